Source: an optimization exercise on an open RTL-to-GDS flow (aim: small area and a short achievable clock period). Production flows keep margins and buffers that such runs may drop. The RTL was checked by simulation tests, not by an equivalence proof against the original design. Runs are listed by start time; runs that overlapped did not see each other's results, and the first one shown may already differ from the original design. Not every run is shown, and edits may drop behaviour that the tests do not exercise. Power figures rest on the tool's default switching activity, not on a simulated workload.

`run.sh`:
```
#!/bin/bash
# synth_recipe.tcl (not shown) runs the flow's synth.tcl, then flattens the netlist and writes it again
# the make line also repeats each setting of config.mk as NAME=value (left out here)
make -C /OpenROAD-flow-scripts/flow DESIGN_CONFIG=/design/flow/config.mk WORK_HOME=/design/flow/orfs CLKGATE_MAP_FILE= SYNTH_SCRIPT=/design/flow/synth_recipe.tcl finish
```
`config.mk`:
```
export PLATFORM = sky130hd
export DESIGN_NAME = risky
export DESIGN_NICKNAME = risky
export VERILOG_FILES = /design/flow/design.v
export SDC_FILE = /design/flow/constraint.sdc
export NUM_CORES = 4
export LEC_CHECK = 0
export CAP_MARGIN = 20
export CORE_MARGIN = 2
export CORE_UTILIZATION = 40
export PLACE_DENSITY = 0.6
export SLEW_MARGIN = 20
```
`design.v`:
```
`default_nettype none
module risky (
    input  logic        clk,
    input  logic        rst_n,
    output logic [31:0] imem_addr_o,
    output logic        imem_re_o,
    input  logic [31:0] imem_rdata_i,
    output logic [ 8:0] dmem_addr_o,
    output logic [ 3:0] dmem_wmask_o,
    output logic [31:0] dmem_wdata_o,
    input  logic [31:0] dmem_rdata_i,
    output logic        wb_we_o,
    output logic [ 4:0] wb_rd_o,
    output logic [31:0] wb_data_o
);
  logic [31:0] f_instr;
  logic        f_flush;
  logic [31:0] pc;
  logic [ 4:0] d_rd;
  logic [31:0] d_imm;
  logic        d_re, d_we;
  logic [ 1:0] d_wd;        
  logic        d_uns;       
  logic        d_br, d_jmp;
  logic [ 2:0] d_f3;        
  logic        d_a_rs1, d_a_pc, d_b_rs2, d_b_imm, d_sub;
  logic        d_r_add, d_r_lt, d_lt_s, d_r_xor, d_r_or, d_r_and, d_r_sll, d_r_srl;
  logic [31:1][31:0] xr;
  logic [31:1]       vld;
  logic [31:0]       rs1q, rs2q;
  logic [ 4:0]       srs1q, srs2q;
  logic [ 4:0] e_rd;
  logic        e_re, e_we;
  logic [ 1:0] e_wd;
  logic        e_uns;
  logic [31:0] e_rs2;
  logic        was_store;
  logic [31:0] e_alu;
  logic [ 4:0] m_rd;
  logic [31:0] m_val;
  logic [ 4:0] w_rd;
  logic        w_we;
  logic [31:0] w_data;
  logic        stall;
  logic        taken;
  logic fetch_bj, incr;
  assign imem_addr_o = pc;
  assign imem_re_o   = ~stall;
  assign fetch_bj = ~stall & (imem_rdata_i[6:0] == 7'b110_0011 ||
                              imem_rdata_i[6:0] == 7'b110_1111);
  assign incr     = f_flush ? d_br : ~fetch_bj;
  always_ff @(posedge clk, negedge rst_n) begin
    if (!rst_n) begin
      f_instr <= '0;
      f_flush <= 1'b0;
    end else begin
      if (f_flush) f_instr <= '0;
      else if (!stall) f_instr <= imem_rdata_i;
      f_flush <= f_flush ? ~d_br : fetch_bj;
    end
  end
  logic [31:0] pc_4, pc_br;
  assign pc_4  = pc + 32'd4;
  assign pc_br = pc + d_imm;
  always_ff @(posedge clk, negedge rst_n) begin
    if (!rst_n) pc <= '0;
    else if (incr) pc <= taken ? pc_br : pc_4;
  end
  logic [31:0] ins;
  logic [ 6:0] op;
  logic [ 2:0] f3;
  logic [ 6:0] f7;
  assign ins = f_instr;
  assign op  = ins[6:0];
  assign f3  = ins[14:12];
  assign f7  = ins[31:25];
  logic is_lui, is_auipc, is_jal, is_jalr, is_br, is_ld, is_st, is_r, is_i;
  logic f7_0, f7_20, sh_i;
  assign f7_0  = (f7 == 7'b000_0000);
  assign f7_20 = (f7 == 7'b010_0000);
  assign sh_i  = (f3 == 3'b001) | (f3 == 3'b101);
  assign is_lui   = (op == 7'b011_0111);
  assign is_auipc = (op == 7'b001_0111);
  assign is_jal   = (op == 7'b110_1111);
  assign is_jalr  = (op == 7'b110_0111) & (f3 == 3'b000);
  assign is_br    = (op == 7'b110_0011) & (f3[2:1] != 2'b01);
  assign is_ld    = (op == 7'b000_0011) & (f3 != 3'b011) & (f3 != 3'b110) & (f3 != 3'b111);
  assign is_st    = (op == 7'b010_0011) & (f3[2] == 1'b0) & (f3 != 3'b011);
  assign is_r     = (op == 7'b011_0011) &
                    (f7_0 | (f7_20 & ((f3 == 3'b000) | (f3 == 3'b101))));
  assign is_i     = (op == 7'b001_0011) &
                    (~sh_i | f7_0 | (f7_20 & (f3 == 3'b101)));
  logic [4:0] sel_rs1, sel_rs2;
  assign sel_rs1 = (is_jalr | is_br | is_ld | is_st | is_r | is_i) ? ins[19:15] : 5'd0;
  assign sel_rs2 = (is_br | is_st | is_r) ? ins[24:20] : 5'd0;
  logic [31:0] imm;
  always_comb begin
    if (is_lui | is_auipc) imm = {ins[31:12], 12'd0};
    else if (is_jal) imm = {{12{ins[31]}}, ins[19:12], ins[20], ins[30:21], 1'b0};
    else if (is_br) imm = {{20{ins[31]}}, ins[7], ins[30:25], ins[11:8], 1'b0};
    else if (is_st) imm = {{20{ins[31]}}, ins[31:25], ins[11:7]};
    else if (is_i & sh_i) imm = {27'd0, ins[24:20]};
    else imm = {20'd0, ins[31:20]};
  end
  logic arith;   
  assign arith = is_r | is_i;
  always_ff @(posedge clk, negedge rst_n) begin
    if (!rst_n) begin
      d_rd    <= '0;
      d_re    <= 1'b0;
      d_we    <= 1'b0;
      d_wd    <= '0;
      d_uns   <= 1'b0;
      d_br    <= 1'b0;
      d_jmp   <= 1'b0;
      d_f3    <= '0;
      d_a_rs1 <= 1'b0;
      d_a_pc  <= 1'b0;
      d_b_rs2 <= 1'b0;
      d_b_imm <= 1'b0;
      d_sub   <= 1'b0;
      d_r_add <= 1'b0;
      d_r_lt  <= 1'b0;
      d_lt_s  <= 1'b0;
      d_r_xor <= 1'b0;
      d_r_or  <= 1'b0;
      d_r_and <= 1'b0;
      d_r_sll <= 1'b0;
      d_r_srl <= 1'b0;
    end else if (!stall) begin
      d_rd    <= (is_lui | is_auipc | is_jal | is_jalr | is_ld | arith) ? ins[11:7] : 5'd0;
      d_re    <= is_ld;
      d_we    <= is_st;
      d_wd    <= (f3[1:0] == 2'b10) ? 2'd2 : (f3[0] ? 2'd1 : 2'd0);
      d_uns   <= f3[2];
      d_br    <= is_br | is_jal;
      d_jmp   <= is_jal | is_jalr;
      d_f3    <= f3;
      d_a_rs1 <= is_br | is_ld | is_st | arith;
      d_a_pc  <= is_auipc | is_jalr;
      d_b_rs2 <= is_br | is_r;
      d_b_imm <= is_lui | is_auipc | is_jal | is_ld | is_st | is_i;
      d_sub   <= is_br | (arith & (f3 == 3'b010 || f3 == 3'b011)) |
                 (is_r & (f3 == 3'b000) & f7_20);
      d_r_add <= ~arith | (f3 == 3'b000);
      d_r_lt  <= arith & (f3 == 3'b010 || f3 == 3'b011);
      d_lt_s  <= ~f3[0];
      d_r_xor <= arith & (f3 == 3'b100);
      d_r_or  <= arith & (f3 == 3'b110);
      d_r_and <= arith & (f3 == 3'b111);
      d_r_sll <= arith & (f3 == 3'b001);
      d_r_srl <= arith & (f3 == 3'b101);
    end
  end
  always_ff @(posedge clk) begin
    if (!stall) d_imm <= imm;
  end
  logic [31:0] rd1, rd2;
  always_comb begin
    rd1 = '0;
    rd2 = '0;
    for (int i = 1; i < 32; i++) begin
      rd1 = rd1 | ({32{(sel_rs1 == 5'(i)) & vld[i]}} & xr[i]);
      rd2 = rd2 | ({32{(sel_rs2 == 5'(i)) & vld[i]}} & xr[i]);
    end
  end
  always_ff @(posedge clk, negedge rst_n) begin
    if (!rst_n) begin
      srs1q <= '0;
      srs2q <= '0;
      vld   <= '0;
    end else begin
      srs1q <= sel_rs1;
      srs2q <= sel_rs2;
      for (int i = 1; i < 32; i++) if (w_we && w_rd == 5'(i)) vld[i] <= 1'b1;
    end
  end
  always_ff @(posedge clk) begin
    rs1q <= rd1;
    rs2q <= rd2;
    for (int i = 1; i < 32; i++) if (w_we && w_rd == 5'(i)) xr[i] <= w_data;
  end
  logic [31:0] ld_data, mval_n;
  always_comb begin
    case (e_wd)
      2'd0:    ld_data = {e_uns ? 24'd0 : {24{dmem_rdata_i[7]}}, dmem_rdata_i[7:0]};
      2'd1:    ld_data = e_uns ? {16'd0, dmem_rdata_i[7:0], dmem_rdata_i[7:0]}
                               : {{16{dmem_rdata_i[15]}}, dmem_rdata_i[15:0]};
      default: ld_data = dmem_rdata_i;
    endcase
    mval_n = e_re ? ld_data : e_alu;
  end
  logic fw1_m, fw1_w, fw2_m, fw2_w;
  assign fw1_m = (srs1q != 5'd0) & (srs1q == e_rd);
  assign fw1_w = (srs1q != 5'd0) & (srs1q == m_rd);
  assign fw2_m = (srs2q != 5'd0) & (srs2q == e_rd);
  assign fw2_w = (srs2q != 5'd0) & (srs2q == m_rd);
  logic [31:0] fwd1, fwd2, rs1_ns;
  assign rs1_ns = fw1_w ? m_val : rs1q;
  assign fwd1   = fw1_m ? mval_n : rs1_ns;
  assign fwd2   = fw2_m ? mval_n : (fw2_w ? m_val : rs2q);
  logic [31:0] opa, opb;
  assign opa = ({32{d_a_rs1}} & fwd1) | ({32{d_a_pc}} & pc);
  assign opb = ({32{d_b_rs2}} & fwd2) | ({32{d_b_imm}} & d_imm);
  logic [31:0] sum;
  logic        cout;
  assign {cout, sum} = {1'b0, opa} + {1'b0, opb ^ {32{d_sub}}} + {32'd0, d_sub};
  logic ltu, lts, eq;
  assign ltu = ~cout;
  assign lts = ltu ^ opa[31] ^ opb[31];
  assign eq  = (opa == opb);
  logic [31:0] sll, srl;
  assign sll = opa << opb[4:0];
  assign srl = (|opb[31:5]) ? 32'd0 : (opa >> opb[4:0]);
  logic [31:0] res;
  assign res = ({32{d_r_add}} & sum) |
               {31'd0, d_r_lt & (d_lt_s ? lts : ltu)} |
               ({32{d_r_xor}} & (opa ^ opb)) |
               ({32{d_r_or}} & (opa | opb)) |
               ({32{d_r_and}} & (opa & opb)) |
               ({32{d_r_sll}} & sll) |
               ({32{d_r_srl}} & srl);
  logic cond;
  assign cond  = d_f3[2] ? (((d_f3[1] ^ d_f3[0]) ? ltu : lts) ^ d_f3[0]) : (eq ^ d_f3[0]);
  assign taken = (d_br & cond) | d_jmp;
  logic [31:0] sa, sb, sc;
  logic [31:0] s_maj;
  assign sa    = rs1_ns;
  assign sb    = d_imm;
  assign sc    = e_alu;
  assign s_maj = (sa & sb) | ((sa | sb) & ~sc);
  assign stall = d_re & was_store & ((sa ^ sb ^ sc) == {s_maj[30:0], 1'b0});
  always_ff @(posedge clk, negedge rst_n) begin
    if (!rst_n) begin
      e_rd      <= '0;
      e_re      <= 1'b0;
      e_we      <= 1'b0;
      e_wd      <= '0;
      e_uns     <= 1'b0;
      was_store <= 1'b0;
    end else begin
      if (!stall) begin
        e_rd  <= d_rd;
        e_re  <= d_re;
        e_we  <= d_we;
        e_wd  <= d_wd;
        e_uns <= d_uns;
      end else begin
        e_rd  <= '0;
        e_re  <= 1'b0;
        e_we  <= 1'b0;
        e_wd  <= '0;
        e_uns <= 1'b0;
      end
      was_store <= d_we;
    end
  end
  always_ff @(posedge clk) begin
    if (!stall) e_rs2 <= fwd2;
    e_alu <= res;
  end
  assign dmem_addr_o  = e_alu[8:0];
  assign dmem_wdata_o = e_rs2;
  assign dmem_wmask_o = e_we ? {e_wd[1], e_wd[1], e_wd != 2'd0, 1'b1} : 4'b0000;
  always_ff @(posedge clk, negedge rst_n) begin
    if (!rst_n) m_rd <= '0;
    else m_rd <= e_rd;
  end
  always_ff @(posedge clk) m_val <= mval_n;
  always_ff @(posedge clk, negedge rst_n) begin
    if (!rst_n) begin
      w_rd <= '0;
      w_we <= 1'b0;
    end else begin
      w_rd <= m_rd;
      w_we <= 1'b1;
    end
  end
  always_ff @(posedge clk) w_data <= m_val;
  assign wb_we_o   = w_we;
  assign wb_rd_o   = w_rd;
  assign wb_data_o = w_data;
endmodule
```
`constraint.sdc`:
```
create_clock -name core_clock -period 16.0 [get_ports {clk}]
set_input_delay 3.2000 -clock core_clock [delete_from_list [all_inputs] [get_ports {clk}]]
set_output_delay 3.2000 -clock core_clock [all_outputs]
set_load 0.01 [all_outputs]
```
==> flow_metrics.py, run 1 <==
metrics = {
    "run_status": {
        "outcome": "no timing/DRC/antenna violations",
    },
    "worst_setup_path": {
        "crit_path_top_delay_cell": "sky130_fd_sc_hd__clkinv_2",
        "critical_path_cell_list": "xor2_1, or3_1, nor2_2, buf_4, mux2_2, fa_1, xor2_1, nand4_1, nor4_1, and4_1, clkinv_2, clkdlybuf4s50_1",
        "critPathMostFrequentCell": "sky130_fd_sc_hd__xor2_1",
        "crit_path_start_kind": "flop",
        "reg2regPathDepth": 24,
        "critical_path_class": "reg -> out",
        "setup.reg_to_reg.worst_slack_ps": 8250,
        "arrival_ps": 6330,
        "crit_path_end_kind": "primary output",
        "rr_endpoint": "pc[0]$_DFFE_PN0P_",
        "path_max_fanout": 37,
        "cpPeakStageDelay_ps": 680,
        "worstReg2RegStart": "srs2q[1]$_DFF_PN0_",
        "critPathRequiredTime_ps": 12800,
    },
    "cts": {
        "clk_pin_slew_worst_setup_hold_paths_ps": 60,
        "post_cts.repair.setup_buffers": 0,
        "worst_skew_pair.late_latency_ps": 810,
        "cts_htree_levels": 4,
        "clock_tree_from_tritoncts": "done",
        "cts_max_path_buffers": 3,
        "root_buffer": "sky130_fd_sc_hd__clkbuf_16",
        "clock-sinks": 1371,
        "number_of_buffers_inserted_during_clock_tree_synthesis": 146,
        "post_cts_hold_buffer_count": 0,
        "cts-resized-gates": 0,
    },
    "placed_design": {
        "placement.setup.worst_slack_ps": 6298,
        "numPortBuffers": 181,
        "finalWeightedCongestion": 0.9930,
        "hpwlAfterDp_um": 191500,
        "detailed_place.area_sq_mm": 0.07069,
    },
    "synthesis": {
        "synth_flop_cell": "sky130_fd_sc_hd__edfxtp_1",
        "synth_edf_count": 1056,
        "main_combinational_cell_family_by_area_after_synthesis": "compound AO/OA/AOI/OAI gates",
        "synth_mux_area_share_pct": 3.210,
        "yosys.area_share.adder_pct": 3.418,
        "avgSynthCellArea_sq_um": 12.20,
        "count_of_yosys_warnings_during_synthesis": 1,
        "post_synthesis_sequential_area_ratio_pct": 58.61,
        "synth_simple_gate_area_share_pct": 9.399,
        "share_of_the_synthesized_area_in_compound_gates_ao_oa_aoi_oai_pct": 20.01,
        "synth.lib_cells_used.distinct": 92,
        "postSynth.asyncResetShare_pct": 11.31,
        "post_synth_inst_count": 5425,
        "ys_seq_elements": 1371,
        "xor_xnor_share_of_the_synthesized_area_pct": 1.919,
        "mapped_area_sq_mm": 0.06619,
    },
    "timing": {
        "worstMarginPinSlew_ps": 1198,
        "timing.final.crit_share_pct": 59.53,
        "rsz0062_at_grt": "false",
        "setup_total_negative_slack_ps": 0,
        "fin_crit_ps": 9525,
        "final-setup-viol-count": 0,
        "fin_skew_ps": 64.82,
        "maxSlewHeadroom_pct": 20.11,
        "hold_violations": 0,
        "max_clock_freq_mhz": 105.0,
        "final_critical_path_setup_slack_ps": 6475,
        "slew_violations": 0,
    },
    "detailed_routing": {
        "via_count": 56810,
        "vias_per_cell": 7.260,
        "routed_wire_length_per_instance_um": 41.90,
        "dr.pass1.iters": 11,
        "first_iter_violations": 11639,
        "detail_route.wirelength_um": 327900,
        "antenna_violating_nets_post_route": 0,
        "remaining_drc_errors": 0,
    },
    "cells_and_area": {
        "layout.filler_cells": 14927,
        "mostFrequentLayoutCell": "sky130_fd_sc_hd__edfxtp_1",
        "final_cell_area_sq_mm": 0.07561,
        "drive_above_1_share_pct": 10.41,
        "finish.utilization_pct": 45.93,
        "layout.cells.most_common_list": "sky130_fd_sc_hd__edfxtp_1, sky130_fd_sc_hd__a22oi_1, sky130_fd_sc_hd__nand2_1, sky130_fd_sc_hd__a22o_1, sky130_fd_sc_hd__a221oi_1",
        "areaGrowthSynthToFinish_pct": 14.23,
        "layout.nets": 5732,
    },
    "global_routing": {
        "antenna_found_initial": 22,
        "gr-usage-met2_pct": 55.30,
        "most_congested_layer_reported_by_global_routing": "met2",
        "grtUsageTotal_pct": 37.65,
        "gr-total-overflow": 0,
        "grt_first_pass_wirelength_um": 439800,
        "grtUsageMet3_pct": 13.50,
        "grt_use_met1_pct": 46.18,
        "first_global_vias": 53171,
        "grt_max_degree": 93,
    },
    "min_path": {
        "worstHoldPathType": "reg -> reg",
        "hold_path.startpoint": "m_val[23]$_DFF_P_",
        "hold-path-cell-count": 0,
        "whs_endpoint": "w_data[23]$_DFF_P_",
    },
    "floorplan": {
        "fp.dieW_um": 410.8,
        "starting_density_of_the_core_pct": 40.21,
        "rows": 149,
        "floorplan.core_area_sq_mm": 0.1646,
        "fp.dieArea_sq_mm": 0.1687,
        "ports": 182,
        "dieHeight_um": 410.8,
    },
    "run": {
        "cap_viol_max_count": 0,
    },
}
## sequential cells by signal, summed over array words and instances (netlist names), 31 cells and up
signal	cells
xr	992
d_imm	32
e_alu	32
e_rs2	32
f_instr	32
m_val	32
pc	32
rs1q	32
rs2q	32
w_data	32
vld	31
## synth_stat cells (all sizes together) (55+ instances only)
library cell | n | area (sq um)
xnor2 | 86 | 753.2
ha | 128 | 1602
o21ai | 182 | 918.4
xor2 | 59 | 516.8
mux2i | 171 | 1715
buf | 139 | 691.9
nand4 | 130 | 813.3
a22oi | 379 | 2845
inv | 153 | 574.3
nor2 | 194 | 733.2
nor3 | 95 | 480.5
o211ai | 55 | 426.7
dfxtp | 160 | 3203
a22o | 289 | 2531
a21o | 62 | 465.5
and3 | 59 | 369.1
clkbuf | 268 | 1006
nand3 | 177 | 890.9
edfxtp | 1056 | 31710
nand2 | 363 | 1363
a221oi | 281 | 2467
dfrtp | 155 | 3879
a222oi | 64 | 640.6
a21oi | 158 | 790.8
## cell type report
cell class | instances | area, sq um | share of cell area [%]
antenna | 9 | 22.52 | 0.02979
clock buffer | 186 | 3958 | 5.234
clock inverter | 84 | 930.9 | 1.231
inverter | 153 | 575.6 | 0.7612
multi-input combinational | 3494 | 25580 | 33.84
sequential | 1371 | 38800 | 51.32
tap | 2189 | 2739 | 3.622
timing repair buffer | 339 | 2999 | 3.967
## worst max-delay path: cells and delay by family (launching register included)
kind,cells,cell delay [ps]
xor gates and xnor gates,2,460
adders and majority gates,1,520
buffers and inverters,3,1690
DFF,1,460
muxes,1,460
and+or+nand+nor,5,1910
## how the worst max path moves through the flow
stage	endpoint	start	depth (start not counted)
final	imem_re_o	srs1q[0]$_DFF_PN0_	12
after detailed placement	pc[1]$_DFFE_PN0P_	dmem_rdata_i[7]	19
after global routing	imem_re_o	srs1q[0]$_DFF_PN0_	12
after CTS	imem_re_o	srs1q[0]$_DFF_PN0_	12
after floorplan	pc[0]$_DFFE_PN0P_	dmem_rdata_i[2]	23
after global placement	pc[0]$_DFFE_PN0P_	dmem_rdata_i[15]	21
## logic make-up after synthesis
group                    count (synthesis)
AO/OA/AOI/OAI                         1731
XOR/XNOR                               145
adder cells (fa/ha/maj)                161
buffers and inverters                  560
flip-flops                            1371
multiplexers                           205
other                                    1
AND/OR/NAND/NOR                       1251
## metal layers
layer / share of wire, % / vias up / routed length [um]
met4: 8.8 / 18 / 28840
met3: 15 / 1552 / 49410
li1: - / 21832 / -
met5: 0.038 / - / 124
met1: 34 / 27678 / 112400
met2: 42 / 5730 / 137100
## through the flow
step,instances,hold slack (ps)
final,7825,363.8
after detailed placement,7546,353.8
after global placement,7546,342.9
after floorplan,5425,330.8
after global routing,7816,372.8
after CTS,7816,362.5
Power of run 1 is not shown: the default activity estimate is doubtful for this run.
==> run 2, diff against run 1 <==
--- a/design.v
+++ b/design.v
@@ -16,18 +16,22 @@
   logic [31:0] f_instr;
   logic        f_flush;
-  logic [31:0] pc;
+  logic [31:0] pc;          
+  logic [31:0] pc_a, pc_b;   
+  logic        pc_s;         
   logic [ 4:0] d_rd;
   logic [31:0] d_imm;
   logic        d_re, d_we;
   logic [ 1:0] d_wd;        
-  logic        d_uns;       
   logic        d_br, d_jmp;
   logic [ 2:0] d_f3;        
-  logic        d_a_rs1, d_a_pc, d_b_rs2, d_b_imm, d_sub;
+  logic        d_sub;
+  logic        a_l0, a_l1, a_lhu, a_lbs, a_lw, a_lhs, a_al, a_w, a_r, a_p;
+  logic        b_l0, b_l1, b_lhu, b_lbs, b_lw, b_lhs, b_al, b_w, b_r, b_i;
+  logic        la_m, la_w, la_r, lb_m, lb_w, lb_r, lb_i;
+  logic        s_m, s_w;
   logic        d_r_add, d_r_lt, d_lt_s, d_r_xor, d_r_or, d_r_and, d_r_sll, d_r_srl;
   logic [31:1][31:0] xr;
   logic [31:1]       vld;
   logic [31:0]       rs1q, rs2q;
-  logic [ 4:0]       srs1q, srs2q;
   logic [ 4:0] e_rd;
   logic        e_re, e_we;
@@ -35,5 +39,5 @@
   logic        e_uns;
   logic [31:0] e_rs2;
-  logic        was_store;
+  logic        ls_pend;     
   logic [31:0] e_alu;
   logic [ 4:0] m_rd;
@@ -63,7 +67,16 @@
   assign pc_4  = pc + 32'd4;
   assign pc_br = pc + d_imm;
+  assign pc = pc_s ? pc_a : pc_b;
   always_ff @(posedge clk, negedge rst_n) begin
-    if (!rst_n) pc <= '0;
-    else if (incr) pc <= taken ? pc_br : pc_4;
+    if (!rst_n) begin
+      pc_b <= '0;
+      pc_s <= 1'b0;
+    end else if (incr) begin
+      pc_b <= pc_4;
+      pc_s <= taken;
+    end
+  end
+  always_ff @(posedge clk) begin
+    if (incr) pc_a <= pc_br;
   end
   logic [31:0] ins;
@@ -111,12 +124,7 @@
       d_we    <= 1'b0;
       d_wd    <= '0;
-      d_uns   <= 1'b0;
       d_br    <= 1'b0;
       d_jmp   <= 1'b0;
       d_f3    <= '0;
-      d_a_rs1 <= 1'b0;
-      d_a_pc  <= 1'b0;
-      d_b_rs2 <= 1'b0;
-      d_b_imm <= 1'b0;
       d_sub   <= 1'b0;
       d_r_add <= 1'b0;
@@ -133,12 +141,7 @@
       d_we    <= is_st;
       d_wd    <= (f3[1:0] == 2'b10) ? 2'd2 : (f3[0] ? 2'd1 : 2'd0);
-      d_uns   <= f3[2];
       d_br    <= is_br | is_jal;
       d_jmp   <= is_jal | is_jalr;
       d_f3    <= f3;
-      d_a_rs1 <= is_br | is_ld | is_st | arith;
-      d_a_pc  <= is_auipc | is_jalr;
-      d_b_rs2 <= is_br | is_r;
-      d_b_imm <= is_lui | is_auipc | is_jal | is_ld | is_st | is_i;
       d_sub   <= is_br | (arith & (f3 == 3'b010 || f3 == 3'b011)) |
                  (is_r & (f3 == 3'b000) & f7_20);
@@ -156,21 +159,102 @@
     if (!stall) d_imm <= imm;
   end
-  logic [31:0] rd1, rd2;
+  logic a_rs1_n, a_pc_n, b_rs2_n, b_imm_n;
+  logic fw1m_n, fw1w_n, fw2m_n, fw2w_n;
+  assign a_rs1_n = stall | is_br | is_ld | is_st | arith;
+  assign a_pc_n  = ~stall & (is_auipc | is_jalr);
+  assign b_rs2_n = ~stall & (is_br | is_r);
+  assign b_imm_n = stall | is_lui | is_auipc | is_jal | is_ld | is_st | is_i;
+  assign fw1m_n  = ~stall & (sel_rs1 != 5'd0) & (sel_rs1 == d_rd);
+  assign fw1w_n  = (sel_rs1 != 5'd0) & (sel_rs1 == e_rd);
+  assign fw2m_n  = ~stall & (sel_rs2 != 5'd0) & (sel_rs2 == d_rd);
+  assign fw2w_n  = (sel_rs2 != 5'd0) & (sel_rs2 == e_rd);
+  logic lg_n;
+  assign lg_n = ~stall & arith & (f3[2] | (f3[1:0] == 2'b01));
+  logic e_re_n, k_w, k_hs, k_hu, k_bs;
+  assign e_re_n = ~stall & d_re;
+  assign k_w    = (d_wd == 2'd2);
+  assign k_hs   = (d_wd == 2'd1) & ~d_f3[2];
+  assign k_hu   = (d_wd == 2'd1) & d_f3[2];
+  assign k_bs   = (d_wd == 2'd0) & ~d_f3[2];
+  logic am_n, aw_n, ar_n, bm_n, bw_n, br_n;
+  assign am_n = a_rs1_n & fw1m_n;
+  assign aw_n = a_rs1_n & ~fw1m_n & fw1w_n;
+  assign ar_n = a_rs1_n & ~fw1m_n & ~fw1w_n;
+  assign bm_n = b_rs2_n & fw2m_n;
+  assign bw_n = b_rs2_n & ~fw2m_n & fw2w_n;
+  assign br_n = b_rs2_n & ~fw2m_n & ~fw2w_n;
+  logic [31:0] oh1, oh2;
   always_comb begin
-    rd1 = '0;
-    rd2 = '0;
+    oh1[0] = 1'b0;
+    oh2[0] = 1'b0;
     for (int i = 1; i < 32; i++) begin
-      rd1 = rd1 | ({32{(sel_rs1 == 5'(i)) & vld[i]}} & xr[i]);
-      rd2 = rd2 | ({32{(sel_rs2 == 5'(i)) & vld[i]}} & xr[i]);
+      oh1[i] = (sel_rs1 == 5'(i)) & vld[i];
+      oh2[i] = (sel_rs2 == 5'(i)) & vld[i];
+    end
+  end
+  logic [31:0][10:0] n1, n2;
+  for (genvar b = 0; b < 32; b++) begin : g_rd
+    for (genvar k = 0; k < 10; k++) begin : g_grp
+      rf_aoi222 u_p1 (
+          .a0(oh1[3*k+1]), .b0(xr[3*k+1][b]),
+          .a1(oh1[3*k+2]), .b1(xr[3*k+2][b]),
+          .a2(oh1[3*k+3]), .b2(xr[3*k+3][b]),
+          .y (n1[b][k])
+      );
+      rf_aoi222 u_p2 (
+          .a0(oh2[3*k+1]), .b0(xr[3*k+1][b]),
+          .a1(oh2[3*k+2]), .b1(xr[3*k+2][b]),
+          .a2(oh2[3*k+3]), .b2(xr[3*k+3][b]),
+          .y (n2[b][k])
+      );
+    end
+    assign n1[b][10] = ~(oh1[31] & xr[31][b]);
+    assign n2[b][10] = ~(oh2[31] & xr[31][b]);
+  end
+  logic [31:0] rd1, rd2;
+  always_comb begin
+    for (int b = 0; b < 32; b++) begin
+      rd1[b] = ~(&n1[b]);
+      rd2[b] = ~(&n2[b]);
     end
   end
   always_ff @(posedge clk, negedge rst_n) begin
     if (!rst_n) begin
-      srs1q <= '0;
-      srs2q <= '0;
+      {a_l0, a_l1, a_lhu, a_lbs, a_lw, a_lhs, a_al, a_w, a_r, a_p} <= '0;
+      {b_l0, b_l1, b_lhu, b_lbs, b_lw, b_lhs, b_al, b_w, b_r, b_i} <= '0;
+      {la_m, la_w, la_r, lb_m, lb_w, lb_r, lb_i} <= '0;
+      s_m   <= 1'b0;
+      s_w   <= 1'b0;
       vld   <= '0;
     end else begin
-      srs1q <= sel_rs1;
-      srs2q <= sel_rs2;
+      a_l0  <= ~lg_n & am_n & e_re_n;
+      a_l1  <= ~lg_n & am_n & e_re_n & (k_w | k_hs);
+      a_lhu <= ~lg_n & am_n & e_re_n & k_hu;
+      a_lbs <= ~lg_n & am_n & e_re_n & k_bs;
+      a_lw  <= ~lg_n & am_n & e_re_n & k_w;
+      a_lhs <= ~lg_n & am_n & e_re_n & k_hs;
+      a_al  <= ~lg_n & am_n & ~e_re_n;
+      a_w   <= ~lg_n & aw_n;
+      a_r   <= ~lg_n & ar_n;
+      a_p   <= a_pc_n;
+      b_l0  <= ~lg_n & bm_n & e_re_n;
+      b_l1  <= ~lg_n & bm_n & e_re_n & (k_w | k_hs);
+      b_lhu <= ~lg_n & bm_n & e_re_n & k_hu;
+      b_lbs <= ~lg_n & bm_n & e_re_n & k_bs;
+      b_lw  <= ~lg_n & bm_n & e_re_n & k_w;
+      b_lhs <= ~lg_n & bm_n & e_re_n & k_hs;
+      b_al  <= ~lg_n & bm_n & ~e_re_n;
+      b_w   <= ~lg_n & bw_n;
+      b_r   <= ~lg_n & br_n;
+      b_i   <= ~lg_n & b_imm_n;
+      la_m  <= lg_n & am_n;
+      la_w  <= lg_n & aw_n;
+      la_r  <= lg_n & ar_n;
+      lb_m  <= lg_n & bm_n;
+      lb_w  <= lg_n & bw_n;
+      lb_r  <= lg_n & br_n;
+      lb_i  <= lg_n & b_imm_n;
+      s_m   <= fw2m_n;
+      s_w   <= ~fw2m_n & fw2w_n;
       for (int i = 1; i < 32; i++) if (w_we && w_rd == 5'(i)) vld[i] <= 1'b1;
     end
@@ -191,16 +275,23 @@
     mval_n = e_re ? ld_data : e_alu;
   end
-  logic fw1_m, fw1_w, fw2_m, fw2_w;
-  assign fw1_m = (srs1q != 5'd0) & (srs1q == e_rd);
-  assign fw1_w = (srs1q != 5'd0) & (srs1q == m_rd);
-  assign fw2_m = (srs2q != 5'd0) & (srs2q == e_rd);
-  assign fw2_w = (srs2q != 5'd0) & (srs2q == m_rd);
-  logic [31:0] fwd1, fwd2, rs1_ns;
-  assign rs1_ns = fw1_w ? m_val : rs1q;
-  assign fwd1   = fw1_m ? mval_n : rs1_ns;
-  assign fwd2   = fw2_m ? mval_n : (fw2_w ? m_val : rs2q);
-  logic [31:0] opa, opb;
-  assign opa = ({32{d_a_rs1}} & fwd1) | ({32{d_a_pc}} & pc);
-  assign opb = ({32{d_b_rs2}} & fwd2) | ({32{d_b_imm}} & d_imm);
+  function automatic logic [31:0] mem_fwd(input logic [31:0] dm, input logic [31:0] alu,
+                                          input logic l0, input logic l1, input logic lhu,
+                                          input logic lbs, input logic lw, input logic lhs,
+                                          input logic al);
+    logic [31:0] v;
+    for (int i = 0; i < 8; i++) v[i] = l0 & dm[i];
+    for (int i = 8; i < 16; i++) v[i] = (l1 & dm[i]) | (lhu & dm[i-8]) | (lbs & dm[7]);
+    for (int i = 16; i < 32; i++) v[i] = (lw & dm[i]) | (lhs & dm[15]) | (lbs & dm[7]);
+    mem_fwd = v | ({32{al}} & alu);
+  endfunction
+  logic [31:0] opa, opb, lga, lgb, fwd2;
+  assign opa  = mem_fwd(dmem_rdata_i, e_alu, a_l0, a_l1, a_lhu, a_lbs, a_lw, a_lhs, a_al) |
+                ({32{a_w}} & m_val) | ({32{a_r}} & rs1q) | ({32{a_p}} & pc);
+  assign opb  = mem_fwd(dmem_rdata_i, e_alu, b_l0, b_l1, b_lhu, b_lbs, b_lw, b_lhs, b_al) |
+                ({32{b_w}} & m_val) | ({32{b_r}} & rs2q) | ({32{b_i}} & d_imm);
+  assign lga  = ({32{la_m}} & mval_n) | ({32{la_w}} & m_val) | ({32{la_r}} & rs1q);
+  assign lgb  = ({32{lb_m}} & mval_n) | ({32{lb_w}} & m_val) | ({32{lb_r}} & rs2q) |
+                ({32{lb_i}} & d_imm);
+  assign fwd2 = s_m ? mval_n : (s_w ? m_val : rs2q);
   logic [31:0] sum;
   logic        cout;
@@ -211,12 +302,12 @@
   assign eq  = (opa == opb);
   logic [31:0] sll, srl;
-  assign sll = opa << opb[4:0];
-  assign srl = (|opb[31:5]) ? 32'd0 : (opa >> opb[4:0]);
+  assign sll = lga << lgb[4:0];
+  assign srl = (|lgb[31:5]) ? 32'd0 : (lga >> lgb[4:0]);
   logic [31:0] res;
   assign res = ({32{d_r_add}} & sum) |
                {31'd0, d_r_lt & (d_lt_s ? lts : ltu)} |
-               ({32{d_r_xor}} & (opa ^ opb)) |
-               ({32{d_r_or}} & (opa | opb)) |
-               ({32{d_r_and}} & (opa & opb)) |
+               ({32{d_r_xor}} & (lga ^ lgb)) |
+               ({32{d_r_or}} & (lga | lgb)) |
+               ({32{d_r_and}} & (lga & lgb)) |
                ({32{d_r_sll}} & sll) |
                ({32{d_r_srl}} & srl);
@@ -224,11 +315,15 @@
   assign cond  = d_f3[2] ? (((d_f3[1] ^ d_f3[0]) ? ltu : lts) ^ d_f3[0]) : (eq ^ d_f3[0]);
   assign taken = (d_br & cond) | d_jmp;
-  logic [31:0] sa, sb, sc;
-  logic [31:0] s_maj;
-  assign sa    = rs1_ns;
-  assign sb    = d_imm;
-  assign sc    = e_alu;
-  assign s_maj = (sa & sb) | ((sa | sb) & ~sc);
-  assign stall = d_re & was_store & ((sa ^ sb ^ sc) == {s_maj[30:0], 1'b0});
+  function automatic logic add_eq(input logic [31:0] a, input logic [31:0] b,
+                                  input logic [31:0] c);
+    logic [31:0] mj, t;
+    mj = (a & b) | ((a | b) & ~c);
+    t  = (a ^ b ^ c) ^ {mj[30:0], 1'b0};
+    add_eq = ~(|t);
+  endfunction
+  logic eq_w, eq_r;
+  assign eq_w  = add_eq(m_val, d_imm, e_alu);
+  assign eq_r  = add_eq(rs1q, d_imm, e_alu);
+  assign stall = ls_pend & (a_w ? eq_w : eq_r);
   always_ff @(posedge clk, negedge rst_n) begin
     if (!rst_n) begin
@@ -238,5 +333,5 @@
       e_wd      <= '0;
       e_uns     <= 1'b0;
-      was_store <= 1'b0;
+      ls_pend   <= 1'b0;
     end else begin
       if (!stall) begin
@@ -245,5 +340,5 @@
         e_we  <= d_we;
         e_wd  <= d_wd;
-        e_uns <= d_uns;
+        e_uns <= d_f3[2];
       end else begin
         e_rd  <= '0;
@@ -253,9 +348,9 @@
         e_uns <= 1'b0;
       end
-      was_store <= d_we;
+      ls_pend   <= ~stall & is_ld & d_we;
     end
   end
   always_ff @(posedge clk) begin
-    if (!stall) e_rs2 <= fwd2;
+    e_rs2 <= fwd2;   
     e_alu <= res;
   end
@@ -282,2 +377,13 @@
   assign wb_data_o = w_data;
 endmodule
+module rf_aoi222 (
+    input  logic a0,
+    input  logic b0,
+    input  logic a1,
+    input  logic b1,
+    input  logic a2,
+    input  logic b2,
+    output logic y
+);
+  assign y = ~((a0 & b0) | (a1 & b1) | (a2 & b2));
+endmodule
--- a/config.mk
+++ b/config.mk
@@ -11,2 +11,3 @@
 export PLACE_DENSITY = 0.6
 export SLEW_MARGIN = 20
+export SYNTH_HIERARCHICAL = 1
==> flow_metrics.py, run 2 <==
metrics = {
    "timing": {
        "hold_violations": 0,
        "final_critical_path_setup_slack_ps": 8282,
        "rsz0062_at_grt": "false",
        "timing.final.crit_share_pct": 48.24,
        "maxSlewHeadroom_pct": 19.50,
        "worstMarginPinSlew_ps": 1195,
        "max_clock_freq_mhz": 129.6,
        "setup_total_negative_slack_ps": 0,
        "slew_violations": 0,
        "fin_crit_ps": 7718,
        "fin_skew_ps": 73.14,
        "final-setup-viol-count": 0,
    },
    "floorplan": {
        "dieHeight_um": 418.4,
        "rows": 152,
        "fp.dieW_um": 418.4,
        "floorplan.core_area_sq_mm": 0.1712,
        "fp.dieArea_sq_mm": 0.1750,
        "ports": 182,
        "starting_density_of_the_core_pct": 40.12,
    },
    "synthesis": {
        "yosys.area.top_type_share_pct": 46.17,
        "avgSynthCellArea_sq_um": 12.62,
        "post_synthesis_sequential_area_ratio_pct": 58.00,
        "synth.top_cells.by_count": "sky130_fd_sc_hd__edfxtp_1, sky130_fd_sc_hd__a222oi_1, sky130_fd_sc_hd__nand2_1",
        "count_of_yosys_warnings_during_synthesis": 7,
        "synth.most_common_cell": "sky130_fd_sc_hd__edfxtp_1",
        "postSynth.asyncResetShare_pct": 12.05,
        "cell_taking_the_most_area_after_synthesis": "sky130_fd_sc_hd__edfxtp_1",
        "synth_edf_count": 1056,
        "mapped_area_sq_mm": 0.06868,
        "synth.lib_cells_used.distinct": 91,
        "synth_flop_cell": "sky130_fd_sc_hd__edfxtp_1",
        "synth.top_cells.by_area": "sky130_fd_sc_hd__edfxtp_1, sky130_fd_sc_hd__a222oi_1, sky130_fd_sc_hd__dfrtp_1, sky130_fd_sc_hd__dfxtp_1, sky130_fd_sc_hd__nand2_1",
        "ys_seq_elements": 1419,
        "post_synth_inst_count": 5441,
    },
    "worst_setup_path": {
        "crit_path_top_delay_cell": "sky130_fd_sc_hd__dfxtp_1",
        "crit_path_end_kind": "primary output",
        "arrival_ps": 4520,
        "setup.reg_to_reg.worst_slack_ps": 10520,
        "worstReg2RegStart": "pc_s$_DFFE_PN0P_",
        "critical_path_class": "reg -> out",
        "critPathTopFamily": "buffers and inverters",
        "rr_endpoint": "e_alu[0]$_DFF_P_",
        "path_max_fanout": 44,
        "crit_path_start_kind": "flop",
        "reg2regPathDepth": 13,
        "path_buf_inv": 3,
        "critical_path_cell_list": "inv_1, fa_1, xor2_1, nor4_1, nand4_1, nor3_1, o21ai_4, buf_4, clkdlybuf4s50_1",
        "cpPeakStageDelay_ps": 730,
        "critPathRequiredTime_ps": 12800,
    },
    "detailed_routing": {
        "via_count": 57298,
        "first_iter_violations": 11699,
        "remaining_drc_errors": 0,
        "vias_per_cell": 7.083,
        "routed_wire_length_per_instance_um": 38.39,
        "dr.pass1.iters": 15,
        "detail_route.wirelength_um": 310500,
        "antenna_violating_nets_post_route": 0,
    },
    "pwr": {
        "worst_vdd_drop_mv": 0.1102,
        "clockPowerShare_pct": 38.5,
        "share_seq_of_total_power_pct": 47.6,
        "leakage_nw": 28.99,
        "swShare_pct": 28.14,
        "net-switching-power_mw": 2.567,
        "comb_power_share_pct": 13.9,
        "power_density_mw_per_mm2": 115.3,
        "p_int_mw": 6.553,
    },
    "placed_design": {
        "hpwlAfterDp_um": 205300,
        "numPortBuffers": 181,
        "finalWeightedCongestion": 1.008,
        "placement.setup.worst_slack_ps": 7852,
    },
    "cells_and_area": {
        "layout.nets": 5982,
        "flip_flop_count_of_the_largest_register_all_copies_and_words_added": 992,
        "layout.filler_cells": 15386,
        "layout.cells.most_common_list": "sky130_fd_sc_hd__edfxtp_1, sky130_fd_sc_hd__a222oi_1, sky130_fd_sc_hd__nand2_1, sky130_fd_sc_hd__o21ai_0, sky130_fd_sc_hd__buf_4",
        "drive_above_1_share_pct": 10.43,
        "mostFrequentLayoutCell": "sky130_fd_sc_hd__edfxtp_1",
        "areaGrowthSynthToFinish_pct": 15.13,
        "top_register": "xr",
    },
    "cts": {
        "post_cts_hold_buffer_count": 0,
        "root_buffer": "sky130_fd_sc_hd__clkbuf_16",
        "clock-sinks": 1419,
        "number_of_buffers_inserted_during_clock_tree_synthesis": 152,
        "post_cts.repair.setup_buffers": 0,
        "clock_tree_from_tritoncts": "done",
        "worst_skew_pair.late_latency_ps": 820,
        "cts_max_path_buffers": 3,
        "clk_pin_slew_worst_setup_hold_paths_ps": 70,
        "cts-resized-gates": 0,
        "cts_htree_levels": 4,
    },
    "global_routing": {
        "grt_first_pass_wirelength_um": 425500,
        "grt_max_degree": 104,
        "gr-total-overflow": 0,
        "grtUsageTotal_pct": 34.45,
        "first_global_vias": 53741,
        "antenna_found_initial": 14,
    },
    "min_path": {
        "hold-path-cell-count": 0,
        "hold_path.startpoint": "m_rd[3]$_DFF_PN0_",
        "worstHoldPathType": "reg -> reg",
        "whs_endpoint": "w_rd[3]$_DFF_PN0_",
    },
    "run": {
        "cap_viol_max_count": 0,
    },
    "run_status": {
        "outcome": "no timing/DRC/antenna violations",
    },
}
==> run 2: changes by cell type in the layout (fill, tap and decap cells not counted), moves of 41 or more <==
| cell | delta |
|---|---|
| sky130_fd_sc_hd__a2111o_1 | +63 |
| sky130_fd_sc_hd__a221oi_1 | -265 |
| sky130_fd_sc_hd__a222oi_1 | +643 |
| sky130_fd_sc_hd__a22o_1 | -242 |
| sky130_fd_sc_hd__a22oi_1 | -265 |
| sky130_fd_sc_hd__and3_1 | +47 |
| sky130_fd_sc_hd__buf_4 | +46 |
| sky130_fd_sc_hd__mux2i_1 | -54 |
| sky130_fd_sc_hd__nand2_1 | +91 |
| sky130_fd_sc_hd__nand3_1 | -87 |
| sky130_fd_sc_hd__nand4_1 | +41 |
| sky130_fd_sc_hd__o21ai_0 | +57 |
| sky130_fd_sc_hd__xnor2_1 | +71 |
==> run 2: cell families (layout without fill, tap and decap cells) <==
logic type	after synthesis	in the layout	share of synthesized area (%)
XOR/XNOR	208	208	2.653
AND/OR/NAND/NOR	1312	1312	9.304
flip-flops	1419	1419	58.00
adder cells (fa/ha/maj)	192	192	4.197
other	1	6	0.005460
multiplexers	178	178	2.800
buffers and inverters	414	824	2.436
AO/OA/AOI/OAI	1717	1717	20.61
==> run 2: layout make-up <==
| class | instances | area (sq um) | area share (%) |
|---|---|---|---|
| diodes | 5 | 12.51 | 0.01582 |
| clock buffers | 222 | 4277 | 5.408 |
| clock inverters | 59 | 675.6 | 0.8545 |
| inverters | 158 | 593.1 | 0.7500 |
| multi-input cells | 3608 | 27530 | 34.81 |
| flip-flops and latches | 1419 | 39850 | 50.39 |
| well taps | 2233 | 2794 | 3.533 |
| repair buffers | 385 | 3347 | 4.233 |
==> run 2: power groups by stage <==
| stage | sequential [mW] | combinational (mW) | clock [mW] |
|---|---|---|---|
| floorplan | 4.32 | 0.721 | 0 |
| global placement | 4.40 | 1.23 | 0 |
| detailed placement | 4.40 | 1.25 | 0 |
| CTS | 4.33 | 1.25 | 3.54 |
| global route | 4.35 | 1.34 | 3.68 |
| finish | 4.34 | 1.27 | 3.51 |
==> run 2: how the worst max path moves through the flow <==
stage / from / to / slack [ps] / cells past startpoint
3_3_place_gp: dmem_rdata_i[7] / e_alu[0]$_DFF_P_ / 7860 / 15
4_1_cts: e_alu[1]$_DFF_P_ / imem_re_o / 8310 / 9
2_1_floorplan: dmem_rdata_i[7] / e_alu[0]$_DFF_P_ / 9050 / 16
6_report: e_alu[1]$_DFF_P_ / imem_re_o / 8280 / 9
3_5_place_dp: dmem_rdata_i[7] / e_alu[0]$_DFF_P_ / 7850 / 15
5_1_grt: e_alu[1]$_DFF_P_ / imem_re_o / 8170 / 9
==> run 2: per-stage QoR <==
step | cell area [sq um] | util (%) | power [mW] | std cells | hold WS [ps]
after floorplan | 68680 | - | 5.037 | 5441 | 331.2
after global placement | 74080 | 43.28 | 5.631 | 7803 | 335.4
after detailed placement | 74090 | 43.29 | 5.653 | 7803 | 334.7
after CTS | 79040 | 46.18 | 9.119 | 8084 | 347.8
after global routing | 79060 | 46.19 | 9.371 | 8084 | 366.5
final | 79070 | 46.20 | 9.120 | 8089 | 346.3
==> run 2: routing by layer <==
| layer | vias up | share of wire [%] | global-route usage (%) | routed length [um] |
|---|---|---|---|---|
| li1 | 23307 | - | - | - |
| met1 | 28776 | 37 | 44.77 | 115200 |
| met2 | 4408 | 45 | 53.42 | 139000 |
| met3 | 801 | 12 | 8.622 | 37890 |
| met4 | 6 | 6.0 | 17.40 | 18500 |
| met5 | - | 0.014 | 0 | 45 |
==> run 2: modules after synthesis (local to each module, per instance) <==
module,flip-flops and latches,cells,area (sq um),times used
risky,1419,4801,62270,1
rf_aoi222,0,1,10.01,640
==> run 3, diff against run 2 <==
--- a/design.v
+++ b/design.v
@@ -301,7 +301,11 @@
   assign lts = ltu ^ opa[31] ^ opb[31];
   assign eq  = (opa == opb);
-  logic [31:0] sll, srl;
-  assign sll = lga << lgb[4:0];
-  assign srl = (|lgb[31:5]) ? 32'd0 : (lga >> lgb[4:0]);
+  logic [31:0] sh_in, sh_out, sh_rev, lga_rev;
+  always_comb begin
+    for (int i = 0; i < 32; i++) lga_rev[i] = lga[31-i];
+    sh_in  = d_r_sll ? lga_rev : lga;
+    sh_out = sh_in >> lgb[4:0];
+    for (int i = 0; i < 32; i++) sh_rev[i] = sh_out[31-i];
+  end
   logic [31:0] res;
   assign res = ({32{d_r_add}} & sum) |
@@ -310,6 +314,6 @@
                ({32{d_r_or}} & (lga | lgb)) |
                ({32{d_r_and}} & (lga & lgb)) |
-               ({32{d_r_sll}} & sll) |
-               ({32{d_r_srl}} & srl);
+               ({32{d_r_sll}} & sh_rev) |
+               ({32{d_r_srl & ~(|lgb[31:5])}} & sh_out);
   logic cond;
   assign cond  = d_f3[2] ? (((d_f3[1] ^ d_f3[0]) ? ltu : lts) ^ d_f3[0]) : (eq ^ d_f3[0]);
==> flow/run.sh (new file) <==
#!/bin/bash
# The standard layout (standard.sh: ORFS synthesis through finish),
# with the resizer's setup repair aiming for 10 ns of slack instead of 0, so
# that repair_timing keeps improving the worst paths past the 16 ns clock.
# Constraints, synthesis and every step are otherwise the standard ones.
set -euo pipefail
bash standard.sh SETUP_SLACK_MARGIN=10 finish > standard_flow.log 2>&1
==> standard.sh (new file) <==
#!/bin/bash
# synth_recipe.tcl (not shown) runs the flow's synth.tcl, then flattens the netlist and writes it again
# the make line also repeats each setting of config.mk as NAME=value (left out here)
make -C /OpenROAD-flow-scripts/flow DESIGN_CONFIG=/design/flow/config.mk WORK_HOME=/design/flow/orfs CLKGATE_MAP_FILE= SYNTH_SCRIPT=/design/flow/synth_recipe.tcl "${@:-finish}"
removed: run.sh
==> flow_metrics.py, run 3 <==
metrics = {
    "run_status": {
        "outcome": "no timing/DRC/antenna violations",
    },
    "global_routing": {
        "grt_max_degree": 100,
        "grt_first_pass_wirelength_um": 416700,
        "gr-total-overflow": 0,
        "grtUsageTotal_pct": 34.05,
        "first_global_vias": 51889,
        "antenna_found_initial": 13,
    },
    "placed_design": {
        "finalWeightedCongestion": 1.008,
        "detailed_place.area_sq_mm": 0.07314,
        "hpwlAfterDp_um": 198300,
        "post-place-cells": 7507,
        "numPortBuffers": 181,
    },
    "floorplan": {
        "dieHeight_um": 415.4,
        "ports": 182,
        "fp.dieArea_sq_mm": 0.1726,
        "fp.dieW_um": 415.4,
        "starting_density_of_the_core_pct": 40.40,
        "floorplan.core_area_sq_mm": 0.1676,
        "rows": 150,
    },
    "cts": {
        "cts_htree_levels": 4,
        "cts_max_path_buffers": 3,
        "clk_pin_slew_worst_setup_hold_paths_ps": 60,
        "clock-sinks": 1419,
        "number_of_buffers_inserted_during_clock_tree_synthesis": 152,
        "clock_tree_from_tritoncts": "done",
        "worst_skew_pair.late_latency_ps": 820,
        "post_cts_hold_buffer_count": 0,
        "root_buffer": "sky130_fd_sc_hd__clkbuf_16",
    },
    "worst_setup_path": {
        "critPathRequiredTime_ps": 12800,
        "crit_path_end_kind": "primary output",
        "crit_path_start_kind": "flop",
        "critical_path_class": "reg -> out",
        "path_max_fanout": 5,
        "reg2regPathDepth": 11,
        "arrival_ps": 3640,
    },
    "cells_and_area": {
        "mostFrequentLayoutCell": "sky130_fd_sc_hd__edfxtp_1",
        "final_cell_area_sq_mm": 0.07966,
        "layout.cells.most_common_list": "sky130_fd_sc_hd__edfxtp_1, sky130_fd_sc_hd__a222oi_1, sky130_fd_sc_hd__nand2_1, sky130_fd_sc_hd__buf_4, sky130_fd_sc_hd__o21ai_0",
        "layout.filler_cells": 14858,
        "finish.utilization_pct": 47.53,
        "stdcell_count": 7887,
        "drive_above_1_share_pct": 15.25,
        "top_register": "xr",
        "flip_flop_count_of_the_largest_register_all_copies_and_words_added": 992,
        "ff_latch_area_sq_mm": 0.03992,
        "layout.nets": 5805,
        "combined_area_of_the_multi_input_logic_cells_sq_mm": 0.02743,
        "areaGrowthSynthToFinish_pct": 17.65,
    },
    "detailed_routing": {
        "vias_per_cell": 7.063,
        "antenna_violating_nets_post_route": 0,
        "dr.pass1.iters": 14,
        "first_iter_violations": 11445,
        "via_count": 55705,
        "routed_wire_length_per_instance_um": 38.60,
        "remaining_drc_errors": 0,
        "detail_route.wirelength_um": 304400,
    },
    "timing": {
        "max_clock_freq_mhz": 146.2,
        "final-setup-viol-count": 0,
        "setup_total_negative_slack_ps": 0,
        "worstMarginPinSlew_ps": 1170,
        "fin_crit_ps": 6840,
        "rsz0062_at_grt": "true",
        "slew_violations": 0,
        "hold_violations": 0,
        "timing.final.crit_share_pct": 42.75,
        "fin_skew_ps": 45.16,
        "maxSlewHeadroom_pct": 22.01,
    },
    "synthesis": {
        "synth_flop_cell": "sky130_fd_sc_hd__edfxtp_1",
        "synth.top_cells.by_count": "sky130_fd_sc_hd__edfxtp_1, sky130_fd_sc_hd__a222oi_1, sky130_fd_sc_hd__nand2_1",
        "synth.top_cells.by_area": "sky130_fd_sc_hd__edfxtp_1, sky130_fd_sc_hd__a222oi_1, sky130_fd_sc_hd__dfrtp_1, sky130_fd_sc_hd__dfxtp_1, sky130_fd_sc_hd__nand2_1",
        "yosys.area.top_type_share_pct": 46.83,
        "synth.lib_cells_used.distinct": 96,
        "avgSynthCellArea_sq_um": 13.12,
        "ys_seq_elements": 1419,
        "synth.most_common_cell": "sky130_fd_sc_hd__edfxtp_1",
        "count_of_yosys_warnings_during_synthesis": 7,
        "synth_edf_count": 1056,
        "cell_taking_the_most_area_after_synthesis": "sky130_fd_sc_hd__edfxtp_1",
        "mapped_area_sq_mm": 0.06771,
        "post_synthesis_sequential_area_ratio_pct": 58.83,
        "postSynth.asyncResetShare_pct": 12.05,
        "post_synth_inst_count": 5159,
    },
    "min_path": {
        "hold-path-cell-count": 0,
        "worstHoldPathType": "reg -> reg",
    },
    "run": {
        "cap_viol_max_count": 0,
    },
}
-- run 3: final timing paths --
kind / startpoint / endpoint / slack (ps)
min: m_rd[1]$_DFF_PN0_ / w_rd[1]$_DFF_PN0_ / 350
max in group asynchronous: rst_n / vld[25]$_DFFE_PN0P_ / 11990
max: e_alu[2]$_DFF_P_ / imem_re_o / 9160
max reg2reg: f_instr[12]$_DFFE_PN0P_ / rs1q[2]$_DFF_P_ / 11150
min in group asynchronous: rst_n / pc_b[12]$_DFFE_PN0P_ / 2480
min reg2reg: m_rd[1]$_DFF_PN0_ / w_rd[1]$_DFF_PN0_ / 350
-- run 3: kinds of logic after synthesis --
logic type / Yosys count / share of synthesized area (%)
buffers and inverters: 357 / 2.162
multiplexers: 177 / 3.273
adder cells (fa/ha/maj): 191 / 4.239
AO/OA/AOI/OAI: 1598 / 19.96
AND/OR/NAND/NOR: 1194 / 8.665
other: 1 / 0.005538
flip-flops: 1419 / 58.83
XOR/XNOR: 222 / 2.872
-- run 3: critical path: stages (launching register included) --
cell                      delay [ps]
sky130_fd_sc_hd__dfxtp_4         470
sky130_fd_sc_hd__inv_1           140
sky130_fd_sc_hd__fa_1            570
sky130_fd_sc_hd__xor2_1          250
sky130_fd_sc_hd__nand4_1         130
sky130_fd_sc_hd__or4_4           580
sky130_fd_sc_hd__o31ai_4         210
sky130_fd_sc_hd__buf_6           170
sky130_fd_sc_hd__nand2_4          60
sky130_fd_sc_hd__buf_12          150
sky130_fd_sc_hd__buf_8           120
-- run 3: final cells by class --
type / count / area share, %
Antenna cell: 6 / 0.01885
Sequential cell: 1419 / 50.11
Timing Repair Buffer: 450 / 4.916
Clock inverter: 82 / 1.165
Multi-Input combinational cell: 3384 / 34.43
Tap cell: 2204 / 3.462
Inverter: 140 / 0.6754
Timing Repair inverter: 1 / 0.006282
Clock buffer: 201 / 5.216
-- run 3: metal layers --
metal  routed length, um  GRT usage, %  vias up
met5                  50             0        -
met4               18440         16.81        8
met3               35980         7.866      744
met2              137300         53.37     4191
met1              112700         44.37    28233
li1                    -             -    22529
-- run 3: per-stage QoR --
| stage | worst slack [ps] | hold WS, ps |
|---|---|---|
| 2_1_floorplan | 9876 | 331.2 |
| 3_3_place_gp | 8092 | 337.4 |
| 3_5_place_dp | 8113 | 337.1 |
| 4_1_cts | 9174 | 356.8 |
| 5_1_grt | 9131 | 372.9 |
| 6_report | 9160 | 351.6 |
-- run 3: modules after synthesis (local to each module, per instance) --
| module | flip-flops and latches | cells | copies in the design | cell area (sq um) |
|---|---|---|---|---|
| rf_aoi222 | 0 | 1 | 640 | 10.01 |
| risky | 1419 | 4519 | 1 | 61300 |
-- run 3: what timing repair did --
action                     4_1_cts  5_1_grt
resized for setup              167       94
setup endpoints to repair       48       38
pin swaps                       29       54
cloned                           2        2
setup buffers                   64       23
Power of run 3 is not shown: the default activity estimate is doubtful for this run.
==> run 4, diff against run 3 <==
--- a/design.v
+++ b/design.v
@@ -319,15 +319,9 @@
   assign cond  = d_f3[2] ? (((d_f3[1] ^ d_f3[0]) ? ltu : lts) ^ d_f3[0]) : (eq ^ d_f3[0]);
   assign taken = (d_br & cond) | d_jmp;
-  function automatic logic add_eq(input logic [31:0] a, input logic [31:0] b,
-                                  input logic [31:0] c);
-    logic [31:0] mj, t;
-    mj = (a & b) | ((a | b) & ~c);
-    t  = (a ^ b ^ c) ^ {mj[30:0], 1'b0};
-    add_eq = ~(|t);
-  endfunction
-  logic eq_w, eq_r;
-  assign eq_w  = add_eq(m_val, d_imm, e_alu);
-  assign eq_r  = add_eq(rs1q, d_imm, e_alu);
-  assign stall = ls_pend & (a_w ? eq_w : eq_r);
+  logic [31:0] sa;
+  always_ff @(posedge clk) begin
+    sa <= (aw_n ? mval_n : rd1) + imm;
+  end
+  assign stall = ls_pend & (sa == e_alu);
   always_ff @(posedge clk, negedge rst_n) begin
     if (!rst_n) begin
==> flow/run.sh (replaced) <==
#!/bin/bash
# The standard layout (standard.sh: ORFS synthesis through finish)
# with two changes to how the layout is made, none to what it is built for:
#  - the resizer's setup repair aims for 10 ns of slack instead of 0, so that
#    repair_timing keeps improving the worst paths past the 16 ns clock;
#  - the port buffers that buffer_ports inserts on every input and output are
#    buf_4 cells instead of the default delay-buffer choice.
set -euo pipefail
bash standard.sh SETUP_SLACK_MARGIN=10 "BUFFER_PORTS_ARGS=-buffer_cell sky130_fd_sc_hd__buf_4" finish \
  > standard_flow.log 2>&1
==> flow_metrics.py, run 4 <==
metrics = {
    "floorplan": {
        "starting_density_of_the_core_pct": 40.32,
        "dieHeight_um": 417.3,
        "rows": 151,
        "fp.dieArea_sq_mm": 0.1741,
        "fp.dieW_um": 417.3,
        "floorplan.core_area_sq_mm": 0.1695,
        "ports": 182,
    },
    "cells_and_area": {
        "drive_above_1_share_pct": 20.19,
        "ff_latch_area_sq_mm": 0.04056,
        "mostFrequentLayoutCell": "sky130_fd_sc_hd__edfxtp_1",
        "areaGrowthSynthToFinish_pct": 20.38,
        "flip_flop_count_of_the_largest_register_all_copies_and_words_added": 992,
        "layout.nets": 6099,
        "layout.cells.most_common_list": "sky130_fd_sc_hd__edfxtp_1, sky130_fd_sc_hd__a222oi_1, sky130_fd_sc_hd__nand2_1, sky130_fd_sc_hd__buf_4, sky130_fd_sc_hd__dfxtp_1",
        "layout.filler_cells": 14941,
        "combined_area_of_the_multi_input_logic_cells_sq_mm": 0.02806,
        "stdcell_count": 8224,
        "top_register": "xr",
    },
    "pwr": {
        "power_density_mw_per_mm2": 109.8,
        "leakage_nw": 31.30,
        "worst_vdd_drop_mv": 0.1140,
        "fin_total_pwr_mw": 9.032,
    },
    "timing": {
        "timing.final.crit_share_pct": 39.33,
        "worstMarginPinSlew_ps": 1247,
        "slew_violations": 0,
        "setup_total_negative_slack_ps": 0,
        "final-setup-viol-count": 0,
        "fin_skew_ps": 29.13,
        "fin_crit_ps": 6293,
        "rsz0062_at_grt": "true",
        "hold_violations": 0,
        "max_clock_freq_mhz": 158.9,
        "maxSlewHeadroom_pct": 16.34,
    },
    "cts": {
        "clock-sinks": 1451,
        "cts_max_path_buffers": 3,
        "clock_tree_from_tritoncts": "done",
        "worst_skew_pair.late_latency_ps": 830,
        "post_cts_hold_buffer_count": 0,
        "root_buffer": "sky130_fd_sc_hd__clkbuf_16",
        "clk_pin_slew_worst_setup_hold_paths_ps": 60,
        "number_of_buffers_inserted_during_clock_tree_synthesis": 158,
        "cts_htree_levels": 4,
    },
    "synthesis": {
        "synth.lib_cells_used.distinct": 108,
        "synth.top_cells.by_count": "sky130_fd_sc_hd__edfxtp_1, sky130_fd_sc_hd__a222oi_1, sky130_fd_sc_hd__nand2_1",
        "count_of_yosys_warnings_during_synthesis": 7,
        "mapped_area_sq_mm": 0.06832,
        "yosys.area.top_type_share_pct": 46.41,
        "synth.top_cells.by_area": "sky130_fd_sc_hd__edfxtp_1, sky130_fd_sc_hd__a222oi_1, sky130_fd_sc_hd__dfxtp_1, sky130_fd_sc_hd__dfrtp_1, sky130_fd_sc_hd__ha_1",
        "cell_taking_the_most_area_after_synthesis": "sky130_fd_sc_hd__edfxtp_1",
        "synth.most_common_cell": "sky130_fd_sc_hd__edfxtp_1",
        "synth_flop_cell": "sky130_fd_sc_hd__edfxtp_1",
        "post_synth_inst_count": 5410,
        "post_synthesis_sequential_area_ratio_pct": 59.24,
        "postSynth.asyncResetShare_pct": 11.78,
        "ys_seq_elements": 1451,
        "avgSynthCellArea_sq_um": 12.63,
        "synth_edf_count": 1056,
    },
    "detailed_routing": {
        "detail_route.wirelength_um": 323600,
        "routed_wire_length_per_instance_um": 39.35,
        "first_iter_violations": 11582,
        "dr.pass1.iters": 12,
        "remaining_drc_errors": 0,
        "antenna_violating_nets_post_route": 0,
        "vias_per_cell": 7.024,
        "via_count": 57764,
    },
    "worst_setup_path": {
        "crit_path_start_kind": "flop",
        "cpPeakStageDelay_ps": 570,
        "critical_path_class": "reg -> reg",
        "arrival_ps": 7040,
        "crit_path_end_kind": "flop",
        "path_buf_inv": 3,
        "crit_path_top_delay_cell": "sky130_fd_sc_hd__a2111o_1",
        "path_max_fanout": 11,
        "critPathTopFamily": "compound AO/OA/AOI/OAI gates",
        "critPathRequiredTime_ps": 16740,
    },
    "global_routing": {
        "grt_max_degree": 67,
        "antenna_found_initial": 10,
        "grtUsageTotal_pct": 36.00,
        "first_global_vias": 54564,
        "grt_first_pass_wirelength_um": 439600,
        "gr-total-overflow": 0,
    },
    "placed_design": {
        "finalWeightedCongestion": 1.089,
        "numPortBuffers": 181,
        "hpwlAfterDp_um": 217700,
        "post-place-cells": 7768,
    },
    "min_path": {
        "worstHoldPathType": "reg -> reg",
    },
    "run_status": {
        "outcome": "no timing/DRC/antenna violations",
    },
    "run": {
        "cap_viol_max_count": 0,
    },
}
run 4: cell count changes in the layout (fill, tap and decap cells not counted), moves of 38 or more:
cell	delta
sky130_fd_sc_hd__xnor2_1	-40
sky130_fd_sc_hd__xor2_1	+40
sky130_fd_sc_hd__a22o_1	-40
sky130_fd_sc_hd__clkdlybuf4s50_1	-147
sky130_fd_sc_hd__fa_1	-62
sky130_fd_sc_hd__dfxtp_1	+38
sky130_fd_sc_hd__nand2_1	+88
sky130_fd_sc_hd__buf_4	+189
run 4: Yosys stat by module (local to each module, per instance):
module / cells inside / flip-flops and latches
rf_aoi222: 1 / 0
risky: 4770 / 1451
run 4: cell type report:
type                            instances  share of cell area [%]
Antenna cell                            2                0.006085
Clock buffer                          224                   5.367
Clock inverter                         68                  0.9325
Inverter                              132                  0.6207
Multi-Input combinational cell       3592                   34.12
Sequential cell                      1451                   49.31
Tap cell                             2218                   3.374
Timing Repair Buffer                  537                   6.273
run 4: metrics by stage:
stage | setup slack (ps) | area, sq um | utilization, % | hold WS [ps]
finish | 9707 | 82250 | 48.53 | 348.7
global route | 9608 | 82250 | 48.53 | 358.8
CTS | 9868 | 81440 | 48.06 | 349.6
detailed placement | 8037 | 73620 | 43.44 | 335.5
global placement | 8041 | 73480 | 43.36 | 334.4
floorplan | 9697 | 68690 | - | 331.2
run 4: layer usage:
layer,global-route usage (%),share of wire [%]
met5,0,0.011
met2,54.61,44
met4,28.89,9.9
met3,8.028,11
met1,44.26,35
run 4: kinds of logic (layout without fill, tap and decap cells):
logic type                 Yosys count  in the layout  synth area share, %
AOI/OAI and AO/OA                 1706           1706                20.54
adders and majority gates          161            161                2.981
muxes                              147            147                2.595
other                                1              3             0.005489
xor gates and xnor gates           210            210                2.692
buffers and inverters              367            961                2.210
DFF                               1451           1451                59.24
and+or+nand+nor                   1367           1367                9.733
run 4: what timing repair did:
action                                  CTS  global route
setup buffers                            98            44
cloned                                   18             2
pin swaps                               108            78
resized for setup                       315           112
endpoints found under the hold margin     0             0
endpoints found under the setup margin   62            36
run 4: report_power, final:
group          leakage, nW  switching, mW  internal [mW]
Clock                 2.51           1.59           2.10
Combinational         14.8          0.631          0.329
Sequential            14.0          0.168           4.21
run 4: path summary, 6_finish.rpt:
kind | depth (start not counted) | startpoint | slack, ps | end
min | 0 | m_rd[1]$_DFF_PN0_ | 350 | w_rd[1]$_DFF_PN0_
max reg2reg | 25 | f_instr[6]$_DFFE_PN0P_ | 9710 | sa[30]$_DFF_P_
max in group asynchronous | 3 | rst_n | 11550 | f_instr[5]$_DFFE_PN0P_
min reg2reg | 0 | m_rd[1]$_DFF_PN0_ | 350 | w_rd[1]$_DFF_PN0_
max | 25 | f_instr[6]$_DFFE_PN0P_ | 9710 | sa[30]$_DFF_P_
min in group asynchronous | 1 | rst_n | 2440 | pc_b[31]$_DFFE_PN0P_
==> run 5, diff against run 4 <==
--- a/design.v
+++ b/design.v
@@ -56,12 +56,15 @@
   always_ff @(posedge clk, negedge rst_n) begin
     if (!rst_n) begin
-      f_instr <= '0;
-      f_flush <= 1'b0;
+      f_instr[6:0] <= '0;
+      f_flush      <= 1'b0;
     end else begin
-      if (f_flush) f_instr <= '0;
-      else if (!stall) f_instr <= imem_rdata_i;
+      if (f_flush) f_instr[6:0] <= '0;
+      else if (!stall) f_instr[6:0] <= imem_rdata_i[6:0];
       f_flush <= f_flush ? ~d_br : fetch_bj;
     end
   end
+  always_ff @(posedge clk) begin
+    if (!stall) f_instr[31:7] <= imem_rdata_i[31:7];
+  end
   logic [31:0] pc_4, pc_br;
   assign pc_4  = pc + 32'd4;
--- a/config.mk
+++ b/config.mk
@@ -9,4 +9,6 @@
 export CORE_MARGIN = 2
 export CORE_UTILIZATION = 40
+export CTS_CLUSTER_DIAMETER = 150
+export CTS_CLUSTER_SIZE = 20
 export PLACE_DENSITY = 0.6
 export SLEW_MARGIN = 20
==> flow_metrics.py, run 5 <==
metrics = {
    "synthesis": {
        "synth.top_cells.by_area": "sky130_fd_sc_hd__edfxtp_1, sky130_fd_sc_hd__a222oi_1, sky130_fd_sc_hd__dfxtp_1, sky130_fd_sc_hd__dfrtp_1, sky130_fd_sc_hd__ha_1",
        "synth_flop_cell": "sky130_fd_sc_hd__edfxtp_1",
        "mapped_area_sq_mm": 0.06811,
        "synth.top_cells.by_count": "sky130_fd_sc_hd__edfxtp_1, sky130_fd_sc_hd__a222oi_1, sky130_fd_sc_hd__nand2_1",
        "cell_taking_the_most_area_after_synthesis": "sky130_fd_sc_hd__edfxtp_1",
        "avgSynthCellArea_sq_um": 12.94,
        "yosys.area.top_type_share_pct": 47.66,
        "count_of_yosys_warnings_during_synthesis": 7,
        "synth_edf_count": 1081,
        "post_synth_inst_count": 5265,
        "postSynth.asyncResetShare_pct": 10.06,
        "synth.most_common_cell": "sky130_fd_sc_hd__edfxtp_1",
        "ys_seq_elements": 1451,
        "synth.lib_cells_used.distinct": 104,
        "post_synthesis_sequential_area_ratio_pct": 59.61,
    },
    "detailed_routing": {
        "detail_route.wirelength_um": 311100,
        "dr.pass1.iters": 14,
        "via_count": 56395,
        "first_iter_violations": 11715,
        "vias_per_cell": 7.142,
        "remaining_drc_errors": 0,
        "antenna_violating_nets_post_route": 0,
        "routed_wire_length_per_instance_um": 39.40,
    },
    "placed_design": {
        "hpwlAfterDp_um": 204100,
        "finalWeightedCongestion": 1.129,
        "numPortBuffers": 181,
    },
    "worst_setup_path": {
        "critical_path_class": "reg -> reg",
        "setup.reg_to_reg.worst_slack_ps": 9700,
        "crit_path_start_kind": "flop",
        "rr_endpoint": "sa[29]$_DFF_P_",
        "worst_setup_path_startpoint": "f_instr[12]$_DFFE_PN_",
        "reg2regPathDepth": 25,
        "worstReg2RegStart": "f_instr[12]$_DFFE_PN_",
        "critPathRequiredTime_ps": 16630,
        "crit_path_end_kind": "flop",
        "path_max_fanout": 6,
        "arrival_ps": 6940,
    },
    "global_routing": {
        "antenna_found_initial": 20,
        "grtUsageTotal_pct": 34.27,
        "grt_first_pass_wirelength_um": 420100,
        "gr-total-overflow": 0,
        "grt_max_degree": 88,
        "first_global_vias": 52141,
    },
    "run_status": {
        "check.faults": "max-slew violations",
        "outcome": "finished with violations",
    },
    "floorplan": {
        "rows": 151,
        "starting_density_of_the_core_pct": 40.23,
        "ports": 182,
        "dieHeight_um": 416.6,
        "floorplan.core_area_sq_mm": 0.1693,
        "fp.dieW_um": 416.6,
        "fp.dieArea_sq_mm": 0.1736,
    },
    "min_path": {
        "hold-path-cell-count": 0,
        "worstHoldPathType": "reg -> reg",
        "hold_path.startpoint": "m_rd[2]$_DFF_PN0_",
        "whs_endpoint": "w_rd[2]$_DFF_PN0_",
    },
    "cells_and_area": {
        "areaGrowthSynthToFinish_pct": 14.40,
        "finish.utilization_pct": 46.03,
        "flip_flop_count_of_the_largest_register_all_copies_and_words_added": 992,
        "layout.cells.most_common_list": "sky130_fd_sc_hd__edfxtp_1, sky130_fd_sc_hd__a222oi_1, sky130_fd_sc_hd__nand2_1, sky130_fd_sc_hd__buf_4, sky130_fd_sc_hd__dfxtp_1",
        "layout.nets": 5833,
        "mostFrequentLayoutCell": "sky130_fd_sc_hd__edfxtp_1",
        "drive_above_1_share_pct": 16.74,
        "top_register": "xr",
    },
    "cts": {
        "number_of_buffers_inserted_during_clock_tree_synthesis": 83,
        "clk_pin_slew_worst_setup_hold_paths_ps": 100,
        "clock_tree_from_tritoncts": "done",
        "root_buffer": "sky130_fd_sc_hd__clkbuf_16",
        "worst_skew_pair.late_latency_ps": 770,
        "cts_htree_levels": 3,
        "post_cts_hold_buffer_count": 0,
        "clock-sinks": 1451,
        "cts_max_path_buffers": 3,
    },
    "timing": {
        "final-setup-viol-count": 0,
        "rsz0062_at_grt": "true",
        "max_clock_freq_mhz": 158.7,
        "worstMarginPinSlew_ps": 1758,
        "fin_crit_ps": 6303,
        "timing.final.crit_share_pct": 39.39,
        "fin_skew_ps": 50.52,
        "maxSlewHeadroom_pct": -17.21,
        "hold_violations": 0,
        "slew_violations": 2,
        "setup_total_negative_slack_ps": 0,
    },
    "run": {
        "cap_viol_max_count": 0,
    },
}
[run 5: changes by cell type after synthesis, moves of 25 or more]
| cell | before | now |
|---|---|---|
| sky130_fd_sc_hd__nand2_1 | 522 | 447 |
| sky130_fd_sc_hd__xnor2_1 | 95 | 140 |
| sky130_fd_sc_hd__xor2_1 | 115 | 75 |
| sky130_fd_sc_hd__a21oi_1 | 189 | 152 |
| sky130_fd_sc_hd__dfrtp_1 | 171 | 146 |
| sky130_fd_sc_hd__edfxtp_1 | 1056 | 1081 |
[run 5: kinds of logic (layout without fill, tap and decap cells)]
kind of cell	count (synthesis)	after routing	synth area share [%]
AND/OR/NAND/NOR	1302	1302	9.494
AO/OA/AOI/OAI	1650	1651	20.14
other	1	16	0.005506
multiplexers	162	162	2.967
adder cells (fa/ha/maj)	161	161	2.991
flip-flops	1451	1451	59.61
XOR/XNOR	215	215	2.765
buffers and inverters	323	720	2.025
[run 5: critical path: stages, from the launching register on]
cell and delay (ps):
sky130_fd_sc_hd__edfxtp_1 440, sky130_fd_sc_hd__buf_6 150, sky130_fd_sc_hd__nand3b_1 140, sky130_fd_sc_hd__a2111oi_4 110
sky130_fd_sc_hd__o31ai_4 300, sky130_fd_sc_hd__and3_4 340, sky130_fd_sc_hd__nor2_4 60, sky130_fd_sc_hd__and2_4 210
sky130_fd_sc_hd__and3_4 160, sky130_fd_sc_hd__buf_12 140, sky130_fd_sc_hd__buf_12 140, sky130_fd_sc_hd__buf_4 150
sky130_fd_sc_hd__a222oi_1 330, sky130_fd_sc_hd__nand4_1 440, sky130_fd_sc_hd__a2111o_1 550, sky130_fd_sc_hd__mux2_4 350
sky130_fd_sc_hd__ha_4 300, sky130_fd_sc_hd__nand4_1 230, sky130_fd_sc_hd__a2111oi_4 330, sky130_fd_sc_hd__o21a_1 180
sky130_fd_sc_hd__o31a_1 200, sky130_fd_sc_hd__o2111ai_2 150, sky130_fd_sc_hd__a311oi_2 390, sky130_fd_sc_hd__a21o_1 180
sky130_fd_sc_hd__a21oi_2 50, sky130_fd_sc_hd__xnor2_1 130
[run 5: final cells by class]
cell class                      count  area (sq um)
Antenna cell                       15         37.54
Inverter                          114         435.4
Timing Repair inverter              1         5.005
Clock buffer                      132          2282
Sequential cell                  1451         40690
Tap cell                         2218          2775
Fill cell                       15123         91370
Multi-Input combinational cell   3492         27290
Clock inverter                     10         176.4
Timing Repair Buffer              463          4224
[run 5: worst max path at each step]
stage | slack (ps) | end | depth (start not counted)
floorplan | 9710 | e_alu[0]$_DFF_P_ | 16
global placement | 8610 | e_alu[0]$_DFF_P_ | 15
detailed placement | 8650 | e_alu[0]$_DFF_P_ | 13
CTS | 9890 | sa[28]$_DFF_P_ | 25
global route | 9570 | sa[28]$_DFF_P_ | 25
finish | 9700 | sa[29]$_DFF_P_ | 25
[run 5: timing repair]
action	4_1_cts	5_1_grt
hold endpoints to repair	0	0
pin swaps	32	82
resized for setup	162	97
setup buffers	48	31
endpoints found under the setup margin	53	43
gates cloned	9	8
[run 5: metrics by stage]
stage	hold slack, ps	instances	setup WS, ps	instance area (sq um)
after floorplan	331.2	5265	9714	68380
after global placement	337.6	7641	8608	73220
after detailed placement	336.3	7642	8651	73230
after CTS	360.8	7841	9890	77010
after global routing	365.8	7882	9569	77880
final	356.9	7896	9697	77920
[run 5: layer usage]
layer | vias up | GRT usage, % | part of all wire (%)
li1 | 22861 | - | -
met1 | 27987 | 42.88 | 35
met2 | 4586 | 53.45 | 44
met3 | 941 | 9.173 | 13
met4 | 20 | 19.90 | 7.8
met5 | - | 0 | 0.034
[run 5: modules after synthesis, one instance, submodules excluded]
module     flip-flops and latches  area (sq um)  times used  cells inside
rf_aoi222                       0         10.01         640             1
risky                        1451         61700           1          4625
Power of run 5 is not shown: the default activity estimate is doubtful for this run.
==> run 6, diff against run 5 <==
--- a/design.v
+++ b/design.v
@@ -28,4 +28,5 @@
   logic        a_l0, a_l1, a_lhu, a_lbs, a_lw, a_lhs, a_al, a_w, a_r, a_p;
   logic        b_l0, b_l1, b_lhu, b_lbs, b_lw, b_lhs, b_al, b_w, b_r, b_i;
+  logic        b_l0n, b_l1n, b_lhun, b_lbsn, b_lwn, b_lhsn, b_z8n, b_z16n;
   logic        la_m, la_w, la_r, lb_m, lb_w, lb_r, lb_i;
   logic        s_m, s_w;
@@ -147,6 +148,5 @@
       d_jmp   <= is_jal | is_jalr;
       d_f3    <= f3;
-      d_sub   <= is_br | (arith & (f3 == 3'b010 || f3 == 3'b011)) |
-                 (is_r & (f3 == 3'b000) & f7_20);
+      d_sub   <= sub_n;
       d_r_add <= ~arith | (f3 == 3'b000);
       d_r_lt  <= arith & (f3 == 3'b010 || f3 == 3'b011);
@@ -174,5 +174,5 @@
   logic lg_n;
   assign lg_n = ~stall & arith & (f3[2] | (f3[1:0] == 2'b01));
-  logic e_re_n, k_w, k_hs, k_hu, k_bs;
+  logic e_re_n, k_w, k_hs, k_hu, k_bs, k_bu;
   assign e_re_n = ~stall & d_re;
   assign k_w    = (d_wd == 2'd2);
@@ -180,4 +180,8 @@
   assign k_hu   = (d_wd == 2'd1) & d_f3[2];
   assign k_bs   = (d_wd == 2'd0) & ~d_f3[2];
+  assign k_bu   = (d_wd == 2'd0) & d_f3[2];
+  logic sub_n;
+  assign sub_n = ~stall & (is_br | (arith & (f3 == 3'b010 || f3 == 3'b011)) |
+                           (is_r & (f3 == 3'b000) & f7_20));
   logic am_n, aw_n, ar_n, bm_n, bw_n, br_n;
   assign am_n = a_rs1_n & fw1m_n;
@@ -226,4 +230,5 @@
       {a_l0, a_l1, a_lhu, a_lbs, a_lw, a_lhs, a_al, a_w, a_r, a_p} <= '0;
       {b_l0, b_l1, b_lhu, b_lbs, b_lw, b_lhs, b_al, b_w, b_r, b_i} <= '0;
+      {b_l0n, b_l1n, b_lhun, b_lbsn, b_lwn, b_lhsn, b_z8n, b_z16n} <= '0;
       {la_m, la_w, la_r, lb_m, lb_w, lb_r, lb_i} <= '0;
       s_m   <= 1'b0;
@@ -241,10 +246,18 @@
       a_r   <= ~lg_n & ar_n;
       a_p   <= a_pc_n;
-      b_l0  <= ~lg_n & bm_n & e_re_n;
-      b_l1  <= ~lg_n & bm_n & e_re_n & (k_w | k_hs);
-      b_lhu <= ~lg_n & bm_n & e_re_n & k_hu;
-      b_lbs <= ~lg_n & bm_n & e_re_n & k_bs;
-      b_lw  <= ~lg_n & bm_n & e_re_n & k_w;
-      b_lhs <= ~lg_n & bm_n & e_re_n & k_hs;
+      b_l0  <= ~lg_n & bm_n & e_re_n & ~sub_n;
+      b_l1  <= ~lg_n & bm_n & e_re_n & ~sub_n & (k_w | k_hs);
+      b_lhu <= ~lg_n & bm_n & e_re_n & ~sub_n & k_hu;
+      b_lbs <= ~lg_n & bm_n & e_re_n & ~sub_n & k_bs;
+      b_lw  <= ~lg_n & bm_n & e_re_n & ~sub_n & k_w;
+      b_lhs <= ~lg_n & bm_n & e_re_n & ~sub_n & k_hs;
+      b_l0n <= ~lg_n & bm_n & e_re_n & sub_n;
+      b_l1n <= ~lg_n & bm_n & e_re_n & sub_n & (k_w | k_hs);
+      b_lhun <= ~lg_n & bm_n & e_re_n & sub_n & k_hu;
+      b_lbsn <= ~lg_n & bm_n & e_re_n & sub_n & k_bs;
+      b_lwn <= ~lg_n & bm_n & e_re_n & sub_n & k_w;
+      b_lhsn <= ~lg_n & bm_n & e_re_n & sub_n & k_hs;
+      b_z8n <= ~lg_n & bm_n & e_re_n & sub_n & k_bu;
+      b_z16n <= ~lg_n & bm_n & e_re_n & sub_n & (k_bu | k_hu);
       b_al  <= ~lg_n & bm_n & ~e_re_n;
       b_w   <= ~lg_n & bw_n;
@@ -288,20 +301,41 @@
     mem_fwd = v | ({32{al}} & alu);
   endfunction
-  logic [31:0] opa, opb, lga, lgb, fwd2;
-  assign opa  = mem_fwd(dmem_rdata_i, e_alu, a_l0, a_l1, a_lhu, a_lbs, a_lw, a_lhs, a_al) |
-                ({32{a_w}} & m_val) | ({32{a_r}} & rs1q) | ({32{a_p}} & pc);
-  assign opb  = mem_fwd(dmem_rdata_i, e_alu, b_l0, b_l1, b_lhu, b_lbs, b_lw, b_lhs, b_al) |
-                ({32{b_w}} & m_val) | ({32{b_r}} & rs2q) | ({32{b_i}} & d_imm);
+  logic [31:0] opa, opbx, lga, lgb, fwd2, a_early, bx_early, sub32, dm;
+  logic        a_sgn8, a_sgn16, b_sgn8, b_sgn16;
+  assign dm       = dmem_rdata_i;
+  assign sub32    = {32{d_sub}};
+  assign a_early  = ({32{a_al}} & e_alu) | ({32{a_w}} & m_val) | ({32{a_r}} & rs1q) |
+                    ({32{a_p}} & pc);
+  assign bx_early = ({32{b_al}} & (e_alu ^ sub32)) | ({32{b_w}} & (m_val ^ sub32)) |
+                    ({32{b_r}} & (rs2q ^ sub32)) | ({32{b_i}} & (d_imm ^ sub32));
+  assign a_sgn8   = a_lbs & dm[7];
+  assign a_sgn16  = (a_lbs & dm[7]) | (a_lhs & dm[15]);
+  assign b_sgn8   = (b_lbs & dm[7]) | (b_lbsn & ~dm[7]) | b_z8n;
+  assign b_sgn16  = (b_lbs & dm[7]) | (b_lhs & dm[15]) | (b_lbsn & ~dm[7]) |
+                    (b_lhsn & ~dm[15]) | b_z16n;
+  for (genvar i = 0; i < 8; i++) begin : g_op0
+    op_sel1 u_a (.l(a_l0), .d(dm[i]), .se(a_early[i]), .y(opa[i]));
+    op_selx1 u_b (.lp(b_l0), .ln(b_l0n), .d(dm[i]), .se(bx_early[i]), .y(opbx[i]));
+  end
+  for (genvar i = 8; i < 16; i++) begin : g_op1
+    op_sel2 u_a (.l1(a_l1), .d1(dm[i]), .l2(a_lhu), .d2(dm[i-8]), .se(a_sgn8 | a_early[i]),
+                 .y(opa[i]));
+    op_selx2 u_b (.l1p(b_l1), .l1n(b_l1n), .d1(dm[i]), .l2p(b_lhu), .l2n(b_lhun), .d2(dm[i-8]),
+                  .se(b_sgn8 | bx_early[i]), .y(opbx[i]));
+  end
+  for (genvar i = 16; i < 32; i++) begin : g_op2
+    op_sel1 u_a (.l(a_lw), .d(dm[i]), .se(a_sgn16 | a_early[i]), .y(opa[i]));
+    op_selx1 u_b (.lp(b_lw), .ln(b_lwn), .d(dm[i]), .se(b_sgn16 | bx_early[i]), .y(opbx[i]));
+  end
   assign lga  = ({32{la_m}} & mval_n) | ({32{la_w}} & m_val) | ({32{la_r}} & rs1q);
   assign lgb  = ({32{lb_m}} & mval_n) | ({32{lb_w}} & m_val) | ({32{lb_r}} & rs2q) |
                 ({32{lb_i}} & d_imm);
   assign fwd2 = s_m ? mval_n : (s_w ? m_val : rs2q);
-  logic [31:0] sum;
-  logic        cout;
-  assign {cout, sum} = {1'b0, opa} + {1'b0, opb ^ {32{d_sub}}} + {32'd0, d_sub};
-  logic ltu, lts, eq;
-  assign ltu = ~cout;
-  assign lts = ltu ^ opa[31] ^ opb[31];
-  assign eq  = (opa == opb);
+  logic [31:0] p0, cn;   
+  logic        ltu;      
+  ks_add32 u_add (.a(opa), .b(opbx), .cin(d_sub), .p(p0), .cn(cn), .coutn(ltu));
+  logic lts_x, eq;
+  assign lts_x = opa[31] ^ opbx[31] ^ d_sub;         
+  assign eq    = &p0;                                
   logic [31:0] sh_in, sh_out, sh_rev, lga_rev;
   always_comb begin
@@ -311,18 +345,28 @@
     for (int i = 0; i < 32; i++) sh_rev[i] = sh_out[31-i];
   end
-  logic [31:0] res;
-  assign res = ({32{d_r_add}} & sum) |
-               {31'd0, d_r_lt & (d_lt_s ? lts : ltu)} |
-               ({32{d_r_xor}} & (lga ^ lgb)) |
-               ({32{d_r_or}} & (lga | lgb)) |
-               ({32{d_r_and}} & (lga & lgb)) |
-               ({32{d_r_sll}} & sh_rev) |
-               ({32{d_r_srl & ~(|lgb[31:5])}} & sh_out);
-  logic cond;
-  assign cond  = d_f3[2] ? (((d_f3[1] ^ d_f3[0]) ? ltu : lts) ^ d_f3[0]) : (eq ^ d_f3[0]);
-  assign taken = (d_br & cond) | d_jmp;
+  logic [31:0] res, res_o;
+  assign res_o = ({32{d_r_xor}} & (lga ^ lgb)) |
+                 ({32{d_r_or}} & (lga | lgb)) |
+                 ({32{d_r_and}} & (lga & lgb)) |
+                 ({32{d_r_sll}} & sh_rev) |
+                 ({32{d_r_srl & ~(|lgb[31:5])}} & sh_out);
+  alu_res0 u_res0 (
+      .p0(p0[0]), .cn(cn[0]), .add(d_r_add), .ltu(ltu), .lts_x(lts_x & d_lt_s),
+      .lt(d_r_lt), .other(res_o[0]), .y(res[0])
+  );
+  for (genvar i = 1; i < 32; i++) begin : g_res
+    alu_res u_res (.p0(p0[i]), .cn(cn[i]), .add(d_r_add), .other(res_o[i]), .y(res[i]));
+  end
+  br_taken u_taken (
+      .ltu(ltu), .t(lts_x & ~(d_f3[1] ^ d_f3[0])), .eq(eq), .f3_2(d_f3[2]), .f3_0(d_f3[0]),
+      .br(d_br), .jmp(d_jmp), .taken(taken)
+  );
   logic [31:0] sa;
+  logic [31:0] sa_a, sa_p, sa_cn;
+  logic        sa_co;
+  assign sa_a = aw_n ? mval_n : rd1;
+  ks_add32 u_sa (.a(sa_a), .b(imm), .cin(1'b0), .p(sa_p), .cn(sa_cn), .coutn(sa_co));
   always_ff @(posedge clk) begin
-    sa <= (aw_n ? mval_n : rd1) + imm;
+    sa <= ~(sa_p ^ sa_cn);
   end
   assign stall = ls_pend & (sa == e_alu);
@@ -389,2 +433,136 @@
   assign y = ~((a0 & b0) | (a1 & b1) | (a2 & b2));
 endmodule
+module ks_cell_n (
+    input  logic g_hi,
+    input  logic p_hi,
+    input  logic g_lo,
+    input  logic p_lo,
+    output logic gn,
+    output logic pn
+);
+  assign gn = ~(g_hi | (p_hi & g_lo));
+  assign pn = ~(p_hi & p_lo);
+endmodule
+module ks_cell_p (
+    input  logic gn_hi,
+    input  logic pn_hi,
+    input  logic gn_lo,
+    input  logic pn_lo,
+    output logic g,
+    output logic p
+);
+  assign g = ~(gn_hi & (pn_hi | gn_lo));
+  assign p = ~(pn_hi | pn_lo);
+endmodule
+module alu_res (
+    input  logic p0,
+    input  logic cn,
+    input  logic add,
+    input  logic other,
+    output logic y
+);
+  assign y = (add & ~(p0 ^ cn)) | other;
+endmodule
+module alu_res0 (
+    input  logic p0,
+    input  logic cn,
+    input  logic add,
+    input  logic ltu,
+    input  logic lts_x,
+    input  logic lt,
+    input  logic other,
+    output logic y
+);
+  assign y = (add & ~(p0 ^ cn)) | (lt & (ltu ^ lts_x)) | other;
+endmodule
+module br_taken (
+    input  logic ltu,
+    input  logic t,
+    input  logic eq,
+    input  logic f3_2,
+    input  logic f3_0,
+    input  logic br,
+    input  logic jmp,
+    output logic taken
+);
+  logic cond;
+  assign cond  = (f3_2 ? (ltu ^ t) : eq) ^ f3_0;
+  assign taken = (br & cond) | jmp;
+endmodule
+module ks_add32 (
+    input  logic [31:0] a,
+    input  logic [31:0] b,
+    input  logic        cin,
+    output logic [31:0] p,
+    output logic [31:0] cn,
+    output logic        coutn
+);
+  logic [5:0][31:0] gl, pl;
+  always_comb begin
+    p        = a ^ b;
+    gl[0]    = a & b;
+    gl[0][0] = (a[0] & b[0]) | (p[0] & cin);
+    pl[0]    = p;
+  end
+  for (genvar k = 1; k <= 5; k++) begin : g_ks
+    for (genvar i = 0; i < 32; i++) begin : g_node
+      if (i < (1 << (k - 1))) begin : g_pass
+        assign gl[k][i] = ~gl[k-1][i];
+        assign pl[k][i] = ~pl[k-1][i];
+      end else if (k % 2 == 1) begin : g_n
+        ks_cell_n u_c (
+            .g_hi(gl[k-1][i]), .p_hi(pl[k-1][i]),
+            .g_lo(gl[k-1][i-(1<<(k-1))]), .p_lo(pl[k-1][i-(1<<(k-1))]),
+            .gn  (gl[k][i]), .pn(pl[k][i])
+        );
+      end else begin : g_p
+        ks_cell_p u_c (
+            .gn_hi(gl[k-1][i]), .pn_hi(pl[k-1][i]),
+            .gn_lo(gl[k-1][i-(1<<(k-1))]), .pn_lo(pl[k-1][i-(1<<(k-1))]),
+            .g    (gl[k][i]), .p(pl[k][i])
+        );
+      end
+    end
+  end
+  assign cn    = {gl[5][30:0], ~cin};
+  assign coutn = gl[5][31];
+endmodule
+module op_sel1 (
+    input  logic l,
+    input  logic d,
+    input  logic se,
+    output logic y
+);
+  assign y = (l & d) | se;
+endmodule
+module op_sel2 (
+    input  logic l1,
+    input  logic d1,
+    input  logic l2,
+    input  logic d2,
+    input  logic se,
+    output logic y
+);
+  assign y = (l1 & d1) | (l2 & d2) | se;
+endmodule
+module op_selx1 (
+    input  logic lp,
+    input  logic ln,
+    input  logic d,
+    input  logic se,
+    output logic y
+);
+  assign y = (lp & d) | (ln & ~d) | se;
+endmodule
+module op_selx2 (
+    input  logic l1p,
+    input  logic l1n,
+    input  logic d1,
+    input  logic l2p,
+    input  logic l2n,
+    input  logic d2,
+    input  logic se,
+    output logic y
+);
+  assign y = (l1p & d1) | (l1n & ~d1) | (l2p & d2) | (l2n & ~d2) | se;
+endmodule
==> flow_metrics.py, run 6 <==
metrics = {
    "worst_setup_path": {
        "path_max_fanout": 6,
        "arrival_ps": 2930,
        "critical_path_class": "reg -> out",
        "crit_path_end_kind": "primary output",
        "cpPeakStageDelay_ps": 650,
        "crit_path_start_kind": "flop",
        "crit_path_top_delay_cell": "sky130_fd_sc_hd__dfxtp_2",
        "critPathRequiredTime_ps": 12800,
        "critical_path_cell_list": "xor2_1, nor4b_1, nand4_1, or4_4, buf_16, buf_6",
    },
    "cells_and_area": {
        "flip_flop_count_of_the_largest_register_all_copies_and_words_added": 992,
        "mostFrequentLayoutCell": "sky130_fd_sc_hd__edfxtp_1",
        "layout.cells.most_common_list": "sky130_fd_sc_hd__edfxtp_1, sky130_fd_sc_hd__a222oi_1, sky130_fd_sc_hd__nand2_1, sky130_fd_sc_hd__buf_4, sky130_fd_sc_hd__dfxtp_1",
        "drive_above_1_share_pct": 19.39,
        "layout.nets": 6113,
        "top_register": "xr",
        "areaGrowthSynthToFinish_pct": 12.19,
    },
    "cts": {
        "number_of_buffers_inserted_during_clock_tree_synthesis": 84,
        "cts_htree_levels": 3,
        "clock-sinks": 1459,
        "root_buffer": "sky130_fd_sc_hd__clkbuf_16",
        "post_cts_hold_buffer_count": 0,
        "clk_pin_slew_worst_setup_hold_paths_ps": 90,
        "clock_tree_from_tritoncts": "done",
        "cts_max_path_buffers": 3,
        "worst_skew_pair.late_latency_ps": 780,
    },
    "detailed_routing": {
        "antenna_violating_nets_post_route": 0,
        "remaining_drc_errors": 0,
        "vias_per_cell": 7.130,
        "first_iter_violations": 13119,
        "dr.pass1.iters": 12,
        "via_count": 59294,
        "detail_route.wirelength_um": 334200,
        "routed_wire_length_per_instance_um": 40.19,
    },
    "timing": {
        "slew_violations": 0,
        "maxSlewHeadroom_pct": 13.65,
        "setup_total_negative_slack_ps": 0,
        "max_clock_freq_mhz": 163.0,
        "rsz0062_at_grt": "true",
        "timing.final.crit_share_pct": 38.34,
        "fin_skew_ps": 61.63,
        "hold_violations": 0,
        "fin_crit_ps": 6134,
        "worstMarginPinSlew_ps": 1295,
        "final-setup-viol-count": 0,
    },
    "synthesis": {
        "mapped_area_sq_mm": 0.07117,
        "count_of_yosys_warnings_during_synthesis": 70,
        "avgSynthCellArea_sq_um": 12.49,
        "post_synth_inst_count": 5700,
    },
    "global_routing": {
        "gr-total-overflow": 0,
        "antenna_found_initial": 18,
        "grt_first_pass_wirelength_um": 448600,
        "grtUsageTotal_pct": 35.39,
        "first_global_vias": 54716,
        "grt_max_degree": 64,
    },
    "floorplan": {
        "ports": 182,
        "dieHeight_um": 425.8,
        "starting_density_of_the_core_pct": 40.32,
        "rows": 154,
        "floorplan.core_area_sq_mm": 0.1765,
        "fp.dieArea_sq_mm": 0.1813,
        "fp.dieW_um": 425.8,
    },
    "placed_design": {
        "finalWeightedCongestion": 1.030,
        "numPortBuffers": 181,
        "hpwlAfterDp_um": 226300,
    },
    "run": {
        "cap_viol_max_count": 0,
    },
    "min_path": {
        "worstHoldPathType": "reg -> reg",
    },
    "run_status": {
        "outcome": "no timing/DRC/antenna violations",
    },
}
-- run 6: worst paths after layout --
path	from	endpoint	slack, ps	cells after the start
worst max register to register	f_instr[13]$_DFFE_PN_	sa[19]$_DFF_P_	9950	21
worst min register to register	m_rd[3]$_DFF_PN0_	w_rd[3]$_DFF_PN0_	350	0
max in group asynchronous	rst_n	d_r_and$_DFFE_PN0N_	12280	2
worst max-delay path	e_alu[20]$_DFF_P_	imem_re_o	9870	6
worst min-delay path	m_rd[3]$_DFF_PN0_	w_rd[3]$_DFF_PN0_	350	0
min in group asynchronous	rst_n	pc_b[17]$_DFFE_PN0P_	2400	1
-- run 6: repair_timing --
item                                    CTS  global route
pin swaps                                32           123
endpoints found under the setup margin   66            56
setup buffers                            22            38
cloned                                    2             6
resized for setup                       126           183
-- run 6: critical path: cells and delay by family, from the launching register on --
family	cells	cell delay, ps
buffers and inverters	2	290
and+or+nand+nor	3	1090
xor gates and xnor gates	1	160
DFF	1	650
-- run 6: per-stage QoR --
stage                     hold WS [ps]  utilization (%)  area [sq um]  instances  setup WS [ps]
final                            350.4            45.24         79840       8316           9866
after global routing             354.1            45.22         79810       8303           9815
after CTS                        351.1            44.53         78600       8251           9904
after detailed placement         335.5            42.74         75430       8069           8804
after global placement           333.5            42.74         75430       8069           8663
after floorplan                  331.2                -         71360       5702           9750
-- run 6: final cells by class --
class,count,area [sq um]
fillers,16153,96660
clock inverters,12,188.9
inverters,145,551.8
multi-input cells,3757,29270
well taps,2340,2928
diodes,18,45.04
repair buffers,439,3633
flip-flops and latches,1459,40890
clock buffers,146,2335
-- run 6: metal layers --
layer | wire length (um) | vias up | track usage, %
met2 | 139300 | 4848 | 51.00
met5 | 84 | - | 0
met3 | 50080 | 744 | 12.46
li1 | - | 23995 | -
met1 | 125500 | 29693 | 47.41
met4 | 19220 | 14 | 16.66
Power of run 6 is not shown: the default activity estimate is doubtful for this run.
==> run 7, diff against run 6 <==
--- a/design.v
+++ b/design.v
@@ -362,5 +362,5 @@
       .br(d_br), .jmp(d_jmp), .taken(taken)
   );
-  logic [31:0] sa;
+  logic [31:0] sa, st_addr;
   logic [31:0] sa_a, sa_p, sa_cn;
   logic        sa_co;
@@ -369,6 +369,7 @@
   always_ff @(posedge clk) begin
     sa <= ~(sa_p ^ sa_cn);
+    if (d_we) st_addr <= res;
   end
-  assign stall = ls_pend & (sa == e_alu);
+  assign stall = ls_pend & (sa == st_addr);
   always_ff @(posedge clk, negedge rst_n) begin
     if (!rst_n) begin
==> flow/run.sh (replaced) <==
#!/bin/bash
# The standard layout (standard.sh: ORFS synthesis through finish)
# with these changes to how the layout is made, none to what it is built for:
#  - the resizer's setup repair aims for 10 ns of slack instead of 0, so that
#    repair_timing keeps improving the worst paths past the 16 ns clock;
#  - repair_timing does not clone gates (a clone placed far from its driver
#    can leave a slew violation after routing);
#  - the port buffers that buffer_ports inserts on every input and output are
#    buf_4 cells instead of the default delay-buffer choice.
set -euo pipefail
bash standard.sh SETUP_SLACK_MARGIN=10 SKIP_GATE_CLONING=1 \
  "BUFFER_PORTS_ARGS=-buffer_cell sky130_fd_sc_hd__buf_4" finish > standard_flow.log 2>&1
--- a/config.mk
+++ b/config.mk
@@ -12,4 +12,4 @@
 export CTS_CLUSTER_SIZE = 20
 export PLACE_DENSITY = 0.6
-export SLEW_MARGIN = 20
+export SLEW_MARGIN = 30
 export SYNTH_HIERARCHICAL = 1
==> flow_metrics.py, run 7 <==
metrics = {
    "run_status": {
        "outcome": "no timing/DRC/antenna violations",
    },
    "synthesis": {
        "mapped_area_sq_mm": 0.07233,
        "avgSynthCellArea_sq_um": 12.60,
        "post_synth_inst_count": 5741,
        "count_of_yosys_warnings_during_synthesis": 70,
    },
    "timing": {
        "maxSlewHeadroom_pct": 23.52,
        "fin_skew_ps": 59.12,
        "rsz0062_at_grt": "true",
        "timing.final.crit_share_pct": 37.78,
        "worstMarginPinSlew_ps": 1142,
        "final-setup-viol-count": 0,
        "max_clock_freq_mhz": 165.4,
        "setup_total_negative_slack_ps": 0,
        "slew_violations": 0,
        "hold_violations": 0,
        "final_critical_path_setup_slack_ps": 9955,
        "fin_crit_ps": 6045,
    },
    "global_routing": {
        "grt_max_degree": 67,
        "antenna_found_initial": 18,
        "grt_first_pass_wirelength_um": 445300,
        "first_global_vias": 54640,
        "grtUsageTotal_pct": 34.15,
        "gr-total-overflow": 0,
    },
    "cells_and_area": {
        "layout.cells.most_common_list": "sky130_fd_sc_hd__edfxtp_1, sky130_fd_sc_hd__a222oi_1, sky130_fd_sc_hd__nand2_1, sky130_fd_sc_hd__buf_4, sky130_fd_sc_hd__dfxtp_1",
        "drive_above_1_share_pct": 18.78,
        "combined_area_of_the_multi_input_logic_cells_sq_mm": 0.02952,
        "areaGrowthSynthToFinish_pct": 11.05,
        "flip_flop_count_of_the_largest_register_all_copies_and_words_added": 992,
        "mostFrequentLayoutCell": "sky130_fd_sc_hd__edfxtp_1",
        "top_register": "xr",
        "finish.utilization_pct": 44.58,
        "ff_latch_area_sq_mm": 0.04178,
        "final_cell_area_sq_mm": 0.08032,
        "layout.filler_cells": 16389,
        "layout.nets": 6122,
    },
    "worst_setup_path": {
        "rr_endpoint": "sa[29]$_DFF_P_",
        "crit_path_start_kind": "input port",
        "setup.reg_to_reg.worst_slack_ps": 10100,
        "worstReg2RegStart": "f_instr[12]$_DFFE_PN_",
        "critPathRequiredTime_ps": 16520,
        "path_max_fanout": 14,
        "crit_path_end_kind": "flop",
        "worst_setup_path_startpoint": "dmem_rdata_i[7]",
        "arrival_ps": 6560,
        "reg2regPathDepth": 23,
        "critical_path_class": "in -> reg",
    },
    "floorplan": {
        "dieHeight_um": 429.2,
        "floorplan.core_area_sq_mm": 0.1802,
        "ports": 182,
        "fp.dieW_um": 429.2,
        "starting_density_of_the_core_pct": 40.15,
        "fp.dieArea_sq_mm": 0.1842,
        "rows": 156,
    },
    "cts": {
        "post_cts_hold_buffer_count": 0,
        "clock_tree_from_tritoncts": "done",
        "worst_skew_pair.late_latency_ps": 770,
        "root_buffer": "sky130_fd_sc_hd__clkbuf_16",
        "number_of_buffers_inserted_during_clock_tree_synthesis": 84,
        "clk_pin_slew_worst_setup_hold_paths_ps": 90,
        "cts_max_path_buffers": 3,
        "clock-sinks": 1491,
        "cts_htree_levels": 3,
    },
    "min_path": {
        "worstHoldPathType": "reg -> reg",
        "whs_endpoint": "w_rd[1]$_DFF_PN0_",
        "hold-path-cell-count": 0,
        "hold_path.startpoint": "m_rd[1]$_DFF_PN0_",
    },
    "detailed_routing": {
        "via_count": 58652,
        "dr.pass1.iters": 13,
        "routed_wire_length_per_instance_um": 39.23,
        "vias_per_cell": 7.055,
        "antenna_violating_nets_post_route": 0,
        "detail_route.wirelength_um": 326200,
        "remaining_drc_errors": 0,
        "first_iter_violations": 11350,
    },
    "run": {
        "cap_viol_max_count": 0,
    },
    "placed_design": {
        "hpwlAfterDp_um": 226100,
        "numPortBuffers": 181,
        "placement.setup.worst_slack_ps": 7946,
        "detailed_place.area_sq_mm": 0.07672,
        "finalWeightedCongestion": 1.051,
    },
}
==> run 7: cell count changes in the layout (fill, tap and decap cells not counted), moves of 14 or more <==
cell and change:
sky130_fd_sc_hd__edfxtp_1 +32, sky130_fd_sc_hd__nand2_1 +30, sky130_fd_sc_hd__buf_4 -29, sky130_fd_sc_hd__clkbuf_1 -26, sky130_fd_sc_hd__xor2_1 +23, sky130_fd_sc_hd__o21ai_0 -22
sky130_fd_sc_hd__dfxtp_1 +21, sky130_fd_sc_hd__xnor2_1 -20, sky130_fd_sc_hd__nand4_1 -18, sky130_fd_sc_hd__nor3_1 -18, sky130_fd_sc_hd__and2_1 +16, sky130_fd_sc_hd__dfxtp_4 -16
sky130_fd_sc_hd__mux2_2 +15, sky130_fd_sc_hd__mux2i_1 +14
==> run 7: final cells by class <==
type | instances | share of cell area, %
sequential | 1491 | 52.01
multi-input combinational | 3773 | 36.76
timing repair buffer | 397 | 3.865
tap | 2370 | 3.692
clock buffer | 121 | 2.803
inverter | 148 | 0.7010
clock inverter | 8 | 0.1511
antenna | 6 | 0.01869
==> run 7: metal layers <==
metal	part of all wire [%]	vias up	global-route usage [%]	wire length, um
li1	-	24030	-	-
met1	37	29494	43.32	119300
met2	44	4348	52.71	144100
met3	12	764	8.278	38000
met4	7.6	16	20.91	24630
met5	0.036	-	0	117
==> run 7: repair_timing <==
action                     in CTS  in global routing
buffers inserted               23                  9
pin swaps                      22                 58
gates resized for setup        82                141
setup endpoints to repair      97                 69
==> run 7: critical path, cell delays in order <==
cell                       delay [ps]
sky130_fd_sc_hd__buf_12           100
sky130_fd_sc_hd__or3b_4           470
sky130_fd_sc_hd__a21o_1           190
sky130_fd_sc_hd__a31oi_1          450
sky130_fd_sc_hd__a21boi_0         470
sky130_fd_sc_hd__and3_1           360
sky130_fd_sc_hd__nand3_1          100
sky130_fd_sc_hd__buf_4            260
sky130_fd_sc_hd__nor2_4           110
sky130_fd_sc_hd__a221oi_1         360
sky130_fd_sc_hd__o21ai_0          240
sky130_fd_sc_hd__a21o_1           220
==> run 7: stage by stage <==
step | hold slack (ps) | std cells
floorplan | 331.2 | 5743
global placement | 332.7 | 8146
detailed placement | 335.6 | 8146
CTS | 355.1 | 8298
global route | 356.9 | 8310
finish | 351.8 | 8314
==> run 7: how the worst max path moves through the flow <==
stage / end / slack (ps) / cells after the start
after floorplan: pc_s$_DFFE_PN0P_ / 9840 / 14
after global placement: st_addr[0]$_DFFE_PP_ / 7970 / 14
after detailed placement: st_addr[0]$_DFFE_PP_ / 7950 / 14
after CTS: st_addr[0]$_DFFE_PP_ / 9900 / 12
after global routing: sa[25]$_DFF_P_ / 9960 / 23
final: st_addr[27]$_DFFE_PP_ / 9950 / 12
Power of run 7 is not shown: the default activity estimate is doubtful for this run.
==> run 8, diff against run 7 <==
--- a/design.v
+++ b/design.v
@@ -28,5 +28,4 @@
   logic        a_l0, a_l1, a_lhu, a_lbs, a_lw, a_lhs, a_al, a_w, a_r, a_p;
   logic        b_l0, b_l1, b_lhu, b_lbs, b_lw, b_lhs, b_al, b_w, b_r, b_i;
-  logic        b_l0n, b_l1n, b_lhun, b_lbsn, b_lwn, b_lhsn, b_z8n, b_z16n;
   logic        la_m, la_w, la_r, lb_m, lb_w, lb_r, lb_i;
   logic        s_m, s_w;
@@ -148,5 +147,6 @@
       d_jmp   <= is_jal | is_jalr;
       d_f3    <= f3;
-      d_sub   <= sub_n;
+      d_sub   <= is_br | (arith & (f3 == 3'b010 || f3 == 3'b011)) |
+                 (is_r & (f3 == 3'b000) & f7_20);
       d_r_add <= ~arith | (f3 == 3'b000);
       d_r_lt  <= arith & (f3 == 3'b010 || f3 == 3'b011);
@@ -174,5 +174,5 @@
   logic lg_n;
   assign lg_n = ~stall & arith & (f3[2] | (f3[1:0] == 2'b01));
-  logic e_re_n, k_w, k_hs, k_hu, k_bs, k_bu;
+  logic e_re_n, k_w, k_hs, k_hu, k_bs;
   assign e_re_n = ~stall & d_re;
   assign k_w    = (d_wd == 2'd2);
@@ -180,8 +180,4 @@
   assign k_hu   = (d_wd == 2'd1) & d_f3[2];
   assign k_bs   = (d_wd == 2'd0) & ~d_f3[2];
-  assign k_bu   = (d_wd == 2'd0) & d_f3[2];
-  logic sub_n;
-  assign sub_n = ~stall & (is_br | (arith & (f3 == 3'b010 || f3 == 3'b011)) |
-                           (is_r & (f3 == 3'b000) & f7_20));
   logic am_n, aw_n, ar_n, bm_n, bw_n, br_n;
   assign am_n = a_rs1_n & fw1m_n;
@@ -196,6 +192,6 @@
     oh2[0] = 1'b0;
     for (int i = 1; i < 32; i++) begin
-      oh1[i] = (sel_rs1 == 5'(i)) & vld[i];
-      oh2[i] = (sel_rs2 == 5'(i)) & vld[i];
+      oh1[i] = (ins[19:15] == 5'(i)) & vld[i];
+      oh2[i] = (ins[24:20] == 5'(i)) & vld[i];
     end
   end
@@ -230,5 +226,4 @@
       {a_l0, a_l1, a_lhu, a_lbs, a_lw, a_lhs, a_al, a_w, a_r, a_p} <= '0;
       {b_l0, b_l1, b_lhu, b_lbs, b_lw, b_lhs, b_al, b_w, b_r, b_i} <= '0;
-      {b_l0n, b_l1n, b_lhun, b_lbsn, b_lwn, b_lhsn, b_z8n, b_z16n} <= '0;
       {la_m, la_w, la_r, lb_m, lb_w, lb_r, lb_i} <= '0;
       s_m   <= 1'b0;
@@ -246,18 +241,10 @@
       a_r   <= ~lg_n & ar_n;
       a_p   <= a_pc_n;
-      b_l0  <= ~lg_n & bm_n & e_re_n & ~sub_n;
-      b_l1  <= ~lg_n & bm_n & e_re_n & ~sub_n & (k_w | k_hs);
-      b_lhu <= ~lg_n & bm_n & e_re_n & ~sub_n & k_hu;
-      b_lbs <= ~lg_n & bm_n & e_re_n & ~sub_n & k_bs;
-      b_lw  <= ~lg_n & bm_n & e_re_n & ~sub_n & k_w;
-      b_lhs <= ~lg_n & bm_n & e_re_n & ~sub_n & k_hs;
-      b_l0n <= ~lg_n & bm_n & e_re_n & sub_n;
-      b_l1n <= ~lg_n & bm_n & e_re_n & sub_n & (k_w | k_hs);
-      b_lhun <= ~lg_n & bm_n & e_re_n & sub_n & k_hu;
-      b_lbsn <= ~lg_n & bm_n & e_re_n & sub_n & k_bs;
-      b_lwn <= ~lg_n & bm_n & e_re_n & sub_n & k_w;
-      b_lhsn <= ~lg_n & bm_n & e_re_n & sub_n & k_hs;
-      b_z8n <= ~lg_n & bm_n & e_re_n & sub_n & k_bu;
-      b_z16n <= ~lg_n & bm_n & e_re_n & sub_n & (k_bu | k_hu);
+      b_l0  <= ~lg_n & bm_n & e_re_n;
+      b_l1  <= ~lg_n & bm_n & e_re_n & (k_w | k_hs);
+      b_lhu <= ~lg_n & bm_n & e_re_n & k_hu;
+      b_lbs <= ~lg_n & bm_n & e_re_n & k_bs;
+      b_lw  <= ~lg_n & bm_n & e_re_n & k_w;
+      b_lhs <= ~lg_n & bm_n & e_re_n & k_hs;
       b_al  <= ~lg_n & bm_n & ~e_re_n;
       b_w   <= ~lg_n & bw_n;
@@ -277,6 +264,6 @@
   end
   always_ff @(posedge clk) begin
-    rs1q <= rd1;
-    rs2q <= rd2;
+    rs1q <= (sel_rs1 != 5'd0) ? rd1 : 32'd0;
+    rs2q <= (sel_rs2 != 5'd0) ? rd2 : 32'd0;
     for (int i = 1; i < 32; i++) if (w_we && w_rd == 5'(i)) xr[i] <= w_data;
   end
@@ -301,41 +288,20 @@
     mem_fwd = v | ({32{al}} & alu);
   endfunction
-  logic [31:0] opa, opbx, lga, lgb, fwd2, a_early, bx_early, sub32, dm;
-  logic        a_sgn8, a_sgn16, b_sgn8, b_sgn16;
-  assign dm       = dmem_rdata_i;
-  assign sub32    = {32{d_sub}};
-  assign a_early  = ({32{a_al}} & e_alu) | ({32{a_w}} & m_val) | ({32{a_r}} & rs1q) |
-                    ({32{a_p}} & pc);
-  assign bx_early = ({32{b_al}} & (e_alu ^ sub32)) | ({32{b_w}} & (m_val ^ sub32)) |
-                    ({32{b_r}} & (rs2q ^ sub32)) | ({32{b_i}} & (d_imm ^ sub32));
-  assign a_sgn8   = a_lbs & dm[7];
-  assign a_sgn16  = (a_lbs & dm[7]) | (a_lhs & dm[15]);
-  assign b_sgn8   = (b_lbs & dm[7]) | (b_lbsn & ~dm[7]) | b_z8n;
-  assign b_sgn16  = (b_lbs & dm[7]) | (b_lhs & dm[15]) | (b_lbsn & ~dm[7]) |
-                    (b_lhsn & ~dm[15]) | b_z16n;
-  for (genvar i = 0; i < 8; i++) begin : g_op0
-    op_sel1 u_a (.l(a_l0), .d(dm[i]), .se(a_early[i]), .y(opa[i]));
-    op_selx1 u_b (.lp(b_l0), .ln(b_l0n), .d(dm[i]), .se(bx_early[i]), .y(opbx[i]));
-  end
-  for (genvar i = 8; i < 16; i++) begin : g_op1
-    op_sel2 u_a (.l1(a_l1), .d1(dm[i]), .l2(a_lhu), .d2(dm[i-8]), .se(a_sgn8 | a_early[i]),
-                 .y(opa[i]));
-    op_selx2 u_b (.l1p(b_l1), .l1n(b_l1n), .d1(dm[i]), .l2p(b_lhu), .l2n(b_lhun), .d2(dm[i-8]),
-                  .se(b_sgn8 | bx_early[i]), .y(opbx[i]));
-  end
-  for (genvar i = 16; i < 32; i++) begin : g_op2
-    op_sel1 u_a (.l(a_lw), .d(dm[i]), .se(a_sgn16 | a_early[i]), .y(opa[i]));
-    op_selx1 u_b (.lp(b_lw), .ln(b_lwn), .d(dm[i]), .se(b_sgn16 | bx_early[i]), .y(opbx[i]));
-  end
+  logic [31:0] opa, opb, lga, lgb, fwd2;
+  assign opa  = mem_fwd(dmem_rdata_i, e_alu, a_l0, a_l1, a_lhu, a_lbs, a_lw, a_lhs, a_al) |
+                ({32{a_w}} & m_val) | ({32{a_r}} & rs1q) | ({32{a_p}} & pc);
+  assign opb  = mem_fwd(dmem_rdata_i, e_alu, b_l0, b_l1, b_lhu, b_lbs, b_lw, b_lhs, b_al) |
+                ({32{b_w}} & m_val) | ({32{b_r}} & rs2q) | ({32{b_i}} & d_imm);
   assign lga  = ({32{la_m}} & mval_n) | ({32{la_w}} & m_val) | ({32{la_r}} & rs1q);
   assign lgb  = ({32{lb_m}} & mval_n) | ({32{lb_w}} & m_val) | ({32{lb_r}} & rs2q) |
                 ({32{lb_i}} & d_imm);
   assign fwd2 = s_m ? mval_n : (s_w ? m_val : rs2q);
-  logic [31:0] p0, cn;   
-  logic        ltu;      
-  ks_add32 u_add (.a(opa), .b(opbx), .cin(d_sub), .p(p0), .cn(cn), .coutn(ltu));
-  logic lts_x, eq;
-  assign lts_x = opa[31] ^ opbx[31] ^ d_sub;         
-  assign eq    = &p0;                                
+  logic [31:0] sum;
+  logic        cout;
+  assign {cout, sum} = {1'b0, opa} + {1'b0, opb ^ {32{d_sub}}} + {32'd0, d_sub};
+  logic ltu, lts, eq;
+  assign ltu = ~cout;
+  assign lts = ltu ^ opa[31] ^ opb[31];
+  assign eq  = (opa == opb);
   logic [31:0] sh_in, sh_out, sh_rev, lga_rev;
   always_comb begin
@@ -345,31 +311,22 @@
     for (int i = 0; i < 32; i++) sh_rev[i] = sh_out[31-i];
   end
-  logic [31:0] res, res_o;
-  assign res_o = ({32{d_r_xor}} & (lga ^ lgb)) |
-                 ({32{d_r_or}} & (lga | lgb)) |
-                 ({32{d_r_and}} & (lga & lgb)) |
-                 ({32{d_r_sll}} & sh_rev) |
-                 ({32{d_r_srl & ~(|lgb[31:5])}} & sh_out);
-  alu_res0 u_res0 (
-      .p0(p0[0]), .cn(cn[0]), .add(d_r_add), .ltu(ltu), .lts_x(lts_x & d_lt_s),
-      .lt(d_r_lt), .other(res_o[0]), .y(res[0])
-  );
-  for (genvar i = 1; i < 32; i++) begin : g_res
-    alu_res u_res (.p0(p0[i]), .cn(cn[i]), .add(d_r_add), .other(res_o[i]), .y(res[i]));
-  end
-  br_taken u_taken (
-      .ltu(ltu), .t(lts_x & ~(d_f3[1] ^ d_f3[0])), .eq(eq), .f3_2(d_f3[2]), .f3_0(d_f3[0]),
-      .br(d_br), .jmp(d_jmp), .taken(taken)
-  );
-  logic [31:0] sa, st_addr;
-  logic [31:0] sa_a, sa_p, sa_cn;
-  logic        sa_co;
-  assign sa_a = aw_n ? mval_n : rd1;
-  ks_add32 u_sa (.a(sa_a), .b(imm), .cin(1'b0), .p(sa_p), .cn(sa_cn), .coutn(sa_co));
+  logic [31:0] res;
+  assign res = ({32{d_r_add}} & sum) |
+               {31'd0, d_r_lt & (d_lt_s ? lts : ltu)} |
+               ({32{d_r_xor}} & (lga ^ lgb)) |
+               ({32{d_r_or}} & (lga | lgb)) |
+               ({32{d_r_and}} & (lga & lgb)) |
+               ({32{d_r_sll}} & sh_rev) |
+               ({32{d_r_srl & ~(|lgb[31:5])}} & sh_out);
+  logic cond;
+  assign cond  = d_f3[2] ? (((d_f3[1] ^ d_f3[0]) ? ltu : lts) ^ d_f3[0]) : (eq ^ d_f3[0]);
+  assign taken = (d_br & cond) | d_jmp;
+  logic aw_s;
+  assign aw_s = (ins[19:15] != 5'd0) & (ins[19:15] == e_rd);
+  logic [31:0] sa;
   always_ff @(posedge clk) begin
-    sa <= ~(sa_p ^ sa_cn);
-    if (d_we) st_addr <= res;
+    sa <= (aw_s ? mval_n : rd1) + {20'd0, ins[31:20]};
   end
-  assign stall = ls_pend & (sa == st_addr);
+  assign stall = ls_pend & (sa == e_alu);
   always_ff @(posedge clk, negedge rst_n) begin
     if (!rst_n) begin
@@ -434,136 +391,2 @@
   assign y = ~((a0 & b0) | (a1 & b1) | (a2 & b2));
 endmodule
-module ks_cell_n (
-    input  logic g_hi,
-    input  logic p_hi,
-    input  logic g_lo,
-    input  logic p_lo,
-    output logic gn,
-    output logic pn
-);
-  assign gn = ~(g_hi | (p_hi & g_lo));
-  assign pn = ~(p_hi & p_lo);
-endmodule
-module ks_cell_p (
-    input  logic gn_hi,
-    input  logic pn_hi,
-    input  logic gn_lo,
-    input  logic pn_lo,
-    output logic g,
-    output logic p
-);
-  assign g = ~(gn_hi & (pn_hi | gn_lo));
-  assign p = ~(pn_hi | pn_lo);
-endmodule
-module alu_res (
-    input  logic p0,
-    input  logic cn,
-    input  logic add,
-    input  logic other,
-    output logic y
-);
-  assign y = (add & ~(p0 ^ cn)) | other;
-endmodule
-module alu_res0 (
-    input  logic p0,
-    input  logic cn,
-    input  logic add,
-    input  logic ltu,
-    input  logic lts_x,
-    input  logic lt,
-    input  logic other,
-    output logic y
-);
-  assign y = (add & ~(p0 ^ cn)) | (lt & (ltu ^ lts_x)) | other;
-endmodule
-module br_taken (
-    input  logic ltu,
-    input  logic t,
-    input  logic eq,
-    input  logic f3_2,
-    input  logic f3_0,
-    input  logic br,
-    input  logic jmp,
-    output logic taken
-);
-  logic cond;
-  assign cond  = (f3_2 ? (ltu ^ t) : eq) ^ f3_0;
-  assign taken = (br & cond) | jmp;
-endmodule
-module ks_add32 (
-    input  logic [31:0] a,
-    input  logic [31:0] b,
-    input  logic        cin,
-    output logic [31:0] p,
-    output logic [31:0] cn,
-    output logic        coutn
-);
-  logic [5:0][31:0] gl, pl;
-  always_comb begin
-    p        = a ^ b;
-    gl[0]    = a & b;
-    gl[0][0] = (a[0] & b[0]) | (p[0] & cin);
-    pl[0]    = p;
-  end
-  for (genvar k = 1; k <= 5; k++) begin : g_ks
-    for (genvar i = 0; i < 32; i++) begin : g_node
-      if (i < (1 << (k - 1))) begin : g_pass
-        assign gl[k][i] = ~gl[k-1][i];
-        assign pl[k][i] = ~pl[k-1][i];
-      end else if (k % 2 == 1) begin : g_n
-        ks_cell_n u_c (
-            .g_hi(gl[k-1][i]), .p_hi(pl[k-1][i]),
-            .g_lo(gl[k-1][i-(1<<(k-1))]), .p_lo(pl[k-1][i-(1<<(k-1))]),
-            .gn  (gl[k][i]), .pn(pl[k][i])
-        );
-      end else begin : g_p
-        ks_cell_p u_c (
-            .gn_hi(gl[k-1][i]), .pn_hi(pl[k-1][i]),
-            .gn_lo(gl[k-1][i-(1<<(k-1))]), .pn_lo(pl[k-1][i-(1<<(k-1))]),
-            .g    (gl[k][i]), .p(pl[k][i])
-        );
-      end
-    end
-  end
-  assign cn    = {gl[5][30:0], ~cin};
-  assign coutn = gl[5][31];
-endmodule
-module op_sel1 (
-    input  logic l,
-    input  logic d,
-    input  logic se,
-    output logic y
-);
-  assign y = (l & d) | se;
-endmodule
-module op_sel2 (
-    input  logic l1,
-    input  logic d1,
-    input  logic l2,
-    input  logic d2,
-    input  logic se,
-    output logic y
-);
-  assign y = (l1 & d1) | (l2 & d2) | se;
-endmodule
-module op_selx1 (
-    input  logic lp,
-    input  logic ln,
-    input  logic d,
-    input  logic se,
-    output logic y
-);
-  assign y = (lp & d) | (ln & ~d) | se;
-endmodule
-module op_selx2 (
-    input  logic l1p,
-    input  logic l1n,
-    input  logic d1,
-    input  logic l2p,
-    input  logic l2n,
-    input  logic d2,
-    input  logic se,
-    output logic y
-);
-  assign y = (l1p & d1) | (l1n & ~d1) | (l2p & d2) | (l2n & ~d2) | se;
-endmodule
==> flow_metrics.py, run 8 <==
metrics = {
    "cts": {
        "clock-sinks": 1451,
        "cts_htree_levels": 3,
        "cts_max_path_buffers": 3,
        "root_buffer": "sky130_fd_sc_hd__clkbuf_16",
        "clk_pin_slew_worst_setup_hold_paths_ps": 100,
        "number_of_buffers_inserted_during_clock_tree_synthesis": 83,
        "post_cts_hold_buffer_count": 0,
        "clock_tree_from_tritoncts": "done",
        "worst_skew_pair.late_latency_ps": 770,
    },
    "worst_setup_path": {
        "path_buf_inv": 3,
        "worst_setup_path_startpoint": "e_alu[28]$_DFF_P_",
        "critical_path_class": "reg -> out",
        "path_max_fanout": 6,
        "crit_path_end_kind": "primary output",
        "worstReg2RegStart": "f_instr[19]$_DFFE_PN_",
        "crit_path_top_delay_cell": "sky130_fd_sc_hd__dfxtp_1",
        "setup.reg_to_reg.worst_slack_ps": 10260,
        "critPathTopFamily": "flip-flops",
        "cpPeakStageDelay_ps": 760,
        "critical_path_cell_list": "xor2_1, or3_1, nor4_4, buf_4, inv_2, buf_4",
        "crit_path_start_kind": "flop",
        "critPathRequiredTime_ps": 12800,
        "arrival_ps": 2870,
        "critPathMostFrequentCell": "sky130_fd_sc_hd__buf_4",
    },
    "global_routing": {
        "first_global_vias": 52269,
        "grt_max_degree": 69,
        "grt_first_pass_wirelength_um": 415800,
        "grtUsageTotal_pct": 33.52,
        "antenna_found_initial": 13,
        "gr-total-overflow": 0,
    },
    "min_path": {
        "hold_path.startpoint": "m_rd[0]$_DFF_PN0_",
        "worstHoldPathType": "reg -> reg",
    },
    "synthesis": {
        "yosys.area.top_type_share_pct": 47.37,
        "synth.top_cells.by_count": "sky130_fd_sc_hd__edfxtp_1, sky130_fd_sc_hd__a222oi_1, sky130_fd_sc_hd__nand2_1",
        "postSynth.asyncResetShare_pct": 10.06,
        "synth_edf_count": 1081,
        "ys_seq_elements": 1451,
        "synth.lib_cells_used.distinct": 109,
        "cell_taking_the_most_area_after_synthesis": "sky130_fd_sc_hd__edfxtp_1",
        "count_of_yosys_warnings_during_synthesis": 7,
        "avgSynthCellArea_sq_um": 12.81,
        "mapped_area_sq_mm": 0.06852,
        "synth.top_cells.by_area": "sky130_fd_sc_hd__edfxtp_1, sky130_fd_sc_hd__a222oi_1, sky130_fd_sc_hd__dfxtp_1, sky130_fd_sc_hd__dfrtp_1, sky130_fd_sc_hd__ha_1",
        "post_synthesis_sequential_area_ratio_pct": 59.25,
        "synth.most_common_cell": "sky130_fd_sc_hd__edfxtp_1",
        "post_synth_inst_count": 5348,
        "synth_flop_cell": "sky130_fd_sc_hd__edfxtp_1",
    },
    "run": {
        "cap_viol_max_count": 0,
    },
    "floorplan": {
        "ports": 182,
        "fp.dieArea_sq_mm": 0.1746,
        "starting_density_of_the_core_pct": 40.34,
        "floorplan.core_area_sq_mm": 0.1698,
        "rows": 151,
        "dieHeight_um": 417.9,
        "fp.dieW_um": 417.9,
    },
    "timing": {
        "setup_total_negative_slack_ps": 0,
        "hold_violations": 0,
        "timing.final.crit_share_pct": 37.94,
        "worstMarginPinSlew_ps": 1127,
        "fin_crit_ps": 6071,
        "fin_skew_ps": 68.80,
        "final-setup-viol-count": 0,
        "maxSlewHeadroom_pct": 24.39,
        "rsz0062_at_grt": "true",
        "slew_violations": 0,
        "max_clock_freq_mhz": 164.7,
    },
    "run_status": {
        "outcome": "no timing/DRC/antenna violations",
    },
    "cells_and_area": {
        "areaGrowthSynthToFinish_pct": 11.79,
        "top_register": "xr",
        "layout.cells.most_common_list": "sky130_fd_sc_hd__edfxtp_1, sky130_fd_sc_hd__a222oi_1, sky130_fd_sc_hd__buf_4, sky130_fd_sc_hd__nand2_1, sky130_fd_sc_hd__nor2_1",
        "flip_flop_count_of_the_largest_register_all_copies_and_words_added": 992,
        "layout.nets": 5820,
        "drive_above_1_share_pct": 14.34,
        "mostFrequentLayoutCell": "sky130_fd_sc_hd__edfxtp_1",
    },
    "detailed_routing": {
        "routed_wire_length_per_instance_um": 38.38,
        "via_count": 56249,
        "vias_per_cell": 7.141,
        "detail_route.wirelength_um": 302400,
        "first_iter_violations": 11688,
        "remaining_drc_errors": 0,
        "antenna_violating_nets_post_route": 0,
        "dr.pass1.iters": 11,
    },
    "placed_design": {
        "numPortBuffers": 181,
        "finalWeightedCongestion": 1.071,
        "hpwlAfterDp_um": 202300,
    },
}
run 8: cell types whose count changed in the layout (fill, tap and decap cells not counted), moves of 28 or more:
cell,delta
sky130_fd_sc_hd__mux2_2,-36
sky130_fd_sc_hd__o22ai_1,-62
sky130_fd_sc_hd__a2111oi_0,+28
sky130_fd_sc_hd__buf_4,+39
sky130_fd_sc_hd__a21oi_1,+34
sky130_fd_sc_hd__edfxtp_1,-32
sky130_fd_sc_hd__nor2_1,+44
sky130_fd_sc_hd__o21ai_2,-102
sky130_fd_sc_hd__a21o_1,-41
sky130_fd_sc_hd__a21oi_2,-147
sky130_fd_sc_hd__a22o_1,+56
sky130_fd_sc_hd__nand2_1,-104
run 8: final cells by class:
| type | count | area (sq um) |
|---|---|---|
| fillers | 15429 | 93250 |
| flip-flops and latches | 1451 | 40630 |
| multi-input cells | 3532 | 27150 |
| repair buffers | 417 | 3166 |
| well taps | 2218 | 2775 |
| clock buffers | 119 | 2233 |
| inverters | 127 | 486.7 |
| clock inverters | 9 | 147.6 |
| diodes | 4 | 10.01 |
run 8: kinds of logic (layout without fill, tap and decap cells):
family,count (synthesis),after routing,share of synthesized area [%]
DFF,1451,1451,59.25
xor gates and xnor gates,208,208,2.659
adders and majority gates,142,142,2.626
and+or+nand+nor,1331,1331,9.781
AOI/OAI and AO/OA,1712,1712,21.22
buffers and inverters,365,672,2.156
muxes,138,138,2.306
other,1,5,0.005472
run 8: worst register-to-register path: cells and delay by family, from the launching register on:
kind                       cells  cell delay [ps]
AOI/OAI and AO/OA              9             2370
xor gates and xnor gates       1              140
adders and majority gates      2              670
buffers and inverters          3              750
DFF                            1              550
and+or+nand+nor                6             1140
run 8: per-module statistics from Yosys (local to each module, per instance):
module     flops+latches  times used
risky               1451           1
rf_aoi222              0         640
run 8: through the flow:
stage                     setup WS, ps  utilization, %  area [sq um]  instances  hold slack, ps
after floorplan                   9937               -         68620       5348           331.2
after global placement            8658           43.30         73550       7711           337.0
after detailed placement          8554           43.31         73570       7711           334.7
after CTS                         9834           44.80         76100       7849           356.1
after global routing              9949           45.10         76590       7873           366.2
final                             9929           45.10         76600       7877           351.6
run 8: final timing paths:
check                                       endpoint  cells past startpoint
worst min-delay path               w_rd[0]$_DFF_PN0_                      0
worst max-delay path                       imem_re_o                      6
worst min register to register     w_rd[0]$_DFF_PN0_                      0
max in group asynchronous         vld[1]$_DFFE_PN0P_                      2
min in group asynchronous       pc_b[14]$_DFFE_PN0P_                      1
worst max register to register        sa[18]$_DFF_P_                     21
run 8: layer usage:
layer / vias up / GRT usage [%] / routed length, um
met3: 728 / 8.620 / 39160
met2: 4365 / 51.69 / 133400
met4: 8 / 17.01 / 19330
met5: - / 0 / 47
li1: 23088 / - / -
met1: 28060 / 43.67 / 110500
run 8: repair_timing:
| action | 4_1_cts | 5_1_grt |
|---|---|---|
| buffers inserted | 10 | 23 |
| endpoints found under the setup margin | 48 | 50 |
| resized for setup | 25 | 60 |
| pin swaps | 4 | 18 |
Power of run 8 is not shown: the default activity estimate is doubtful for this run.
==> run 9, diff against run 8 <==
--- a/design.v
+++ b/design.v
@@ -28,5 +28,7 @@
   logic        a_l0, a_l1, a_lhu, a_lbs, a_lw, a_lhs, a_al, a_w, a_r, a_p;
   logic        b_l0, b_l1, b_lhu, b_lbs, b_lw, b_lhs, b_al, b_w, b_r, b_i;
-  logic        la_m, la_w, la_r, lb_m, lb_w, lb_r, lb_i;
+  logic        la_w, la_r, lb_w, lb_r, lb_i;
+  logic        la_l0, la_l1, la_lhu, la_lbs, la_lw, la_lhs, la_al;
+  logic        lb_l0, lb_l1, lb_lhu, lb_lbs, lb_lw, lb_lhs, lb_al;
   logic        s_m, s_w;
   logic        d_r_add, d_r_lt, d_lt_s, d_r_xor, d_r_or, d_r_and, d_r_sll, d_r_srl;
@@ -226,5 +228,7 @@
       {a_l0, a_l1, a_lhu, a_lbs, a_lw, a_lhs, a_al, a_w, a_r, a_p} <= '0;
       {b_l0, b_l1, b_lhu, b_lbs, b_lw, b_lhs, b_al, b_w, b_r, b_i} <= '0;
-      {la_m, la_w, la_r, lb_m, lb_w, lb_r, lb_i} <= '0;
+      {la_w, la_r, lb_w, lb_r, lb_i} <= '0;
+      {la_l0, la_l1, la_lhu, la_lbs, la_lw, la_lhs, la_al} <= '0;
+      {lb_l0, lb_l1, lb_lhu, lb_lbs, lb_lw, lb_lhs, lb_al} <= '0;
       s_m   <= 1'b0;
       s_w   <= 1'b0;
@@ -251,8 +255,20 @@
       b_r   <= ~lg_n & br_n;
       b_i   <= ~lg_n & b_imm_n;
-      la_m  <= lg_n & am_n;
+      la_l0  <= lg_n & am_n & e_re_n;
+      la_l1  <= lg_n & am_n & e_re_n & (k_w | k_hs);
+      la_lhu <= lg_n & am_n & e_re_n & k_hu;
+      la_lbs <= lg_n & am_n & e_re_n & k_bs;
+      la_lw  <= lg_n & am_n & e_re_n & k_w;
+      la_lhs <= lg_n & am_n & e_re_n & k_hs;
+      la_al  <= lg_n & am_n & ~e_re_n;
       la_w  <= lg_n & aw_n;
       la_r  <= lg_n & ar_n;
-      lb_m  <= lg_n & bm_n;
+      lb_l0  <= lg_n & bm_n & e_re_n;
+      lb_l1  <= lg_n & bm_n & e_re_n & (k_w | k_hs);
+      lb_lhu <= lg_n & bm_n & e_re_n & k_hu;
+      lb_lbs <= lg_n & bm_n & e_re_n & k_bs;
+      lb_lw  <= lg_n & bm_n & e_re_n & k_w;
+      lb_lhs <= lg_n & bm_n & e_re_n & k_hs;
+      lb_al  <= lg_n & bm_n & ~e_re_n;
       lb_w  <= lg_n & bw_n;
       lb_r  <= lg_n & br_n;
@@ -293,6 +309,8 @@
   assign opb  = mem_fwd(dmem_rdata_i, e_alu, b_l0, b_l1, b_lhu, b_lbs, b_lw, b_lhs, b_al) |
                 ({32{b_w}} & m_val) | ({32{b_r}} & rs2q) | ({32{b_i}} & d_imm);
-  assign lga  = ({32{la_m}} & mval_n) | ({32{la_w}} & m_val) | ({32{la_r}} & rs1q);
-  assign lgb  = ({32{lb_m}} & mval_n) | ({32{lb_w}} & m_val) | ({32{lb_r}} & rs2q) |
+  assign lga  = mem_fwd(dmem_rdata_i, e_alu, la_l0, la_l1, la_lhu, la_lbs, la_lw, la_lhs, la_al) |
+                ({32{la_w}} & m_val) | ({32{la_r}} & rs1q);
+  assign lgb  = mem_fwd(dmem_rdata_i, e_alu, lb_l0, lb_l1, lb_lhu, lb_lbs, lb_lw, lb_lhs, lb_al) |
+                ({32{lb_w}} & m_val) | ({32{lb_r}} & rs2q) |
                 ({32{lb_i}} & d_imm);
   assign fwd2 = s_m ? mval_n : (s_w ? m_val : rs2q);
==> flow_metrics.py, run 9 <==
metrics = {
    "run_status": {
        "outcome": "no timing/DRC/antenna violations",
    },
    "synthesis": {
        "synth_flop_cell": "sky130_fd_sc_hd__edfxtp_1",
        "post_synthesis_sequential_area_ratio_pct": 59.78,
        "main_combinational_cell_family_by_area_after_synthesis": "compound AO/OA/AOI/OAI gates",
        "yosys.area.top_type_share_pct": 47.45,
        "ys_seq_elements": 1463,
        "mapped_area_sq_mm": 0.06842,
        "synth.most_common_cell": "sky130_fd_sc_hd__edfxtp_1",
        "synth_simple_gate_area_share_pct": 9.925,
        "count_of_yosys_warnings_during_synthesis": 7,
        "cell_taking_the_most_area_after_synthesis": "sky130_fd_sc_hd__edfxtp_1",
        "synth_edf_count": 1081,
        "yosys.area_share.adder_pct": 2.630,
        "synth_mux_area_share_pct": 3.422,
        "share_of_the_synthesized_area_in_compound_gates_ao_oa_aoi_oai_pct": 19.30,
        "xor_xnor_share_of_the_synthesized_area_pct": 2.739,
        "synth.lib_cells_used.distinct": 84,
        "synth.top_cells.by_count": "sky130_fd_sc_hd__edfxtp_1, sky130_fd_sc_hd__a222oi_1, sky130_fd_sc_hd__nand2_1",
        "synth.top_cells.by_area": "sky130_fd_sc_hd__edfxtp_1, sky130_fd_sc_hd__a222oi_1, sky130_fd_sc_hd__dfxtp_1, sky130_fd_sc_hd__dfrtp_1, sky130_fd_sc_hd__ha_1",
        "post_synth_inst_count": 5396,
        "avgSynthCellArea_sq_um": 12.68,
        "postSynth.asyncResetShare_pct": 10.80,
    },
    "pwr": {
        "worst_vdd_drop_mv": 0.1023,
        "leakage_nw": 28.47,
        "fin_total_pwr_mw": 7.635,
        "power_density_mw_per_mm2": 99.62,
    },
    "worst_setup_path": {
        "crit_path_start_kind": "flop",
        "critPathRequiredTime_ps": 12800,
        "crit_path_end_kind": "primary output",
        "arrival_ps": 2810,
        "path_max_fanout": 21,
        "critical_path_class": "reg -> out",
    },
    "timing": {
        "worstMarginPinSlew_ps": 1060,
        "final-setup-viol-count": 0,
        "setup_total_negative_slack_ps": 0,
        "fin_crit_ps": 6010,
        "timing.final.crit_share_pct": 37.56,
        "maxSlewHeadroom_pct": 29.20,
        "max_clock_freq_mhz": 166.4,
        "fin_skew_ps": 76.21,
        "slew_violations": 0,
        "final_critical_path_setup_slack_ps": 9990,
        "rsz0062_at_grt": "true",
        "hold_violations": 0,
    },
    "cts": {
        "clock_tree_from_tritoncts": "done",
        "clk_pin_slew_worst_setup_hold_paths_ps": 100,
        "clock-sinks": 1463,
        "worst_skew_pair.late_latency_ps": 760,
        "root_buffer": "sky130_fd_sc_hd__clkbuf_16",
        "cts_max_path_buffers": 3,
        "number_of_buffers_inserted_during_clock_tree_synthesis": 84,
        "cts_htree_levels": 3,
        "post_cts_hold_buffer_count": 0,
    },
    "floorplan": {
        "starting_density_of_the_core_pct": 40.33,
        "floorplan.core_area_sq_mm": 0.1697,
        "rows": 151,
        "fp.dieW_um": 417.6,
        "ports": 182,
        "fp.dieArea_sq_mm": 0.1744,
        "dieHeight_um": 417.6,
    },
    "global_routing": {
        "gr-total-overflow": 0,
        "grt_max_degree": 78,
        "first_global_vias": 52396,
        "antenna_found_initial": 21,
        "grt_first_pass_wirelength_um": 408600,
        "grtUsageTotal_pct": 32.76,
    },
    "detailed_routing": {
        "vias_per_cell": 7.004,
        "first_iter_violations": 11593,
        "routed_wire_length_per_instance_um": 37.22,
        "remaining_drc_errors": 0,
        "antenna_violating_nets_post_route": 0,
        "dr.pass1.iters": 12,
        "detail_route.wirelength_um": 295600,
        "via_count": 55631,
    },
    "cells_and_area": {
        "finish.utilization_pct": 45.17,
        "areaGrowthSynthToFinish_pct": 12.02,
        "top_register": "xr",
        "layout.filler_cells": 15432,
        "final_cell_area_sq_mm": 0.07664,
        "flip_flop_count_of_the_largest_register_all_copies_and_words_added": 992,
        "layout.cells.most_common_list": "sky130_fd_sc_hd__edfxtp_1, sky130_fd_sc_hd__a222oi_1, sky130_fd_sc_hd__nand2_1, sky130_fd_sc_hd__buf_4, sky130_fd_sc_hd__nor2_1",
        "layout.nets": 5877,
        "mostFrequentLayoutCell": "sky130_fd_sc_hd__edfxtp_1",
        "drive_above_1_share_pct": 13.54,
    },
    "placed_design": {
        "hpwlAfterDp_um": 197800,
        "numPortBuffers": 181,
        "finalWeightedCongestion": 0.9960,
        "detailed_place.area_sq_mm": 0.07342,
        "placement.setup.worst_slack_ps": 8476,
    },
    "run": {
        "cap_viol_max_count": 0,
    },
    "min_path": {
        "worstHoldPathType": "reg -> reg",
    },
}
run 9: final cells by class:
cell class	count	area, sq um	area share, %
clock buffers	121	2293	2.992
repair buffers	429	3299	4.305
diodes	14	35.03	0.04571
inverters	132	500.5	0.6530
multi-input cells	3559	26720	34.86
clock inverters	7	92.59	0.1208
flip-flops and latches	1463	40930	53.40
well taps	2218	2775	3.621
run 9: Yosys stat by module, one instance, submodules excluded:
module | flops+latches | times used
risky | 1463 | 1
rf_aoi222 | 0 | 640
run 9: where the power goes:
part / switching, mW / internal, mW / total, mW
Combinational: 0.651 / 0.351 / 1.00
Clock: 1.28 / 1.01 / 2.29
Sequential: 0.108 / 4.23 / 4.34
run 9: what timing repair did:
action / CTS / global route
gates resized for setup: 32 / 49
buffers inserted: 21 / 34
endpoints found under the setup margin: 25 / 36
pin swaps: 15 / 24
run 9: stage by stage:
stage	std cells	hold WS (ps)
global placement	7744	337.9
finish	7943	358.1
detailed placement	7746	335.5
global route	7936	354.1
floorplan	5396	331.2
CTS	7895	352.7
run 9: path summary, 6_finish.rpt:
check | from | endpoint | slack, ps | cells after the start
min in group asynchronous | rst_n | pc_b[12]$_DFFE_PN0P_ | 2410 | 1
max | e_alu[3]$_DFF_P_ | imem_re_o | 9990 | 8
min | m_rd[0]$_DFF_PN0_ | w_rd[0]$_DFF_PN0_ | 360 | 0
max reg2reg | f_instr[19]$_DFFE_PN_ | sa[28]$_DFF_P_ | 10200 | 20
min reg2reg | m_rd[0]$_DFF_PN0_ | w_rd[0]$_DFF_PN0_ | 360 | 0
max in group asynchronous | rst_n | vld[1]$_DFFE_PN0P_ | 11650 | 3
run 9: layer usage:
layer	routed length, um	vias up	track usage (%)	share of wire (%)
li1	-	23038	-	-
met1	108200	27743	41.89	37
met3	35410	741	8.051	12
met2	134300	4089	51.75	45
met4	17630	20	16.58	6.0
met5	138	-	0	0.047
run 9: kinds of logic after synthesis:
family / count (synthesis)
flip-flops: 1463
AND/OR/NAND/NOR: 1400
multiplexers: 191
XOR/XNOR: 214
buffers and inverters: 374
adder cells (fa/ha/maj): 142
AO/OA/AOI/OAI: 1611
other: 1
run 9: critical path, cell delays in order (launching register included):
cell,delay [ps]
sky130_fd_sc_hd__dfxtp_1,440
sky130_fd_sc_hd__buf_6,210
sky130_fd_sc_hd__xor2_1,160
sky130_fd_sc_hd__nor4_1,320
sky130_fd_sc_hd__nand4_1,120
sky130_fd_sc_hd__nor3_1,220
sky130_fd_sc_hd__nand4_1,120
sky130_fd_sc_hd__buf_6,220
sky130_fd_sc_hd__buf_4,190
==> run 10, diff against run 9 <==
==> flow/run.sh (replaced) <==
#!/bin/bash
# The standard layout (standard.sh: ORFS synthesis through finish)
# with these changes to how the layout is made, none to what it is built for:
#  - the resizer's setup repair aims for 11 ns of slack instead of 0, so that
#    repair_timing keeps improving the worst paths past the 16 ns clock;
#  - repair_timing does not clone gates (a clone placed far from its driver
#    can leave a slew violation after routing);
#  - the port buffers that buffer_ports inserts on every input and output are
#    buf_4 cells instead of the default delay-buffer choice.
set -euo pipefail
bash standard.sh SETUP_SLACK_MARGIN=11 SKIP_GATE_CLONING=1 \
  "BUFFER_PORTS_ARGS=-buffer_cell sky130_fd_sc_hd__buf_4" finish > standard_flow.log 2>&1
==> flow_metrics.py, run 10 <==
metrics = {
    "run_status": {
        "outcome": "no timing/DRC/antenna violations",
    },
    "timing": {
        "max_clock_freq_mhz": 168.3,
        "hold_violations": 0,
        "final-setup-viol-count": 0,
        "final_critical_path_setup_slack_ps": 10060,
        "slew_violations": 0,
        "fin_crit_ps": 5941,
        "maxSlewHeadroom_pct": 25.87,
        "worstMarginPinSlew_ps": 1100,
        "fin_skew_ps": 47.75,
        "timing.final.crit_share_pct": 37.13,
        "setup_total_negative_slack_ps": 0,
        "rsz0062_at_grt": "true",
    },
    "detailed_routing": {
        "antenna_violating_nets_post_route": 0,
        "detail_route.wirelength_um": 289000,
        "remaining_drc_errors": 0,
        "via_count": 56569,
        "routed_wire_length_per_instance_um": 35.56,
        "dr.pass1.iters": 11,
        "first_iter_violations": 11496,
        "vias_per_cell": 6.961,
    },
    "synthesis": {
        "ys_seq_elements": 1463,
        "avgSynthCellArea_sq_um": 12.68,
        "synth_edf_count": 1081,
        "synth.most_common_cell": "sky130_fd_sc_hd__edfxtp_1",
        "count_of_yosys_warnings_during_synthesis": 7,
        "cell_taking_the_most_area_after_synthesis": "sky130_fd_sc_hd__edfxtp_1",
        "yosys.area.top_type_share_pct": 47.45,
        "synth.top_cells.by_area": "sky130_fd_sc_hd__edfxtp_1, sky130_fd_sc_hd__a222oi_1, sky130_fd_sc_hd__dfxtp_1, sky130_fd_sc_hd__dfrtp_1, sky130_fd_sc_hd__ha_1",
        "synth.lib_cells_used.distinct": 84,
        "mapped_area_sq_mm": 0.06842,
        "post_synth_inst_count": 5396,
        "synth_flop_cell": "sky130_fd_sc_hd__edfxtp_1",
        "synth.top_cells.by_count": "sky130_fd_sc_hd__edfxtp_1, sky130_fd_sc_hd__a222oi_1, sky130_fd_sc_hd__nand2_1",
        "postSynth.asyncResetShare_pct": 10.80,
        "post_synthesis_sequential_area_ratio_pct": 59.78,
    },
    "cts": {
        "cts_max_path_buffers": 3,
        "number_of_buffers_inserted_during_clock_tree_synthesis": 83,
        "clock_tree_from_tritoncts": "done",
        "worst_skew_pair.late_latency_ps": 750,
        "post_cts_hold_buffer_count": 0,
        "clock-sinks": 1463,
        "clk_pin_slew_worst_setup_hold_paths_ps": 100,
        "root_buffer": "sky130_fd_sc_hd__clkbuf_16",
        "cts_htree_levels": 3,
    },
    "floorplan": {
        "fp.dieArea_sq_mm": 0.1744,
        "fp.dieW_um": 417.6,
        "ports": 182,
        "rows": 151,
        "starting_density_of_the_core_pct": 40.33,
        "dieHeight_um": 417.6,
        "floorplan.core_area_sq_mm": 0.1697,
    },
    "worst_setup_path": {
        "critPathRequiredTime_ps": 16610,
        "arrival_ps": 6560,
        "critical_path_class": "in -> reg",
        "crit_path_start_kind": "input port",
        "crit_path_end_kind": "flop",
        "path_max_fanout": 10,
    },
    "cells_and_area": {
        "drive_above_1_share_pct": 19.64,
        "layout.filler_cells": 15227,
        "flip_flop_count_of_the_largest_register_all_copies_and_words_added": 992,
        "areaGrowthSynthToFinish_pct": 17.01,
        "finish.utilization_pct": 47.18,
        "layout.cells.most_common_list": "sky130_fd_sc_hd__edfxtp_1, sky130_fd_sc_hd__a222oi_1, sky130_fd_sc_hd__buf_4, sky130_fd_sc_hd__nand2_1, sky130_fd_sc_hd__nor2_1",
        "top_register": "xr",
        "mostFrequentLayoutCell": "sky130_fd_sc_hd__edfxtp_1",
        "layout.nets": 6053,
    },
    "placed_design": {
        "finalWeightedCongestion": 1.035,
        "hpwlAfterDp_um": 191800,
        "numPortBuffers": 181,
        "placement.setup.worst_slack_ps": 8627,
    },
    "pwr": {
        "fin_total_pwr_mw": 7.883,
        "leakage_nw": 29.95,
        "power_density_mw_per_mm2": 98.47,
        "worst_vdd_drop_mv": 0.1016,
    },
    "min_path": {
        "worstHoldPathType": "reg -> reg",
    },
    "global_routing": {
        "grtUsageTotal_pct": 31.97,
        "antenna_found_initial": 23,
        "grt_max_degree": 85,
        "grt_first_pass_wirelength_um": 403500,
        "first_global_vias": 53602,
        "gr-total-overflow": 0,
    },
    "run": {
        "cap_viol_max_count": 0,
    },
}
-- run 10: final timing paths --
| path | start | end | slack (ps) | depth (start not counted) |
|---|---|---|---|---|
| max in group asynchronous | rst_n | e_wd[0]$_DFF_PN0_ | 12120 | 2 |
| max | dmem_rdata_i[0] | e_alu[22]$_DFF_P_ | 10060 | 16 |
| min | m_rd[1]$_DFF_PN0_ | w_rd[1]$_DFF_PN0_ | 360 | 0 |
| min in group asynchronous | rst_n | pc_b[10]$_DFFE_PN0P_ | 2560 | 1 |
| max reg2reg | f_instr[19]$_DFFE_PN_ | sa[25]$_DFF_P_ | 10630 | 20 |
| min reg2reg | m_rd[1]$_DFF_PN0_ | w_rd[1]$_DFF_PN0_ | 360 | 0 |
-- run 10: cell families (layout without fill, tap and decap cells) --
family                     count (synthesis)  in the layout  synth area share (%)
muxes                                    191            191                 3.422
DFF                                     1463           1463                 59.78
adders and majority gates                142            142                 2.630
xor gates and xnor gates                 214            214                 2.739
AOI/OAI and AO/OA                       1611           1611                 19.30
other                                      1              9              0.005481
and+or+nand+nor                         1400           1400                 9.925
buffers and inverters                    374            879                 2.202
-- run 10: Yosys stat by module (local to each module, per instance) --
module     times used  area [sq um]  cells
risky               1         62010   4756
rf_aoi222         640         10.01      1
-- run 10: metrics by stage --
| step | std cells | cell area (sq um) | hold WS (ps) |
|---|---|---|---|
| floorplan | 5396 | 69030 | 331.2 |
| global placement | 7739 | 73670 | 338.6 |
| detailed placement | 7742 | 73710 | 336.5 |
| CTS | 8068 | 79100 | 365.3 |
| global route | 8123 | 80040 | 371.1 |
| finish | 8127 | 80050 | 362.0 |
-- run 10: timing repair --
item	CTS	global route
buffers inserted	185	51
setup endpoints to repair	92	91
resized for setup	326	126
pin swaps	103	68
-- run 10: final cells by class --
| class | count | area [sq um] | area share [%] |
|---|---|---|---|
| Antenna cell | 8 | 20.02 | 0.02501 |
| Clock buffer | 133 | 2296 | 2.868 |
| Clock inverter | 8 | 163.9 | 0.2047 |
| Inverter | 132 | 549.3 | 0.6861 |
| Multi-Input combinational cell | 3559 | 28080 | 35.08 |
| Sequential cell | 1463 | 40950 | 51.16 |
| Tap cell | 2218 | 2775 | 3.467 |
| Timing Repair Buffer | 606 | 5216 | 6.516 |
-- run 10: where the power goes --
part | internal (mW) | switching (mW)
clock | 1.00 | 1.30
sequential | 4.23 | 0.119
combinational | 0.528 | 0.699
total | 5.77 | 2.12
-- run 10: per-layer routing --
metal  part of all wire, %  wire length (um)  global-route usage (%)  vias up
li1                      -                 -                       -    23352
met5                 0.052               151                       0        -
met4                   6.2             17960                   16.31       22
met2                    46            131800                   50.92     4102
met1                    37            106300                   40.94    28221
met3                    11             32820                   7.143      872
-- run 10: critical path, stage by stage --
cell and delay [ps]:
sky130_fd_sc_hd__buf_4 170, sky130_fd_sc_hd__a22oi_1 170, sky130_fd_sc_hd__nand2_1 140, sky130_fd_sc_hd__mux2i_2 240, sky130_fd_sc_hd__fa_2 480, sky130_fd_sc_hd__nor2b_4 160, sky130_fd_sc_hd__o31ai_4 80, sky130_fd_sc_hd__a211oi_4 210
sky130_fd_sc_hd__buf_6 150, sky130_fd_sc_hd__nor2_4 50, sky130_fd_sc_hd__o31ai_4 230, sky130_fd_sc_hd__nand4_1 170, sky130_fd_sc_hd__a311o_2 490, sky130_fd_sc_hd__buf_4 160, sky130_fd_sc_hd__xnor2_2 130, sky130_fd_sc_hd__a221o_1 320
==> run 11, diff against run 10 <==
--- a/design.v
+++ b/design.v
@@ -28,4 +28,5 @@
   logic        a_l0, a_l1, a_lhu, a_lbs, a_lw, a_lhs, a_al, a_w, a_r, a_p;
   logic        b_l0, b_l1, b_lhu, b_lbs, b_lw, b_lhs, b_al, b_w, b_r, b_i;
+  logic        b_l0n, b_l1n, b_lhun, b_lbsn, b_lwn, b_lhsn, b_z8n, b_z16n;
   logic        la_w, la_r, lb_w, lb_r, lb_i;
   logic        la_l0, la_l1, la_lhu, la_lbs, la_lw, la_lhs, la_al;
@@ -149,6 +150,5 @@
       d_jmp   <= is_jal | is_jalr;
       d_f3    <= f3;
-      d_sub   <= is_br | (arith & (f3 == 3'b010 || f3 == 3'b011)) |
-                 (is_r & (f3 == 3'b000) & f7_20);
+      d_sub   <= sub_n;
       d_r_add <= ~arith | (f3 == 3'b000);
       d_r_lt  <= arith & (f3 == 3'b010 || f3 == 3'b011);
@@ -176,5 +176,5 @@
   logic lg_n;
   assign lg_n = ~stall & arith & (f3[2] | (f3[1:0] == 2'b01));
-  logic e_re_n, k_w, k_hs, k_hu, k_bs;
+  logic e_re_n, k_w, k_hs, k_hu, k_bs, k_bu;
   assign e_re_n = ~stall & d_re;
   assign k_w    = (d_wd == 2'd2);
@@ -182,4 +182,8 @@
   assign k_hu   = (d_wd == 2'd1) & d_f3[2];
   assign k_bs   = (d_wd == 2'd0) & ~d_f3[2];
+  assign k_bu   = (d_wd == 2'd0) & d_f3[2];
+  logic sub_n;
+  assign sub_n = ~stall & (is_br | (arith & (f3 == 3'b010 || f3 == 3'b011)) |
+                           (is_r & (f3 == 3'b000) & f7_20));
   logic am_n, aw_n, ar_n, bm_n, bw_n, br_n;
   assign am_n = a_rs1_n & fw1m_n;
@@ -228,4 +232,5 @@
       {a_l0, a_l1, a_lhu, a_lbs, a_lw, a_lhs, a_al, a_w, a_r, a_p} <= '0;
       {b_l0, b_l1, b_lhu, b_lbs, b_lw, b_lhs, b_al, b_w, b_r, b_i} <= '0;
+      {b_l0n, b_l1n, b_lhun, b_lbsn, b_lwn, b_lhsn, b_z8n, b_z16n} <= '0;
       {la_w, la_r, lb_w, lb_r, lb_i} <= '0;
       {la_l0, la_l1, la_lhu, la_lbs, la_lw, la_lhs, la_al} <= '0;
@@ -245,10 +250,18 @@
       a_r   <= ~lg_n & ar_n;
       a_p   <= a_pc_n;
-      b_l0  <= ~lg_n & bm_n & e_re_n;
-      b_l1  <= ~lg_n & bm_n & e_re_n & (k_w | k_hs);
-      b_lhu <= ~lg_n & bm_n & e_re_n & k_hu;
-      b_lbs <= ~lg_n & bm_n & e_re_n & k_bs;
-      b_lw  <= ~lg_n & bm_n & e_re_n & k_w;
-      b_lhs <= ~lg_n & bm_n & e_re_n & k_hs;
+      b_l0  <= ~lg_n & bm_n & e_re_n & ~sub_n;
+      b_l1  <= ~lg_n & bm_n & e_re_n & ~sub_n & (k_w | k_hs);
+      b_lhu <= ~lg_n & bm_n & e_re_n & ~sub_n & k_hu;
+      b_lbs <= ~lg_n & bm_n & e_re_n & ~sub_n & k_bs;
+      b_lw  <= ~lg_n & bm_n & e_re_n & ~sub_n & k_w;
+      b_lhs <= ~lg_n & bm_n & e_re_n & ~sub_n & k_hs;
+      b_l0n <= ~lg_n & bm_n & e_re_n & sub_n;
+      b_l1n <= ~lg_n & bm_n & e_re_n & sub_n & (k_w | k_hs);
+      b_lhun <= ~lg_n & bm_n & e_re_n & sub_n & k_hu;
+      b_lbsn <= ~lg_n & bm_n & e_re_n & sub_n & k_bs;
+      b_lwn <= ~lg_n & bm_n & e_re_n & sub_n & k_w;
+      b_lhsn <= ~lg_n & bm_n & e_re_n & sub_n & k_hs;
+      b_z8n <= ~lg_n & bm_n & e_re_n & sub_n & k_bu;
+      b_z16n <= ~lg_n & bm_n & e_re_n & sub_n & (k_bu | k_hu);
       b_al  <= ~lg_n & bm_n & ~e_re_n;
       b_w   <= ~lg_n & bw_n;
@@ -304,9 +317,22 @@
     mem_fwd = v | ({32{al}} & alu);
   endfunction
-  logic [31:0] opa, opb, lga, lgb, fwd2;
+  logic [31:0] opa, opbx, lga, lgb, fwd2, bx_early, bx_late, sub32, dm;
+  assign dm       = dmem_rdata_i;
+  assign sub32    = {32{d_sub}};
+  assign bx_early = ({32{b_al}} & (e_alu ^ sub32)) | ({32{b_w}} & (m_val ^ sub32)) |
+                    ({32{b_r}} & (rs2q ^ sub32)) | ({32{b_i}} & (d_imm ^ sub32));
+  always_comb begin
+    for (int i = 0; i < 8; i++)
+      bx_late[i] = (b_l0 & dm[i]) | (b_l0n & ~dm[i]);
+    for (int i = 8; i < 16; i++)
+      bx_late[i] = (b_l1 & dm[i]) | (b_lhu & dm[i-8]) | (b_lbs & dm[7]) |
+                   (b_l1n & ~dm[i]) | (b_lhun & ~dm[i-8]) | (b_lbsn & ~dm[7]) | b_z8n;
+    for (int i = 16; i < 32; i++)
+      bx_late[i] = (b_lw & dm[i]) | (b_lhs & dm[15]) | (b_lbs & dm[7]) |
+                   (b_lwn & ~dm[i]) | (b_lhsn & ~dm[15]) | (b_lbsn & ~dm[7]) | b_z16n;
+  end
+  assign opbx = bx_early | bx_late;
   assign opa  = mem_fwd(dmem_rdata_i, e_alu, a_l0, a_l1, a_lhu, a_lbs, a_lw, a_lhs, a_al) |
                 ({32{a_w}} & m_val) | ({32{a_r}} & rs1q) | ({32{a_p}} & pc);
-  assign opb  = mem_fwd(dmem_rdata_i, e_alu, b_l0, b_l1, b_lhu, b_lbs, b_lw, b_lhs, b_al) |
-                ({32{b_w}} & m_val) | ({32{b_r}} & rs2q) | ({32{b_i}} & d_imm);
   assign lga  = mem_fwd(dmem_rdata_i, e_alu, la_l0, la_l1, la_lhu, la_lbs, la_lw, la_lhs, la_al) |
                 ({32{la_w}} & m_val) | ({32{la_r}} & rs1q);
@@ -317,9 +343,9 @@
   logic [31:0] sum;
   logic        cout;
-  assign {cout, sum} = {1'b0, opa} + {1'b0, opb ^ {32{d_sub}}} + {32'd0, d_sub};
+  assign {cout, sum} = {1'b0, opa} + {1'b0, opbx} + {32'd0, d_sub};
   logic ltu, lts, eq;
   assign ltu = ~cout;
-  assign lts = ltu ^ opa[31] ^ opb[31];
-  assign eq  = (opa == opb);
+  assign lts = ltu ^ opa[31] ^ opbx[31] ^ d_sub;
+  assign eq  = &(opa ^ opbx);   
   logic [31:0] sh_in, sh_out, sh_rev, lga_rev;
   always_comb begin
@@ -343,6 +369,15 @@
   assign aw_s = (ins[19:15] != 5'd0) & (ins[19:15] == e_rd);
   logic [31:0] sa;
+  logic sl_re, sl_l1, sl_lhu, sl_lbs, sl_lw, sl_lhs, sl_al;
+  assign sl_re  = aw_s & e_re;
+  assign sl_l1  = sl_re & ((e_wd == 2'd2) | ((e_wd == 2'd1) & ~e_uns));
+  assign sl_lhu = sl_re & (e_wd == 2'd1) & e_uns;
+  assign sl_lbs = sl_re & (e_wd == 2'd0) & ~e_uns;
+  assign sl_lw  = sl_re & (e_wd == 2'd2);
+  assign sl_lhs = sl_re & (e_wd == 2'd1) & ~e_uns;
+  assign sl_al  = aw_s & ~e_re;
   always_ff @(posedge clk) begin
-    sa <= (aw_s ? mval_n : rd1) + {20'd0, ins[31:20]};
+    sa <= (mem_fwd(dmem_rdata_i, e_alu, sl_re, sl_l1, sl_lhu, sl_lbs, sl_lw, sl_lhs, sl_al) |
+           ({32{~aw_s}} & rd1)) + {20'd0, ins[31:20]};
   end
   assign stall = ls_pend & (sa == e_alu);
==> flow/run.sh (replaced) <==
#!/bin/bash
# The standard layout (standard.sh: ORFS synthesis through finish)
# with these changes to how the layout is made, none to what it is built for:
#  - the resizer's setup repair aims for 10 ns of slack instead of 0, so that
#    repair_timing keeps improving the worst paths past the 16 ns clock;
#  - repair_timing does not clone gates (a clone placed far from its driver
#    can leave a slew violation after routing);
#  - the port buffers that buffer_ports inserts on every input and output are
#    buf_4 cells instead of the default delay-buffer choice.
set -euo pipefail
bash standard.sh SETUP_SLACK_MARGIN=10 SKIP_GATE_CLONING=1 \
  "BUFFER_PORTS_ARGS=-buffer_cell sky130_fd_sc_hd__buf_4" finish > standard_flow.log 2>&1
==> flow_metrics.py, run 11 <==
metrics = {
    "cells_and_area": {
        "top_register": "xr",
        "mostFrequentLayoutCell": "sky130_fd_sc_hd__edfxtp_1",
        "final_cell_area_sq_mm": 0.07828,
        "areaGrowthSynthToFinish_pct": 11.87,
        "flip_flop_count_of_the_largest_register_all_copies_and_words_added": 992,
        "drive_above_1_share_pct": 14.34,
        "layout.filler_cells": 15965,
        "layout.nets": 6040,
        "stdcell_count": 8208,
        "layout.cells.most_common_list": "sky130_fd_sc_hd__edfxtp_1, sky130_fd_sc_hd__a222oi_1, sky130_fd_sc_hd__buf_4, sky130_fd_sc_hd__nand2_1, sky130_fd_sc_hd__nor2_1",
    },
    "floorplan": {
        "ports": 182,
        "floorplan.core_area_sq_mm": 0.1738,
        "fp.dieArea_sq_mm": 0.1783,
        "rows": 153,
        "fp.dieW_um": 422.3,
        "dieHeight_um": 422.3,
        "starting_density_of_the_core_pct": 40.26,
    },
    "worst_setup_path": {
        "worstReg2RegStart": "f_instr[17]$_DFFE_PN_",
        "critical_path_cell_list": "buf_6, mux2i_1, o21ai_0, a211o_1, ha_4, nor2b_1, o31ai_4, a211oi_1, o21ai_0, nand2b_1, a311oi_1, o21bai_1, xor2_1, a21oi_1, o211ai_1",
        "critical_path_class": "in -> reg",
        "crit_path_top_delay_cell": "sky130_fd_sc_hd__a311oi_1",
        "crit_path_start_kind": "input port",
        "cpPeakStageDelay_ps": 600,
        "critPathMostFrequentCell": "sky130_fd_sc_hd__o21ai_0",
        "path_max_fanout": 11,
        "worst_setup_path_startpoint": "dmem_rdata_i[1]",
        "arrival_ps": 6680,
        "critPathRequiredTime_ps": 16640,
        "crit_path_end_kind": "flop",
    },
    "timing": {
        "max_clock_freq_mhz": 165.5,
        "slew_violations": 0,
        "timing.final.crit_share_pct": 37.77,
        "maxSlewHeadroom_pct": 27.32,
        "rsz0062_at_grt": "true",
        "final_critical_path_setup_slack_ps": 9956,
        "fin_skew_ps": 49.92,
        "fin_crit_ps": 6044,
        "setup_total_negative_slack_ps": 0,
        "hold_violations": 0,
        "worstMarginPinSlew_ps": 1088,
        "final-setup-viol-count": 0,
    },
    "detailed_routing": {
        "vias_per_cell": 7.064,
        "via_count": 57981,
        "antenna_violating_nets_post_route": 0,
        "detail_route.wirelength_um": 321600,
        "routed_wire_length_per_instance_um": 39.19,
        "dr.pass1.iters": 12,
        "remaining_drc_errors": 0,
        "first_iter_violations": 11697,
    },
    "cts": {
        "clock_tree_from_tritoncts": "done",
        "cts_htree_levels": 3,
        "number_of_buffers_inserted_during_clock_tree_synthesis": 84,
        "worst_skew_pair.late_latency_ps": 790,
        "clk_pin_slew_worst_setup_hold_paths_ps": 90,
        "root_buffer": "sky130_fd_sc_hd__clkbuf_16",
        "clock-sinks": 1471,
        "cts_max_path_buffers": 3,
    },
    "global_routing": {
        "most_congested_layer_reported_by_global_routing": "met2",
        "antenna_found_initial": 12,
        "first_global_vias": 54311,
        "gr-total-overflow": 0,
        "grtUsageTotal_pct": 34.68,
        "grt_max_degree": 78,
        "grt_use_met1_pct": 42.39,
        "grtUsageMet3_pct": 8.009,
        "grt_first_pass_wirelength_um": 438000,
        "gr-usage-met2_pct": 53.61,
    },
    "placed_design": {
        "hpwlAfterDp_um": 211800,
        "placement.setup.worst_slack_ps": 8558,
        "post-place-cells": 8034,
        "finalWeightedCongestion": 1.057,
        "detailed_place.area_sq_mm": 0.07507,
        "numPortBuffers": 181,
    },
    "run_status": {
        "outcome": "no timing/DRC/antenna violations",
    },
    "synthesis": {
        "post_synthesis_sequential_area_ratio_pct": 58.73,
        "synth_flop_cell": "sky130_fd_sc_hd__edfxtp_1",
        "synth.lib_cells_used.distinct": 101,
        "avgSynthCellArea_sq_um": 12.46,
        "cell_taking_the_most_area_after_synthesis": "sky130_fd_sc_hd__edfxtp_1",
        "ys_seq_elements": 1471,
        "count_of_yosys_warnings_during_synthesis": 7,
        "mapped_area_sq_mm": 0.06998,
        "synth.top_cells.by_count": "sky130_fd_sc_hd__edfxtp_1, sky130_fd_sc_hd__a222oi_1, sky130_fd_sc_hd__nand2_1",
        "synth_edf_count": 1081,
        "postSynth.asyncResetShare_pct": 11.28,
        "yosys.area.top_type_share_pct": 46.39,
        "synth.top_cells.by_area": "sky130_fd_sc_hd__edfxtp_1, sky130_fd_sc_hd__a222oi_1, sky130_fd_sc_hd__dfxtp_1, sky130_fd_sc_hd__dfrtp_1, sky130_fd_sc_hd__ha_1",
        "post_synth_inst_count": 5615,
        "synth.most_common_cell": "sky130_fd_sc_hd__edfxtp_1",
    },
    "min_path": {
        "hold_path.startpoint": "m_rd[1]$_DFF_PN0_",
        "worstHoldPathType": "reg -> reg",
    },
    "run": {
        "cap_viol_max_count": 0,
    },
}
-- run 11: cell types whose count changed after synthesis, sizes merged, moves of 27 or more --
cell / delta
a22oi: -27
and3: +43
clkbuf: +52
nand2: -36
o21ai: +29
o22ai: +49
xor2: -43
-- run 11: repair_timing --
| action | CTS | global route |
|---|---|---|
| hold buffers | 0 | 0 |
| endpoints found under the setup margin | 35 | 38 |
| pin swaps | 8 | 33 |
| resized for setup | 32 | 77 |
| setup buffers | 12 | 23 |
-- run 11: routing by layer --
| layer | wire [um] | part of all wire (%) | vias up |
|---|---|---|---|
| met3 | 37340 | 12 | 957 |
| met5 | 65 | 0.020 | - |
| li1 | - | - | 23785 |
| met2 | 142100 | 44 | 4451 |
| met1 | 112800 | 35 | 28778 |
| met4 | 29330 | 9.1 | 10 |
-- run 11: final cells by class --
class,count,area (sq um),share of cell area [%]
timing repair buffer,436,3354,4.285
multi-input combinational,3699,27880,35.61
clock buffer,126,2302,2.941
tap,2325,2909,3.716
inverter,138,523.0,0.6681
sequential,1471,41160,52.57
antenna,6,15.01,0.01918
clock inverter,7,145.1,0.1854
-- run 11: kinds of logic after synthesis --
| logic type | Yosys count | share of synthesized area [%] |
|---|---|---|
| other | 1 | 0.005359 |
| and+or+nand+nor | 1425 | 10.14 |
| muxes | 218 | 3.665 |
| adders and majority gates | 144 | 2.618 |
| buffers and inverters | 445 | 2.635 |
| AOI/OAI and AO/OA | 1741 | 20.08 |
| DFF | 1471 | 58.73 |
| xor gates and xnor gates | 170 | 2.128 |
-- run 11: final timing paths --
kind                                             end  slack [ps]  depth (start not counted)
worst min-delay path               w_rd[1]$_DFF_PN0_         350                          0
min in group asynchronous       pc_b[30]$_DFFE_PN0P_        2370                          1
max in group asynchronous             lb_r$_DFF_PN0_       11690                          3
worst max-delay path               e_alu[15]$_DFF_P_        9960                         15
worst max register to register        sa[31]$_DFF_P_       10180                         20
worst min register to register     w_rd[1]$_DFF_PN0_         350                          0
-- run 11: Yosys stat by module (local to each module, per instance) --
module	times used	flip-flops and latches	cells inside
risky	1	1471	4975
rf_aoi222	640	0	1
-- run 11: worst max-delay path: cells and delay by family --
kind	cells	cell delay (ps)
AND/OR/NAND/NOR	2	340
multiplexers	1	190
buffers and inverters	1	150
AO/OA/AOI/OAI	9	2320
XOR/XNOR	1	210
adder cells (fa/ha/maj)	1	250
-- run 11: stage by stage --
stage          hold WS (ps)  utilization [%]
5_1_grt               364.2            45.03
3_3_place_gp          337.3            43.18
2_1_floorplan         331.2                -
3_5_place_dp          335.5            43.19
6_report              352.5            45.04
4_1_cts               354.6            44.73
Power of run 11 is not shown: the default activity estimate is doubtful for this run.
==> run 12, diff against run 11 <==
==> design.v: back to that of run 9 <==
==> flow/run.sh (replaced) <==
#!/bin/bash
# The standard layout (standard.sh: ORFS synthesis through finish)
# with these changes to how the layout is made, none to what it is built for:
#  - the resizer's setup repair aims for 9.5 ns of slack instead of 0, so that
#    repair_timing keeps improving the worst paths past the 16 ns clock;
#  - repair_timing does not clone gates (a clone placed far from its driver
#    can leave a slew violation after routing);
#  - the port buffers that buffer_ports inserts on every input and output are
#    buf_4 cells instead of the default delay-buffer choice.
set -euo pipefail
bash standard.sh SETUP_SLACK_MARGIN=9.5 SKIP_GATE_CLONING=1 \
  "BUFFER_PORTS_ARGS=-buffer_cell sky130_fd_sc_hd__buf_4" finish > standard_flow.log 2>&1
==> flow_metrics.py, run 12 <==
metrics = {
    "run_status": {
        "outcome": "no timing/DRC/antenna violations",
    },
    "run": {
        "cap_viol_max_count": 0,
    },
    "pwr": {
        "power_density_mw_per_mm2": 101.1,
        "fin_total_pwr_mw": 7.694,
        "leakage_nw": 28.21,
        "worst_vdd_drop_mv": 0.1054,
    },
    "synthesis": {
        "ys_seq_elements": 1463,
        "avgSynthCellArea_sq_um": 12.68,
        "synth.most_common_cell": "sky130_fd_sc_hd__edfxtp_1",
        "post_synthesis_sequential_area_ratio_pct": 59.78,
        "synth_flop_cell": "sky130_fd_sc_hd__edfxtp_1",
        "synth_edf_count": 1081,
        "mapped_area_sq_mm": 0.06842,
        "yosys.area.top_type_share_pct": 47.45,
        "postSynth.asyncResetShare_pct": 10.80,
        "synth.lib_cells_used.distinct": 84,
        "cell_taking_the_most_area_after_synthesis": "sky130_fd_sc_hd__edfxtp_1",
        "synth.top_cells.by_count": "sky130_fd_sc_hd__edfxtp_1, sky130_fd_sc_hd__a222oi_1, sky130_fd_sc_hd__nand2_1",
        "synth.top_cells.by_area": "sky130_fd_sc_hd__edfxtp_1, sky130_fd_sc_hd__a222oi_1, sky130_fd_sc_hd__dfxtp_1, sky130_fd_sc_hd__dfrtp_1, sky130_fd_sc_hd__ha_1",
        "post_synth_inst_count": 5396,
        "count_of_yosys_warnings_during_synthesis": 7,
    },
    "cells_and_area": {
        "mostFrequentLayoutCell": "sky130_fd_sc_hd__edfxtp_1",
        "layout.nets": 5832,
        "layout.filler_cells": 15513,
        "areaGrowthSynthToFinish_pct": 11.22,
        "flip_flop_count_of_the_largest_register_all_copies_and_words_added": 992,
        "stdcell_count": 7916,
        "final_cell_area_sq_mm": 0.07610,
        "finish.utilization_pct": 44.85,
        "layout.cells.most_common_list": "sky130_fd_sc_hd__edfxtp_1, sky130_fd_sc_hd__a222oi_1, sky130_fd_sc_hd__nand2_1, sky130_fd_sc_hd__buf_4, sky130_fd_sc_hd__nor2_1",
        "drive_above_1_share_pct": 11.76,
        "top_register": "xr",
    },
    "worst_setup_path": {
        "critPathRequiredTime_ps": 12800,
        "arrival_ps": 3280,
        "worst_setup_path_startpoint": "e_alu[28]$_DFF_P_",
        "critPathMostFrequentCell": "sky130_fd_sc_hd__nand4_1",
        "setup.reg_to_reg.worst_slack_ps": 9700,
        "cpPeakStageDelay_ps": 730,
        "setup.worst_path.end": "imem_re_o",
        "cp_num_cells": 7,
        "critPathTopFamily": "simple AND/OR/NAND/NOR gates",
        "rr_endpoint": "sa[28]$_DFF_P_",
        "crit_path_start_kind": "flop",
        "reg2regPathDepth": 20,
        "critical_path_cell_list": "xor2_1, nor4_1, nand4_1, nor3_1, nand4_1, buf_12, buf_4",
        "crit_path_top_delay_cell": "sky130_fd_sc_hd__dfxtp_1",
        "critical_path_class": "reg -> out",
        "crit_path_end_kind": "primary output",
        "path_buf_inv": 2,
        "path_max_fanout": 97,
        "worstReg2RegStart": "f_instr[19]$_DFFE_PN_",
    },
    "placed_design": {
        "placement.setup.worst_slack_ps": 8306,
        "numPortBuffers": 181,
        "post-place-cells": 7746,
        "hpwlAfterDp_um": 195600,
        "finalWeightedCongestion": 1.019,
        "detailed_place.area_sq_mm": 0.07334,
    },
    "floorplan": {
        "rows": 151,
        "starting_density_of_the_core_pct": 40.33,
        "ports": 182,
        "fp.dieArea_sq_mm": 0.1744,
        "fp.dieW_um": 417.6,
        "floorplan.core_area_sq_mm": 0.1697,
        "dieHeight_um": 417.6,
    },
    "timing": {
        "worstMarginPinSlew_ps": 1101,
        "slew_violations": 0,
        "setup_total_negative_slack_ps": 0,
        "fin_skew_ps": 57.34,
        "max_clock_freq_mhz": 154.4,
        "maxSlewHeadroom_pct": 24.67,
        "timing.final.crit_share_pct": 40.48,
        "final-setup-viol-count": 0,
        "whs_ps": 356.3,
        "hold_violations": 0,
        "rsz0062_at_grt": "true",
        "final_critical_path_setup_slack_ps": 9523,
        "fin_crit_ps": 6477,
    },
    "global_routing": {
        "gr-total-overflow": 0,
        "grt_first_pass_wirelength_um": 404900,
        "grtUsageTotal_pct": 32.39,
        "grt_max_degree": 98,
        "first_global_vias": 52713,
        "antenna_found_initial": 25,
    },
    "cts": {
        "clock_tree_from_tritoncts": "done",
        "number_of_buffers_inserted_during_clock_tree_synthesis": 85,
        "post_cts_hold_buffer_count": 0,
        "root_buffer": "sky130_fd_sc_hd__clkbuf_16",
        "cts_max_path_buffers": 3,
        "clock-sinks": 1463,
        "worst_skew_pair.late_latency_ps": 780,
        "clk_pin_slew_worst_setup_hold_paths_ps": 100,
        "cts_htree_levels": 3,
    },
    "detailed_routing": {
        "detail_route.wirelength_um": 290700,
        "antenna_violating_nets_post_route": 0,
        "dr.pass1.iters": 14,
        "via_count": 55375,
        "remaining_drc_errors": 0,
        "first_iter_violations": 10975,
        "routed_wire_length_per_instance_um": 36.72,
        "vias_per_cell": 6.995,
    },
    "min_path": {
        "hold-path-cell-count": 0,
        "worstHoldPathType": "reg -> reg",
    },
}
[run 12: timing repair]
action,in CTS,in global routing
setup buffers,8,0
resized for setup,5,4
pin swaps,1,2
setup endpoints to repair,25,15
[run 12: per-module statistics from Yosys (local to each module, per instance)]
module | cells | copies in the design
rf_aoi222 | 1 | 640
risky | 4756 | 1
[run 12: report_power, final]
group / internal [mW] / switching (mW)
sequential: 4.23 / 0.107
combinational: 0.348 / 0.630
clock: 1.05 / 1.32
total: 5.63 / 2.06
[run 12: layout make-up]
| cell class | count | area, sq um | share of cell area [%] |
|---|---|---|---|
| Clock inverter | 12 | 220.2 | 0.2894 |
| Multi-Input combinational cell | 3559 | 26380 | 34.67 |
| Timing Repair Buffer | 383 | 2932 | 3.852 |
| Inverter | 132 | 498.0 | 0.6544 |
| Clock buffer | 138 | 2357 | 3.098 |
| Sequential cell | 1463 | 40910 | 53.76 |
| Tap cell | 2218 | 2775 | 3.647 |
| Antenna cell | 11 | 27.53 | 0.03617 |
[run 12: worst register-to-register path, stage by stage, from the launching register on]
cell	delay [ps]
sky130_fd_sc_hd__edfxtp_1	760
sky130_fd_sc_hd__nor3_1	360
sky130_fd_sc_hd__and3_1	270
sky130_fd_sc_hd__buf_4	270
sky130_fd_sc_hd__a222oi_1	490
sky130_fd_sc_hd__nand4_1	380
sky130_fd_sc_hd__a2111o_1	460
sky130_fd_sc_hd__nor2_1	110
sky130_fd_sc_hd__nor2_1	50
sky130_fd_sc_hd__ha_1	220
sky130_fd_sc_hd__fa_1	440
sky130_fd_sc_hd__a21o_1	200
sky130_fd_sc_hd__a21oi_1	220
sky130_fd_sc_hd__o21bai_1	90
sky130_fd_sc_hd__a21oi_1	360
sky130_fd_sc_hd__o211ai_1	220
sky130_fd_sc_hd__a31oi_1	570
sky130_fd_sc_hd__nor2_1	230
sky130_fd_sc_hd__and2_1	250
sky130_fd_sc_hd__nand3b_1	110
sky130_fd_sc_hd__xor2_1	150
[run 12: layer usage]
layer,vias to the layer above,routed length (um),global-route usage (%)
li1,22918,-,-
met1,27747,107400,41.75
met2,4003,132900,51.65
met3,693,34060,7.113
met4,14,16220,15.87
met5,-,104,0
[run 12: logic make-up (layout without fill, tap and decap cells)]
logic type,count (synthesis),after routing,synth area share (%)
AOI/OAI and AO/OA,1611,1611,19.30
xor gates and xnor gates,214,214,2.739
adders and majority gates,142,142,2.630
buffers and inverters,374,665,2.202
DFF,1463,1463,59.78
muxes,191,191,3.422
other,1,12,0.005481
and+or+nand+nor,1400,1400,9.925
[run 12: worst min path at each step]
stage                            from           endpoint
global route        m_rd[1]$_DFF_PN0_  w_rd[1]$_DFF_PN0_
finish              m_rd[4]$_DFF_PN0_  w_rd[4]$_DFF_PN0_
global placement    m_rd[1]$_DFF_PN0_  w_rd[1]$_DFF_PN0_
CTS                 m_rd[1]$_DFF_PN0_  w_rd[1]$_DFF_PN0_
detailed placement  m_rd[4]$_DFF_PN0_  w_rd[4]$_DFF_PN0_
floorplan           m_rd[0]$_DFF_PN0_  w_rd[0]$_DFF_PN0_

==> static timing again, ports no longer ideal <==
The flow's constraints put no driver on any port. The routed layouts listed below were extracted and timed again, unchanged, in two steps. Step 1 (the two cells are an assumption about what drives the block):
set clk [get_ports {clk}]
set_driving_cell -lib_cell sky130_fd_sc_hd__clkbuf_16 $clk
set_driving_cell -lib_cell sky130_fd_sc_hd__buf_2 [delete_from_list [all_inputs] $clk]
Step 2, shift: input delay + t, output delay - t, t = (earliest + latest rising clock arrival at the registers) / 2. This alone moves slack from input paths to output paths. Slacks: ideal / step 1 / step 2; pairs: ideal / step 1.
run | t (ns) | setup WS [ns] | clock arrival spread, ns | pins driven straight from the clock port
run 1 | 0.855 | 6.475 / 6.395 / 6.087 | 0.070 / 0.070 | 1
run 2 | 0.874 | 8.282 / 8.195 / 7.570 | 0.076 / 0.076 | 1
run 3 | 0.881 | 9.160 / 9.076 / 9.117 | 0.048 / 0.048 | 1
run 4 | 0.909 | 9.707 / 9.707 / 8.919 | 0.029 / 0.030 | 1
run 5 | 0.836 | 9.697 / 9.697 / 8.897 | 0.059 / 0.059 | 1
run 6 | 0.829 | 9.866 / 9.782 / 9.102 | 0.062 / 0.062 | 1
run 7 | 0.834 | 9.955 / 9.916 / 9.082 | 0.062 / 0.062 | 1
run 8 | 0.820 | 9.929 / 9.848 / 9.151 | 0.069 / 0.069 | 1
run 9 | 0.800 | 9.990 / 9.910 / 9.148 | 0.082 / 0.081 | 1
run 10 | 0.811 | 10.059 / 9.983 / 9.263 | 0.051 / 0.050 | 1
run 11 | 0.843 | 9.956 / 9.918 / 9.075 | 0.070 / 0.070 | 1
run 12 | 0.833 | 9.523 / 9.438 / 8.731 | 0.068 / 0.069 | 1
For run 11, which loses most, drivers alone change the setup slack by -0.038 ns; drivers and shift together by -0.881 ns.
